Context: an optimization exercise on an open-source flow, tuned for small area, a short achievable clock period and few clock cycles per item. The choices shown serve that exercise and are no tape-out recipe. RTL that was checked went through simulation tests only; none was proved equivalent to the original. Runs are listed by start time; runs that overlapped did not see each other's results, and the first one shown may already differ from the original design. Some runs may be left out. An edit can pass the tests and still lose a function that they never use. The RTL of runs 2 to 5, 13, 15 and 24 to 27 was laid out without a check of its function. Power is estimated from default activity; no workload was simulated.

File: design/flow/run.sh
#!/bin/bash
# synth_recipe.tcl (not shown) runs the flow's synth.tcl, then flattens the netlist and writes it again
# the make line also repeats each setting of config.mk as NAME=value (left out here)
make -C /OpenROAD-flow-scripts/flow DESIGN_CONFIG=/design/flow/config.mk WORK_HOME=/design/flow/orfs CLKGATE_MAP_FILE= SYNTH_SCRIPT=/design/flow/synth_recipe.tcl finish
File: design/flow/config.mk
export PLATFORM = sky130hd
export DESIGN_NAME = rank_order
export DESIGN_NICKNAME = rank_order
export VERILOG_FILES = /design/flow/design.v
export SDC_FILE = /design/flow/constraint.sdc
export NUM_CORES = 4
export LEC_CHECK = 0
export CAP_MARGIN = 20
export CORE_MARGIN = 2
export CORE_UTILIZATION = 40
export SLEW_MARGIN = 20
File: design/flow/constraint.sdc
create_clock -name core_clock -period 5.0 [get_ports {iClk}]
set_input_delay 1.0000 -clock core_clock [delete_from_list [all_inputs] [get_ports {iClk}]]
set_output_delay 1.0000 -clock core_clock [all_outputs]
set_load 0.01 [all_outputs]
File: design/flow/design.v
module comparison (
	input 	    iClk,
	input [7:0] iNum1,
	input [7:0] iNum2,
	output reg [7:0] oNum_Smaller,
	output reg [7:0] oNum_Greater
);
	always@ (posedge iClk) begin
		if (iNum1 <= iNum2) begin
			oNum_Smaller <=  iNum1;
			oNum_Greater <=  iNum2;
		end
		else begin
			oNum_Smaller <=  iNum2;
			oNum_Greater <=  iNum1;
		end
	end
endmodule
module rank_order(
	input iClk,
	input iRst_n,
	input iValid,
	output oReady,
	input [3:0] iOrder,
	input [7:0] iNum1, iNum2, iNum3,
	input [7:0] iNum4, iNum5, iNum6,
	input [7:0] iNum7, iNum8, iNum9,
	output reg [7:0] oValue,
	output reg oValid
);
	assign oReady = 1'b1;
	reg [9:1] vld;
	reg [3:0] ord [1:9];
	integer k;
	always @ (posedge iClk) begin
		if (!iRst_n) vld <= 9'd0;
		else vld <= {vld[8:1], iValid};
		ord[1] <= iOrder;
		for (k = 2; k <= 9; k = k + 1) ord[k] <= ord[k-1];
	end
	wire [7:0] buffer [0 : 8];
	wire [7:0] A11, A12, A13, A14, A15, A16, A17, A18, A19;
	comparison C11(.iClk(iClk), .iNum1(iNum1), .iNum2(iNum2), .oNum_Smaller(A11), .oNum_Greater(A12) );
	comparison C12(.iClk(iClk), .iNum1(iNum3), .iNum2(iNum4), .oNum_Smaller(A13), .oNum_Greater(A14) );
	comparison C13(.iClk(iClk), .iNum1(iNum5), .iNum2(iNum6), .oNum_Smaller(A15), .oNum_Greater(A16) );
	comparison C14(.iClk(iClk), .iNum1(iNum7), .iNum2(iNum8), .oNum_Smaller(A17), .oNum_Greater(A18) );
	reg [7:0] A19_q; always @ (posedge iClk) A19_q <= iNum9; assign A19 = A19_q;
	wire [7:0] A21, A22, A23, A24, A25, A26, A27, A28, A29;
	reg [7:0] A21_q; always @ (posedge iClk) A21_q <= A11; assign A21 = A21_q;
	comparison C21(.iClk(iClk), .iNum1(A12), .iNum2(A13), .oNum_Smaller(A22), .oNum_Greater(A23) );
	comparison C22(.iClk(iClk), .iNum1(A14), .iNum2(A15), .oNum_Smaller(A24), .oNum_Greater(A25) );
	comparison C23(.iClk(iClk), .iNum1(A16), .iNum2(A17), .oNum_Smaller(A26), .oNum_Greater(A27) );
	comparison C24(.iClk(iClk), .iNum1(A18), .iNum2(A19), .oNum_Smaller(A28), .oNum_Greater(A29) );
	wire [7:0] A31, A32, A33, A34, A35, A36, A37, A38, A39;
	comparison C31(.iClk(iClk), .iNum1(A21), .iNum2(A22), .oNum_Smaller(A31), .oNum_Greater(A32) );
	comparison C32(.iClk(iClk), .iNum1(A23), .iNum2(A24), .oNum_Smaller(A33), .oNum_Greater(A34) );
	comparison C33(.iClk(iClk), .iNum1(A25), .iNum2(A26), .oNum_Smaller(A35), .oNum_Greater(A36) );
	comparison C34(.iClk(iClk), .iNum1(A27), .iNum2(A28), .oNum_Smaller(A37), .oNum_Greater(A38) );
	reg [7:0] A39_q; always @ (posedge iClk) A39_q <= A29; assign A39 = A39_q;
	wire [7:0] A41, A42, A43, A44, A45, A46, A47, A48, A49;
	reg [7:0] A41_q; always @ (posedge iClk) A41_q <= A31; assign A41 = A41_q;
	comparison C41(.iClk(iClk), .iNum1(A32), .iNum2(A33), .oNum_Smaller(A42), .oNum_Greater(A43) );
	comparison C42(.iClk(iClk), .iNum1(A34), .iNum2(A35), .oNum_Smaller(A44), .oNum_Greater(A45) );
	comparison C43(.iClk(iClk), .iNum1(A36), .iNum2(A37), .oNum_Smaller(A46), .oNum_Greater(A47) );
	comparison C44(.iClk(iClk), .iNum1(A38), .iNum2(A39), .oNum_Smaller(A48), .oNum_Greater(A49) );
	wire [7:0] A51, A52, A53, A54, A55, A56, A57, A58, A59;
	comparison C51(.iClk(iClk), .iNum1(A41), .iNum2(A42), .oNum_Smaller(A51), .oNum_Greater(A52) );
	comparison C52(.iClk(iClk), .iNum1(A43), .iNum2(A44), .oNum_Smaller(A53), .oNum_Greater(A54) );
	comparison C53(.iClk(iClk), .iNum1(A45), .iNum2(A46), .oNum_Smaller(A55), .oNum_Greater(A56) );
	comparison C54(.iClk(iClk), .iNum1(A47), .iNum2(A48), .oNum_Smaller(A57), .oNum_Greater(A58) );
	reg [7:0] A59_q; always @ (posedge iClk) A59_q <= A49; assign A59 = A59_q;
	wire [7:0] A61, A62, A63, A64, A65, A66, A67, A68, A69;
	reg [7:0] A61_q; always @ (posedge iClk) A61_q <= A51; assign A61 = A61_q;
	comparison C61(.iClk(iClk), .iNum1(A52), .iNum2(A53), .oNum_Smaller(A62), .oNum_Greater(A63) );
	comparison C62(.iClk(iClk), .iNum1(A54), .iNum2(A55), .oNum_Smaller(A64), .oNum_Greater(A65) );
	comparison C63(.iClk(iClk), .iNum1(A56), .iNum2(A57), .oNum_Smaller(A66), .oNum_Greater(A67) );
	comparison C64(.iClk(iClk), .iNum1(A58), .iNum2(A59), .oNum_Smaller(A68), .oNum_Greater(A69) );
	wire [7:0] A71, A72, A73, A74, A75, A76, A77, A78, A79;
	comparison C71(.iClk(iClk), .iNum1(A61), .iNum2(A62), .oNum_Smaller(A71), .oNum_Greater(A72) );
	comparison C72(.iClk(iClk), .iNum1(A63), .iNum2(A64), .oNum_Smaller(A73), .oNum_Greater(A74) );
	comparison C73(.iClk(iClk), .iNum1(A65), .iNum2(A66), .oNum_Smaller(A75), .oNum_Greater(A76) );
	comparison C74(.iClk(iClk), .iNum1(A67), .iNum2(A68), .oNum_Smaller(A77), .oNum_Greater(A78) );
	reg [7:0] A79_q; always @ (posedge iClk) A79_q <= A69; assign A79 = A79_q;
	wire [7:0] A81, A82, A83, A84, A85, A86, A87, A88, A89;
	reg [7:0] A81_q; always @ (posedge iClk) A81_q <= A71; assign A81 = A81_q;
	comparison C81(.iClk(iClk), .iNum1(A72), .iNum2(A73), .oNum_Smaller(A82), .oNum_Greater(A83) );
	comparison C82(.iClk(iClk), .iNum1(A74), .iNum2(A75), .oNum_Smaller(A84), .oNum_Greater(A85) );
	comparison C83(.iClk(iClk), .iNum1(A76), .iNum2(A77), .oNum_Smaller(A86), .oNum_Greater(A87) );
	comparison C84(.iClk(iClk), .iNum1(A78), .iNum2(A79), .oNum_Smaller(A88), .oNum_Greater(A89) );
	comparison C91(.iClk(iClk), .iNum1(A81), .iNum2(A82), .oNum_Smaller(buffer[0]), .oNum_Greater(buffer[1]) );
	comparison C92(.iClk(iClk), .iNum1(A83), .iNum2(A84), .oNum_Smaller(buffer[2]), .oNum_Greater(buffer[3]) );
	comparison C93(.iClk(iClk), .iNum1(A85), .iNum2(A86), .oNum_Smaller(buffer[4]), .oNum_Greater(buffer[5]) );
	comparison C94(.iClk(iClk), .iNum1(A87), .iNum2(A88), .oNum_Smaller(buffer[6]), .oNum_Greater(buffer[7]) );
	reg [7:0] B8_q; always @ (posedge iClk) B8_q <= A89; assign buffer[8] = B8_q;
	always @ (posedge iClk) begin
		if (!iRst_n) oValid <= 1'b0;
		else oValid <= vld[9];
		oValue <= buffer[ord[9] - 1'b1];
	end
endmodule
==> results of run 1 <==
[power by group]
| group | switching, mW | internal, mW |
|---|---|---|
| Clock | 2.25 | 3.60 |
| Sequential | 1.94 | 8.24 |
| Combinational | 5.70 | 8.70 |
[per-stage QoR]
step           area (µm²)  instances  power, mW
6_report            35800       3584       30.4
5_1_grt             35800       3584       32.4
4_1_cts             35800       3584       30.8
3_5_place_dp        33100       3441       24.8
3_3_place_gp        33100       3441       24.3
2_1_floorplan       31600       2350       23.0
[kinds of logic after synthesis]
kind of cell | after synthesis | synth area share [%]
AOI/OAI and AO/OA | 249 | 8.97
other | 1 | 0.0118
xor gates and xnor gates | 1 | 0.0277
DFF | 702 | 44.4
and+or+nand+nor | 183 | 4.03
adders and majority gates | 288 | 11.4
buffers and inverters | 334 | 5.86
muxes | 592 | 25.3
[Yosys cell counts (2+ instances only)]
| master | number |
|---|---|
| dfxtp_1 | 702 |
| a21oi_1 | 36 |
| nand4_1 | 72 |
| nor2b_4 | 36 |
| inv_1 | 288 |
| mux2_4 | 360 |
| nor2_1 | 48 |
| o211ai_2 | 36 |
| clkbuf_1 | 3 |
| and2_1 | 10 |
| a22oi_1 | 14 |
| buf_4 | 2 |
| ha_1 | 288 |
| nand3_1 | 2 |
| a211o_1 | 8 |
| o221ai_1 | 8 |
| o21ai_0 | 36 |
| o32ai_4 | 36 |
| a32oi_1 | 2 |
| nor2b_1 | 4 |
| a21oi_2 | 37 |
| mux2_2 | 224 |
| buf_12 | 36 |
| mux2i_1 | 8 |
| buf_1 | 3 |
| nand2_1 | 7 |
| a211oi_2 | 36 |
[worst max-delay path: stages]
cell and delay (ns):
clkdlybuf4s50_1 0.51, inv_1 0.06, ha_1 0.31, a211oi_2 0.25, nor2_1 0.10, o32ai_4 0.79
mux2_2 0.42
[worst min path at each step]
stage	startpoint	to	slack (ns)	depth (start not counted)
after floorplan	C11.oNum_Smaller[0]	A21_q[0]	0.31	0
after global placement	C24.oNum_Greater[1]	A39_q[1]	0.32	0
after detailed placement	ord[8][1]	ord[9][1]	0.31	0
after CTS	C71.oNum_Smaller[1]	A81_q[1]	0.32	0
after global routing	C44.oNum_Greater[1]	A59_q[1]	0.32	0
final	C44.oNum_Greater[1]	A59_q[1]	0.32	0
[layer usage]
metal	routed length [µm]	GRT usage, %	part of all wire [%]	up-vias
li1	-	-	-	8565
met1	25200	16.8	45	7994
met3	1750	2.30	3.2	114
met4	1830	5.69	3.3	0
met2	26600	23.8	48	240
met5	0	0	0	-
[final cells by class]
| type | count | area, µm² | share of cell area (%) |
|---|---|---|---|
| Tap cell | 1050 | 1310 | 3.67 |
| Inverter | 288 | 1080 | 3.02 |
| Multi-Input combinational cell | 1314 | 15700 | 44.0 |
| Clock buffer | 103 | 2210 | 6.17 |
| Sequential cell | 702 | 14100 | 39.3 |
| Clock inverter | 40 | 513 | 1.43 |
| Timing Repair Buffer | 87 | 871 | 2.43 |
==> run notes, run 1 <==
Die X 285 µm; Hold Path Class flip-flop to flip-flop; Post-synth EDFFs 0; commonest non-fill, non-tap cell in the layout dfxtp_1; fin nets around 2,800; Cell Rows 103; Post-Syn Area between 30,000 and 40,000 µm²; Final Hold Viols 0; crit path kind primary input to flip-flop; WHS 0.323 ns; number of port buffers between 80 and 90; DP HPWL approximately 43,000 µm; Core ar. 78,600 µm²; #FFs+latches synth between 700 and 800; initial cell density of the core ~40%; Unique masters post-synth 35; CP endpoint C11.oNum_Smaller[3]; Die H 285 µm; PnR worst setup slack just over 2 ns; Largest register FFs 36; maxcap violations 0; clk root buf clkbuf_16; Antenna diodes 0; CP Max Fanout 16; DR vias/cell 4.72; clk sinks between 700 and 800; postcts setup bufs 0; clk slew on worst S/H paths roughly 0.060 ns; first drt pass iteration count 5; Max Slew Vio Count 0; Final min period a little under 3 ns; vias in the first global route roughly 18,000; RSZ-0062 raised after global routing false; Leak approximately 16 nW; Most flops, register ord; Antenna Nets Post-Route 0; Tcrit/Tclk final between 50% and 60%; Num CTS Buffers between 70 and 80; CTS tree built; crit path launch type primary input; CP required 5.49 ns; Area Growth Syn to Fin 13.1%; leading area contributor after synthesis dfxtp_1; total gr overflow 0; Clock Skews between 0.02 and 0.025 ns; peak supply drop about 350 µV; initial detailed-routing violation count 510; Util after Layout 45.5%; FF-to-FF End C52.oNum_Smaller[1]; drt total wl 55,400 µm; pin count of the biggest net entering global routing 22; Post-CTS Hold Buffers 0; Rel. slew slack between 30% and 40%; Vias between 15,000 and 20,000; Top FF cell, synth dfxtp_1; YS warnings 4; first-pass GRT wire length just over 90,000 µm; post-synthesis sequential area ratio between 40% and 50%; cells on worst reg2reg path 6; clk buf depth 3; # fillers 7,101; CP arrival approximately 3.4 ns; IO Pins 89; ratio of cells with drive above 1 in the final layout 35.5%; share of the synthesized area in the top cell type between 40 and 50%; Fmax approximately 340 MHz; Synth Area per Inst ~13 µm²; Mapped Cells 2,350; CTS resizes 0; Global Route Usage Sum a little over an eighth; Pwr per Cell Area around 850 nW/µm²; die area about 80,000 µm²; top post-synthesis cells by area dfxtp_1 44%, mux2_4 17%, ha_1 11%; status timing/DRC/antenna clean; asr flop ratio synth 0%; gpl congestion 0.835; FF-to-FF setup slack 2.53 ns; WL/cell between 15 and 20 µm; Tightest Pin Transition between 1 and 1.5 ns; Critical R2R Launch C42.oNum_Smaller[5]; biggest regs ord (36), vld (9); initial antenna violation count 0; pre-CTS setup slack roughly 1.4 ns; Max H-tree Level 3; Setup crit start iNum2[5]; crit end category flip-flop; drt drc 0; Final Setup Violations 0; syn nets roughly 2,700; commonest non-fill, non-tap cells in the layout 702 x dfxtp_1, 360 x mux2_4, 288 x inv_1, 288 x ha_1, 224 x mux2_2; Clock Latency Late Sink between 0.6 and 0.7 ns; setup TNS 0 ns
Testbench counts, summed over its fixed seeds: cycles 9,680, items 9,600.
==> inputs of run 2 (changes only) <==
==> design/flow/design.v (replaced) <==
module comparison (
	input       iClk,
	input [7:0] iNum1,
	input [7:0] iNum2,
	output reg [7:0] oNum_Smaller,
	output reg [7:0] oNum_Greater
);
	always @(posedge iClk) begin
		if (iNum1 <= iNum2) begin
			oNum_Smaller <= iNum1;
			oNum_Greater <= iNum2;
		end else begin
			oNum_Smaller <= iNum2;
			oNum_Greater <= iNum1;
		end
	end
endmodule
module rank_order(
	input iClk,
	input iRst_n,
	input iValid,
	output oReady,
	input [3:0] iOrder,
	input [7:0] iNum1, iNum2, iNum3,
	input [7:0] iNum4, iNum5, iNum6,
	input [7:0] iNum7, iNum8, iNum9,
	output reg [7:0] oValue,
	output reg oValid
);
	assign oReady = 1'b1;
	wire [7:0] x [0:8];
	assign x[0] = iNum1; assign x[1] = iNum2; assign x[2] = iNum3;
	assign x[3] = iNum4; assign x[4] = iNum5; assign x[5] = iNum6;
	assign x[6] = iNum7; assign x[7] = iNum8; assign x[8] = iNum9;
	reg [3:0] rank [0:8];
	reg [8:0] sel;
	reg [7:0] res;
	reg le;
	integer i, j;
	always @* begin
		for (i = 0; i < 9; i = i + 1) rank[i] = 4'd0;
		for (i = 0; i < 9; i = i + 1)
			for (j = 0; j < i; j = j + 1) begin
				le = (x[j] <= x[i]);
				rank[i] = rank[i] + le;
				rank[j] = rank[j] + !le;
			end
		res = 8'd0;
		for (i = 0; i < 9; i = i + 1) begin
			sel[i] = (rank[i] == iOrder - 4'd1);
			res = res | ({8{sel[i]}} & x[i]);
		end
	end
	always @(posedge iClk) begin
		if (!iRst_n) oValid <= 1'b0;
		else oValid <= iValid;
		oValue <= res;
	end
endmodule
==> run 2 against run 1 <==
Compared with the run above: now fails the layout checks on setup timing; die area is 71% lower; area after synthesis is 71% lower; via count is 43% lower; combinational power is 77% lower; non-clock buffer count is 284 higher; first-iteration DRC count is 27% higher; count of clock-buffer cells in the layout is 99 lower; fmax is 50% lower; critical path depth is 12 higher; total power is 88% lower; synthesized cell count is 55% lower; sequential share of layout area is 38 points lower; highest routed layer is now met5.
==> run notes, run 2 <==
Leak about 6.9 nW; crit path kind primary input to flip-flop; setup TNS -7.39 ns; Tightest Pin Transition 0.690 ns; post-synthesis sequential area ratio 1.98%; maxcap violations 0; xor and xnor area share after synthesis 4.51%; initial cell density of the core between 40% and 50%; peak supply drop around 240 µV; Post-synth EDFFs 0; number of port buffers 87; pin count of the biggest net entering global routing 17; Final Hold Viols 0; first drt pass iteration count 7; Mapped Cells roughly 1,100; Synth Area per Inst ~8.6 µm²; drt total wl roughly 36,000 µm; share of the synthesized area in the top cell type a little over two fifths; largest family of logic cells by synthesized area adder cells; Most flops, register oValue; commonest non-fill, non-tap cell in the layout ha_1; CP max-delay cell fa_2; Antenna Nets Post-Route 0; status failed layout checks; Largest register FFs 8; DP HPWL between 30,000 and 40,000 µm; top post-synthesis cells by area ha_1 44%, fa_1 7.5%, a21o_1 6.1%; Max Slew Vio Count 0; Top FF cell, synth dfxtp_1; non-filler cells, final 1,705; IO Pins 89; Area Growth Syn to Fin 44.5%; PnR worst setup slack -0.939 ns; max incr delay on CP about 0.58 ns; Post-CTS Hold Buffers 0; Top delay family on crit path adder cells; clk slew on worst S/H paths 0.04 ns; Die X approximately 150 µm; first-pass GRT wire length between 50,000 and 60,000 µm; Fmax 168 MHz; CP required 5.18 ns; Vias between 9,000 and 10,000; clk buf depth 2; drt drc 0; leading area contributor after synthesis ha_1; # fillers roughly 2,000; layout check failures setup timing; Final min period about 5.9 ns; Antenna diodes 0; synthesized-area fraction occupied by and/or/nand/nor cells around an eighth; initial antenna violation count 1; WP buf/inv 6; total gr overflow 0; Post-Synth Adder-Cell Area 51.3%; ratio of cells with drive above 1 in the final layout between 20% and 30%; count leader, synth ha_1; YS warnings 2; WL/cell between 20 and 25 µm; biggest regs oValue (8), oValid (1); vias in the first global route 9,389; crit-path cells clkdlybuf4s50_1 -> inv_2 -> buf_4 -> ha_4 -> nand4_1 -> o21a_1 -> fa_1 -> inv_1 -> fa_1 -> fa_1 -> inv_1 -> ha_2 -> inv_2 -> fa_2 -> xnor2_2 -> nand2_2 -> o32ai_4 -> a22oi_1 -> nand4_1; Rel. slew slack around 54%; compound-cell area share of the yosys netlist 23.9%; clk root buf clkbuf_16; mux cell area share after synthesis less than 1%; #FFs+latches synth 9; die area roughly 24,000 µm²; Core ar. 22,400 µm²; CTS tree built; fin nets roughly 1,900; initial detailed-routing violation count 650; crit end category flip-flop; Unique masters post-synth between 50 and 60; DR vias/cell approximately 5.7; gpl congestion approximately 0.95; crit path launch type primary input; placed cells approximately 1,700; asr flop ratio synth 0%; Global Route Usage Sum 29.6%; Hold Path Class primary input to flip-flop; Top cell by count, worst path fa_1; CP Max Fanout 8; syn nets about 1,500; commonest cells in the netlist 318 x ha_1, 113 x inv_1, 101 x o21ai_0, 81 x a21oi_1, 78 x nand4_1; RSZ-0062 raised after global routing true; Die H about 150 µm; Max H-tree Level 1; CP arrival between 6 and 7 ns; commonest non-fill, non-tap cells in the layout 304 x ha_1, 266 x buf_4, 93 x inv_1; Cell Rows 55; clk sinks 9; Tcrit/Tclk final 119%; Num CTS Buffers 3; Pwr per Cell Area around 270 nW/µm²; Post-Syn Area roughly 9100 µm²; Final Setup Violations 8; pre-CTS setup slack -1.63 ns
[run 2: cell types whose count changed in the layout (fill, tap and decap cells not counted), sizes merged, moves of 74 or more]
| cell | before | now |
|---|---|---|
| a21o | 0 | 74 |
| buf | 0 | 284 |
| clkbuf | 103 | 6 |
| dfxtp | 702 | 9 |
| inv | 291 | 112 |
| mux2 | 584 | 0 |
[run 2: per-stage QoR]
stage,power [mW],instance area [µm²],utilization (%),hold slack [ns]
floorplan,1.88,9150,-,1.12
global placement,2.81,12300,55.0,1.58
detailed placement,2.87,12300,55.0,1.60
CTS,3.26,12700,56.8,1.32
global route,3.90,13100,58.5,1.21
finish,3.58,13100,58.5,1.18
[run 2: tightest hold or removal path: stages]
cell	delay [ns]
clkbuf_2	0.10
buf_4	0.16
a21boi_2	0.06
nand3_1	0.07
[run 2: worst paths after layout]
kind / depth (start not counted) / from / slack [ns] / endpoint
hold / removal: 4 / iNum6[5] / 1.18 / oValue[5]
setup / recovery: 19 / iNum6[7] / -0.94 / oValue[4]
[run 2: logic make-up after synthesis]
family / Yosys count
flops: 9
other cells: 1
buf+inv: 120
mux: 3
fa+ha+maj: 352
simple gates: 191
compound gates: 335
xor+xnor: 41
[run 2: area by class of cell]
| class | count | area, µm² | area share, % |
|---|---|---|---|
| timing repair buffer | 371 | 3140 | 23.9 |
| clock buffer | 4 | 78.8 | 0.601 |
| multi-input combinational | 923 | 8940 | 68.1 |
| sequential | 9 | 180 | 1.37 |
| tap | 285 | 357 | 2.72 |
| inverter | 113 | 428 | 3.26 |
[run 2: where the power goes]
group	leakage, nW	internal (mW)	switching (mW)
Clock	0.0382	0.107	0.0400
Sequential	0.0750	0.108	0.0128
Combinational	6.77	1.63	1.68
Total	6.88	1.84	1.73
[run 2: per-layer routing]
layer  part of all wire, %  GRT usage [%]  up-vias
li1                      -              -     4742
met1                    44           39.9     4546
met2                    44           47.7      324
met3                   7.0           4.82       97
met4                   4.5           10.7        2
met5                 0.033              0        -
[run 2: repair_timing]
action / in CTS / in global routing
endpoints found under the setup margin: 8 / 8
pin swaps: 25 / 50
buffers inserted: 13 / 12
gates resized for setup: 64 / 111
==> inputs of run 3 (changes only) <==
--- a/design/flow/design.v
+++ b/design/flow/design.v
@@ -32,22 +32,60 @@
 	assign x[0] = iNum1; assign x[1] = iNum2; assign x[2] = iNum3;
 	assign x[3] = iNum4; assign x[4] = iNum5; assign x[5] = iNum6;
 	assign x[6] = iNum7; assign x[7] = iNum8; assign x[8] = iNum9;
+	function [1:0] fa(input a, input b, input c);
+		fa = {(a & b) | (a & c) | (b & c), a ^ b ^ c};
+	endfunction
+	function [3:0] pc8(input [7:0] v);
+		reg [1:0] f0, f1, f2, f3, f4;
+		reg h0c, h0s, h1c, h1s;
+		begin
+			f0 = fa(v[0], v[1], v[2]);
+			f1 = fa(v[3], v[4], v[5]);
+			h0s = v[6] ^ v[7]; h0c = v[6] & v[7];
+			f2 = fa(f0[0], f1[0], h0s);             
+			f3 = fa(f0[1], f1[1], h0c);             
+			h1s = f3[0] ^ f2[1]; h1c = f3[0] & f2[1];    
+			f4 = {f3[1] & h1c, f3[1] ^ h1c};        
+			pc8 = {f4[1], f4[0], h1s, f2[0]};
+		end
+	endfunction
+	function le8(input [7:0] a, input [7:0] b);
+		reg [7:0] g, e;  
+		reg [3:0] g2, e2; reg [1:0] g4, e4;
+		integer n;
+		begin
+			g = a & ~b; e = ~(g | (~a & b));
+			for (n = 0; n < 4; n = n + 1) begin
+				g2[n] = g[2*n+1] | (e[2*n+1] & g[2*n]);
+				e2[n] = e[2*n+1] & e[2*n];
+			end
+			for (n = 0; n < 2; n = n + 1) begin
+				g4[n] = g2[2*n+1] | (e2[2*n+1] & g2[2*n]);
+				e4[n] = e2[2*n+1] & e2[2*n];
+			end
+			le8 = ~(g4[1] | (e4[1] & g4[0]));
+		end
+	endfunction
+	reg [7:0] c [0:8];    
 	reg [3:0] rank [0:8];
+	reg [3:0] km1;
 	reg [8:0] sel;
 	reg [7:0] res;
 	reg le;
 	integer i, j;
 	always @* begin
-		for (i = 0; i < 9; i = i + 1) rank[i] = 4'd0;
+		for (i = 0; i < 9; i = i + 1) c[i] = 8'd0;
 		for (i = 0; i < 9; i = i + 1)
 			for (j = 0; j < i; j = j + 1) begin
-				le = (x[j] <= x[i]);
-				rank[i] = rank[i] + le;
-				rank[j] = rank[j] + !le;
+				le = le8(x[j], x[i]);
+				c[i][j] = le;        
+				c[j][i-1] = !le;     
 			end
+		km1 = iOrder - 4'd1;
 		res = 8'd0;
 		for (i = 0; i < 9; i = i + 1) begin
-			sel[i] = (rank[i] == iOrder - 4'd1);
+			rank[i] = pc8(c[i]);
+			sel[i] = (rank[i] == km1);
 			res = res | ({8{sel[i]}} & x[i]);
 		end
 	end
==> run 3 against run 2 <==
Compared with the run above: critical endpoint is now oValue[1]; combinational power down 25%; count of clock-buffer cells in the layout unchanged; die area down 12%; cell count down 15%; the layout still fails its checks (setup timing); core utilization up 4.3 points; critical path type unchanged; highest routed layer is now met4.
==> run notes, run 3 <==
commonest non-fill, non-tap cells in the layout 252 x ha_1, 194 x buf_4, 85 x inv_1; placed cells 1,415; CTS tree built; # fillers ~1,600; Antenna diodes 0; Leak a little over 6 nW; syn nets approximately 1,300; design area 12,200 µm²; Final min period ~5.0 ns; crit end category flip-flop; gpl congestion 0.983; clk root buf clkbuf_16; pin count of the biggest net entering global routing 12; layout check failures setup timing; Die H 145 µm; Cell Rows 51; initial cell density of the core 40.7%; peak supply drop around 120 µV; status failed layout checks; PnR worst setup slack -0.00441 ns; ratio of cells with drive above 1 in the final layout between 30 and 40%; top post-synthesis cells by area ha_1 44%, fa_1 8.6%, inv_1 5.9%; vias in the first global route about 8,300; total gr overflow 0; placed cell areas approximately 11,000 µm²; Tcrit/Tclk final 100%; Hold Crit Endpoint oValue[3]; crit path launch type primary input; crit path kind primary input to flip-flop; Post-synth EDFFs 0; WL/cell about 21 µm; Die X between 100 and 150 µm; CP required 5.19 ns; Pwr per Cell Area roughly 230 nW/µm²; Global Route Usage Sum 28.9%; Fmax 200 MHz; Max Slew Vio Count 0; commonest cells in the netlist 281 x ha_1, 124 x inv_1, 57 x o21a_1, 52 x a21oi_1, 43 x o21ai_0; YS warnings 3; Rel. slew slack 50.2%; pre-CTS setup slack -0.721 ns; commonest non-fill, non-tap cell in the layout ha_1; area of the multi-input gates 8260 µm²; die area ~21,000 µm²; first-pass GRT wire length 45,800 µm; first drt pass iteration count 5; count leader, synth ha_1; DP HPWL between 20,000 and 25,000 µm; Core ar. 19,500 µm²; Mapped Cells 875; clk slew on worst S/H paths approximately 0.04 ns; non-filler cells, final 1,445; worst hold start iNum6[3]; Unique masters post-synth between 40 and 50; clk sinks 9; Num CTS Buffers 3; IO Pins 89; CP arrival roughly 5.2 ns; CP Max Fanout 7; Vias ~8,200; Top FF cell, synth dfxtp_1; asr flop ratio synth 0%; Area Growth Syn to Fin 54.1%; Largest register FFs 8; Post-CTS Hold Buffers 0; Most flops, register oValue; Hold Path Class primary input to flip-flop; Max H-tree Level 1; clk buf depth 2; biggest regs oValue (8), oValid (1); #FFs+latches synth 9; number of port buffers between 80 and 90; Tightest Pin Transition between 0.7 and 0.8 ns; Final Setup Violations 2; Synth Area per Inst ~9.1 µm²; Final Power roughly 2.8 mW; Final Hold Viols 0; hold path cells 4; fin nets 1,575; drt drc 0; share of the synthesized area in the top cell type between 40 and 50%; maxcap violations 0; Post-Syn Area between 7000 and 8000 µm²; initial antenna violation count 0; DR vias/cell about 5.7; Reg area between 150 and 200 µm²; initial detailed-routing violation count around 490; leading area contributor after synthesis ha_1; drt total wl 30,300 µm; Antenna Nets Post-Route 0; post-synthesis sequential area ratio approximately 2.3%
## run 3: worst max-delay path by stage
stage                     slack [ns]  depth (start not counted)      from        end
after floorplan                 0.26                         18  iNum7[1]  oValue[0]
after global placement         -0.67                         19  iNum8[1]  oValue[7]
after detailed placement       -0.72                         19  iNum8[1]  oValue[7]
after CTS                    0.00002                         18  iNum6[5]  oValue[3]
after global routing           -0.06                         20  iNum3[7]  oValue[0]
final                         -0.004                         20  iNum2[1]  oValue[1]
## run 3: power by group
group | total [mW] | internal [mW] | leakage, nW | switching (mW)
clock | 0.159 | 0.108 | 0.0382 | 0.0509
sequential | 0.123 | 0.107 | 0.0750 | 0.0158
combinational | 2.47 | 1.26 | 5.95 | 1.22
total | 2.75 | 1.47 | 6.07 | 1.28
## run 3: logic make-up (layout without fill, tap and decap cells)
group / after synthesis / in the layout / synth area share, %
buffers and inverters: 135 / 440 / 6.64
adders and majority gates: 315 / 315 / 53.0
AOI/OAI and AO/OA: 278 / 278 / 24.6
xor gates and xnor gates: 41 / 41 / 6.00
and+or+nand+nor: 96 / 96 / 7.43
other: 1 / 1 / 0.0473
DFF: 9 / 9 / 2.27
## run 3: routing by layer
| metal | global-route usage [%] | up-vias | routed length [µm] |
|---|---|---|---|
| met5 | 0 | - | 0 |
| met4 | 7.41 | 0 | 1040 |
| met3 | 1.35 | 63 | 1550 |
| met2 | 48.0 | 266 | 13900 |
| met1 | 41.3 | 3947 | 13900 |
| li1 | - | 3899 | - |
## run 3: timing repair
action	in CTS	in global routing
setup buffers	8	19
resized for setup	155	186
endpoints found under the setup margin	8	8
hold endpoints to repair	0	0
gates cloned	0	1
pin swaps	69	86
## run 3: metrics by stage
step	hold WS [ns]	utilization, %	TNS, ns
after detailed placement	1.58	55.0	-5.28
after global placement	1.57	55.0	-4.86
final	1.19	62.7	-0.00492
after global routing	1.23	62.7	-0.313
after CTS	1.28	57.8	0
after floorplan	1.12	-	0
## run 3: layout make-up
| cell class | instances | area share (%) |
|---|---|---|
| clock buffer | 4 | 0.646 |
| inverter | 124 | 4.11 |
| multi-input combinational | 731 | 67.6 |
| sequential | 9 | 1.48 |
| tap | 265 | 2.72 |
| timing repair buffer | 312 | 23.4 |
## run 3: worst max-delay path: stages
cell and delay [ns]:
dlygate4sd2_1 0.24, buf_6 0.14, ha_1 0.29, a31o_2 0.21, a21oi_2 0.17, nor2b_1 0.08, o211ai_1 0.29, a21oi_2 0.16
fa_1 0.52, inv_2 0.04, fa_2 0.35, inv_2 0.09, ha_4 0.14, ha_4 0.20, xnor2_4 0.13, nor4_4 0.60
buf_4 0.25, a22oi_2 0.08, o21a_1 0.11, nand3_1 0.10
==> inputs of run 4 (changes only) <==
==> design/flow/design.v (replaced) <==
module comparison (
	input       iClk,
	input [7:0] iNum1,
	input [7:0] iNum2,
	output reg [7:0] oNum_Smaller,
	output reg [7:0] oNum_Greater
);
	always @(posedge iClk) begin
		if (iNum1 <= iNum2) begin
			oNum_Smaller <= iNum1;
			oNum_Greater <= iNum2;
		end else begin
			oNum_Smaller <= iNum2;
			oNum_Greater <= iNum1;
		end
	end
endmodule
module rank_order(
	input iClk,
	input iRst_n,
	input iValid,
	output oReady,
	input [3:0] iOrder,
	input [7:0] iNum1, iNum2, iNum3,
	input [7:0] iNum4, iNum5, iNum6,
	input [7:0] iNum7, iNum8, iNum9,
	output reg [7:0] oValue,
	output reg oValid
);
	assign oReady = 1'b1;
	wire [7:0] x [0:8];
	assign x[0] = iNum1; assign x[1] = iNum2; assign x[2] = iNum3;
	assign x[3] = iNum4; assign x[4] = iNum5; assign x[5] = iNum6;
	assign x[6] = iNum7; assign x[7] = iNum8; assign x[8] = iNum9;
	function ge8(input [7:0] a, input [7:0] b);
		reg cy; integer q;
		begin
			cy = 1'b1;
			for (q = 0; q < 8; q = q + 1) cy = (a[q] & ~b[q]) | (a[q] & cy) | (~b[q] & cy);
			ge8 = cy;
		end
	endfunction
	function [1:0] fa(input a, input b, input c);
		fa = {(a & b) | (a & c) | (b & c), a ^ b ^ c};
	endfunction
	function [3:0] pc8(input [7:0] v);
		reg [1:0] f0, f1, f2, f3, f4;
		reg h0c, h0s, h1c, h1s;
		begin
			f0 = fa(v[0], v[1], v[2]);
			f1 = fa(v[3], v[4], v[5]);
			h0s = v[6] ^ v[7]; h0c = v[6] & v[7];
			f2 = fa(f0[0], f1[0], h0s);
			f3 = fa(f0[1], f1[1], h0c);
			h1s = f3[0] ^ f2[1]; h1c = f3[0] & f2[1];
			f4 = {f3[1] & h1c, f3[1] ^ h1c};
			pc8 = {f4[1], f4[0], h1s, f2[0]};
		end
	endfunction
	reg [35:0] ge_d;
	integer i, j, n;
	always @* begin
		n = 0;
		for (i = 1; i < 9; i = i + 1)
			for (j = 0; j < i; j = j + 1) begin
				ge_d[n] = ge8(x[i], x[j]);
				n = n + 1;
			end
	end
	reg [35:0] ge_q;
	reg [71:0] x_q;
	reg [3:0] ord_q;
	reg vld_q;
	always @(posedge iClk) begin
		if (!iRst_n) vld_q <= 1'b0;
		else vld_q <= iValid;
		ge_q <= ge_d;
		x_q <= {iNum9, iNum8, iNum7, iNum6, iNum5, iNum4, iNum3, iNum2, iNum1};
		ord_q <= iOrder;
	end
	reg [7:0] c [0:8];
	reg [3:0] km1;
	reg [7:0] res;
	always @* begin
		for (i = 0; i < 9; i = i + 1) c[i] = 8'd0;
		n = 0;
		for (i = 1; i < 9; i = i + 1)
			for (j = 0; j < i; j = j + 1) begin
				c[i][j] = ge_q[n];
				c[j][i-1] = !ge_q[n];
				n = n + 1;
			end
		km1 = ord_q - 4'd1;
		res = 8'd0;
		for (i = 0; i < 9; i = i + 1)
			if (pc8(c[i]) == km1) res = res | x_q[8*i +: 8];
	end
	always @(posedge iClk) begin
		if (!iRst_n) oValid <= 1'b0;
		else oValid <= vld_q;
		oValue <= res;
	end
endmodule
==> run 4 against run 3 <==
Compared with the run above: now clean on timing, DRC and antenna; critical path type is now flip-flop to flip-flop; clock power grew to 8.2 times the previous value; sequential cell count grew 113; combinational power down 19%; count of clock-buffer cells in the layout is 14 higher; area after synthesis grew 17%; setup slack better by 1.4 ns; core utilization is 15 points lower; total power up 62%; sequential power rose to 9.3 times the previous value.
==> run notes, run 4 <==
Top FF cell, synth dfxtp_1; Post-synth EDFFs 0; Reg power frac 25.7%; WP buf/inv 2; Internal about 2.7 mW; Max Slew Vio Count 0; Area Growth Syn to Fin 16.9%; biggest regs x_q (72), ge_q (36), oValue (8); CP max-delay cell a2111oi_0; initial antenna violation count 0; Synth Area per Inst a little under 8 µm²; commonest cells in the netlist 165 x inv_1, 122 x dfxtp_1, 104 x nand2_1, 81 x nor2_1, 69 x clkbuf_1; maxcap violations 0; Vias around 9,500; Num CTS Buffers 17; Antenna Nets Post-Route 0; design area between 10,000 and 15,000 µm²; IO Pins around 90; Unique masters post-synth between 40 and 50; Largest register FFs 72; Post-Syn Area 9300 µm²; max incr delay on CP 0.69 ns; Tcrit/Tclk final about 70%; Clock Latency Late Sink 0.43 ns; crit path launch type flip-flop; CP arrival ~3.8 ns; crit path kind flip-flop to flip-flop; peak supply drop between 200 and 250 µV; fin nets between 1,000 and 1,500; clk slew on worst S/H paths roughly 0.070 ns; Final Power between 4 and 5 mW; WL/cell around 24 µm; first-pass GRT wire length about 54,000 µm; postcts setup bufs 0; Pwr per Cell Area a little over 400 nW/µm²; Clock Skews between 0.008 and 0.009 ns; Max H-tree Level 4; Cell Rows 55; Fmax about 280 MHz; setup TNS 0 ns; Tightest Pin Transition 1.10 ns; share of the synthesized area in the top cell type between 20% and 30%; non-filler cells, final 1,495; drt drc 0; post-synthesis sequential area ratio about a quarter; crit-path cells inv_1 -> fa_1 -> fa_1 -> inv_1 -> ha_1 -> ha_1 -> xor2_1 -> nor4bb_1 -> a2111oi_0 -> nand3_1; Mapped Cells about 1,200; syn nets about 1,300; # fillers roughly 2,200; total gr overflow 0; commonest non-fill, non-tap cells in the layout 165 x inv_1, 122 x dfxtp_1, 104 x nand2_1; number of port buffers 87; clk buf depth 2; Sw Ratio 40.0%; CTS tree built; placed cell areas approximately 10,000 µm²; logic gate share of total power about 45%; Util after Layout between 40% and 50%; drt total wl 36,000 µm; crit end category flip-flop; Die H approximately 160 µm; CTS resizes 0; initial detailed-routing violation count 1,570; clk sinks roughly 120; count leader, synth inv_1; Final Setup Violations 0; Most flops, register x_q; Antenna diodes 0; Rel. slew slack a little over a quarter; leading area contributor after synthesis dfxtp_1; die area around 24,000 µm²; YS warnings 2; Top delay family on crit path adder cells; top post-synthesis cells by area dfxtp_1 26%, fa_1 7.8%, inv_1 6.7%; commonest non-fill, non-tap cell in the layout inv_1; placed cells roughly 1,500; gpl congestion between 1 and 1.5; pre-CTS setup slack approximately 1.4 ns; Die X about 160 µm; switching power roughly 1.8 mW; RSZ-0062 raised after global routing false; pin count of the biggest net entering global routing 23; Post-CTS Hold Buffers 0; ratio of cells with drive above 1 in the final layout between 4 and 5%; CP required 5.26 ns; Leak approximately 4.7 nW; #FFs+latches synth 122; clock power share 29.1%; WHS 0.440 ns; initial cell density of the core around 40%; clk root buf clkbuf_16; Core ar. 22,700 µm²; status timing/DRC/antenna clean; first drt pass iteration count 11; asr flop ratio synth 0%; Final Hold Viols 0; CP Max Fanout 8; PnR worst setup slack 1.42 ns; DP HPWL 26,800 µm; vias in the first global route 8,681; DR vias/cell 6.35; Final min period about 3.6 ns; Global Route Usage Sum between 20% and 30%; Hold Path Class flip-flop to flip-flop
run 4: cell count changes in the layout (fill, tap and decap cells not counted), sizes merged, moves of 36 or more:
cell,change
a222oi,+38
buf,-214
clkdlybuf4s50,+42
dfxtp,+113
ha,-253
inv,+56
nand2,+86
nor2,+59
nor3,+61
nor4,+36
o21a,-57
o31ai,+37
run 4: per-layer routing:
metal	up-vias	track usage (%)	part of all wire, %
li1	4277	-	-
met1	4464	41.4	43
met2	645	45.9	44
met3	107	5.15	9.6
met4	0	9.17	3.4
met5	-	0	0
run 4: kinds of logic after synthesis:
logic type	after synthesis	share of synthesized area, %
other cells	1	0.0403
simple gates	376	21.0
buf+inv	256	10.6
xor+xnor	38	5.01
fa+ha+maj	71	12.3
flops	122	26.3
compound gates	304	24.9
run 4: power groups by stage:
stage               clock (mW)  combinational (mW)  sequential (mW)
global route              1.35                2.19             1.15
global placement             0                1.93             1.17
finish                    1.30                2.01             1.14
detailed placement           0                1.97             1.17
CTS                       1.31                1.98             1.15
floorplan                    0                1.34             1.15
run 4: worst paths after layout:
path | slack (ns) | cells past startpoint | from | endpoint
max | 1.42 | 10 | ge_q[5] | oValue[2]
min | 0.44 | 1 | vld_q | oValid
max reg2reg | 1.42 | 10 | ge_q[5] | oValue[2]
min reg2reg | 0.44 | 1 | vld_q | oValid
run 4: cell type report:
| type | count | area, µm² | share of cell area (%) |
|---|---|---|---|
| Timing Repair Buffer | 97 | 946 | 8.71 |
| Multi-Input combinational cell | 790 | 5870 | 54.0 |
| Clock buffer | 18 | 439 | 4.04 |
| Sequential cell | 122 | 2440 | 22.5 |
| Tap cell | 285 | 357 | 3.28 |
| Inverter | 169 | 634 | 5.84 |
| Clock inverter | 14 | 174 | 1.60 |
==> inputs of run 5 (changes only) <==
==> design/flow/flow/run.sh (new file) <==
#!/bin/bash
# Standard ORFS layout, with plain buffers on the ports and free cell swaps in repair.
set -euo pipefail
bash standard.sh "BUFFER_PORTS_ARGS=-buffer_cell sky130_fd_sc_hd__buf_2" MATCH_CELL_FOOTPRINT=0 finish > standard.log 2>&1
==> design/flow/standard.sh (new file) <==
#!/bin/bash
# synth_recipe.tcl (not shown) runs the flow's synth.tcl, then flattens the netlist and writes it again
# the make line also repeats each setting of config.mk as NAME=value (left out here)
make -C /OpenROAD-flow-scripts/flow DESIGN_CONFIG=/design/flow/config.mk WORK_HOME=/design/flow/orfs CLKGATE_MAP_FILE= SYNTH_SCRIPT=/design/flow/synth_recipe.tcl "${@:-finish}"
removed: design/flow/run.sh
==> run 5 against run 4 <==
Compared with the run above: register-to-register slack better by 0.17 ns; area after synthesis did not move; clock skew increased by 0.0031 ns; combinational power shrank 7%; cell count shrank 0.67%; fmax grew 5.0%; sequential share of layout area rose by 1.1 points; critical path depth stayed put; first-iteration DRC count fell by 23%; hold slack worse by 0.011 ns; synthesized cell count unchanged; count of clock-buffer cells in the layout is the same.
==> run notes, run 5 <==
Die X 156 µm; Hold Path Class flip-flop to flip-flop; Max Slew Vio Count 0; clk buf depth 2; CP max-delay cell a2111oi_0; peak supply drop ~250 µV; asr flop ratio synth 0%; commonest cells in the netlist 165 x inv_1, 122 x dfxtp_1, 104 x nand2_1, 81 x nor2_1, 69 x clkbuf_1; Final Hold Viols 0; Synth Area per Inst between 7 and 8 µm²; initial antenna violation count 3; Mapped Cells between 1,000 and 1,500; Cell Rows 55; Die H 156 µm; Fmax 294 MHz; vias in the first global route between 8,000 and 9,000; clock power share between 30% and 40%; logic gate share of total power 43.4%; Clock Latency Late Sink around 0.42 ns; Unique masters post-synth 49; first drt pass iteration count 10; CP arrival between 3 and 4 ns; initial detailed-routing violation count roughly 1,200; Core ar. 22,700 µm²; hold path cells 1; clk sinks ~120; worst hold start vld_q; postcts setup bufs 0; Reg power frac 26.5%; initial cell density of the core 40.9%; pin count of the biggest net entering global routing 23; fin nets roughly 1,300; WHS 0.429 ns; post-synthesis sequential area ratio 26.3%; crit path launch type flip-flop; leading area contributor after synthesis dfxtp_1; Max H-tree Level 4; Rel. slew slack 39.8%; CTS resizes 0; clk root buf clkbuf_16; Num CTS Buffers 17; syn nets roughly 1,300; design area 10,400 µm²; Critical R2R Launch ge_q[4]; CP required 5.28 ns; crit-path cells inv_1 -> fa_1 -> fa_1 -> inv_1 -> ha_1 -> ha_1 -> xor2_1 -> nor4bb_1 -> a2111oi_0 -> nand3_1; Internal 2.67 mW; RSZ-0062 raised after global routing false; # fillers 2,257; CTS tree built; drt drc 0; crit end category flip-flop; cells on worst reg2reg path 10; drt total wl 35,400 µm; Sw Ratio between 30% and 40%; DP HPWL roughly 27,000 µm; Final Setup Violations 0; crit path kind flip-flop to flip-flop; gpl congestion a little over 1; Final min period 3.41 ns; share of the synthesized area in the top cell type 26.3%; switching power 1.64 mW; Pwr per Cell Area approximately 420 nW/µm²; commonest non-fill, non-tap cell in the layout inv_1; Leak approximately 4.6 nW; Post-CTS Hold Buffers 0; commonest non-fill, non-tap cells in the layout 165 x inv_1, 122 x dfxtp_1, 104 x nand2_1; WL/cell 23.9 µm; ratio of cells with drive above 1 in the final layout about a tenth; Antenna diodes 0; Clock Skews between 0.01 and 0.015 ns; die area 24,500 µm²; clk slew on worst S/H paths roughly 0.060 ns; Post-synth EDFFs 0; biggest regs x_q (72), ge_q (36), oValue (8); status timing/DRC/antenna clean; DR vias/cell ~6.3; YS warnings 2; total gr overflow 0; Post-Syn Area 9300 µm²; Antenna Nets Post-Route 0; Tightest Pin Transition 0.880 ns; Tcrit/Tclk final around two thirds; setup TNS 0 ns; first-pass GRT wire length 52,800 µm; Vias roughly 9,300; Area Growth Syn to Fin 11.5%; top post-synthesis cells by area dfxtp_1 26%, fa_1 7.8%, inv_1 6.7%; count leader, synth inv_1; maxcap violations 0; #FFs+latches synth 122; max incr delay on CP about 0.77 ns; placed cell areas slightly below 10,000 µm²; Final Power 4.32 mW; Most flops, register x_q; Setup crit start ge_q[4]; IO Pins roughly 90; number of port buffers 87; Largest register FFs 72; CP Max Fanout 8; Top FF cell, synth dfxtp_1; Global Route Usage Sum between 20 and 30%
-- run 5: cells by family after synthesis --
logic type                 count (synthesis)  share of synthesized area [%]
and+or+nand+nor                          376                           21.0
AOI/OAI and AO/OA                        304                           24.9
xor gates and xnor gates                  38                           5.01
buffers and inverters                    256                           10.6
DFF                                      122                           26.3
other                                      1                         0.0403
adders and majority gates                 71                           12.3
-- run 5: per-stage QoR --
stage | utilization, % | instances | setup slack [ns]
2_1_floorplan | - | 1168 | 2.15
3_3_place_gp | 42.9 | 1453 | 1.75
3_5_place_dp | 42.9 | 1453 | 1.68
4_1_cts | 45.6 | 1485 | 1.67
5_1_grt | 45.6 | 1485 | 1.52
6_report | 45.6 | 1485 | 1.59
-- run 5: per-layer routing --
layer  track usage [%]  routed length, µm  vias to the layer above
met2              46.3              16000                      625
met1              40.4              15000                     4374
met5                 0                 12                        -
met4              7.69                885                        2
met3              5.79               3550                       92
li1                  -                  -                     4249
-- run 5: final cells by class --
type / instances / area, µm² / area share (%)
Timing Repair Buffer: 87 / 435 / 4.20
Multi-Input combinational cell: 790 / 5870 / 56.7
Sequential cell: 122 / 2440 / 23.6
Tap cell: 285 / 357 / 3.44
Clock buffer: 18 / 429 / 4.14
Clock inverter: 14 / 194 / 1.87
Inverter: 169 / 634 / 6.12
-- run 5: power groups by stage --
stage | Combinational, mW | Sequential (mW) | Clock [mW]
3_5_place_dp | 1.83 | 1.17 | 0
2_1_floorplan | 1.34 | 1.15 | 0
3_3_place_gp | 1.78 | 1.17 | 0
6_report | 1.87 | 1.14 | 1.30
5_1_grt | 2.05 | 1.15 | 1.35
4_1_cts | 1.85 | 1.15 | 1.31
-- run 5: final timing paths --
| path | to | slack, ns |
|---|---|---|
| max | oValue[6] | 1.59 |
| min | oValid | 0.43 |
| max reg2reg | oValue[6] | 1.59 |
| min reg2reg | oValid | 0.43 |
-- run 5: critical path: cells and delay by family, from the launching register on --
| kind | cells | cell delay [ns] |
|---|---|---|
| compound gates | 1 | 0.77 |
| xor+xnor | 1 | 0.23 |
| fa+ha+maj | 4 | 1.43 |
| buf+inv | 2 | 0.11 |
| flops | 1 | 0.35 |
| simple gates | 2 | 0.37 |
==> inputs of run 6 (changes only) <==
--- a/design/flow/design.v
+++ b/design/flow/design.v
@@ -28,10 +28,7 @@
 	output reg oValid
 );
 	assign oReady = 1'b1;
-	wire [7:0] x [0:8];
-	assign x[0] = iNum1; assign x[1] = iNum2; assign x[2] = iNum3;
-	assign x[3] = iNum4; assign x[4] = iNum5; assign x[5] = iNum6;
-	assign x[6] = iNum7; assign x[7] = iNum8; assign x[8] = iNum9;
+	wire [71:0] x = {iNum9, iNum8, iNum7, iNum6, iNum5, iNum4, iNum3, iNum2, iNum1};
 	function ge8(input [7:0] a, input [7:0] b);
 		reg cy; integer q;
 		begin
@@ -57,44 +54,45 @@
 			pc8 = {f4[1], f4[0], h1s, f2[0]};
 		end
 	endfunction
-	reg [35:0] ge_d;
-	integer i, j, n;
-	always @* begin
-		n = 0;
-		for (i = 1; i < 9; i = i + 1)
-			for (j = 0; j < i; j = j + 1) begin
-				ge_d[n] = ge8(x[i], x[j]);
-				n = n + 1;
+	wire [80:0] ge_d;
+	reg  [80:0] ge_q;
+	genvar gi, gj;
+	generate
+		for (gi = 0; gi < 9; gi = gi + 1) begin : row
+			for (gj = 0; gj < gi; gj = gj + 1) begin : col
+				assign ge_d[9*gi+gj] = ge8(x[8*gi +: 8], x[8*gj +: 8]);
+				always @(posedge iClk) ge_q[9*gi+gj] <= ge_d[9*gi+gj];
 			end
-	end
-	reg [35:0] ge_q;
+		end
+	endgenerate
 	reg [71:0] x_q;
 	reg [3:0] ord_q;
 	reg vld_q;
 	always @(posedge iClk) begin
 		if (!iRst_n) vld_q <= 1'b0;
 		else vld_q <= iValid;
-		ge_q <= ge_d;
-		x_q <= {iNum9, iNum8, iNum7, iNum6, iNum5, iNum4, iNum3, iNum2, iNum1};
+		x_q <= x;
 		ord_q <= iOrder;
 	end
-	reg [7:0] c [0:8];
-	reg [3:0] km1;
-	reg [7:0] res;
-	always @* begin
-		for (i = 0; i < 9; i = i + 1) c[i] = 8'd0;
-		n = 0;
-		for (i = 1; i < 9; i = i + 1)
-			for (j = 0; j < i; j = j + 1) begin
-				c[i][j] = ge_q[n];
-				c[j][i-1] = !ge_q[n];
-				n = n + 1;
+	wire [3:0] km1 = ord_q - 4'd1;
+	wire [8:0] sel;
+	wire [71:0] pick;
+	generate
+		for (gi = 0; gi < 9; gi = gi + 1) begin : rank
+			wire [7:0] c;
+			for (gj = 0; gj < 9; gj = gj + 1) begin : cb
+				if (gj < gi) begin : lo
+					assign c[gj] = ge_q[9*gi+gj];
+				end else if (gj > gi) begin : hi
+					assign c[gj-1] = ~ge_q[9*gj+gi];
+				end
 			end
-		km1 = ord_q - 4'd1;
-		res = 8'd0;
-		for (i = 0; i < 9; i = i + 1)
-			if (pc8(c[i]) == km1) res = res | x_q[8*i +: 8];
-	end
+			assign sel[gi] = (pc8(c) == km1);
+			assign pick[8*gi +: 8] = {8{sel[gi]}} & x_q[8*gi +: 8];
+		end
+	endgenerate
+	wire [7:0] res = pick[7:0] | pick[15:8] | pick[23:16] | pick[31:24] | pick[39:32]
+	               | pick[47:40] | pick[55:48] | pick[63:56] | pick[71:64];
 	always @(posedge iClk) begin
 		if (!iRst_n) oValid <= 1'b0;
 		else oValid <= vld_q;
==> run 6 against run 5 <==
Compared with the run above: still clean on timing, DRC and antenna; first-iteration DRC count increased by 6.2%; count of clock-buffer cells in the layout unchanged; sequential cell count unchanged; sequential share of layout area decreased by 0.11 points; register-to-register slack got worse by 0.16 ns; via count decreased by 1.7%; total power decreased by 0.88%; combinational power increased by 3%.
==> run notes, run 6 <==
Final min period ~3.6 ns; Clock Latency Late Sink approximately 0.42 ns; #FFs+latches synth approximately 120; Post-Syn Area approximately 9400 µm²; Post-CTS Hold Buffers 0; top post-synthesis cells by area dfxtp_1 26%, fa_1 7.7%, inv_1 6.7%; CP Max Fanout 8; Max H-tree Level 4; Tcrit/Tclk final 71.4%; FF-to-FF End oValue[7]; crit path launch type flip-flop; Leak 4.65 nW; Mapped Cells about 1,200; PnR worst setup slack roughly 1.4 ns; post-synthesis sequential area ratio a little over a quarter; Setup crit start ge_q[9]; hold path cells 1; total gr overflow 0; asr flop ratio synth 0%; drt drc 0; clk root buf clkbuf_16; cells on worst reg2reg path 11; Global Route Usage Sum ~28%; ratio of cells with drive above 1 in the final layout between 10 and 15%; clk slew on worst S/H paths approximately 0.060 ns; Final Hold Viols 0; IO Pins 89; Vias ~9,000; setup TNS 0 ns; status timing/DRC/antenna clean; leading area contributor after synthesis dfxtp_1; Die H 157 µm; max incr delay on CP between 0.8 and 0.9 ns; Area Growth Syn to Fin 11.2%; Most flops, register x_q; Final Setup Violations 0; initial cell density of the core 41.1%; YS warnings 1; peak supply drop ~290 µV; Cell Rows 55; WHS 0.432 ns; maxcap violations 0; commonest non-fill, non-tap cell in the layout inv_1; Final Power approximately 4.3 mW; pre-CTS setup slack roughly 1.5 ns; drt total wl 34,400 µm; fin nets between 1,000 and 1,500; Top FF cell, synth dfxtp_1; clk sinks 122; biggest regs x_q (72), ge_q (36), oValue (8); number of port buffers 87; Die X roughly 160 µm; Hold Path Class flip-flop to flip-flop; WP buf/inv 2; first drt pass iteration count 10; CP required between 5 and 6 ns; Largest register FFs about 70; CTS tree built; Unique masters post-synth 50; Pwr per Cell Area roughly 410 nW/µm²; crit-path cells inv_1 -> fa_1 -> fa_1 -> inv_1 -> ha_1 -> ha_1 -> xnor3_2 -> nand4_1 -> nor2_1 -> a2111oi_0 -> nand3_1; gpl congestion ~0.96; Top delay family on crit path adder cells; pin count of the biggest net entering global routing 23; Rel. slew slack 32.7%; syn nets 1,320; FF-to-FF setup slack ~1.4 ns; CP max-delay cell a2111oi_0; Max Slew Vio Count 0; Levels on crit path 11; commonest non-fill, non-tap cells in the layout 166 x inv_1, 122 x dfxtp_1, 103 x nand2_1; initial detailed-routing violation count ~1,300; Antenna Nets Post-Route 0; die area approximately 25,000 µm²; DP HPWL between 20,000 and 30,000 µm; vias in the first global route between 8,000 and 9,000; clk buf depth 2; crit end category flip-flop; switching power between 1.5 and 2 mW; share of the synthesized area in the top cell type 26.1%; count leader, synth inv_1; Synth Area per Inst between 7 and 8 µm²; crit path kind flip-flop to flip-flop; initial antenna violation count 2; Post-synth EDFFs 0; Clock Skews 0.0150 ns; WL/cell roughly 23 µm; CTS resizes 0; RSZ-0062 raised after global routing false; Sw Ratio between 40% and 50%; Internal 2.56 mW; first-pass GRT wire length roughly 52,000 µm; clock power share around 28%; logic gate share of total power a little under half; DR vias/cell a little over 6; Critical R2R Launch ge_q[9]; CP endpoint oValue[7]; Num CTS Buffers 17; CP arrival about 3.8 ns; Fmax between 200 and 300 MHz; commonest cells in the netlist 166 x inv_1, 122 x dfxtp_1, 103 x nand2_1, 89 x nor2_1, 73 x clkbuf_1; Tightest Pin Transition about 1 ns; Reg power frac a little over a quarter; Core ar. between 20,000 and 25,000 µm²; postcts setup bufs 0
[run 6: cell types whose count changed in the layout (fill, tap and decap cells not counted), moves of 2 or more]
| cell | before | now |
|---|---|---|
| inv_6 | 3 | 5 |
| bufinv_16 | 4 | 1 |
| a2111oi_0 | 8 | 5 |
| nand4_1 | 0 | 8 |
| nor4bb_1 | 23 | 5 |
| nor2_1 | 81 | 89 |
| xnor2_1 | 13 | 10 |
| and4bb_2 | 0 | 6 |
| a2111oi_4 | 0 | 3 |
| nor4b_1 | 1 | 5 |
[run 6: logic make-up (layout without fill, tap and decap cells)]
kind of cell               count (synthesis)  count (layout)  share of synthesized area (%)
and+or+nand+nor                          384             384                           20.8
AOI/OAI and AO/OA                        304             304                           25.2
buffers and inverters                    258             289                           10.6
DFF                                      122             122                           26.1
adders and majority gates                 71              71                           12.2
xor gates and xnor gates                  37              37                           5.06
other                                      1               2                         0.0400
[run 6: worst min path at each step]
stage | start | end | slack, ns
3_3_place_gp | vld_q | oValid | 0.42
4_1_cts | vld_q | oValid | 0.44
2_1_floorplan | vld_q | oValid | 0.41
3_5_place_dp | vld_q | oValid | 0.42
5_1_grt | vld_q | oValid | 0.44
6_report | vld_q | oValid | 0.43
[run 6: routing by layer]
layer | share of wire, % | track usage (%) | vias up | wire [µm]
met5 | 0 | 0 | - | 0
met1 | 44 | 39.9 | 4291 | 15100
met2 | 44 | 43.7 | 539 | 15100
met3 | 9.2 | 5.40 | 69 | 3180
li1 | - | - | 4281 | -
met4 | 3.1 | 8.21 | 0 | 1080
[run 6: power groups by stage]
stage / sequential (mW) / combinational, mW / clock, mW
2_1_floorplan: 1.15 / 1.36 / 0
3_3_place_gp: 1.17 / 1.86 / 0
3_5_place_dp: 1.17 / 1.90 / 0
4_1_cts: 1.15 / 1.91 / 1.21
5_1_grt: 1.15 / 2.14 / 1.26
6_report: 1.15 / 1.93 / 1.20
[run 6: cell type report]
cell class,count,area (µm²)
multi-input combinational,797,5930
tap,313,392
sequential,122,2440
timing repair buffer,87,435
inverter,170,638
clock buffer,18,439
antenna,1,2.50
clock inverter,14,136
fill,2278,12400
[run 6: metrics by stage]
stage	cells	instance area, µm²	util, %
6_report	1522	10400	45.7
5_1_grt	1521	10400	45.7
4_1_cts	1521	10400	45.7
3_5_place_dp	1489	9830	43.2
3_3_place_gp	1489	9830	43.2
2_1_floorplan	1177	9360	-
Testbench counts for the RTL of run 6, summed over its fixed seeds: cycles 9,616, items 9,600.
==> inputs of run 7 (changes only) <==
--- a/design/flow/config.mk
+++ b/design/flow/config.mk
@@ -8,4 +8,6 @@
 export CAP_MARGIN = 20
 export CORE_MARGIN = 2
 export CORE_UTILIZATION = 40
+export CTS_BUF_LIST = sky130_fd_sc_hd__clkbuf_4 sky130_fd_sc_hd__clkbuf_8
+export SETUP_SLACK_MARGIN = 2.2
 export SLEW_MARGIN = 20
==> run 7 against run 6 <==
Compared with the run above: total power rose by 7.6%; highest routed layer unchanged; largest cell class unchanged; hold slack better by 0.012 ns; area after synthesis did not move; cell count grew 0.92%; routed wire length grew 3.1%.
==> run notes, run 7 <==
placed cells approximately 1,500; ratio of cells with drive above 1 in the final layout between 20% and 30%; maxcap violations 0; Tightest Pin Transition around 0.90 ns; Synth Area per Inst 7.96 µm²; fin nets 1,354; Sw Ratio between 40% and 50%; Core ar. 22,800 µm²; logic gate share of total power a little over half; Die H 157 µm; Post-Syn Area between 9000 and 10,000 µm²; clk slew on worst S/H paths roughly 0.080 ns; CP max-delay cell fa_1; Antenna diodes 0; leading area contributor after synthesis dfxtp_1; first-pass GRT wire length 51,800 µm; initial detailed-routing violation count between 1,000 and 1,500; Fmax between 300 and 400 MHz; crit path launch type flip-flop; Final Power roughly 4.6 mW; DR vias/cell around 6.1; share of the synthesized area in the top cell type 26.1%; Hold Path Class flip-flop to flip-flop; Final Hold Viols 0; CP required between 5 and 6 ns; initial antenna violation count 1; worst hold start vld_q; number of port buffers 87; peak supply drop 269 µV; Post-synth EDFFs 0; CTS tree built; Clock Latency Late Sink between 0.4 and 0.5 ns; Global Route Usage Sum 28.5%; pin count of the biggest net entering global routing 23; count leader, synth inv_1; #FFs+latches synth roughly 120; Leak approximately 4.7 nW; first drt pass iteration count 12; Mapped Cells 1,177; Post-CTS Hold Buffers 0; drt total wl roughly 35,000 µm; Top cell by count, worst path ha_4; Reg power frac ~25%; clk root buf clkbuf_8; global-route met3 utilization 5.81%; setup TNS 0 ns; Tcrit/Tclk final between 60% and 70%; status timing/DRC/antenna clean; clk buf depth 2; total gr overflow 0; Vias between 9,000 and 10,000; Area Growth Syn to Fin 16.6%; IO Pins 89; Most Crowded Layer GR met2; Clock Skews approximately 0.014 ns; crit end category flip-flop; commonest non-fill, non-tap cell in the layout inv_1; switching power 1.91 mW; commonest cells in the netlist 166 x inv_1, 122 x dfxtp_1, 103 x nand2_1, 89 x nor2_1, 73 x clkbuf_1; met1 usage 40.1%; Rel. slew slack between 30% and 40%; syn nets ~1,300; Largest register FFs slightly above 70; Antenna Nets Post-Route 0; RSZ-0062 raised after global routing true; Pwr per Cell Area 422 nW/µm²; clk sinks between 100 and 150; Final min period between 3 and 4 ns; Final Setup Violations 0; commonest non-fill, non-tap cells in the layout 146 x inv_1, 101 x dfxtp_1, 100 x nand2_1; die area 24,700 µm²; Setup crit start ge_q[55]; Unique masters post-synth 50; max incr delay on CP 0.55 ns; crit path kind flip-flop to flip-flop; Cell Rows 55; clock power share a little over 20%; CP arrival between 3 and 4 ns; post-synthesis sequential area ratio between 20% and 30%; WL/cell roughly 23 µm; DP HPWL between 20,000 and 30,000 µm; biggest regs x_q (72), ge_q (36), oValue (8); YS warnings 1; asr flop ratio synth 0%; Critical R2R Launch ge_q[55]; non-filler cells, final about 1,500; Internal about 2.7 mW; Most flops, register x_q; top post-synthesis cells by area dfxtp_1 26%, fa_1 7.7%, inv_1 6.7%; Top FF cell, synth dfxtp_1; vias in the first global route just over 8,000; initial cell density of the core between 40% and 50%; Max H-tree Level 4; met2 usage between 40% and 50%; Num CTS Buffers 17; CP Max Fanout 6; crit-path cells fa_2 -> fa_1 -> inv_1 -> ha_4 -> ha_4 -> xnor3_2 -> nand4_1 -> nor2_2 -> a2111oi_4 -> nand3_1; Max Slew Vio Count 0; Util after Layout between 40% and 50%; gpl congestion 0.922; drt drc 0; Die X ~160 µm
-- run 7: stage by stage --
stage	hold slack [ns]	area [µm²]	worst slack (ns)
finish	0.444	10900	1.96
global route	0.468	10900	1.90
CTS	0.442	10600	1.99
detailed placement	0.423	9870	1.42
global placement	0.416	9860	1.22
floorplan	0.412	9390	2.20
-- run 7: final timing paths --
path | slack [ns] | cells after the start | endpoint
worst max-delay path | 1.96 | 10 | oValue[6]
worst max register to register | 1.96 | 10 | oValue[6]
worst min register to register | 0.44 | 1 | oValid
worst min-delay path | 0.44 | 1 | oValid
-- run 7: power by group through the flow --
stage	clock network, mW	registers, mW	logic [mW]
detailed placement	0	1.17	1.91
floorplan	0	1.15	1.37
global placement	0	1.17	1.88
global route	1.00	1.16	2.70
CTS	0.950	1.15	2.16
finish	0.950	1.15	2.50
-- run 7: repair_timing --
action,4_1_cts,5_1_grt
cloned,0,0
pin swaps,22,38
hold endpoints to repair,0,0
endpoints found under the setup margin,8,8
gates resized for setup,55,67
setup buffers,4,12
-- run 7: layer usage --
metal  part of all wire, %  vias up  wire length [µm]
met5                     0        -                 0
met1                    43     4363             15200
met4                   3.0        0              1050
met2                    44      553             15800
li1                      -     4305                 -
met3                   9.7       76              3430
-- run 7: cell type report --
cell class | count | area [µm²]
Clock inverter | 12 | 165
Timing Repair Buffer | 103 | 571
Clock buffer | 19 | 255
Sequential cell | 122 | 2480
Tap cell | 313 | 392
Fill cell | 2217 | 11900
Multi-Input combinational cell | 797 | 6420
Inverter | 170 | 638
-- run 7: cell families after synthesis --
family	count (synthesis)	share of synthesized area [%]
and+or+nand+nor	384	20.8
other	1	0.0400
xor gates and xnor gates	37	5.06
AOI/OAI and AO/OA	304	25.2
adders and majority gates	71	12.2
DFF	122	26.1
buffers and inverters	258	10.6
-- run 7: worst max-delay path, delay by kind of cell (launching register included) --
kind	cells	cell delay, ns
xor gates and xnor gates	1	0.32
buffers and inverters	1	0.06
and+or+nand+nor	3	0.33
adders and majority gates	4	1.37
AOI/OAI and AO/OA	1	0.47
DFF	1	0.34
==> inputs of run 8 (changes only) <==
--- a/design/flow/design.v
+++ b/design/flow/design.v
@@ -40,18 +40,14 @@
 	function [1:0] fa(input a, input b, input c);
 		fa = {(a & b) | (a & c) | (b & c), a ^ b ^ c};
 	endfunction
-	function [3:0] pc8(input [7:0] v);
-		reg [1:0] f0, f1, f2, f3, f4;
-		reg h0c, h0s, h1c, h1s;
+	function [2:0] pc7(input [6:0] v);
+		reg [1:0] f0, f1, f2, f3;
 		begin
 			f0 = fa(v[0], v[1], v[2]);
 			f1 = fa(v[3], v[4], v[5]);
-			h0s = v[6] ^ v[7]; h0c = v[6] & v[7];
-			f2 = fa(f0[0], f1[0], h0s);
-			f3 = fa(f0[1], f1[1], h0c);
-			h1s = f3[0] ^ f2[1]; h1c = f3[0] & f2[1];
-			f4 = {f3[1] & h1c, f3[1] ^ h1c};
-			pc8 = {f4[1], f4[0], h1s, f2[0]};
+			f2 = fa(f0[0], f1[0], v[6]);    
+			f3 = fa(f0[1], f1[1], f2[1]);   
+			pc7 = {f3[1], f3[0], f2[0]};
 		end
 	endfunction
 	wire [80:0] ge_d;
@@ -75,6 +71,7 @@
 		ord_q <= iOrder;
 	end
 	wire [3:0] km1 = ord_q - 4'd1;
+	wire [3:0] km2 = ord_q - 4'd2;
 	wire [8:0] sel;
 	wire [71:0] pick;
 	generate
@@ -87,7 +84,8 @@
 					assign c[gj-1] = ~ge_q[9*gj+gi];
 				end
 			end
-			assign sel[gi] = (pc8(c) == km1);
+			wire [3:0] p = {1'b0, pc7(c[6:0])};
+			assign sel[gi] = c[7] ? (p == km2) : (p == km1);
 			assign pick[8*gi +: 8] = {8{sel[gi]}} & x_q[8*gi +: 8];
 		end
 	endgenerate
==> run 8 against run 7 <==
Compared with the run above: fmax up 2.8%; final area down 14%; setup slack improved by 0.083 ns; still clean on timing, DRC and antenna; critical path depth is 2 higher; non-clock buffer count is 8 lower; synthesized cell count decreased by 15%; sequential power about the same; sequential cell count did not move; count of clock-buffer cells in the layout decreased by 1; die area down 12%; largest cell class unchanged.
==> run notes, run 8 <==
Reg area ~2500 µm²; asr flop ratio synth 0%; Num CTS Buffers 17; Clock Skews about 0.017 ns; Final Setup Violations 0; Final min period 2.95 ns; CP max-delay cell fa_1; Vias ~8,500; #FFs+latches synth 122; crit end category flip-flop; non-filler cells, final ~1,300; Rel. slew slack approximately half; commonest non-fill, non-tap cell in the layout o21ai_0; clk slew on worst S/H paths roughly 0.08 ns; post-synthesis sequential area ratio 29.6%; Most flops, register x_q; DR vias/cell between 6 and 7; Die X roughly 150 µm; Fmax between 300 and 400 MHz; first-pass GRT wire length roughly 47,000 µm; status timing/DRC/antenna clean; top post-synthesis cells by area dfxtp_1 30%, o21ai_0 8.9%, fa_1 8.7%; Max H-tree Level 4; Top cell by count, worst path fa_2; global-route met3 utilization under 10%; Antenna diodes 0; Largest register FFs 72; Max Slew Vio Count 0; Die H approximately 150 µm; clk root buf clkbuf_8; Cell Rows 52; WP buf/inv 3; Post-Syn Area 8240 µm²; Hold Path Class flip-flop to flip-flop; Tcrit/Tclk final between 50 and 60%; total gr overflow 0; setup TNS 0 ns; RSZ-0062 raised after global routing true; gpl congestion ~0.93; vias in the first global route a little under 8,000; YS warnings 1; area of the multi-input gates roughly 5300 µm²; first drt pass iteration count 9; clk sinks 122; initial detailed-routing violation count 1,298; max incr delay on CP 0.53 ns; Area Growth Syn to Fin 13.3%; crit-path cells fa_1 -> inv_1 -> fa_2 -> inv_2 -> fa_2 -> xor2_1 -> nor4_1 -> a41oi_2 -> buf_6 -> o22ai_1 -> a221oi_2 -> nand4_1; CTS tree built; Setup crit start ge_q[38]; commonest non-fill, non-tap cells in the layout 145 x o21ai_0, 109 x dfxtp_1, 87 x inv_1, 87 x buf_2, 73 x o22ai_1; met1 usage ~40%; hold path cells 1; clk buf depth 2; Final Power ~3.6 mW; fin nets roughly 1,200; share of the synthesized area in the top cell type between 20% and 30%; WL/cell approximately 24 µm; pin count of the biggest net entering global routing 25; biggest regs x_q (72), ge_q (36), oValue (8); initial antenna violation count 1; initial cell density of the core 40.7%; count leader, synth o21ai_0; Pwr per Cell Area 383 nW/µm²; Clock Latency Late Sink 0.45 ns; IO Pins 89; crit path kind flip-flop to flip-flop; Tightest Pin Transition 0.757 ns; Hold Crit Endpoint oValid; Core ar. between 20,000 and 25,000 µm²; met2 usage approximately 45%; Post-synth EDFFs 0; Antenna Nets Post-Route 0; placed cells around 1,300; leading area contributor after synthesis dfxtp_1; DP HPWL 23,000 µm; Most Crowded Layer GR met2; Final Hold Viols 0; commonest cells in the netlist 146 x o21ai_0, 122 x dfxtp_1, 94 x inv_1, 76 x o22ai_1, 59 x clkbuf_1; drt drc 0; Top delay family on crit path adder cells; Critical R2R Launch ge_q[38]; CP required 5.38 ns; peak supply drop between 200 and 250 µV; maxcap violations 0; die area between 20,000 and 25,000 µm²; FF-to-FF setup slack ~2 ns; FF-to-FF End oValue[4]; number of port buffers 87; worst hold start vld_q; Top FF cell, synth dfxtp_1; CP arrival around 3.3 ns; syn nets roughly 1,100; cells on worst reg2reg path 12; Global Route Usage Sum between 20% and 30%; Leak about 3.6 nW; crit path launch type flip-flop; CP Max Fanout 8; Mapped Cells ~1,000; drt total wl 31,900 µm; Unique masters post-synth 53; Synth Area per Inst ~8.2 µm²; ratio of cells with drive above 1 in the final layout 18.3%; # fillers around 2,000
## run 8: cell count changes after synthesis, moves of 25 or more
cell,before,now
a21o_1,35,4
o21ai_0,40,146
a21oi_1,27,54
o31ai_1,37,2
a221o_1,27,1
nor3_1,63,4
nor4_1,39,3
nor2_1,89,37
o22ai_1,29,76
a31oi_1,0,25
ha_1,28,3
nand2_1,103,56
maj3_1,7,39
inv_1,166,94
## run 8: kinds of logic (layout without fill, tap and decap cells)
logic type,after synthesis,after routing,share of synthesized area [%]
other cells,1,1,0.0455
fa+ha+maj,82,82,14.5
flops,122,122,29.6
buf+inv,180,225,8.55
simple gates,137,137,7.91
mux,3,3,0.365
xor+xnor,39,39,4.33
compound gates,436,436,34.7
## run 8: worst max-delay path by stage
stage                end  slack (ns)  cells past startpoint
2_1_floorplan  oValue[6]        2.19                     12
3_3_place_gp   oValue[4]        1.79                     11
3_5_place_dp   oValue[7]        1.69                     11
4_1_cts        oValue[5]        2.00                     13
5_1_grt        oValue[4]        1.94                     12
6_report       oValue[4]        2.05                     12
## run 8: timing repair
item,CTS,global route
gates resized for setup,27,21
hold buffers,0,0
endpoints found under the setup margin,8,8
pin swaps,16,19
buffers inserted,7,1
## run 8: worst reg2reg max path, stage by stage, from the launching register on
cell      delay (ns)
dfxtp_2         0.35
fa_1            0.53
inv_1           0.05
fa_2            0.35
inv_2           0.06
fa_2            0.45
xor2_1          0.18
nor4_1          0.32
a41oi_2         0.07
buf_6           0.19
o22ai_1         0.22
a221oi_2        0.05
nand4_1         0.07
## run 8: cell type report
| cell class | count | area share, % |
|---|---|---|
| clock buffer | 18 | 2.59 |
| clock inverter | 14 | 1.23 |
| inverter | 98 | 3.94 |
| multi-input combinational | 698 | 56.6 |
| sequential | 122 | 26.3 |
| tap | 270 | 3.62 |
| timing repair buffer | 95 | 5.70 |
## run 8: metal layers
layer | vias up | part of all wire [%] | routed length, µm
met2 | 585 | 45 | 14400
met4 | 0 | 4.1 | 1310
met1 | 4018 | 40 | 12900
met3 | 77 | 10 | 3290
met5 | - | 0 | 0
li1 | 3802 | - | -
## run 8: metrics by stage
stage / setup WS, ns / utilization [%] / cell area, µm² / hold slack, ns
after global placement: 1.79 / 43.0 / 8710 / 0.416
after detailed placement: 1.69 / 43.0 / 8710 / 0.430
final: 2.05 / 46.1 / 9340 / 0.446
after global routing: 1.94 / 46.1 / 9340 / 0.475
after floorplan: 2.19 / - / 8270 / 0.412
after CTS: 2.00 / 45.8 / 9270 / 0.449
## run 8: report_power, final
group          switching, mW  internal, mW  leakage [nW]
Sequential            0.0851          1.08          1.03
Clock                  0.433         0.358         0.180
Combinational          0.947         0.680          2.42
Testbench counts for the RTL of run 8, summed over its fixed seeds: cycles 9,616, items 9,600.
==> inputs of run 9 (changes only) <==
==> design/flow/flow/run.sh (replaced) <==
#!/bin/bash
# Standard ORFS layout with three changes: no full/half adder cells in synthesis
# (ABC maps that logic itself), plain buffers on the ports, and free cell swaps
# in repair.
set -euo pipefail
bash standard.sh ADDER_MAP_FILE= "BUFFER_PORTS_ARGS=-buffer_cell sky130_fd_sc_hd__buf_2" MATCH_CELL_FOOTPRINT=0 finish > standard.log 2>&1
==> run 9 against run 8 <==
Compared with the run above: non-clock buffer count is 15 higher; largest cell class unchanged; critical endpoint is now ge_q[76]; register-to-register slack better by 0.23 ns; clock skew is 0.0049 ns higher; via count shrank 7.5%; die area is 15% higher; synthesized cell count rose by 5.3%; highest routed layer is now met5; core utilization grew 0.96 points.
==> run notes, run 9 <==
commonest cells in the netlist 167 x maj3_2, 122 x dfxtp_1, 59 x inv_1, 49 x nand2_1; gpl congestion roughly 0.86; Die H 158 µm; Critical R2R Launch ge_q[47]; DP HPWL a little under 20,000 µm; clk sinks between 100 and 150; clk root buf clkbuf_8; Cell Rows 56; clk slew on worst S/H paths 0.09 ns; CP Max Fanout 8; initial detailed-routing violation count 392; commonest non-fill, non-tap cell in the layout maj3_2; leading area contributor after synthesis dfxtp_1; Synth Area per Inst 8.99 µm²; # fillers ~2,200; worst hold start vld_q; biggest regs x_q (72), ge_q (36), oValue (8); status timing/DRC/antenna clean; drt total wl ~26,000 µm; syn nets approximately 1,100; maxcap violations 0; setup TNS 0 ns; Max Slew Vio Count 0; Post-Syn Area 9470 µm²; post-synthesis sequential area ratio about a quarter; Clock Skews about 0.022 ns; Largest register FFs a little over 70; Final Hold Viols 0; #FFs+latches synth 122; Num CTS Buffers 17; commonest non-fill, non-tap cells in the layout 179 x maj3_2, 103 x dfxtp_1, 72 x buf_2; crit end category flip-flop; clk buf depth 2; Antenna Nets Post-Route 0; Clock Latency Late Sink between 0.4 and 0.5 ns; Vias about 7,800; placed cells ~1,400; crit path kind primary input to flip-flop; Unique masters post-synth between 70 and 80; die area approximately 25,000 µm²; Setup crit start iNum9[0]; RSZ-0062 raised after global routing true; Max H-tree Level 4; WL/cell about 18 µm; Final min period about 2.8 ns; Leak 4.36 nW; Fmax 357 MHz; Most flops, register x_q; YS warnings 1; Final Setup Violations 0; IO Pins 89; asr flop ratio synth 0%; Tightest Pin Transition about 0.8 ns; Die X between 150 and 200 µm; fin nets 1,187; top post-synthesis cells by area dfxtp_1 26%, maj3_2 20%, maj3_1 3.9%; Top FF cell, synth dfxtp_1; CP required 5.33 ns; vias in the first global route between 7,000 and 8,000; Post-CTS Hold Buffers 0; total gr overflow 0; Area Growth Syn to Fin 16.0%; Antenna diodes 0; non-filler cells, final roughly 1,400; Core ar. 23,300 µm²; Tcrit/Tclk final a little under three fifths; Final Power around 3.6 mW; number of port buffers a little under 90; Post-synth EDFFs 0; Pwr per Cell Area around 330 nW/µm²; Mapped Cells 1,053; crit path launch type primary input; first-pass GRT wire length about 42,000 µm; DR vias/cell 5.45; CP arrival 3.13 ns; Global Route Usage Sum between 20% and 30%; peak supply drop roughly 180 µV; count leader, synth maj3_2; initial antenna violation count 1; initial cell density of the core between 40% and 50%; share of the synthesized area in the top cell type 25.8%; first drt pass iteration count 5; CTS tree built; drt drc 0; ratio of cells with drive above 1 in the final layout 36.0%; Rel. slew slack 46.5%; Hold Path Class flip-flop to flip-flop; pin count of the biggest net entering global routing 31
## run 9: worst max-delay path: stages
cell and delay, ns:
buf_12 0.10, nor2_4 0.20, a21o_1 0.15, a31oi_1 0.10, maj3_2 0.32, maj3_2 0.31
maj3_2 0.31, maj3_2 0.31, maj3_2 0.31
## run 9: cells by family after synthesis
| kind of cell | after synthesis | synth area share (%) |
|---|---|---|
| other | 1 | 0.0396 |
| XOR/XNOR | 76 | 10.1 |
| AND/OR/NAND/NOR | 260 | 15.2 |
| adder cells (fa/ha/maj) | 204 | 23.8 |
| AO/OA/AOI/OAI | 235 | 17.3 |
| multiplexers | 11 | 1.19 |
| buffers and inverters | 144 | 6.60 |
| flip-flops | 122 | 25.8 |
## run 9: report_power, final
| group | total [mW] | internal, mW | switching, mW |
|---|---|---|---|
| sequential | 1.19 | 1.07 | 0.116 |
| combinational | 1.49 | 0.720 | 0.772 |
| clock | 0.911 | 0.421 | 0.490 |
| total | 3.59 | 2.21 | 1.38 |
## run 9: routing by layer
metal	vias up	global-route usage, %	part of all wire [%]
met5	-	0	0.064
met4	2	8.74	3.2
met3	46	3.37	3.7
met2	187	37.9	51
met1	3682	26.8	42
li1	3928	-	-
## run 9: per-stage QoR
stage	hold slack [ns]	util, %	worst slack [ns]	cell area (µm²)
2_1_floorplan	0.412	-	1.94	9620
3_3_place_gp	0.416	42.9	1.65	10000
3_5_place_dp	0.420	42.9	1.63	10000
4_1_cts	0.436	45.5	2.17	10600
5_1_grt	0.445	47.1	2.15	11000
6_report	0.434	47.1	2.20	11000
## run 9: repair_timing
action / CTS / global route
pin swaps: 21 / 64
resized for setup: 51 / 68
hold endpoints to repair: 0 / 0
buffers inserted: 3 / 17
endpoints found under the setup margin: 31 / 39
## run 9: final cells by class
type / count / area (µm²) / share of cell area [%]
Sequential cell: 122 / 2480 / 22.6
Inverter: 70 / 273 / 2.48
Clock buffer: 17 / 234 / 2.13
Timing Repair Buffer: 110 / 767 / 6.98
Clock inverter: 15 / 179 / 1.63
Tap cell: 319 / 399 / 3.63
Multi-Input combinational cell: 787 / 6660 / 60.6
## run 9: worst paths after layout
kind / end / slack, ns / depth (start not counted)
worst max-delay path: ge_q[76] / 2.20 / 9
worst min-delay path: oValid / 0.43 / 1
worst max register to register: oValue[0] / 2.28 / 8
worst min register to register: oValid / 0.43 / 1
==> inputs of run 10 (changes only) <==
--- a/design/flow/design.v
+++ b/design/flow/design.v
@@ -40,25 +40,29 @@
 	function [1:0] fa(input a, input b, input c);
 		fa = {(a & b) | (a & c) | (b & c), a ^ b ^ c};
 	endfunction
-	function [2:0] pc7(input [6:0] v);
-		reg [1:0] f0, f1, f2, f3;
-		begin
-			f0 = fa(v[0], v[1], v[2]);
-			f1 = fa(v[3], v[4], v[5]);
-			f2 = fa(f0[0], f1[0], v[6]);    
-			f3 = fa(f0[1], f1[1], f2[1]);   
-			pc7 = {f3[1], f3[0], f2[0]};
-		end
-	endfunction
-	wire [80:0] ge_d;
-	reg  [80:0] ge_q;
+	wire [80:0] ge;
 	genvar gi, gj;
 	generate
+		for (gi = 0; gi < 9; gi = gi + 1) begin : cmp
+			for (gj = 0; gj < gi; gj = gj + 1) begin : col
+				assign ge[9*gi+gj] = ge8(x[8*gi +: 8], x[8*gj +: 8]);
+			end
+		end
+	endgenerate
+	reg [5:0] cs_q [0:8];
+	generate
 		for (gi = 0; gi < 9; gi = gi + 1) begin : row
-			for (gj = 0; gj < gi; gj = gj + 1) begin : col
-				assign ge_d[9*gi+gj] = ge8(x[8*gi +: 8], x[8*gj +: 8]);
-				always @(posedge iClk) ge_q[9*gi+gj] <= ge_d[9*gi+gj];
+			wire [7:0] c;
+			for (gj = 0; gj < 9; gj = gj + 1) begin : cb
+				if (gj < gi) begin : lo
+					assign c[gj] = ge[9*gi+gj];
+				end else if (gj > gi) begin : hi
+					assign c[gj-1] = ~ge[9*gj+gi];
+				end
 			end
+			wire [1:0] f0 = fa(c[0], c[1], c[2]);
+			wire [1:0] f1 = fa(c[3], c[4], c[5]);
+			always @(posedge iClk) cs_q[gi] <= {c[7], c[6], f1, f0};
 		end
 	endgenerate
 	reg [71:0] x_q;
@@ -76,16 +80,11 @@
 	wire [71:0] pick;
 	generate
 		for (gi = 0; gi < 9; gi = gi + 1) begin : rank
-			wire [7:0] c;
-			for (gj = 0; gj < 9; gj = gj + 1) begin : cb
-				if (gj < gi) begin : lo
-					assign c[gj] = ge_q[9*gi+gj];
-				end else if (gj > gi) begin : hi
-					assign c[gj-1] = ~ge_q[9*gj+gi];
-				end
-			end
-			wire [3:0] p = {1'b0, pc7(c[6:0])};
-			assign sel[gi] = c[7] ? (p == km2) : (p == km1);
+			wire [5:0] v = cs_q[gi];
+			wire [1:0] f2 = fa(v[0], v[2], v[4]);
+			wire [1:0] f3 = fa(v[1], v[3], f2[1]);
+			wire [3:0] p = {1'b0, f3[1], f3[0], f2[0]};
+			assign sel[gi] = v[5] ? (p == km2) : (p == km1);
 			assign pick[8*gi +: 8] = {8{sel[gi]}} & x_q[8*gi +: 8];
 		end
 	endgenerate
==> design/flow/flow/run.sh (replaced) <==
#!/bin/bash
# Standard ORFS layout (standard.sh) with three changes:
#  - synthesis is the standard flow's own script, except that the final ABC mapping uses
#    flow/abc_delay.script (delay-targeted mapping) instead of ORFS's speed script;
#  - the port buffers are plain buf_2 cells;
#  - repair may swap cells across footprints.
set -euo pipefail
work=$(pwd)
export MY_ABC_SCRIPT=$work/flow/abc_delay.script
export FLOW_SYNTH_TCL=$work/synth_recipe.tcl
bash standard.sh "SYNTH_SCRIPT=$work/flow/synth.tcl" \
  "BUFFER_PORTS_ARGS=-buffer_cell sky130_fd_sc_hd__buf_2" MATCH_CELL_FOOTPRINT=0 \
  finish > standard.log 2>&1
==> design/flow/flow/abc_delay.script (new file) <==
strash
dch
map -D 1500
topo
buffer -c
upsize -c -D 1500
dnsize -c -D 1500
==> design/flow/flow/synth.tcl (new file) <==
# The standard flow's synthesis script, with the final ABC call pointed at our own ABC script.
proc abc {args} {
  set i [lsearch -exact $args -script]
  if {$i >= 0} { lset args [expr {$i + 1}] $::env(MY_ABC_SCRIPT) }
  yosys abc {*}$args
}
source $::env(FLOW_SYNTH_TCL)
==> run 10 against run 9 <==
Compared with the run above: global-route usage is 4.3 points higher; combinational power is about 10% lower; count of clock-buffer cells in the layout stayed put; register-to-register slack better by 0.07 ns; sequential share of layout area is 8.9 points higher; first-iteration DRC count is 150% higher; area after synthesis is 16% lower; fmax is 0.17% lower; via count is 0.24% higher; total power is 0.49% higher; largest cell class unchanged; largest power group is now registers.
==> run notes, run 10 <==
status timing/DRC/antenna clean; hold path cells 2; Final Setup Violations 0; pin count of the biggest net entering global routing 18; WL/cell between 20 and 25 µm; Max Slew Vio Count 0; Top FF cell, synth dfxtp_1; Core ar. around 19,000 µm²; count leader, synth inv_1; CP Max Fanout 10; total gr overflow 0; Post-Synth Adder-Cell Area about 8.9%; syn nets 1,064; Num CTS Buffers 17; crit path launch type primary input; commonest non-fill, non-tap cells in the layout 159 x inv_1, 145 x o22ai_1, 139 x dfxtp_1; design area 8910 µm²; clk buf depth 2; placed cell areas 8460 µm²; top post-synthesis cells by area dfxtp_1 35%, o22ai_1 11%, o221ai_1 8.9%; Hold Crit Endpoint oValid; maxcap violations 0; IO Pins roughly 90; Area Growth Syn to Fin 12.0%; Post-CTS Hold Buffers 0; FF-to-FF End oValue[3]; Tcrit/Tclk final a little under three fifths; CP required between 5 and 6 ns; asr flop ratio synth 0%; drt total wl 28,000 µm; Most flops, register x_q; die area roughly 21,000 µm²; synthesized-area fraction occupied by and/or/nand/nor cells between 4 and 5%; FF-to-FF setup slack 2.35 ns; setup TNS 0 ns; CTS tree built; commonest cells in the netlist 161 x inv_1, 145 x o22ai_1, 140 x dfxtp_1, 81 x o221ai_1, 66 x a22oi_1; initial detailed-routing violation count 976; Post-Syn Area between 7000 and 8000 µm²; Final min period around 2.8 ns; cells on worst reg2reg path 14; RSZ-0062 raised after global routing true; Leak 3.83 nW; first drt pass iteration count 8; initial cell density of the core 40.9%; Global Route Usage Sum 26.1%; biggest regs x_q (72), cs_q (54), oValue (8); share of the synthesized area in the top cell type 35.2%; Mapped Cells roughly 950; gpl congestion 0.950; Rel. slew slack 62.6%; crit path kind primary input to flip-flop; CP arrival 3.13 ns; Synth Area per Inst between 8 and 9 µm²; Final Hold Viols 0; Clock Latency Late Sink ~0.46 ns; Vias 7,864; peak supply drop 153 µV; DR vias/cell just over 6; xor and xnor area share after synthesis approximately 3.6%; clk sinks 140; Tightest Pin Transition about 0.56 ns; Die X 145 µm; Post-synth EDFFs 0; largest family of logic cells by synthesized area compound AO/OA/AOI/OAI gates; #FFs+latches synth 140; Max H-tree Level 4; DP HPWL ~21,000 µm; Largest register FFs 72; Clock Skews roughly 0.0077 ns; Cell Rows slightly above 50; drt drc 0; compound-cell area share of the yosys netlist a little over a third; Die H about 150 µm; mux cell area share after synthesis 0.126%; fin nets 1,106; Fmax approximately 360 MHz; leading area contributor after synthesis dfxtp_1; first-pass GRT wire length about 43,000 µm; post-synthesis sequential area ratio between 30% and 40%; Unique masters post-synth 38; Critical R2R Launch ord_q[1]; vias in the first global route around 7,300; initial antenna violation count 1; Pwr per Cell Area around 400 nW/µm²; clk slew on worst S/H paths around 0.080 ns; Hold Path Class flip-flop to flip-flop; crit end category flip-flop; clk root buf clkbuf_8; Antenna Nets Post-Route 0; worst hold start vld_q; number of port buffers slightly below 90; ratio of cells with drive above 1 in the final layout around 14%; commonest non-fill, non-tap cell in the layout inv_1; YS warnings 2
## run 10: cell type report
type / instances / area, µm²
fill: 1936 / 10500
multi-input combinational: 567 / 4270
sequential: 140 / 2810
inverter: 173 / 657
timing repair buffer: 89 / 463
tap: 265 / 332
clock buffer: 17 / 234
clock inverter: 14 / 146
antenna: 1 / 2.50
## run 10: per-stage QoR
stage               hold slack (ns)  worst slack (ns)  power [mW]  util [%]  instances
global placement              0.397              1.81        2.67      43.5       1232
finish                        0.412              2.19        3.61      45.8       1266
CTS                           0.421              2.23        3.58      45.5       1263
global route                  0.431              2.17        3.81      45.8       1266
floorplan                     0.388              2.33        2.26         -        946
detailed placement            0.409              1.83        2.68      43.5       1232
## run 10: logic make-up after synthesis
family,count (synthesis)
AO/OA/AOI/OAI,417
XOR/XNOR,31
adder cells (fa/ha/maj),39
buffers and inverters,239
flip-flops,140
multiplexers,1
other,1
AND/OR/NAND/NOR,78
## run 10: power breakdown
group	internal (mW)	total [mW]	switching, mW
registers	1.28	1.37	0.0847
logic	0.532	1.34	0.811
clock network	0.441	0.898	0.457
## run 10: repair_timing
| action | 4_1_cts | 5_1_grt |
|---|---|---|
| endpoints found under the setup margin | 8 | 9 |
| gates resized for setup | 4 | 9 |
| cloned | 0 | 0 |
| pin swaps | 0 | 1 |
| hold endpoints to repair | 0 | 0 |
| buffers inserted | 0 | 2 |
## run 10: worst max-delay path, stage by stage
cell      delay, ns
buf_2          0.23
inv_1          0.21
o221ai_1       0.25
o221ai_1       0.25
o221ai_1       0.16
a21oi_1        0.13
o22ai_1        0.36
fa_1           0.52
## run 10: layer usage
layer	track usage, %	up-vias	share of wire, %
li1	-	3592	-
met1	37.6	3789	45
met2	39.6	440	44
met3	4.94	43	8.7
met4	8.09	0	2.2
met5	0	-	0
## run 10: how the worst max path moves through the flow
| stage | from | depth (start not counted) | slack, ns | endpoint |
|---|---|---|---|---|
| floorplan | iNum2[4] | 8 | 2.33 | cs_q[1][2] |
| global placement | iNum9[2] | 8 | 1.81 | cs_q[8][0] |
| detailed placement | iNum9[2] | 8 | 1.83 | cs_q[8][0] |
| CTS | ord_q[1] | 12 | 2.23 | oValue[3] |
| global route | ord_q[1] | 14 | 2.17 | oValue[7] |
| finish | iNum9[2] | 8 | 2.19 | cs_q[8][0] |
Testbench counts for the RTL of run 10, summed over its fixed seeds: cycles 9,616, items 9,600.
==> inputs of run 11 (changes only) <==
--- a/design/flow/design.v
+++ b/design/flow/design.v
@@ -40,29 +40,25 @@
 	function [1:0] fa(input a, input b, input c);
 		fa = {(a & b) | (a & c) | (b & c), a ^ b ^ c};
 	endfunction
-	wire [80:0] ge;
+	function [2:0] pc7(input [6:0] v);
+		reg [1:0] f0, f1, f2, f3;
+		begin
+			f0 = fa(v[0], v[1], v[2]);
+			f1 = fa(v[3], v[4], v[5]);
+			f2 = fa(f0[0], f1[0], v[6]);    
+			f3 = fa(f0[1], f1[1], f2[1]);   
+			pc7 = {f3[1], f3[0], f2[0]};
+		end
+	endfunction
+	wire [80:0] ge_d;
+	reg  [80:0] ge_q;
 	genvar gi, gj;
 	generate
-		for (gi = 0; gi < 9; gi = gi + 1) begin : cmp
+		for (gi = 0; gi < 9; gi = gi + 1) begin : row
 			for (gj = 0; gj < gi; gj = gj + 1) begin : col
-				assign ge[9*gi+gj] = ge8(x[8*gi +: 8], x[8*gj +: 8]);
+				assign ge_d[9*gi+gj] = ge8(x[8*gi +: 8], x[8*gj +: 8]);
+				always @(posedge iClk) ge_q[9*gi+gj] <= ge_d[9*gi+gj];
 			end
-		end
-	endgenerate
-	reg [5:0] cs_q [0:8];
-	generate
-		for (gi = 0; gi < 9; gi = gi + 1) begin : row
-			wire [7:0] c;
-			for (gj = 0; gj < 9; gj = gj + 1) begin : cb
-				if (gj < gi) begin : lo
-					assign c[gj] = ge[9*gi+gj];
-				end else if (gj > gi) begin : hi
-					assign c[gj-1] = ~ge[9*gj+gi];
-				end
-			end
-			wire [1:0] f0 = fa(c[0], c[1], c[2]);
-			wire [1:0] f1 = fa(c[3], c[4], c[5]);
-			always @(posedge iClk) cs_q[gi] <= {c[7], c[6], f1, f0};
 		end
 	endgenerate
 	reg [71:0] x_q;
@@ -80,11 +76,16 @@
 	wire [71:0] pick;
 	generate
 		for (gi = 0; gi < 9; gi = gi + 1) begin : rank
-			wire [5:0] v = cs_q[gi];
-			wire [1:0] f2 = fa(v[0], v[2], v[4]);
-			wire [1:0] f3 = fa(v[1], v[3], f2[1]);
-			wire [3:0] p = {1'b0, f3[1], f3[0], f2[0]};
-			assign sel[gi] = v[5] ? (p == km2) : (p == km1);
+			wire [7:0] c;
+			for (gj = 0; gj < 9; gj = gj + 1) begin : cb
+				if (gj < gi) begin : lo
+					assign c[gj] = ge_q[9*gi+gj];
+				end else if (gj > gi) begin : hi
+					assign c[gj-1] = ~ge_q[9*gj+gi];
+				end
+			end
+			wire [3:0] p = {1'b0, pc7(c[6:0])};
+			assign sel[gi] = c[7] ? (p == km2) : (p == km1);
 			assign pick[8*gi +: 8] = {8{sel[gi]}} & x_q[8*gi +: 8];
 		end
 	endgenerate
==> run 11 against run 10 <==
Compared with the run above: register-to-register slack lost 0.31 ns; cell count shrank 6.7%; critical path type is now flip-flop to flip-flop; still clean on timing, DRC and antenna; largest power group is now combinational cells; clock power is essentially flat; sequential share of layout area shrank 2.5 points; via count shrank 7.0%.
==> run notes, run 11 <==
status timing/DRC/antenna clean; Hold Path Class flip-flop to flip-flop; WL/cell approximately 22 µm; Die H around 140 µm; drt total wl 25,800 µm; Post-CTS Hold Buffers 0; Rel. slew slack just over 60%; non-filler cells, final about 1,200; clk root buf clkbuf_8; Pwr per Cell Area about 410 nW/µm²; clk sinks about 120; fin nets 1,057; commonest non-fill, non-tap cell in the layout o22ai_1; drt drc 0; IO Pins 89; design area 8550 µm²; crit path kind flip-flop to flip-flop; Core ar. 18,100 µm²; crit end category flip-flop; WL met1 around 11,000 µm; WL met3 about 2200 µm; switching power approximately 1.3 mW; Mapped Cells about 900; Fmax 338 MHz; leading area contributor after synthesis dfxtp_1; Global Route Usage Sum between 20% and 30%; Final Hold Viols 0; Tightest Pin Transition approximately 0.58 ns; first-pass GRT wire length about 38,000 µm; cells on worst reg2reg path 13; maxcap violations 0; Internal around 2.2 mW; FF-to-FF End oValue[7]; Cell Rows 49; Post-Syn Area around 7400 µm²; Unique masters post-synth 34; Antenna Nets Post-Route 0; share of the synthesized area in the top cell type between 30 and 40%; CP required between 5 and 6 ns; Leak about 3.5 nW; Tcrit/Tclk final between 50% and 60%; asr flop ratio synth 0%; gpl congestion around 0.87; number of port buffers just under 90; met2 WL roughly 12,000 µm; Max H-tree Level 4; post-synthesis sequential area ratio approximately 33%; Critical R2R Launch ge_q[19]; top post-synthesis cells by area dfxtp_1 33%, a22oi_1 12%, o22ai_1 12%; clock power share between 20% and 30%; Vias around 7,300; crit path launch type flip-flop; Clock Latency Late Sink approximately 0.45 ns; Synth Area per Inst between 8 and 9 µm²; die area 19,700 µm²; Reg power frac between 30% and 40%; vias in the first global route slightly below 7,000; initial detailed-routing violation count between 800 and 900; setup TNS 0 ns; Final Setup Violations 0; Top FF cell, synth dfxtp_1; pin count of the biggest net entering global routing 18; CP arrival around 3.3 ns; logic gate share of total power about two fifths; Final min period between 2 and 3 ns; syn nets a little over 1,000; Sw Ratio 38.2%; initial cell density of the core 41.1%; FF-to-FF setup slack approximately 2.0 ns; initial antenna violation count 0; peak supply drop ~150 µV; Die X around 140 µm; #FFs+latches synth roughly 120; Largest register FFs 72; DP HPWL between 15,000 and 20,000 µm; RSZ-0062 raised after global routing true; placed cells ~1,100; count leader, synth o22ai_1; commonest cells in the netlist 144 x o22ai_1, 122 x dfxtp_1, 121 x a22oi_1, 113 x inv_1, 65 x nand2_1; placed cell areas just under 8000 µm²; Most flops, register x_q; top layer in use met4; Post-synth EDFFs 0; total gr overflow 0; commonest non-fill, non-tap cells in the layout 143 x o22ai_1, 114 x a22oi_1, 102 x dfxtp_1; Hold Crit Endpoint oValid; Clock Skews between 0.01 and 0.015 ns; Antenna diodes 0; # fillers 1,748; clk slew on worst S/H paths ~0.080 ns; Area Growth Syn to Fin 15.1%; Num CTS Buffers 17; first drt pass iteration count 6; DR vias/cell between 6 and 7; CTS tree built; YS warnings 1; Max Slew Vio Count 0; hold path cells 2; biggest regs x_q (72), ge_q (36), oValue (8); ratio of cells with drive above 1 in the final layout 21.5%; clk buf depth 2; worst hold start vld_q; CP Max Fanout 2
==> run 11: cell count changes after synthesis, moves of 6 or more <==
cell	change
a221oi_1	-17
a22oi_1	+55
buf_1	+8
buf_2	-7
clkinv_1	-6
dfxtp_1	-18
fa_1	+7
ha_1	-7
inv_1	-48
nand2_1	+26
nand4_1	+6
nor2_1	-16
o21ai_0	+17
o221ai_1	-42
==> run 11: area by class of cell <==
| class | count | area [µm²] | share of cell area, % |
|---|---|---|---|
| timing repair buffer | 98 | 533 | 6.23 |
| clock buffer | 18 | 248 | 2.90 |
| inverter | 120 | 455 | 5.32 |
| tap | 229 | 287 | 3.35 |
| multi-input combinational | 580 | 4390 | 51.4 |
| clock inverter | 14 | 163 | 1.90 |
| sequential | 122 | 2470 | 28.9 |
==> run 11: timing repair <==
item                       CTS  global route
setup endpoints to repair    8             8
resized for setup           42            32
buffers inserted             8             3
pin swaps                   18            21
==> run 11: critical path: stages, from the launching register on <==
cell     delay (ns)
dfxtp_2        0.33
inv_2          0.05
fa_1           0.56
inv_2          0.05
fa_2           0.33
inv_2          0.06
fa_2           0.46
xnor2_2        0.25
nor4_4         0.06
buf_4          0.14
a22oi_2        0.18
nand4_1        0.14
a21oi_1        0.13
nand4_1        0.08
==> run 11: cell families after synthesis <==
family / after synthesis / share of synthesized area, %
AO/OA/AOI/OAI: 417 / 37.5
XOR/XNOR: 30 / 3.99
adder cells (fa/ha/maj): 39 / 10.2
buffers and inverters: 187 / 9.57
flip-flops: 122 / 32.9
other: 1 / 0.0505
AND/OR/NAND/NOR: 93 / 5.79
==> run 11: stage by stage <==
step           power (mW)  setup WS, ns  util [%]  hold WS [ns]
3_3_place_gp         2.41          1.94      43.6         0.403
6_report             3.48          2.04      47.3         0.415
5_1_grt              3.69          1.93      47.3         0.452
2_1_floorplan        2.05          2.24         -         0.388
3_5_place_dp         2.43          1.86      43.6         0.406
4_1_cts              3.41          2.15      46.8         0.418
==> run 11: worst max path at each step <==
| stage | endpoint | start | slack (ns) | cells past startpoint |
|---|---|---|---|---|
| floorplan | oValue[4] | ge_q[54] | 2.24 | 11 |
| global placement | oValue[1] | ge_q[28] | 1.94 | 11 |
| detailed placement | oValue[7] | ge_q[18] | 1.86 | 12 |
| CTS | oValue[3] | ge_q[19] | 2.15 | 13 |
| global route | oValue[7] | ge_q[19] | 1.93 | 13 |
| finish | oValue[7] | ge_q[19] | 2.04 | 13 |
==> run 11: power groups by stage <==
stage	clock network [mW]	logic [mW]	registers, mW
after detailed placement	0	1.26	1.17
after global placement	0	1.25	1.17
after CTS	0.909	1.36	1.15
after global routing	0.953	1.58	1.16
final	0.899	1.43	1.15
after floorplan	0	0.883	1.16
==> run 11: per-layer routing <==
layer / GRT usage, % / up-vias
met5: 0 / -
met3: 4.72 / 42
met4: 6.86 / 0
met1: 35.8 / 3490
li1: - / 3419
met2: 40.7 / 361
Testbench counts for the RTL of run 11, summed over its fixed seeds: cycles 9,616, items 9,600.
==> inputs of run 12 (changes only) <==
--- a/design/flow/design.v
+++ b/design/flow/design.v
@@ -40,25 +40,29 @@
 	function [1:0] fa(input a, input b, input c);
 		fa = {(a & b) | (a & c) | (b & c), a ^ b ^ c};
 	endfunction
-	function [2:0] pc7(input [6:0] v);
-		reg [1:0] f0, f1, f2, f3;
-		begin
-			f0 = fa(v[0], v[1], v[2]);
-			f1 = fa(v[3], v[4], v[5]);
-			f2 = fa(f0[0], f1[0], v[6]);    
-			f3 = fa(f0[1], f1[1], f2[1]);   
-			pc7 = {f3[1], f3[0], f2[0]};
-		end
-	endfunction
-	wire [80:0] ge_d;
-	reg  [80:0] ge_q;
+	wire [80:0] ge;
 	genvar gi, gj;
 	generate
+		for (gi = 0; gi < 9; gi = gi + 1) begin : cmp
+			for (gj = 0; gj < gi; gj = gj + 1) begin : col
+				assign ge[9*gi+gj] = ge8(x[8*gi +: 8], x[8*gj +: 8]);
+			end
+		end
+	endgenerate
+	reg [5:0] cs_q [0:8];
+	generate
 		for (gi = 0; gi < 9; gi = gi + 1) begin : row
-			for (gj = 0; gj < gi; gj = gj + 1) begin : col
-				assign ge_d[9*gi+gj] = ge8(x[8*gi +: 8], x[8*gj +: 8]);
-				always @(posedge iClk) ge_q[9*gi+gj] <= ge_d[9*gi+gj];
+			wire [7:0] c;
+			for (gj = 0; gj < 9; gj = gj + 1) begin : cb
+				if (gj < gi) begin : lo
+					assign c[gj] = ge[9*gi+gj];
+				end else if (gj > gi) begin : hi
+					assign c[gj-1] = ~ge[9*gj+gi];
+				end
 			end
+			wire [1:0] f0 = fa(c[0], c[1], c[2]);
+			wire [1:0] f1 = fa(c[3], c[4], c[5]);
+			always @(posedge iClk) cs_q[gi] <= {c[7], c[6], f1, f0};
 		end
 	endgenerate
 	reg [71:0] x_q;
@@ -76,16 +80,11 @@
 	wire [71:0] pick;
 	generate
 		for (gi = 0; gi < 9; gi = gi + 1) begin : rank
-			wire [7:0] c;
-			for (gj = 0; gj < 9; gj = gj + 1) begin : cb
-				if (gj < gi) begin : lo
-					assign c[gj] = ge_q[9*gi+gj];
-				end else if (gj > gi) begin : hi
-					assign c[gj-1] = ~ge_q[9*gj+gi];
-				end
-			end
-			wire [3:0] p = {1'b0, pc7(c[6:0])};
-			assign sel[gi] = c[7] ? (p == km2) : (p == km1);
+			wire [5:0] v = cs_q[gi];
+			wire [1:0] f2 = fa(v[0], v[2], v[4]);
+			wire [1:0] f3 = fa(v[1], v[3], f2[1]);
+			wire [3:0] p = {1'b0, f3[1], f3[0], f2[0]};
+			assign sel[gi] = v[5] ? (p == km2) : (p == km1);
 			assign pick[8*gi +: 8] = {8{sel[gi]}} & x_q[8*gi +: 8];
 		end
 	endgenerate
--- a/design/flow/config.mk
+++ b/design/flow/config.mk
@@ -7,7 +7,7 @@
 export LEC_CHECK = 0
 export CAP_MARGIN = 20
 export CORE_MARGIN = 2
-export CORE_UTILIZATION = 40
+export CORE_UTILIZATION = 55
 export CTS_BUF_LIST = sky130_fd_sc_hd__clkbuf_4 sky130_fd_sc_hd__clkbuf_8
-export SETUP_SLACK_MARGIN = 2.2
+export SETUP_SLACK_MARGIN = 2.6
 export SLEW_MARGIN = 20
==> run 12 against run 11 <==
Compared with the run above: still clean on timing, DRC and antenna; core utilization increased by 27 points; global-route usage increased by 13 points; first-iteration DRC count increased by 84%; routed wire length increased by 24%; via count increased by 20%; synthesized cell count increased by 6.4%; setup slack improved by 0.45 ns; hold slack improved by 0.0044 ns; area after synthesis increased by 7.1%; cell count increased by 4.3%; final area increased by 21%; sequential cell count increased by 18; critical path type unchanged; critical endpoint is now oValue[3]; largest cell class unchanged; largest power group unchanged.
==> run notes, run 12 <==
Tightest Pin Transition between 0.5 and 0.6 ns; max incr delay on CP approximately 0.47 ns; initial detailed-routing violation count between 1,500 and 2,000; #FFs+latches synth 140; Antenna diodes 0; DR vias/cell just over 7; die area about 15,000 µm²; Synth Area per Inst between 8 and 9 µm²; Post-Syn Area about 8000 µm²; clk root buf clkbuf_8; CP required ~5.4 ns; RSZ-0062 raised after global routing true; FF-to-FF setup slack roughly 2.5 ns; Tcrit/Tclk final 50.2%; clock power share a little under a quarter; CTS tree built; Final Hold Viols 0; initial cell density of the core 56.9%; Reg power frac 33.0%; Clock Skews 0.0141 ns; Die X 124 µm; Most flops, register x_q; drt total wl ~32,000 µm; Global Route Usage Sum between 30% and 40%; clk sinks 140; placed cells between 1,000 and 1,500; Top cell by count, worst path fa_1; first drt pass iteration count 7; Top delay family on crit path adder cells; Antenna Nets Post-Route 0; number of port buffers between 80 and 90; Top FF cell, synth dfxtp_1; Final min period approximately 2.5 ns; crit path kind flip-flop to flip-flop; Largest register FFs 72; post-synthesis sequential area ratio a little over a third; WP buf/inv 3; Hold Path Class flip-flop to flip-flop; crit end category flip-flop; worst hold start vld_q; commonest non-fill, non-tap cells in the layout 131 x dfxtp_1, 125 x inv_1, 104 x o22ai_1; first-pass GRT wire length approximately 47,000 µm; syn nets around 1,100; Post-CTS Hold Buffers 0; Fmax between 300 and 400 MHz; logic gate share of total power around 43%; gpl congestion between 0.9 and 1; peak supply drop 258 µV; setup TNS 0 ns; crit path launch type flip-flop; initial antenna violation count 0; clk slew on worst S/H paths about 0.1 ns; Area Growth Syn to Fin 30.1%; Util after Layout between 70% and 80%; Core ar. ~14,000 µm²; placed cell areas 8480 µm²; DP HPWL 21,700 µm; Cell Rows 43; commonest cells in the netlist 161 x inv_1, 145 x o22ai_1, 140 x dfxtp_1, 81 x o221ai_1, 66 x a22oi_1; design area approximately 10,000 µm²; Post-synth EDFFs 0; Levels on crit path 10; switching power around 1.7 mW; Setup crit start cs_q[5][0]; Final Setup Violations 0; clk buf depth 2; total gr overflow 0; status timing/DRC/antenna clean; Die H approximately 120 µm; drt drc 0; Pwr per Cell Area 401 nW/µm²; Leak around 4.2 nW; biggest regs x_q (72), cs_q (54), oValue (8); Sw Ratio ~41%; pin count of the biggest net entering global routing 18; count leader, synth inv_1; IO Pins 89; crit-path cells fa_1 -> inv_1 -> fa_1 -> nor2_2 -> a2111oi_4 -> nand2_1 -> buf_4 -> clkinvlp_4 -> a221oi_2 -> o2111ai_1; share of the synthesized area in the top cell type a little over a third; Hold Crit Endpoint oValid; Rel. slew slack ~65%; commonest non-fill, non-tap cell in the layout dfxtp_1; Mapped Cells 946; Critical R2R Launch cs_q[5][0]; Max Slew Vio Count 0; leading area contributor after synthesis dfxtp_1; Clock Latency Late Sink approximately 0.48 ns; YS warnings 2; non-filler cells, final 1,232; asr flop ratio synth 0%; CP max-delay cell fa_1; WL/cell 25.9 µm; Num CTS Buffers 17; maxcap violations 0; Unique masters post-synth 38; Max H-tree Level 4; fin nets ~1,200; cells on worst reg2reg path 10; hold path cells 2; top post-synthesis cells by area dfxtp_1 35%, o22ai_1 11%, o221ai_1 8.9%; FF-to-FF End oValue[3]; Internal 2.45 mW; Vias between 8,000 and 9,000; vias in the first global route approximately 8,000; CP arrival 2.86 ns; ratio of cells with drive above 1 in the final layout 36.2%; CP Max Fanout 4
==> run 12: changes by cell type after synthesis, moves of 6 or more <==
cell      delta
ha_1         +7
o221ai_1    +42
o21ai_0     -17
nand2_1     -26
fa_1         -7
buf_2        +7
nor2_1      +16
buf_1        -8
a22oi_1     -55
a221oi_1    +17
inv_1       +48
clkinv_1     +6
dfxtp_1     +18
nand4_1      -6
==> run 12: layout make-up <==
type	instances	area, µm²
repair inverters	3	22.5
multi-input cells	569	5160
repair buffers	135	950
clock buffers	17	234
inverters	173	741
fillers	1033	3640
clock inverters	15	200
flip-flops and latches	140	2820
well taps	180	225
==> run 12: tightest hold or removal path, stage by stage, from the launching register on <==
cell	delay, ns
dfxtp_1	0.31
inv_1	0.05
nor2_1	0.03
==> run 12: metal layers <==
layer	vias to the layer above	track usage (%)	part of all wire [%]
li1	3716	-	-
met1	4149	54.2	40
met2	756	59.1	44
met3	136	8.59	13
met4	0	12.4	3.5
met5	-	0	0
==> run 12: stage by stage <==
step                      hold slack (ns)  worst slack (ns)  total power [mW]
after floorplan                     0.388              2.51              2.29
after global placement              0.396              1.82              2.68
after detailed placement            0.408              1.85              2.74
after CTS                           0.423              2.52              3.87
after global routing                0.432              2.42              4.31
final                               0.419              2.49              4.15
==> run 12: worst max path at each step <==
stage	to	slack, ns
3_5_place_dp	cs_q[3][2]	1.85
5_1_grt	oValue[3]	2.42
2_1_floorplan	cs_q[3][2]	2.51
3_3_place_gp	cs_q[3][2]	1.82
6_report	oValue[3]	2.49
4_1_cts	oValue[3]	2.52
==> run 12: power groups by stage <==
stage          clock network, mW  logic (mW)  registers, mW
2_1_floorplan                  0       0.910           1.38
3_3_place_gp                   0        1.30           1.38
3_5_place_dp                   0        1.35           1.39
4_1_cts                    0.981        1.52           1.37
5_1_grt                     1.03        1.89           1.39
6_report                   0.989        1.79           1.37
==> run 12: logic make-up (layout without fill, tap and decap cells) <==
group | after synthesis | after routing | share of synthesized area, %
AO/OA/AOI/OAI | 417 | 417 | 36.3
buffers and inverters | 239 | 343 | 11.5
flip-flops | 140 | 140 | 35.2
AND/OR/NAND/NOR | 78 | 78 | 4.34
adder cells (fa/ha/maj) | 39 | 39 | 8.87
XOR/XNOR | 31 | 33 | 3.60
other | 1 | 1 | 0.0471
multiplexers | 1 | 1 | 0.126
==> run 12: repair_timing <==
action,4_1_cts,5_1_grt
pin swaps,32,52
buffers inserted,18,30
endpoints found under the hold margin,0,0
cloned,2,3
resized for setup,86,163
setup endpoints to repair,38,43
Testbench counts for the RTL of run 12, summed over its fixed seeds: cycles 9,616, items 9,600.
==> inputs of run 13 (changes only) <==
--- a/design/flow/design.v
+++ b/design/flow/design.v
@@ -40,51 +40,59 @@
 	function [1:0] fa(input a, input b, input c);
 		fa = {(a & b) | (a & c) | (b & c), a ^ b ^ c};
 	endfunction
-	wire [80:0] ge;
+	function [4:0] oh4(input [3:0] v);
+		reg n0, x0, a0, n1, x1, a1;
+		begin
+			n0 = ~(v[0] | v[1]); a0 = v[0] & v[1]; x0 = v[0] ^ v[1];
+			n1 = ~(v[2] | v[3]); a1 = v[2] & v[3]; x1 = v[2] ^ v[3];
+			oh4[0] = n0 & n1;
+			oh4[1] = (x0 & n1) | (n0 & x1);
+			oh4[2] = (a0 & n1) | (x0 & x1) | (n0 & a1);
+			oh4[3] = (a0 & x1) | (x0 & a1);
+			oh4[4] = a0 & a1;
+		end
+	endfunction
+	wire [80:0] ge_d;
+	reg  [80:0] ge_q;
 	genvar gi, gj;
 	generate
-		for (gi = 0; gi < 9; gi = gi + 1) begin : cmp
+		for (gi = 0; gi < 9; gi = gi + 1) begin : row
 			for (gj = 0; gj < gi; gj = gj + 1) begin : col
-				assign ge[9*gi+gj] = ge8(x[8*gi +: 8], x[8*gj +: 8]);
+				assign ge_d[9*gi+gj] = ge8(x[8*gi +: 8], x[8*gj +: 8]);
+				always @(posedge iClk) ge_q[9*gi+gj] <= ge_d[9*gi+gj];
 			end
 		end
 	endgenerate
-	reg [5:0] cs_q [0:8];
-	generate
-		for (gi = 0; gi < 9; gi = gi + 1) begin : row
-			wire [7:0] c;
-			for (gj = 0; gj < 9; gj = gj + 1) begin : cb
-				if (gj < gi) begin : lo
-					assign c[gj] = ge[9*gi+gj];
-				end else if (gj > gi) begin : hi
-					assign c[gj-1] = ~ge[9*gj+gi];
-				end
-			end
-			wire [1:0] f0 = fa(c[0], c[1], c[2]);
-			wire [1:0] f1 = fa(c[3], c[4], c[5]);
-			always @(posedge iClk) cs_q[gi] <= {c[7], c[6], f1, f0};
-		end
-	endgenerate
 	reg [71:0] x_q;
-	reg [3:0] ord_q;
+	reg [8:0] kh_q;    
 	reg vld_q;
 	always @(posedge iClk) begin
 		if (!iRst_n) vld_q <= 1'b0;
 		else vld_q <= iValid;
 		x_q <= x;
-		ord_q <= iOrder;
+		kh_q <= 9'd1 << (iOrder - 4'd1);
 	end
-	wire [3:0] km1 = ord_q - 4'd1;
-	wire [3:0] km2 = ord_q - 4'd2;
 	wire [8:0] sel;
 	wire [71:0] pick;
 	generate
 		for (gi = 0; gi < 9; gi = gi + 1) begin : rank
-			wire [5:0] v = cs_q[gi];
-			wire [1:0] f2 = fa(v[0], v[2], v[4]);
-			wire [1:0] f3 = fa(v[1], v[3], f2[1]);
-			wire [3:0] p = {1'b0, f3[1], f3[0], f2[0]};
-			assign sel[gi] = v[5] ? (p == km2) : (p == km1);
+			wire [7:0] c;
+			for (gj = 0; gj < 9; gj = gj + 1) begin : cb
+				if (gj < gi) begin : lo
+					assign c[gj] = ge_q[9*gi+gj];
+				end else if (gj > gi) begin : hi
+					assign c[gj-1] = ~ge_q[9*gj+gi];
+				end
+			end
+			wire [1:0] f0 = fa(c[0], c[1], c[2]);
+			wire [1:0] f1 = fa(c[3], c[4], c[5]);
+			wire [4:0] ohu = oh4({c[7], c[6], f1[0], f0[0]});
+			wire [2:0] ohv = {f0[1] & f1[1], f0[1] ^ f1[1], ~(f0[1] | f1[1])};
+			wire [2:0] m;
+			for (gj = 0; gj < 3; gj = gj + 1) begin : mw
+				assign m[gj] = |(ohu & kh_q[2*gj +: 5]);
+			end
+			assign sel[gi] = |(ohv & m);
 			assign pick[8*gi +: 8] = {8{sel[gi]}} & x_q[8*gi +: 8];
 		end
 	endgenerate
--- a/design/flow/config.mk
+++ b/design/flow/config.mk
@@ -7,7 +7,7 @@
 export LEC_CHECK = 0
 export CAP_MARGIN = 20
 export CORE_MARGIN = 2
-export CORE_UTILIZATION = 55
+export CORE_UTILIZATION = 40
 export CTS_BUF_LIST = sky130_fd_sc_hd__clkbuf_4 sky130_fd_sc_hd__clkbuf_8
-export SETUP_SLACK_MARGIN = 2.6
+export SETUP_SLACK_MARGIN = 2.2
 export SLEW_MARGIN = 20
==> run 13 against run 12 <==
Compared with the run above: register-to-register slack got worse by 0.20 ns; critical path type unchanged; largest cell class unchanged; first-iteration DRC count shrank 36%; die area up 43%; still clean on timing, DRC and antenna; highest routed layer is now met5; count of clock-buffer cells in the layout up 3; hold slack got worse by 0.013 ns.
==> run notes, run 13 <==
status timing/DRC/antenna clean; Fmax around 370 MHz; YS warnings 1; FF-to-FF setup slack ~2.3 ns; top post-synthesis cells by area dfxtp_1 30%, a22oi_1 15%, o22ai_1 11%; maxcap violations 0; Antenna Nets Post-Route 0; Final min period 2.71 ns; Core ar. approximately 20,000 µm²; first-pass GRT wire length approximately 47,000 µm; IO Pins 89; clk root buf clkbuf_8; Synth Area per Inst ~8 µm²; drt drc 0; peak supply drop 152 µV; Unique masters post-synth 21; commonest cells in the netlist 168 x a22oi_1, 143 x o22ai_1, 127 x dfxtp_1, 127 x inv_1, 116 x nand2_1; DP HPWL ~23,000 µm; placed cells 1,351; cells on worst reg2reg path 14; fin nets 1,251; Clock Skews roughly 0.017 ns; commonest non-fill, non-tap cells in the layout 143 x o22ai_1, 131 x a22oi_1, 127 x inv_1; ratio of cells with drive above 1 in the final layout between 10% and 20%; Cell Rows 52; non-filler cells, final around 1,400; Leak just over 4 nW; Final Hold Viols 0; first drt pass iteration count 6; Setup crit start ge_q[19]; pin count of the biggest net entering global routing 28; Die H 149 µm; # fillers between 2,000 and 2,500; post-synthesis sequential area ratio roughly 30%; Post-Syn Area approximately 8400 µm²; syn nets 1,225; #FFs+latches synth 127; setup TNS 0 ns; Area Growth Syn to Fin 15.3%; vias in the first global route 8,188; clk sinks roughly 130; initial detailed-routing violation count slightly below 1,000; number of port buffers between 80 and 90; commonest non-fill, non-tap cell in the layout o22ai_1; die area ~22,000 µm²; Tcrit/Tclk final between 50% and 60%; Hold Crit Endpoint oValid; CP required between 5 and 6 ns; crit end category flip-flop; Util after Layout 47.4%; Post-synth EDFFs 0; postcts setup bufs 0; Post-CTS Hold Buffers 0; Vias roughly 8,900; area of the multi-input gates about 5400 µm²; Largest register FFs 72; DR vias/cell about 6.5; crit-path cells inv_1 -> fa_2 -> inv_1 -> ha_2 -> a22oi_1 -> nand2_1 -> a22oi_2 -> nand3_1 -> a22oi_2 -> nand2_4 -> nand2_1 -> nand2_1 -> a21oi_2 -> nand4_1; total gr overflow 0; Global Route Usage Sum 27.7%; leading area contributor after synthesis dfxtp_1; Final Setup Violations 0; CTS tree built; clk buf depth 2; biggest regs x_q (72), ge_q (36), kh_q (9); Final Power approximately 3.4 mW; CP Max Fanout 8; count leader, synth a22oi_1; worst hold start vld_q; Rel. slew slack 24.3%; WL/cell 22.6 µm; Most flops, register x_q; Hold Path Class flip-flop to flip-flop; share of the synthesized area in the top cell type between 30% and 40%; Max Slew Vio Count 0; CP max-delay cell fa_2; crit path kind flip-flop to flip-flop; FF-to-FF End oValue[2]; asr flop ratio synth 0%; Critical R2R Launch ge_q[19]; Num CTS Buffers 17; max incr delay on CP just under 0.6 ns; hold path cells 2; Tightest Pin Transition about 1.1 ns; initial antenna violation count 4; Top FF cell, synth dfxtp_1; CP arrival 3.03 ns; Reg area between 2000 and 3000 µm²; Top cell by count, worst path nand2_1; Clock Latency Late Sink ~0.44 ns; Mapped Cells around 1,100; initial cell density of the core between 40% and 50%; crit path launch type flip-flop; clk slew on worst S/H paths approximately 0.08 ns; Die X about 150 µm; Pwr per Cell Area around 360 nW/µm²; drt total wl roughly 31,000 µm; RSZ-0062 raised after global routing false; gpl congestion 0.954; Max H-tree Level 4
run 13: kinds of logic after synthesis:
| group | share of synthesized area [%] |
|---|---|
| DFF | 30.3 |
| other | 0.0447 |
| adders and majority gates | 12.3 |
| and+or+nand+nor | 10.1 |
| buffers and inverters | 9.53 |
| AOI/OAI and AO/OA | 37.6 |
run 13: worst max path at each step:
stage               depth (start not counted)  slack (ns)   endpoint
floorplan                                  14        2.55  oValue[0]
global placement                           11        2.08  oValue[3]
detailed placement                         11        2.07  oValue[7]
CTS                                        12        2.16  oValue[7]
global route                               14        2.14  oValue[2]
finish                                     14        2.29  oValue[2]
run 13: critical path: cells and delay by family, from the launching register on:
family / cells / cell delay, ns
buffers and inverters: 2 / 0.13
AND/OR/NAND/NOR: 6 / 0.67
adder cells (fa/ha/maj): 2 / 0.79
AO/OA/AOI/OAI: 4 / 0.67
flip-flops: 1 / 0.31
run 13: metrics by stage:
| stage | hold WS (ns) | area (µm²) | setup WS (ns) |
|---|---|---|---|
| 6_report | 0.406 | 9680 | 2.29 |
| 5_1_grt | 0.430 | 9680 | 2.14 |
| 4_1_cts | 0.410 | 9310 | 2.16 |
| 3_5_place_dp | 0.401 | 8860 | 2.07 |
| 3_3_place_gp | 0.389 | 8860 | 2.08 |
| 2_1_floorplan | 0.388 | 8390 | 2.55 |
run 13: area by class of cell:
cell class,instances,share of cell area [%]
Multi-Input combinational cell,735,56.0
Sequential cell,127,26.4
Inverter,132,5.12
Timing Repair Buffer,87,4.50
Tap cell,270,3.49
Clock buffer,20,2.84
Clock inverter,11,1.60
Antenna cell,2,0.0517
run 13: routing by layer:
layer | share of wire, % | wire [µm] | global-route usage (%)
met5 | 0.086 | 27 | 0
met4 | 2.1 | 643 | 8.57
met3 | 9.2 | 2880 | 5.57
met2 | 45 | 14300 | 43.8
met1 | 43 | 13500 | 38.3
run 13: what timing repair did:
action | in CTS | in global routing
pin swaps | 2 | 41
setup endpoints to repair | 8 | 8
resized for setup | 10 | 79
run 13: report_power, final:
group | switching, mW | internal [mW] | total [mW]
clock network | 0.410 | 0.534 | 0.944
logic | 0.814 | 0.501 | 1.31
registers | 0.0733 | 1.11 | 1.18
total | 1.30 | 2.14 | 3.44
==> inputs of run 14 (changes only) <==
==> design/flow/design.v: back to that of run 10 <==
--- a/design/flow/flow/run.sh
+++ b/design/flow/flow/run.sh
@@ -9,5 +9,5 @@
 export MY_ABC_SCRIPT=$work/flow/abc_delay.script
 export FLOW_SYNTH_TCL=$work/synth_recipe.tcl
 bash standard.sh "SYNTH_SCRIPT=$work/flow/synth.tcl" \
-  "BUFFER_PORTS_ARGS=-buffer_cell sky130_fd_sc_hd__buf_2" MATCH_CELL_FOOTPRINT=0 \
+  "BUFFER_PORTS_ARGS=-buffer_cell sky130_fd_sc_hd__buf_1" MATCH_CELL_FOOTPRINT=0 \
   finish > standard.log 2>&1
--- a/design/flow/config.mk
+++ b/design/flow/config.mk
@@ -7,7 +7,7 @@
 export LEC_CHECK = 0
 export CAP_MARGIN = 20
 export CORE_MARGIN = 2
-export CORE_UTILIZATION = 40
+export CORE_UTILIZATION = 55
 export CTS_BUF_LIST = sky130_fd_sc_hd__clkbuf_4 sky130_fd_sc_hd__clkbuf_8
 export SETUP_SLACK_MARGIN = 2.2
 export SLEW_MARGIN = 20
==> run 14 against run 13 <==
Compared with the run above: cell count decreased by 13%; count of clock-buffer cells in the layout down 3; sequential share of layout area is 5.0 points higher; largest power group unchanged; sequential power grew 15%.
==> run notes, run 14 <==
fin nets around 1,100; Clock Skews 0.0117 ns; initial antenna violation count 0; count leader, synth inv_1; Fmax around 360 MHz; Die X 124 µm; Tcrit/Tclk final a little under three fifths; pin count of the biggest net entering global routing 18; # fillers roughly 1,200; Synth Area per Inst between 8 and 9 µm²; Critical R2R Launch ord_q[1]; Hold Path Class flip-flop to flip-flop; Clock Latency Late Sink 0.46 ns; Die H between 100 and 150 µm; Global Route Usage Sum between 30 and 40%; vias in the first global route roughly 7,700; #FFs+latches synth 140; Post-CTS Hold Buffers 0; peak supply drop between 200 and 250 µV; ratio of cells with drive above 1 in the final layout approximately an eighth; setup TNS 0 ns; CTS tree built; initial cell density of the core 56.9%; Leak roughly 3.7 nW; leading area contributor after synthesis dfxtp_1; Final min period 2.80 ns; crit path launch type primary input; commonest non-fill, non-tap cell in the layout inv_1; Antenna Nets Post-Route 0; commonest non-fill, non-tap cells in the layout 154 x inv_1, 141 x o22ai_1, 139 x dfxtp_1; Reg area around 2800 µm²; Area Growth Syn to Fin 12.3%; CP max-delay cell o22ai_1; Post-synth EDFFs 0; area of the multi-input gates 4320 µm²; clk root buf clkbuf_8; total gr overflow 0; WHS 0.410 ns; commonest cells in the netlist 161 x inv_1, 145 x o22ai_1, 140 x dfxtp_1, 81 x o221ai_1, 66 x a22oi_1; Mapped Cells about 950; syn nets 1,064; asr flop ratio synth 0%; share of the synthesized area in the top cell type between 30% and 40%; clk sinks 140; max incr delay on CP about 0.32 ns; CP arrival 3.12 ns; Top FF cell, synth dfxtp_1; Pwr per Cell Area 403 nW/µm²; Final Hold Viols 0; hold path cells 2; Post-Syn Area ~8000 µm²; drt total wl between 20,000 and 30,000 µm; Num CTS Buffers 17; YS warnings 2; Hold Crit Endpoint oValid; Rel. slew slack 33.9%; first-pass GRT wire length 43,000 µm; Most flops, register x_q; top post-synthesis cells by area dfxtp_1 35%, o22ai_1 11%, o221ai_1 8.9%; DR vias/cell around 7; Antenna diodes 0; Core ar. 14,000 µm²; die area between 15,000 and 20,000 µm²; first drt pass iteration count 9; Final Power approximately 3.6 mW; RSZ-0062 raised after global routing true; CP Max Fanout 11; Largest register FFs 72; Vias between 8,000 and 9,000; post-synthesis sequential area ratio roughly a third; number of port buffers between 80 and 90; IO Pins 89; Max H-tree Level 4; WL/cell between 20 and 25 µm; clk buf depth 2; clk slew on worst S/H paths about 0.09 ns; Tightest Pin Transition approximately 0.99 ns; crit end category flip-flop; cells on worst reg2reg path 11; Final Setup Violations 0; maxcap violations 0; Max Slew Vio Count 0; crit path kind primary input to flip-flop; CP required between 5 and 6 ns; status timing/DRC/antenna clean; crit-path cells clkbuf_2 -> inv_1 -> o221ai_1 -> o221ai_1 -> a21oi_1 -> a221oi_1 -> o22ai_1 -> inv_1 -> ha_1 -> a21oi_1 -> o21ai_0; initial detailed-routing violation count between 1,500 and 2,000; FF-to-FF setup slack 2.34 ns; Unique masters post-synth 38; Cell Rows 43; worst hold start vld_q; DP HPWL around 21,000 µm; pre-CTS setup slack 1.39 ns; PnR worst setup slack around 2.2 ns; gpl congestion between 0.9 and 1; drt drc 0; FF-to-FF End oValue[3]; Util after Layout a little under two thirds; biggest regs x_q (72), cs_q (54), oValue (8)
[run 14: cell types whose count changed in the layout (fill, tap and decap cells not counted), moves of 17 or more]
cell and change:
clkbuf_2 +30, nand3_1 -50, o221ai_1 +43, buf_1 +55, dfxtp_1 +21, a22oi_1 -65, inv_1 +27, nand2_1 -64
buf_4 +17, a22oi_2 -37, ha_1 -37, a32oi_1 -27, buf_2 -87
[run 14: worst max-delay path by stage]
stage,cells past startpoint,slack [ns],startpoint,to
after floorplan,8,2.33,iNum2[4],cs_q[1][2]
after global placement,9,1.31,iNum7[2],cs_q[3][2]
after detailed placement,9,1.39,iNum7[2],cs_q[3][2]
after CTS,9,2.18,iNum5[2],cs_q[3][2]
after global routing,8,2.15,iNum6[3],cs_q[5][0]
final,11,2.20,iNum6[2],cs_q[4][3]
[run 14: timing repair]
action	4_1_cts	5_1_grt
setup buffers	3	10
gates resized for setup	17	52
cloned	0	1
pin swaps	1	1
setup endpoints to repair	29	38
[run 14: worst max-delay path, delay by kind of cell]
family	cells	cell delay [ns]
AO/OA/AOI/OAI	7	1.38
buffers and inverters	3	0.55
adder cells (fa/ha/maj)	1	0.19
[run 14: layout make-up]
cell class	instances	area share, %
timing repair buffer	106	6.03
clock buffer	17	2.62
clock inverter	15	1.43
sequential	140	31.4
tap	180	2.52
multi-input combinational	567	48.3
timing repair inverter	1	0.0560
inverter	173	7.60
[run 14: cells by family (layout without fill, tap and decap cells)]
family	count (synthesis)	count (layout)	synth area share (%)
simple gates	78	78	4.34
other cells	1	1	0.0471
compound gates	417	417	36.3
fa+ha+maj	39	39	8.87
xor+xnor	31	31	3.60
buf+inv	239	312	11.5
flops	140	140	35.2
mux	1	1	0.126
[run 14: layer usage]
| layer | GRT usage [%] | part of all wire, % | wire (µm) |
|---|---|---|---|
| met4 | 11.1 | 2.8 | 789 |
| met3 | 9.15 | 13 | 3760 |
| met1 | 50.8 | 42 | 11800 |
| met2 | 52.5 | 42 | 12000 |
| met5 | 0 | 0 | 0 |
[run 14: per-stage QoR]
step / instances / instance area (µm²)
finish: 1199 / 8940
global route: 1199 / 8940
CTS: 1188 / 8710
detailed placement: 1153 / 8290
global placement: 1153 / 8290
floorplan: 946 / 7960
[run 14: report_power, final]
group / leakage (nW) / switching [mW] / internal (mW) / total [mW]
combinational: 2.39 / 0.851 / 0.538 / 1.39
sequential: 1.18 / 0.0832 / 1.28 / 1.36
clock: 0.174 / 0.492 / 0.358 / 0.850
Testbench counts for the RTL of run 14, summed over its fixed seeds: cycles 9,616, items 9,600.
==> inputs of run 15 (changes only) <==
--- a/design/flow/design.v
+++ b/design/flow/design.v
@@ -66,16 +66,18 @@
 		end
 	endgenerate
 	reg [71:0] x_q;
-	reg [3:0] ord_q;
+	reg [2:0] k1_q, k2_q;
+	reg k1_ok, k2_ok;
 	reg vld_q;
 	always @(posedge iClk) begin
 		if (!iRst_n) vld_q <= 1'b0;
 		else vld_q <= iValid;
 		x_q <= x;
-		ord_q <= iOrder;
+		k1_q <= iOrder - 4'd1;
+		k2_q <= iOrder - 4'd2;
+		k1_ok <= (iOrder >= 4'd1) && (iOrder <= 4'd8);
+		k2_ok <= (iOrder >= 4'd2) && (iOrder <= 4'd9);
 	end
-	wire [3:0] km1 = ord_q - 4'd1;
-	wire [3:0] km2 = ord_q - 4'd2;
 	wire [8:0] sel;
 	wire [71:0] pick;
 	generate
@@ -83,8 +85,8 @@
 			wire [5:0] v = cs_q[gi];
 			wire [1:0] f2 = fa(v[0], v[2], v[4]);
 			wire [1:0] f3 = fa(v[1], v[3], f2[1]);
-			wire [3:0] p = {1'b0, f3[1], f3[0], f2[0]};
-			assign sel[gi] = v[5] ? (p == km2) : (p == km1);
+			wire [2:0] p = {f3[1], f3[0], f2[0]};
+			assign sel[gi] = v[5] ? (k2_ok && p == k2_q) : (k1_ok && p == k1_q);
 			assign pick[8*gi +: 8] = {8{sel[gi]}} & x_q[8*gi +: 8];
 		end
 	endgenerate
--- a/design/flow/flow/run.sh
+++ b/design/flow/flow/run.sh
@@ -9,5 +9,5 @@
 export MY_ABC_SCRIPT=$work/flow/abc_delay.script
 export FLOW_SYNTH_TCL=$work/synth_recipe.tcl
 bash standard.sh "SYNTH_SCRIPT=$work/flow/synth.tcl" \
-  "BUFFER_PORTS_ARGS=-buffer_cell sky130_fd_sc_hd__buf_1" MATCH_CELL_FOOTPRINT=0 \
+  "BUFFER_PORTS_ARGS=-buffer_cell sky130_fd_sc_hd__buf_2" MATCH_CELL_FOOTPRINT=0 \
   finish > standard.log 2>&1
--- a/design/flow/config.mk
+++ b/design/flow/config.mk
@@ -7,7 +7,7 @@
 export LEC_CHECK = 0
 export CAP_MARGIN = 20
 export CORE_MARGIN = 2
-export CORE_UTILIZATION = 55
+export CORE_UTILIZATION = 40
 export CTS_BUF_LIST = sky130_fd_sc_hd__clkbuf_4 sky130_fd_sc_hd__clkbuf_8
-export SETUP_SLACK_MARGIN = 2.2
+export SETUP_SLACK_MARGIN = 2.0
 export SLEW_MARGIN = 20
==> run 15 against run 14 <==
Compared with the run above: still clean on timing, DRC and antenna; non-clock buffer count fell by 17; count of clock-buffer cells in the layout rose by 2; clock skew decreased by 0.0022 ns; sequential share of layout area increased by 0.58 points; area after synthesis rose by 1.1%; clock power increased by 18%; core utilization down 18 points; fmax fell by 0.86%; sequential cell count grew 4; total power is 3.6% higher; global-route usage is 8.7 points lower; setup slack worse by 0.024 ns; highest routed layer unchanged.
==> run notes, run 15 <==
status timing/DRC/antenna clean; drt total wl 28,700 µm; Area Growth Syn to Fin 12.0%; Max Slew Vio Count 0; Rel. slew slack about 36%; Final Setup Violations 0; WHS between 0.4 and 0.5 ns; Core ar. a little under 20,000 µm²; Synth Area per Inst 8.46 µm²; Max H-tree Level 4; YS warnings 2; top post-synthesis cells by area dfxtp_1 36%, o22ai_1 12%, o221ai_1 8.8%; Setup crit start iNum7[2]; Pwr per Cell Area a little over 400 nW/µm²; Unique masters post-synth 35; pin count of the biggest net entering global routing 18; syn nets about 1,100; ratio of cells with drive above 1 in the final layout between 10% and 20%; clock power share 26.8%; WP buf/inv 3; commonest non-fill, non-tap cell in the layout inv_1; leading area contributor after synthesis dfxtp_1; Antenna Nets Post-Route 0; crit end category flip-flop; maxcap violations 0; die area between 20,000 and 25,000 µm²; vias in the first global route about 7,300; Vias roughly 8,000; Fmax roughly 350 MHz; drt drc 0; CP max-delay cell fa_1; Final Hold Viols 0; logic gate share of total power a little over a third; first-pass GRT wire length about 44,000 µm; crit path launch type primary input; Post-synth EDFFs 0; Tcrit/Tclk final 56.4%; Hold Path Class flip-flop to flip-flop; Global Route Usage Sum between 20% and 30%; biggest regs x_q (72), cs_q (54), oValue (8); Reg power frac a little under two fifths; share of the synthesized area in the top cell type a little over a third; worst hold start vld_q; gpl congestion ~0.95; #FFs+latches synth roughly 140; Largest register FFs 72; Mapped Cells 951; clk sinks approximately 140; WL met3 3030 µm; crit-path cells buf_2 -> clkinv_1 -> o221ai_1 -> o221ai_1 -> a21oi_1 -> a221oi_1 -> o22ai_1 -> inv_1 -> fa_1; count leader, synth inv_1; Num CTS Buffers 17; Sw Ratio roughly 37%; initial cell density of the core between 40% and 50%; Top FF cell, synth dfxtp_1; initial detailed-routing violation count 1,267; DR vias/cell ~6.3; Top delay family on crit path compound AO/OA/AOI/OAI gates; WL/cell ~23 µm; WL met1 approximately 12,000 µm; Die X around 150 µm; clk root buf clkbuf_8; first drt pass iteration count 9; Top cell by count, worst path o221ai_1; number of port buffers between 80 and 90; Final min period 2.82 ns; RSZ-0062 raised after global routing false; setup TNS 0 ns; post-synthesis sequential area ratio 35.8%; initial antenna violation count 1; top layer in use met4; Critical R2R Launch cs_q[0][0]; IO Pins 89; DP HPWL around 21,000 µm; asr flop ratio synth 0%; Most flops, register x_q; CTS tree built; peak supply drop 161 µV; Tightest Pin Transition 0.967 ns; CP required 5.32 ns; Clock Skews between 0.009 and 0.01 ns; switching power ~1.4 mW; CP Max Fanout 10; Post-Syn Area just over 8000 µm²; max incr delay on CP roughly 0.43 ns; Post-CTS Hold Buffers 0; Die H between 100 and 150 µm; Cell Rows 51; crit path kind primary input to flip-flop; clk slew on worst S/H paths 0.08 ns; Clock Latency Late Sink roughly 0.45 ns; fin nets between 1,000 and 1,500; clk buf depth 2; commonest cells in the netlist 166 x inv_1, 148 x o22ai_1, 144 x dfxtp_1, 81 x o221ai_1, 66 x a22oi_1; Internal around 2.4 mW; CP arrival 3.14 ns; total gr overflow 0; met2 WL 12,500 µm; commonest non-fill, non-tap cells in the layout 166 x inv_1, 148 x o22ai_1, 144 x dfxtp_1; Leak 3.84 nW
run 15: changes by cell type after synthesis, sizes merged, moves of 5 or more:
cell	delta
buf	+5
nand2	-25
xor2	-7
nor2	+8
a21oi	+8
a2111oi	+5
run 15: what timing repair did:
action                     in CTS  in global routing
resized for setup               0                  6
setup endpoints to repair       0                  8
setup buffers                   0                  0
run 15: worst paths after layout:
check	endpoint	slack, ns	cells past startpoint
max	cs_q[3][2]	2.18	9
min	oValid	0.41	2
max reg2reg	oValue[0]	2.20	7
min reg2reg	oValid	0.41	2
run 15: cell families after synthesis:
family                   synth area share, %
AO/OA/AOI/OAI                           37.2
buffers and inverters                   11.7
flip-flops                              35.8
AND/OR/NAND/NOR                         3.02
adder cells (fa/ha/maj)                 8.77
XOR/XNOR                                3.05
multiplexers                           0.373
other                                 0.0466
run 15: power by group through the flow:
stage | Clock [mW] | Sequential, mW | Combinational (mW)
after detailed placement | 0 | 1.43 | 1.29
after global placement | 0 | 1.43 | 1.27
after global routing | 1.06 | 1.43 | 1.47
after floorplan | 0 | 1.42 | 0.896
after CTS | 1.01 | 1.41 | 1.29
final | 0.999 | 1.41 | 1.32
run 15: worst reg2reg max path, cell delays in order, from the launching register on:
cell and delay, ns:
dfxtp_1 0.33, fa_1 0.41, inv_1 0.07, fa_1 0.48
xnor2_1 0.18, o32ai_2 0.84, a221oi_1 0.27, nand4_1 0.15
run 15: final cells by class:
type / count / area, µm²
fillers: 1932 / 10600
clock buffers: 19 / 262
diodes: 1 / 2.50
multi-input cells: 563 / 4260
inverters: 175 / 657
well taps: 265 / 332
repair buffers: 89 / 450
clock inverters: 13 / 173
flip-flops and latches: 144 / 2880
run 15: through the flow:
step	setup slack, ns	utilization [%]	total power, mW	cell area (µm²)	instances
after floorplan	2.34	-	2.31	8050	951
after global placement	1.82	43.7	2.71	8560	1236
after detailed placement	1.82	43.7	2.72	8560	1236
after CTS	2.01	45.9	3.71	8990	1268
after global routing	2.05	46.0	3.96	9010	1269
final	2.18	46.0	3.73	9010	1269
run 15: routing by layer:
metal / vias to the layer above / global-route usage (%)
li1: 3636 / -
met1: 3754 / 38.9
met2: 552 / 40.0
met3: 72 / 5.64
met4: 0 / 7.45
met5: - / 0
==> inputs of run 16 (changes only) <==
--- a/design/flow/design.v
+++ b/design/flow/design.v
@@ -66,18 +66,16 @@
 		end
 	endgenerate
 	reg [71:0] x_q;
-	reg [2:0] k1_q, k2_q;
-	reg k1_ok, k2_ok;
+	reg [3:0] ord_q;
 	reg vld_q;
 	always @(posedge iClk) begin
 		if (!iRst_n) vld_q <= 1'b0;
 		else vld_q <= iValid;
 		x_q <= x;
-		k1_q <= iOrder - 4'd1;
-		k2_q <= iOrder - 4'd2;
-		k1_ok <= (iOrder >= 4'd1) && (iOrder <= 4'd8);
-		k2_ok <= (iOrder >= 4'd2) && (iOrder <= 4'd9);
+		ord_q <= iOrder;
 	end
+	wire [3:0] km1 = ord_q - 4'd1;
+	wire [3:0] km2 = ord_q - 4'd2;
 	wire [8:0] sel;
 	wire [71:0] pick;
 	generate
@@ -85,8 +83,8 @@
 			wire [5:0] v = cs_q[gi];
 			wire [1:0] f2 = fa(v[0], v[2], v[4]);
 			wire [1:0] f3 = fa(v[1], v[3], f2[1]);
-			wire [2:0] p = {f3[1], f3[0], f2[0]};
-			assign sel[gi] = v[5] ? (k2_ok && p == k2_q) : (k1_ok && p == k1_q);
+			wire [3:0] p = {1'b0, f3[1], f3[0], f2[0]};
+			assign sel[gi] = v[5] ? (p == km2) : (p == km1);
 			assign pick[8*gi +: 8] = {8{sel[gi]}} & x_q[8*gi +: 8];
 		end
 	endgenerate
==> run 16 against run 15 <==
Compared with the run above: fmax up 1.6%; routed wire length fell by 2.8%; critical path type is now flip-flop to flip-flop; count of clock-buffer cells in the layout shrank 2; register-to-register slack improved by 0.02 ns; first-iteration DRC count decreased by 22%; synthesized cell count is 0.53% lower; critical path depth is the same; die area is 1.1% lower; setup slack gained 0.045 ns; combinational power barely moved.
==> run notes, run 16 <==
vias in the first global route between 7,000 and 8,000; Largest register FFs 72; gpl congestion approximately 0.95; clk root buf clkbuf_8; Tightest Pin Transition 0.921 ns; Cell Rows a little over 50; IO Pins 89; RSZ-0062 raised after global routing false; met2 WL about 12,000 µm; Post-synth EDFFs 0; drt drc 0; Vias 7,880; Final Hold Viols 0; Unique masters post-synth 38; Core ar. 19,500 µm²; Clock Skews 0.00709 ns; Antenna Nets Post-Route 0; top layer in use met4; count leader, synth inv_1; number of port buffers 87; ratio of cells with drive above 1 in the final layout between 10% and 20%; first drt pass iteration count 6; #FFs+latches synth 140; clk buf depth 2; CTS tree built; placed cells between 1,000 and 1,500; syn nets 1,064; Num CTS Buffers 17; Fmax approximately 360 MHz; # fillers approximately 1,900; PnR worst setup slack between 2 and 2.5 ns; CP Max Fanout 10; YS warnings 2; Most flops, register x_q; Pwr per Cell Area between 400 and 500 nW/µm²; WL/cell around 22 µm; commonest non-fill, non-tap cell in the layout inv_1; peak supply drop about 150 µV; asr flop ratio synth 0%; Clock Latency Late Sink ~0.46 ns; area of the multi-input gates ~4300 µm²; total gr overflow 0; Max Slew Vio Count 0; crit end category flip-flop; Global Route Usage Sum roughly a quarter; Die H about 150 µm; fin nets 1,105; share of the synthesized area in the top cell type roughly a third; clk sinks 140; Synth Area per Inst 8.41 µm²; status timing/DRC/antenna clean; die area around 21,000 µm²; Rel. slew slack between 30% and 40%; clk slew on worst S/H paths around 0.08 ns; Hold Path Class flip-flop to flip-flop; pre-CTS setup slack approximately 1.8 ns; commonest cells in the netlist 161 x inv_1, 145 x o22ai_1, 140 x dfxtp_1, 81 x o221ai_1, 66 x a22oi_1; initial antenna violation count 1; crit path launch type flip-flop; pin count of the biggest net entering global routing 18; drt total wl about 28,000 µm; maxcap violations 0; DR vias/cell about 6.2; CP required 5.40 ns; CP max-delay cell a2111oi_1; leading area contributor after synthesis dfxtp_1; WL met1 12,500 µm; initial cell density of the core between 40% and 50%; WL met3 roughly 2500 µm; Final Setup Violations 0; initial detailed-routing violation count between 900 and 1,000; commonest non-fill, non-tap cells in the layout 160 x inv_1, 145 x o22ai_1, 139 x dfxtp_1; top post-synthesis cells by area dfxtp_1 35%, o22ai_1 11%, o221ai_1 8.9%; Top FF cell, synth dfxtp_1; Util after Layout between 40% and 50%; crit-path cells clkinv_1 -> ha_1 -> o21ai_0 -> nor2_1 -> a2111oi_1 -> nand2_1 -> inv_1 -> a21oi_1 -> nand4_1; Die X around 150 µm; Post-Syn Area between 7000 and 8000 µm²; Mapped Cells 946; Final min period between 2 and 3 ns; Leak 3.82 nW; first-pass GRT wire length 42,600 µm; crit path kind flip-flop to flip-flop; CP arrival approximately 3.2 ns; Reg area roughly 2800 µm²; Tcrit/Tclk final between 50 and 60%; Max H-tree Level 4; max incr delay on CP 0.51 ns; biggest regs x_q (72), cs_q (54), oValue (8); DP HPWL roughly 21,000 µm; non-filler cells, final 1,265; post-synthesis sequential area ratio between 30% and 40%; WHS 0.412 ns; Area Growth Syn to Fin 11.3%; setup TNS 0 ns
==> run 16: cell types whose count changed in the layout (fill, tap and decap cells not counted), moves of 4 or more <==
cell and change:
a2111oi_0 -5, a21oi_1 -8, dfxtp_1 -5, inv_1 -6, nand2_1 +25, nand3_1 +4, nor2_1 -8, xnor2_1 -4
xor2_1 +5
==> run 16: final cells by class <==
class / instances / share of cell area, %
diodes: 1 / 0.0282
multi-input cells: 567 / 48.0
repair buffers: 88 / 5.00
clock inverters: 14 / 1.65
clock buffers: 17 / 2.64
flip-flops and latches: 140 / 31.6
well taps: 265 / 3.74
inverters: 173 / 7.33
==> run 16: power breakdown <==
part | internal, mW | switching, mW
Combinational | 0.516 | 0.800
Clock | 0.441 | 0.455
Sequential | 1.28 | 0.0836
==> run 16: critical path: cells and delay by family (launching register included) <==
kind                     cells  cell delay (ns)
AO/OA/AOI/OAI                3             0.91
adder cells (fa/ha/maj)      1             0.48
buffers and inverters        2             0.51
AND/OR/NAND/NOR              3             0.45
flip-flops                   1             0.36
==> run 16: final timing paths <==
| check | start | slack [ns] | end | cells past startpoint |
|---|---|---|---|---|
| worst max-delay path | ord_q[1] | 2.22 | oValue[0] | 9 |
| worst min-delay path | vld_q | 0.41 | oValid | 2 |
| worst max register to register | ord_q[1] | 2.22 | oValue[0] | 9 |
| worst min register to register | vld_q | 0.41 | oValid | 2 |
==> run 16: through the flow <==
step	area, µm²	total power, mW
2_1_floorplan	7960	2.26
3_3_place_gp	8460	2.67
3_5_place_dp	8460	2.68
4_1_cts	8840	3.57
5_1_grt	8860	3.78
6_report	8860	3.58
==> run 16: routing by layer <==
layer / up-vias / track usage (%)
met4: 0 / 8.09
met3: 47 / 4.94
met2: 446 / 39.5
li1: 3593 / -
met1: 3794 / 37.6
met5: - / 0
==> run 16: cell families (layout without fill, tap and decap cells) <==
logic type,Yosys count,in the layout,share of synthesized area (%)
other,1,2,0.0471
DFF,140,140,35.2
muxes,1,1,0.126
AOI/OAI and AO/OA,417,417,36.3
xor gates and xnor gates,31,31,3.60
buffers and inverters,239,292,11.5
and+or+nand+nor,78,78,4.34
adders and majority gates,39,39,8.87
==> run 16: what timing repair did <==
item	4_1_cts	5_1_grt
setup buffers	0	1
gates resized for setup	2	2
hold buffers	0	0
gates cloned	0	0
pin swaps	0	1
endpoints found under the setup margin	6	5
Testbench counts for the RTL of run 16, summed over its fixed seeds: cycles 9,616, items 9,600.
==> inputs of run 17 (changes only) <==
--- a/design/flow/config.mk
+++ b/design/flow/config.mk
@@ -9,5 +9,7 @@
 export CORE_MARGIN = 2
 export CORE_UTILIZATION = 40
 export CTS_BUF_LIST = sky130_fd_sc_hd__clkbuf_4 sky130_fd_sc_hd__clkbuf_8
+export CTS_CLUSTER_DIAMETER = 60
+export CTS_CLUSTER_SIZE = 30
 export SETUP_SLACK_MARGIN = 2.0
 export SLEW_MARGIN = 20
==> run 17 against run 16 <==
Compared with the run above: cell count unchanged; register-to-register slack about the same; first-iteration DRC count stayed put; critical path type unchanged; largest cell class unchanged.
==> run notes, run 17 <==
commonest non-fill, non-tap cells in the layout 160 x inv_1, 145 x o22ai_1, 139 x dfxtp_1; clk root buf clkbuf_8; YS warnings 2; maxcap violations 0; cells on worst reg2reg path 9; Pwr per Cell Area 404 nW/µm²; worst hold start vld_q; largest family of logic cells by synthesized area compound AO/OA/AOI/OAI gates; Reg area 2800 µm²; top post-synthesis cells by area dfxtp_1 35%, o22ai_1 11%, o221ai_1 8.9%; commonest non-fill, non-tap cell in the layout inv_1; CTS tree built; RSZ-0062 raised after global routing false; biggest regs x_q (72), cs_q (54), oValue (8); placed cells ~1,200; Area Growth Syn to Fin 11.3%; Tcrit/Tclk final between 50% and 60%; Die H 145 µm; Clock Latency Late Sink between 0.4 and 0.5 ns; WP buf/inv 2; Critical R2R Launch ord_q[1]; vias in the first global route 7,344; syn nets 1,064; Most flops, register x_q; drt total wl about 28,000 µm; number of port buffers between 80 and 90; Largest register FFs 72; Post-Syn Area between 7000 and 8000 µm²; Die X 145 µm; total gr overflow 0; count leader, synth inv_1; share of the synthesized area in the top cell type 35.2%; DP HPWL roughly 21,000 µm; #FFs+latches synth 140; Clock Skews approximately 0.0071 ns; peak supply drop 153 µV; synthesized-area fraction occupied by and/or/nand/nor cells approximately 4.3%; compound-cell area share of the yosys netlist 36.3%; post-synthesis sequential area ratio between 30% and 40%; Post-synth EDFFs 0; Hold Path Class flip-flop to flip-flop; clk buf depth 2; clk slew on worst S/H paths 0.08 ns; CP max-delay cell a2111oi_1; Cell Rows just over 50; Rel. slew slack 38.3%; Post-Synth Adder-Cell Area slightly below 9%; status timing/DRC/antenna clean; clk sinks 140; Tightest Pin Transition 0.921 ns; Final min period 2.78 ns; IO Pins 89; gpl congestion 0.950; mux cell area share after synthesis less than 1%; max incr delay on CP around 0.51 ns; Vias 7,880; Synth Area per Inst about 8.4 µm²; Leak between 3 and 4 nW; ratio of cells with drive above 1 in the final layout a little over an eighth; Mapped Cells ~950; leading area contributor after synthesis dfxtp_1; Core ar. 19,500 µm²; Fmax roughly 360 MHz; setup TNS 0 ns; non-filler cells, final 1,265; Num CTS Buffers 17; FF-to-FF End oValue[0]; Top delay family on crit path compound AO/OA/AOI/OAI gates; Max H-tree Level 4; asr flop ratio synth 0%; WL/cell 22.1 µm; Antenna Nets Post-Route 0; commonest cells in the netlist 161 x inv_1, 145 x o22ai_1, 140 x dfxtp_1, 81 x o221ai_1, 66 x a22oi_1; Global Route Usage Sum about a quarter; crit end category flip-flop; crit-path cells clkinv_1 -> ha_1 -> o21ai_0 -> nor2_1 -> a2111oi_1 -> nand2_1 -> inv_1 -> a21oi_1 -> nand4_1; Final Power roughly 3.6 mW; die area around 21,000 µm²; Util after Layout a little under half; area of the multi-input gates 4250 µm²; Top FF cell, synth dfxtp_1; initial cell density of the core 40.9%; first drt pass iteration count 6; Final Setup Violations 0; DR vias/cell between 6 and 7; fin nets about 1,100; placed cell areas around 8500 µm²; design area 8860 µm²; first-pass GRT wire length approximately 43,000 µm; xor and xnor area share after synthesis 3.60%; CP required between 5 and 6 ns; pin count of the biggest net entering global routing 18; drt drc 0; Final Hold Viols 0; hold path cells 2; CP Max Fanout 10; crit path launch type flip-flop; Hold Crit Endpoint oValid; initial detailed-routing violation count between 900 and 1,000; Max Slew Vio Count 0; # fillers 1,949; FF-to-FF setup slack around 2.2 ns; crit path kind flip-flop to flip-flop; CP arrival about 3.2 ns; initial antenna violation count 1; Unique masters post-synth 38
==> run 17: cell counts in the layout (fill, tap and decap cells not counted) <==
Identical to the previous run, type by type.
==> run 17: layout make-up <==
class / instances / share of cell area, %
multi-input combinational: 567 / 48.0
sequential: 140 / 31.6
inverter: 173 / 7.33
timing repair buffer: 88 / 5.00
tap: 265 / 3.74
clock buffer: 17 / 2.64
clock inverter: 14 / 1.65
antenna: 1 / 0.0282
==> run 17: kinds of logic after synthesis <==
group,after synthesis
and+or+nand+nor,78
adders and majority gates,39
AOI/OAI and AO/OA,417
buffers and inverters,239
muxes,1
DFF,140
other,1
xor gates and xnor gates,31
==> run 17: routing by layer <==
| metal | vias to the layer above | share of wire [%] | wire length (µm) | global-route usage [%] |
|---|---|---|---|---|
| li1 | 3593 | - | - | - |
| met1 | 3794 | 45 | 12500 | 37.6 |
| met2 | 446 | 44 | 12200 | 39.5 |
| met3 | 47 | 9.1 | 2530 | 4.94 |
| met4 | 0 | 2.3 | 634 | 8.09 |
| met5 | - | 0 | 0 | 0 |
==> run 17: per-stage QoR <==
| stage | setup WS (ns) | hold WS [ns] |
|---|---|---|
| 2_1_floorplan | 2.33 | 0.388 |
| 3_3_place_gp | 1.81 | 0.397 |
| 3_5_place_dp | 1.83 | 0.409 |
| 4_1_cts | 2.16 | 0.421 |
| 5_1_grt | 2.02 | 0.431 |
| 6_report | 2.22 | 0.412 |
==> run 17: worst max path at each step <==
stage               startpoint          to  slack, ns  cells past startpoint
floorplan             iNum2[4]  cs_q[1][2]       2.33                      8
global placement      iNum9[2]  cs_q[8][0]       1.81                      8
detailed placement    iNum9[2]  cs_q[8][0]       1.83                      8
CTS                   ord_q[1]   oValue[2]       2.16                     10
global route          ord_q[1]   oValue[5]       2.02                     10
finish                ord_q[1]   oValue[0]       2.22                      9
==> run 17: worst register-to-register path, stage by stage, from the launching register on <==
cell and delay, ns:
dfxtp_1 0.36, clkinv_1 0.27, ha_1 0.48, o21ai_0 0.28, nor2_1 0.07, a2111oi_1 0.51, nand2_1 0.27, inv_1 0.24
a21oi_1 0.13, nand4_1 0.11
==> run 17: power breakdown <==
group	leakage (nW)	switching, mW	internal [mW]
combinational	2.45	0.800	0.516
clock	0.188	0.455	0.441
sequential	1.18	0.0836	1.28
total	3.82	1.34	2.24
==> run 17: what timing repair did <==
action / CTS / global route
hold endpoints to repair: 0 / 0
gates resized for setup: 2 / 2
hold buffers: 0 / 0
setup endpoints to repair: 6 / 5
pin swaps: 0 / 1
buffers inserted: 0 / 1
==> inputs of run 18 (changes only) <==
==> design/flow/flow/abc_delay.script (replaced) <==
strash
dch
map -D 1500
topo
--- a/design/flow/config.mk
+++ b/design/flow/config.mk
@@ -9,7 +9,5 @@
 export CORE_MARGIN = 2
 export CORE_UTILIZATION = 40
 export CTS_BUF_LIST = sky130_fd_sc_hd__clkbuf_4 sky130_fd_sc_hd__clkbuf_8
-export CTS_CLUSTER_DIAMETER = 60
-export CTS_CLUSTER_SIZE = 30
 export SETUP_SLACK_MARGIN = 2.0
 export SLEW_MARGIN = 20
==> run 18 against run 17 <==
Compared with the run above: still clean on timing, DRC and antenna; cell count is 1.9% lower; setup slack lost 0.076 ns; critical path depth is 3 higher; critical path type is now primary input to flip-flop; critical endpoint is now cs_q[6][3]; largest cell class unchanged; largest power group unchanged.
==> run notes, run 18 <==
syn nets between 900 and 1,000; peak supply drop between 150 and 200 µV; die area between 20,000 and 25,000 µm²; setup TNS 0 ns; Cell Rows 50; leading area contributor after synthesis dfxtp_1; Die X 142 µm; drt total wl about 27,000 µm; crit end category flip-flop; Area Growth Syn to Fin 16.5%; asr flop ratio synth 0%; initial detailed-routing violation count around 1,100; CP required ~5.3 ns; Max Slew Vio Count 0; Post-CTS Hold Buffers 0; number of port buffers between 80 and 90; Die H ~140 µm; Vias around 8,000; # fillers between 1,500 and 2,000; #FFs+latches synth 140; IO Pins a little under 90; Final Hold Viols 0; Antenna Nets Post-Route 0; Most flops, register x_q; Fmax 351 MHz; Clock Latency Late Sink between 0.4 and 0.5 ns; clk root buf clkbuf_8; WL/cell approximately 22 µm; DR vias/cell ~6.4; area of the multi-input gates between 4000 and 5000 µm²; Leak ~3.2 nW; Final min period approximately 2.9 ns; first-pass GRT wire length 41,200 µm; gpl congestion between 0.9 and 1; Rel. slew slack 43.8%; fin nets 1,111; top post-synthesis cells by area dfxtp_1 37%, o22ai_1 12%, o221ai_1 9.3%; Unique masters post-synth 27; biggest regs x_q (72), cs_q (54), oValue (8); commonest cells in the netlist 173 x clkinv_1, 145 x o22ai_1, 140 x dfxtp_1, 81 x o221ai_1, 66 x a22oi_1; Synth Area per Inst 8.66 µm²; RSZ-0062 raised after global routing false; clk sinks 140; Post-synth EDFFs 0; Final Setup Violations 0; initial antenna violation count 0; DP HPWL between 20,000 and 25,000 µm; Hold Path Class flip-flop to flip-flop; Final Power approximately 3.6 mW; Global Route Usage Sum around 27%; count leader, synth clkinv_1; CTS tree built; Pwr per Cell Area about 400 nW/µm²; total gr overflow 0; Tcrit/Tclk final 57.0%; Core ar. 18,700 µm²; Reg area around 2800 µm²; YS warnings 2; worst hold start vld_q; initial cell density of the core roughly two fifths; first drt pass iteration count 8; post-synthesis sequential area ratio between 30% and 40%; Num CTS Buffers 17; vias in the first global route just over 7,000; CP arrival approximately 3.2 ns; commonest non-fill, non-tap cell in the layout clkinv_1; Mapped Cells just under 900; commonest non-fill, non-tap cells in the layout 167 x clkinv_1, 145 x o22ai_1, 139 x dfxtp_1; Max H-tree Level 4; clk slew on worst S/H paths roughly 0.080 ns; crit path launch type primary input; pin count of the biggest net entering global routing 18; drt drc 0; Critical R2R Launch ord_q[1]; Post-Syn Area around 7600 µm²; Tightest Pin Transition 0.839 ns; Clock Skews about 0.011 ns; Top FF cell, synth dfxtp_1; ratio of cells with drive above 1 in the final layout ~14%; Largest register FFs about 70; maxcap violations 0; clk buf depth 2; crit path kind primary input to flip-flop; CP Max Fanout 11; status timing/DRC/antenna clean; share of the synthesized area in the top cell type between 30% and 40%; Setup crit start iNum6[1]
run 18: cell types whose count changed in the layout (fill, tap and decap cells not counted), moves of 2 or more:
cell | before | now
clkinv_2 | 4 | 0
inv_6 | 3 | 6
o21ai_1 | 2 | 0
inv_1 | 160 | 0
a221oi_2 | 2 | 0
o21ai_0 | 37 | 39
a221oi_1 | 17 | 19
inv_8 | 0 | 2
clkinv_1 | 11 | 167
inv_2 | 2 | 0
buf_4 | 1 | 7
clkinvlp_4 | 3 | 8
run 18: final cells by class:
cell class	instances	share of cell area [%]
diodes	1	0.0281
clock buffers	17	2.63
clock inverters	15	1.98
inverters	173	7.56
multi-input cells	567	47.4
flip-flops and latches	140	31.6
well taps	234	3.29
repair buffers	94	5.49
run 18: final timing paths:
kind                                   end  slack, ns  depth (start not counted)
worst max-delay path            cs_q[6][3]       2.15                         12
worst min register to register      oValid       0.41                          2
worst max register to register   oValue[3]       2.27                         11
worst min-delay path                oValid       0.41                          2
run 18: power by group:
| part | switching (mW) | internal, mW |
|---|---|---|
| clock | 0.481 | 0.460 |
| sequential | 0.0840 | 1.28 |
| combinational | 0.814 | 0.528 |
| total | 1.38 | 2.27 |
run 18: critical path, stage by stage:
cell,delay [ns]
buf_2,0.17
clkinv_1,0.33
o22ai_1,0.27
o221ai_1,0.20
o221ai_1,0.12
a21oi_1,0.10
a221oi_1,0.25
a221oi_1,0.11
a21oi_2,0.27
clkinv_1,0.13
a21oi_1,0.14
o21ai_0,0.09
run 18: logic make-up (layout without fill, tap and decap cells):
kind of cell / count (synthesis) / in the layout / share of synthesized area (%)
simple gates: 78 / 78 / 4.33
flops: 140 / 140 / 36.7
fa+ha+maj: 39 / 39 / 9.25
compound gates: 417 / 417 / 37.4
other cells: 1 / 2 / 0.0491
xor+xnor: 31 / 31 / 3.56
mux: 1 / 1 / 0.131
buf+inv: 174 / 299 / 8.61
run 18: per-layer routing:
layer  GRT usage (%)  share of wire [%]  vias up  wire [µm]
li1                -                  -     3628          -
met1            39.6                 46     3738      12300
met2            38.6                 42      477      11400
met3            6.59                 10       57       2700
met4            7.58                2.0        0        538
met5               0                  0        -          0
run 18: repair_timing:
action | 4_1_cts | 5_1_grt
gates resized for setup | 7 | 8
pin swaps | 1 | 0
endpoints found under the setup margin | 8 | 15
setup buffers | 1 | 5
endpoints found under the hold margin | 0 | 0
run 18: stage by stage:
stage / area, µm² / cells / hold slack [ns] / utilization (%) / setup slack (ns)
final: 8890 / 1241 / 0.407 / 47.5 / 2.15
after CTS: 8810 / 1235 / 0.408 / 47.1 / 2.00
after global placement: 8360 / 1202 / 0.390 / 44.7 / 1.52
after floorplan: 7630 / 881 / 0.383 / - / 2.33
after detailed placement: 8360 / 1202 / 0.392 / 44.7 / 1.51
after global routing: 8890 / 1240 / 0.441 / 47.5 / 2.01
==> inputs of run 19 (changes only) <==
--- a/design/flow/design.v
+++ b/design/flow/design.v
@@ -49,20 +49,24 @@
 			end
 		end
 	endgenerate
-	reg [5:0] cs_q [0:8];
+	function cbit(input [80:0] g, input integer i, input integer j);
+		cbit = (j < i) ? g[9*i+j] : ~g[9*j+i];
+	endfunction
+	reg [3:0] cs_q [0:8];
+	reg [8:0] ring_q;    
 	generate
 		for (gi = 0; gi < 9; gi = gi + 1) begin : row
-			wire [7:0] c;
-			for (gj = 0; gj < 9; gj = gj + 1) begin : cb
-				if (gj < gi) begin : lo
-					assign c[gj] = ge[9*gi+gj];
-				end else if (gj > gi) begin : hi
-					assign c[gj-1] = ~ge[9*gj+gi];
-				end
+			localparam integer A = (gi + 2) % 9, B = (gi + 3) % 9, C = (gi + 4) % 9;
+			localparam integer D = (gi + 5) % 9, E = (gi + 6) % 9, F = (gi + 7) % 9;
+			wire [1:0] f0 = fa(cbit(ge, gi, A), cbit(ge, gi, B), cbit(ge, gi, C));
+			wire [1:0] f1 = fa(cbit(ge, gi, D), cbit(ge, gi, E), cbit(ge, gi, F));
+			always @(posedge iClk) cs_q[gi] <= {f1, f0};
+			localparam integer N = (gi + 1) % 9;
+			if (N < gi) begin : rl
+				always @(posedge iClk) ring_q[gi] <= ge[9*gi+N];
+			end else begin : rh
+				always @(posedge iClk) ring_q[gi] <= ge[9*N+gi];
 			end
-			wire [1:0] f0 = fa(c[0], c[1], c[2]);
-			wire [1:0] f1 = fa(c[3], c[4], c[5]);
-			always @(posedge iClk) cs_q[gi] <= {c[7], c[6], f1, f0};
 		end
 	endgenerate
 	reg [71:0] x_q;
@@ -80,11 +84,14 @@
 	wire [71:0] pick;
 	generate
 		for (gi = 0; gi < 9; gi = gi + 1) begin : rank
-			wire [5:0] v = cs_q[gi];
-			wire [1:0] f2 = fa(v[0], v[2], v[4]);
+			wire [3:0] v = cs_q[gi];
+			localparam integer P = (gi + 8) % 9, N = (gi + 1) % 9;
+			wire rp = (P < gi) ? ring_q[P] : ~ring_q[P];    
+			wire rn = (N < gi) ? ring_q[gi] : ~ring_q[gi];  
+			wire [1:0] f2 = fa(v[0], v[2], rp);
 			wire [1:0] f3 = fa(v[1], v[3], f2[1]);
 			wire [3:0] p = {1'b0, f3[1], f3[0], f2[0]};
-			assign sel[gi] = v[5] ? (p == km2) : (p == km1);
+			assign sel[gi] = rn ? (p == km2) : (p == km1);
 			assign pick[8*gi +: 8] = {8{sel[gi]}} & x_q[8*gi +: 8];
 		end
 	endgenerate
==> design/flow/flow/abc_delay.script (replaced) <==
strash
dch
map -D 1500
topo
buffer -c
upsize -c -D 1500
dnsize -c -D 1500
==> run 19 against run 18 <==
Compared with the run above: still clean on timing, DRC and antenna; sequential cell count is 9 lower; synthesized cell count is 7.6% higher; cell count is 2.3% higher; hold slack better by 0.00089 ns; count of clock-buffer cells in the layout is 1 higher; via count is 0.75% lower; largest cell class unchanged.
==> run notes, run 19 <==
crit end category flip-flop; clk sinks about 130; commonest non-fill, non-tap cells in the layout 143 x o22ai_1, 134 x inv_1, 129 x dfxtp_1; placed cell areas between 8000 and 9000 µm²; FF-to-FF setup slack ~2.3 ns; asr flop ratio synth 0%; ratio of cells with drive above 1 in the final layout a little over an eighth; compound-cell area share of the yosys netlist 37.6%; YS warnings 2; Vias between 7,000 and 8,000; initial detailed-routing violation count around 1,100; Unique masters post-synth 43; Tcrit/Tclk final approximately 56%; Max H-tree Level 4; FF-to-FF End oValue[2]; total gr overflow 0; Final Setup Violations 0; worst hold start vld_q; Die H 143 µm; xor and xnor area share after synthesis 4.14%; Reg power frac a little over a third; drt drc 0; Post-Synth Adder-Cell Area under 10%; CP Max Fanout 14; Pwr per Cell Area a little over 400 nW/µm²; vias in the first global route between 7,000 and 8,000; Post-Syn Area a little under 8000 µm²; Core ar. roughly 19,000 µm²; Top FF cell, synth dfxtp_1; biggest regs x_q (72), cs_q (36), ring_q (9); Num CTS Buffers 17; Leak roughly 3.7 nW; #FFs+latches synth around 130; Area Growth Syn to Fin 12.9%; initial cell density of the core between 40% and 50%; setup TNS 0 ns; pin count of the biggest net entering global routing 17; largest family of logic cells by synthesized area compound AO/OA/AOI/OAI gates; DP HPWL around 21,000 µm; Fmax roughly 360 MHz; CP required between 5 and 6 ns; status timing/DRC/antenna clean; Sw Ratio 35.9%; maxcap violations 0; count leader, synth o22ai_1; Final Hold Viols 0; number of port buffers between 80 and 90; DR vias/cell between 6 and 7; Final Power between 3 and 4 mW; top post-synthesis cells by area dfxtp_1 34%, o22ai_1 12%, a22oi_1 10%; fin nets 1,112; first drt pass iteration count 6; Global Route Usage Sum approximately 28%; Die X approximately 140 µm; WHS between 0.4 and 0.5 ns; CP max-delay cell fa_1; RSZ-0062 raised after global routing false; leading area contributor after synthesis dfxtp_1; WL/cell 22.4 µm; Post-synth EDFFs 0; crit path launch type primary input; Clock Latency Late Sink 0.45 ns; commonest cells in the netlist 143 x o22ai_1, 135 x inv_1, 131 x dfxtp_1, 104 x a22oi_1, 63 x o21ai_0; drt total wl ~28,000 µm; initial antenna violation count 0; Mapped Cells 948; clk buf depth 2; clk root buf clkbuf_8; CTS tree built; Internal between 2 and 2.5 mW; Hold Path Class flip-flop to flip-flop; Largest register FFs 72; commonest non-fill, non-tap cell in the layout o22ai_1; Final min period between 2 and 3 ns; switching power 1.29 mW; clk slew on worst S/H paths ~0.080 ns; Max Slew Vio Count 0; Rel. slew slack between 30% and 40%; crit-path cells buf_2 -> inv_1 -> o22ai_1 -> o221ai_1 -> o221ai_1 -> a21oi_1 -> a221oi_1 -> o22ai_1 -> fa_1 -> inv_1; die area ~21,000 µm²; design area 8760 µm²; post-synthesis sequential area ratio 33.8%; CP arrival about 3.2 ns; logic gate share of total power around 35%; CP endpoint cs_q[1][0]; Cell Rows 50; synthesized-area fraction occupied by and/or/nand/nor cells under 10%; IO Pins a little under 90; max incr delay on CP 0.54 ns; gpl congestion 0.943; cells on worst reg2reg path 14; Util after Layout 46.4%; Antenna Nets Post-Route 0; Critical R2R Launch ord_q[0]; first-pass GRT wire length between 40,000 and 50,000 µm; crit path kind primary input to flip-flop; Most flops, register x_q; clock power share between 20% and 30%; Setup crit start iNum2[1]; Synth Area per Inst ~8 µm²; peak supply drop around 160 µV; # fillers 1,944; syn nets 1,064; share of the synthesized area in the top cell type about a third; Clock Skews about 0.011 ns; mux cell area share after synthesis 0%; Tightest Pin Transition just over 1 ns
-- run 19: layer usage --
metal / track usage, % / vias to the layer above / routed length [µm]
li1: - / 3593 / -
met1: 40.8 / 3759 / 12800
met2: 43.0 / 453 / 12500
met3: 5.33 / 36 / 2660
met4: 6.81 / 0 / 412
met5: 0 / - / 0
-- run 19: cell type report --
cell class	count	area, µm²	share of cell area (%)
repair buffers	87	435	4.97
clock inverters	14	226	2.59
multi-input cells	602	4310	49.2
diodes	1	2.50	0.0286
flip-flops and latches	131	2630	30.0
well taps	260	325	3.71
inverters	157	594	6.78
clock buffers	18	241	2.76
-- run 19: timing repair --
action                                 CTS  global route
pin swaps                                1             0
endpoints found under the hold margin    0             0
gates resized for setup                  1             3
setup buffers                            0             0
setup endpoints to repair                8             2
hold buffers                             0             0
-- run 19: cell families (layout without fill, tap and decap cells) --
kind of cell	count (synthesis)	in the layout
AOI/OAI and AO/OA	439	439
buffers and inverters	215	276
DFF	131	131
and+or+nand+nor	90	90
adders and majority gates	37	37
xor gates and xnor gates	35	35
other	1	2
-- run 19: power by group through the flow --
stage / registers, mW / clock network (mW) / logic [mW]
global placement: 1.30 / 0 / 1.24
detailed placement: 1.30 / 0 / 1.26
floorplan: 1.29 / 0 / 0.876
finish: 1.28 / 1.04 / 1.27
global route: 1.29 / 1.11 / 1.42
CTS: 1.28 / 1.07 / 1.26
-- run 19: worst min path at each step --
stage                         to  cells after the start
final                     oValid                      2
after global routing      oValid                      2
after CTS                 oValid                      2
after detailed placement  oValid                      2
after global placement    oValid                      2
after floorplan           oValid                      2
-- run 19: stage by stage --
step | cells | worst slack, ns
after floorplan | 948 | 2.27
after global placement | 1237 | 1.79
after detailed placement | 1237 | 1.79
after CTS | 1269 | 2.18
after global routing | 1269 | 2.00
final | 1270 | 2.20
-- run 19: critical path, delay by kind of cell --
| family | cells | cell delay (ns) |
|---|---|---|
| adders and majority gates | 1 | 0.54 |
| buffers and inverters | 3 | 0.46 |
| AOI/OAI and AO/OA | 6 | 1.15 |
Testbench counts for the RTL of run 19, summed over its fixed seeds: cycles 9,616, items 9,600.
==> inputs of run 20 (changes only) <==
--- a/design/flow/config.mk
+++ b/design/flow/config.mk
@@ -9,5 +9,5 @@
 export CORE_MARGIN = 2
 export CORE_UTILIZATION = 40
 export CTS_BUF_LIST = sky130_fd_sc_hd__clkbuf_4 sky130_fd_sc_hd__clkbuf_8
-export SETUP_SLACK_MARGIN = 2.0
+export SETUP_SLACK_MARGIN = 2.4
 export SLEW_MARGIN = 20
==> run 20 against run 19 <==
Compared with the run above: clock skew rose by 0.0015 ns; cell count rose by 2.5%; sequential share of layout area fell by 1.3 points; non-clock buffer count rose by 33; critical path depth rose by 1; synthesized cell count did not move; still clean; total power fell by 1.9%; first-iteration DRC count rose by 2.6%; die area did not move.
==> run notes, run 20 <==
die area a little over 20,000 µm²; clk slew on worst S/H paths around 0.090 ns; Most Crowded Layer GR met2; non-filler cells, final 1,302; drt drc 0; initial antenna violation count 0; met2 usage about two fifths; fin nets 1,145; clk buf depth 2; clk sinks approximately 130; Final Setup Violations 0; asr flop ratio synth 0%; first-pass GRT wire length roughly 42,000 µm; pre-CTS setup slack about 1.9 ns; Clock Latency Late Sink roughly 0.45 ns; initial cell density of the core a little over 40%; top post-synthesis cells by area dfxtp_1 34%, o22ai_1 12%, a22oi_1 10%; peak supply drop 126 µV; PnR worst setup slack around 2.4 ns; post-synthesis sequential area ratio 33.8%; DP HPWL between 20,000 and 25,000 µm; Leak between 3 and 4 nW; met1 usage between 30% and 40%; IO Pins 89; first drt pass iteration count 6; Final min period 2.59 ns; Core ar. 18,900 µm²; Post-synth EDFFs 0; Top FF cell, synth dfxtp_1; setup TNS 0 ns; status timing/DRC/antenna clean; Fmax 385 MHz; Num CTS Buffers 17; maxcap violations 0; YS warnings 2; placed cell areas between 8000 and 9000 µm²; Largest register FFs between 70 and 80; vias in the first global route around 7,000; Vias ~8,000; gpl congestion approximately 0.96; pin count of the biggest net entering global routing 17; number of port buffers 87; Area Growth Syn to Fin 18.7%; Antenna diodes 0; design area about 9200 µm²; Max H-tree Level 4; crit path kind primary input to flip-flop; Post-CTS Hold Buffers 0; crit end category flip-flop; Hold Path Class flip-flop to flip-flop; # fillers 1,861; global-route met3 utilization 5.73%; Global Route Usage Sum between 20% and 30%; clk root buf clkbuf_8; commonest cells in the netlist 143 x o22ai_1, 135 x inv_1, 131 x dfxtp_1, 104 x a22oi_1, 63 x o21ai_0; Die X approximately 140 µm; placed cells 1,237; share of the synthesized area in the top cell type about a third; commonest non-fill, non-tap cells in the layout 127 x o22ai_1, 125 x dfxtp_1, 124 x inv_1; CP Max Fanout 7; leading area contributor after synthesis dfxtp_1; Max Slew Vio Count 0; Tcrit/Tclk final about 52%; DR vias/cell 6.13; CTS tree built; total gr overflow 0; Final Hold Viols 0; Antenna Nets Post-Route 0; Die H 143 µm; CP required around 5.3 ns; Util after Layout 48.7%; count leader, synth o22ai_1; CP arrival between 2 and 3 ns; syn nets 1,064; Mapped Cells approximately 950; crit path launch type primary input; Post-Syn Area 7760 µm²; commonest non-fill, non-tap cell in the layout o22ai_1; Most flops, register x_q; Cell Rows 50; biggest regs x_q (72), cs_q (36), ring_q (9); ratio of cells with drive above 1 in the final layout approximately a fifth; RSZ-0062 raised after global routing true; #FFs+latches synth 131; drt total wl about 28,000 µm; Unique masters post-synth 43; Pwr per Cell Area about 380 nW/µm²; Synth Area per Inst just over 8 µm²; initial detailed-routing violation count ~1,100; Clock Skews 0.0127 ns; WL/cell around 22 µm
[run 20: cell counts after synthesis]
Identical to the previous run, type by type.
[run 20: final cells by class]
type | instances | area, µm² | share of cell area, %
multi-input cells | 602 | 4500 | 48.8
flip-flops and latches | 131 | 2640 | 28.7
repair buffers | 120 | 719 | 7.81
inverters | 157 | 642 | 6.97
well taps | 260 | 325 | 3.53
clock buffers | 17 | 234 | 2.54
clock inverters | 15 | 150 | 1.63
[run 20: routing by layer]
| metal | vias to the layer above | wire, µm | share of wire (%) |
|---|---|---|---|
| met5 | - | 0 | 0 |
| met4 | 0 | 752 | 2.7 |
| met3 | 71 | 2910 | 10 |
| met2 | 451 | 12300 | 43 |
| met1 | 3794 | 12400 | 44 |
| li1 | 3659 | - | - |
[run 20: logic make-up (layout without fill, tap and decap cells)]
group | after synthesis | count (layout) | synth area share (%)
flip-flops | 131 | 131 | 33.8
AND/OR/NAND/NOR | 90 | 90 | 5.06
XOR/XNOR | 35 | 35 | 4.14
buffers and inverters | 215 | 309 | 10.7
adder cells (fa/ha/maj) | 37 | 37 | 8.68
AO/OA/AOI/OAI | 439 | 439 | 37.6
other | 1 | 1 | 0.0483
[run 20: final timing paths]
check / startpoint / to / slack [ns] / depth (start not counted)
max: iNum6[1] / cs_q[5][0] / 2.41 / 11
min: vld_q / oValid / 0.42 / 2
max reg2reg: ring_q[1] / oValue[5] / 2.50 / 10
min reg2reg: vld_q / oValid / 0.42 / 2
[run 20: through the flow]
| step | hold slack, ns | total power, mW |
|---|---|---|
| after global placement | 0.392 | 2.55 |
| after floorplan | 0.388 | 2.17 |
| after CTS | 0.420 | 3.47 |
| after global routing | 0.446 | 3.73 |
| final | 0.421 | 3.53 |
| after detailed placement | 0.408 | 2.57 |
[run 20: report_power, final]
part / switching, mW / internal (mW) / total, mW
Clock: 0.455 / 0.404 / 0.860
Sequential: 0.0738 / 1.20 / 1.27
Combinational: 0.813 / 0.584 / 1.40
[run 20: repair_timing]
| action | in CTS | in global routing |
|---|---|---|
| buffers inserted | 5 | 28 |
| cloned | 0 | 0 |
| resized for setup | 14 | 57 |
| setup endpoints to repair | 13 | 33 |
| pin swaps | 2 | 15 |
[run 20: worst max-delay path, cell delays in order]
cell        delay, ns
buf_2            0.18
clkinvlp_4       0.19
o22ai_1          0.18
o221ai_1         0.14
o221ai_2         0.13
o221ai_1         0.19
a21oi_1          0.22
o22ai_1          0.14
inv_1            0.13
ha_1             0.25
xor2_1           0.16
==> inputs of run 21 (changes only) <==
--- a/design/flow/config.mk
+++ b/design/flow/config.mk
@@ -9,5 +9,5 @@
 export CORE_MARGIN = 2
 export CORE_UTILIZATION = 40
 export CTS_BUF_LIST = sky130_fd_sc_hd__clkbuf_4 sky130_fd_sc_hd__clkbuf_8
-export SETUP_SLACK_MARGIN = 2.4
+export SETUP_SLACK_MARGIN = 2.8
 export SLEW_MARGIN = 20
==> run 21 against run 20 <==
Compared with the run above: still clean; global-route usage grew 2.3 points; fmax grew 6.2%; final area grew 22%; core utilization grew 10 points; critical path type is now flip-flop to flip-flop; critical endpoint is now oValue[5].
==> run notes, run 21 <==
status timing/DRC/antenna clean; count leader, synth o22ai_1; Cell Rows 50; hold path cells 2; Clock Skews approximately 0.012 ns; PnR worst setup slack 2.56 ns; gpl congestion around 0.9; max incr delay on CP 0.46 ns; clk root buf clkbuf_8; crit end category flip-flop; crit path kind flip-flop to flip-flop; placed cells around 1,200; non-filler cells, final ~1,400; #FFs+latches synth between 100 and 150; CP Max Fanout 8; Levels on crit path 9; cells on worst reg2reg path 9; total gr overflow 0; Die H approximately 140 µm; Max H-tree Level 4; asr flop ratio synth 0%; Final Power between 4 and 5 mW; CTS tree built; clk slew on worst S/H paths roughly 0.080 ns; setup TNS 0 ns; IO Pins between 80 and 90; Mapped Cells 948; crit-path cells fa_2 -> inv_2 -> fa_1 -> o21ai_2 -> a211oi_2 -> nand2_1 -> clkinvlp_4 -> a221oi_2 -> o2111ai_1; Leak between 4 and 5 nW; top post-synthesis cells by area dfxtp_1 34%, o22ai_1 12%, a22oi_1 10%; maxcap violations 0; leading area contributor after synthesis dfxtp_1; Die X 143 µm; Post-synth EDFFs 0; CP max-delay cell fa_1; WHS roughly 0.40 ns; commonest non-fill, non-tap cells in the layout 115 x dfxtp_1, 108 x o22ai_1, 93 x buf_4; Clock Latency Late Sink between 0.4 and 0.5 ns; area of the multi-input gates around 5300 µm²; RSZ-0062 raised after global routing true; Final Hold Viols 0; Area Growth Syn to Fin 44.2%; drt drc 0; crit path launch type flip-flop; Largest register FFs a little over 70; clk sinks around 130; Tcrit/Tclk final between 40 and 50%; Most flops, register x_q; Antenna Nets Post-Route 0; Pwr per Cell Area roughly 360 nW/µm²; Global Route Usage Sum between 20 and 30%; first-pass GRT wire length between 40,000 and 50,000 µm; peak supply drop around 150 µV; Top delay family on crit path adder cells; Max Slew Vio Count 0; Num CTS Buffers 17; commonest cells in the netlist 143 x o22ai_1, 135 x inv_1, 131 x dfxtp_1, 104 x a22oi_1, 63 x o21ai_0; Antenna diodes 0; Post-CTS Hold Buffers 0; # fillers about 1,600; commonest non-fill, non-tap cell in the layout dfxtp_1; first drt pass iteration count 8; YS warnings 2; CP required about 5.3 ns; vias in the first global route approximately 7,900; number of port buffers between 80 and 90; ratio of cells with drive above 1 in the final layout between 40% and 50%; Top FF cell, synth dfxtp_1; syn nets roughly 1,100; die area 20,500 µm²; initial cell density of the core roughly two fifths; WL/cell ~23 µm; initial antenna violation count 0; WP buf/inv 2; fin nets about 1,200; Post-Syn Area about 7800 µm²; share of the synthesized area in the top cell type between 30% and 40%; Synth Area per Inst roughly 8.2 µm²; Reg area roughly 2700 µm²; pin count of the biggest net entering global routing 17; post-synthesis sequential area ratio approximately 34%; Core ar. around 19,000 µm²; clk buf depth 2; Hold Path Class flip-flop to flip-flop; Final min period approximately 2.4 ns; initial detailed-routing violation count about 1,300; DP HPWL 21,500 µm; drt total wl roughly 32,000 µm; Vias just under 9,000; Unique masters post-synth 43; Final Setup Violations 0; pre-CTS setup slack roughly 1.9 ns; CP arrival ~2.8 ns; biggest regs x_q (72), cs_q (36), ring_q (9); DR vias/cell 6.34; Fmax between 400 and 500 MHz
## run 21: cell counts after synthesis
No cell type changed its count.
## run 21: layer usage
layer / routed length, µm / up-vias / global-route usage (%)
met1: 12900 / 4156 / 41.2
met3: 3730 / 116 / 6.71
met4: 1050 / 0 / 10.3
met2: 14000 / 632 / 45.2
li1: - / 3838 / -
met5: 0 / - / 0
## run 21: area by class of cell
class,instances,area share (%)
multi-input combinational,602,47.0
sequential,131,23.8
timing repair buffer,188,14.6
inverter,157,7.21
tap,260,2.91
clock buffer,19,2.28
clock inverter,13,1.62
timing repair inverter,8,0.470
## run 21: stage by stage
step	cell area (µm²)	utilization, %
6_report	11200	59.2
5_1_grt	11200	59.2
4_1_cts	10500	55.5
3_5_place_dp	8600	45.5
3_3_place_gp	8600	45.5
2_1_floorplan	8320	-
## run 21: path summary, 6_finish.rpt
check              end        from  slack (ns)
max          oValue[5]  cs_q[4][2]        2.56
min             oValid       vld_q        0.40
max reg2reg  oValue[5]  cs_q[4][2]        2.56
min reg2reg     oValid       vld_q        0.40
## run 21: power by group
group | internal (mW) | total, mW | switching [mW]
Clock | 0.562 | 0.987 | 0.425
Combinational | 0.791 | 1.77 | 0.984
Sequential | 1.20 | 1.28 | 0.0772
Total | 2.56 | 4.04 | 1.49
## run 21: logic make-up (layout without fill, tap and decap cells)
family,count (synthesis),count (layout),share of synthesized area [%]
AOI/OAI and AO/OA,439,439,37.6
xor gates and xnor gates,35,35,4.14
and+or+nand+nor,90,90,5.06
other,1,1,0.0483
adders and majority gates,37,37,8.68
buffers and inverters,215,385,10.7
DFF,131,131,33.8
## run 21: worst reg2reg max path, cell delays in order (launching register included)
cell and delay [ns]:
dfxtp_2 0.34, fa_2 0.38, inv_2 0.06, fa_1 0.46, o21ai_2 0.16, a211oi_2 0.06, nand2_1 0.11, clkinvlp_4 0.27
a221oi_2 0.32, o2111ai_1 0.15
## run 21: what timing repair did
item,CTS,global route
gates cloned,7,2
setup buffers,61,39
pin swaps,87,61
setup endpoints to repair,44,34
resized for setup,290,97
==> inputs of run 22 (changes only) <==
--- a/design/flow/config.mk
+++ b/design/flow/config.mk
@@ -9,5 +9,5 @@
 export CORE_MARGIN = 2
 export CORE_UTILIZATION = 40
 export CTS_BUF_LIST = sky130_fd_sc_hd__clkbuf_4 sky130_fd_sc_hd__clkbuf_8
-export SETUP_SLACK_MARGIN = 2.8
+export SETUP_SLACK_MARGIN = 2.6
 export SLEW_MARGIN = 20
==> run 22 against run 21 <==
Compared with the run above: still clean; sequential cell count is the same; final area shrank 11%; total power shrank 6.1%; global-route usage shrank 0.78 points; critical path type is now primary input to flip-flop; largest cell class unchanged.
==> run notes, run 22 <==
status timing/DRC/antenna clean; CP required between 5 and 6 ns; IO Pins 89; clk root buf clkbuf_8; gpl congestion 0.926; Largest register FFs roughly 70; Final Power between 3 and 4 mW; Tcrit/Tclk final about half; commonest non-fill, non-tap cells in the layout 120 x dfxtp_1, 118 x o22ai_1, 103 x inv_1; Num CTS Buffers 17; CP arrival ~2.7 ns; placed cell areas around 8400 µm²; initial detailed-routing violation count slightly above 1,000; Vias roughly 8,300; YS warnings 2; #FFs+latches synth roughly 130; logic gate share of total power a little over 40%; pin count of the biggest net entering global routing 17; drt total wl 29,800 µm; Final min period 2.41 ns; biggest regs x_q (72), cs_q (36), ring_q (9); CP Max Fanout 11; met1 usage between 40% and 50%; Die H between 100 and 150 µm; pre-CTS setup slack approximately 1.8 ns; syn nets 1,064; WL/cell 22.5 µm; Core ar. 18,900 µm²; Pwr per Cell Area about 380 nW/µm²; DP HPWL 21,800 µm; Max Slew Vio Count 0; commonest cells in the netlist 143 x o22ai_1, 135 x inv_1, 131 x dfxtp_1, 104 x a22oi_1, 63 x o21ai_0; fin nets approximately 1,200; peak supply drop around 140 µV; maxcap violations 0; Post-CTS Hold Buffers 0; Synth Area per Inst between 8 and 9 µm²; asr flop ratio synth 0%; Sw Ratio roughly 37%; Max H-tree Level 4; first drt pass iteration count 5; Top FF cell, synth dfxtp_1; Global Route Usage Sum approximately 29%; share of the synthesized area in the top cell type around 34%; PnR worst setup slack approximately 2.6 ns; clock power share about a quarter; DR vias/cell between 6 and 7; Hold Path Class flip-flop to flip-flop; Cell Rows 50; Post-Syn Area 7760 µm²; Area Growth Syn to Fin 28.0%; Clock Skews between 0.01 and 0.015 ns; crit path kind primary input to flip-flop; Mapped Cells 948; count leader, synth o22ai_1; FF-to-FF setup slack around 2.6 ns; total gr overflow 0; number of port buffers 87; Reg power frac 33.7%; Util after Layout a little over half; Internal 2.38 mW; placed cells approximately 1,200; initial antenna violation count 1; drt drc 0; setup TNS 0 ns; Final Hold Viols 0; CTS tree built; Clock Latency Late Sink 0.45 ns; Post-synth EDFFs 0; design area 9930 µm²; global-route met3 utilization between 5 and 6%; ratio of cells with drive above 1 in the final layout around 32%; clk slew on worst S/H paths 0.08 ns; Leak 4.08 nW; Fmax about 420 MHz; top post-synthesis cells by area dfxtp_1 34%, o22ai_1 12%, a22oi_1 10%; met2 usage 43.5%; clk buf depth 2; Die X about 140 µm; commonest non-fill, non-tap cell in the layout dfxtp_1; Most flops, register x_q; crit end category flip-flop; first-pass GRT wire length between 40,000 and 50,000 µm; Antenna Nets Post-Route 0; die area slightly above 20,000 µm²; Final Setup Violations 0; crit path launch type primary input; switching power 1.42 mW; vias in the first global route between 7,000 and 8,000; Most Crowded Layer GR met2; clk sinks 131; post-synthesis sequential area ratio 33.8%; Unique masters post-synth 43; non-filler cells, final between 1,000 and 1,500; leading area contributor after synthesis dfxtp_1; RSZ-0062 raised after global routing true; initial cell density of the core between 40% and 50%; WHS ~0.41 ns
run 22: changes by cell type in the layout (fill, tap and decap cells not counted), sizes merged:
cell | previous run | this run
clkinv | 15 | 7
clkinvlp | 20 | 18
clkbuf | 36 | 38
inv | 139 | 145
buf | 171 | 119
bufinv | 4 | 3
diode | 0 | 1
run 22: cell type report:
class | instances | area [µm²]
well taps | 260 | 325
clock inverters | 14 | 178
inverters | 157 | 684
clock buffers | 18 | 241
multi-input cells | 602 | 4870
flip-flops and latches | 131 | 2650
diodes | 1 | 2.50
fillers | 1871 | 8960
repair inverters | 2 | 12.5
repair buffers | 139 | 956
run 22: metal layers:
| layer | vias to the layer above | part of all wire (%) |
|---|---|---|
| li1 | 3722 | - |
| met1 | 3964 | 44 |
| met2 | 513 | 44 |
| met3 | 67 | 10 |
| met4 | 0 | 2.3 |
| met5 | - | 0 |
run 22: cell families (layout without fill, tap and decap cells):
kind of cell | count (synthesis) | count (layout) | synth area share [%]
other | 1 | 2 | 0.0483
xor gates and xnor gates | 35 | 35 | 4.14
buffers and inverters | 215 | 330 | 10.7
DFF | 131 | 131 | 33.8
and+or+nand+nor | 90 | 90 | 5.06
AOI/OAI and AO/OA | 439 | 439 | 37.6
adders and majority gates | 37 | 37 | 8.68
run 22: worst max-delay path, stage by stage:
cell      delay, ns
clkbuf_4       0.17
inv_6          0.12
o22ai_1        0.08
o21ai_0        0.23
o221ai_1       0.21
a21oi_2        0.23
o22ai_2        0.13
fa_1           0.54
run 22: power by group through the flow:
stage,Clock (mW),Sequential [mW],Combinational [mW]
floorplan,0,1.29,0.904
detailed placement,0,1.30,1.28
CTS,0.958,1.28,1.43
global placement,0,1.30,1.27
global route,1.01,1.29,1.72
finish,0.946,1.28,1.57
run 22: path summary, 6_finish.rpt:
kind                endpoint  depth (start not counted)       from
setup / recovery  cs_q[7][2]                          8   iNum8[2]
hold / removal        oValid                          2      vld_q
setup reg to reg   oValue[7]                         10  ring_q[3]
hold reg to reg       oValid                          2      vld_q
run 22: timing repair:
item	CTS	global route
gates cloned	1	1
resized for setup	103	112
hold endpoints to repair	0	0
setup buffers	32	20
endpoints found under the setup margin	34	35
pin swaps	32	42
==> inputs of run 23 (changes only) <==
--- a/design/flow/config.mk
+++ b/design/flow/config.mk
@@ -7,7 +7,7 @@
 export LEC_CHECK = 0
 export CAP_MARGIN = 20
 export CORE_MARGIN = 2
-export CORE_UTILIZATION = 40
+export CORE_UTILIZATION = 50
 export CTS_BUF_LIST = sky130_fd_sc_hd__clkbuf_4 sky130_fd_sc_hd__clkbuf_8
 export SETUP_SLACK_MARGIN = 2.6
 export SLEW_MARGIN = 20
==> run 23 against run 22 <==
Compared with the run above: still clean; clock power is 6.1% lower; total power shrank 1.7%; via count up 0.42%; sequential share of layout area is 0.73 points higher; synthesized cell count unchanged; hold slack improved by 0.0039 ns; first-iteration DRC count up 8.6%.
==> run notes, run 23 <==
status timing/DRC/antenna clean; CP required 5.31 ns; Global Route Usage Sum a little over a third; placed cell areas 8320 µm²; setup TNS 0 ns; Top FF cell, synth dfxtp_1; Final Power between 3 and 4 mW; Most Crowded Layer GR met2; number of port buffers 87; Post-synth EDFFs 0; post-synthesis sequential area ratio 33.8%; clk sinks roughly 130; vias in the first global route roughly 7,800; Most flops, register x_q; worst hold start vld_q; count leader, synth o22ai_1; Post-CTS Hold Buffers 0; max incr delay on CP about 0.45 ns; initial cell density of the core about half; met2 usage a little over half; commonest cells in the netlist 143 x o22ai_1, 135 x inv_1, 131 x dfxtp_1, 104 x a22oi_1, 63 x o21ai_0; pin count of the biggest net entering global routing 17; WP buf/inv 2; design area between 9000 and 10,000 µm²; Fmax between 400 and 500 MHz; Hold Path Class flip-flop to flip-flop; biggest regs x_q (72), cs_q (36), ring_q (9); asr flop ratio synth 0%; initial antenna violation count 0; Leak between 4 and 5 nW; CP arrival between 2 and 3 ns; drt drc 0; Synth Area per Inst between 8 and 9 µm²; ratio of cells with drive above 1 in the final layout ~31%; crit end category flip-flop; Core ar. 15,200 µm²; Die H between 100 and 150 µm; Post-Syn Area between 7000 and 8000 µm²; Top delay family on crit path adder cells; hold path cells 2; global-route met3 utilization ~8.5%; syn nets around 1,100; Die X 129 µm; clk root buf clkbuf_8; Util after Layout between 60% and 70%; Clock Latency Late Sink 0.44 ns; CP Max Fanout 7; Unique masters post-synth 43; Max H-tree Level 4; Largest register FFs a little over 70; crit path launch type flip-flop; met1 usage between 50% and 60%; crit-path cells fa_2 -> inv_2 -> fa_1 -> o21ai_1 -> a211oi_1 -> nand2_1 -> clkinvlp_4 -> a221oi_2 -> o2111ai_1; Tcrit/Tclk final 49.7%; DP HPWL 21,800 µm; RSZ-0062 raised after global routing true; crit path kind flip-flop to flip-flop; FF-to-FF setup slack roughly 2.5 ns; Num CTS Buffers 17; total gr overflow 0; CTS tree built; CP max-delay cell fa_1; share of the synthesized area in the top cell type between 30% and 40%; cells on worst reg2reg path 9; clk slew on worst S/H paths around 0.080 ns; commonest non-fill, non-tap cell in the layout o22ai_1; die area around 17,000 µm²; Final Setup Violations 0; WHS approximately 0.41 ns; gpl congestion around 1; Cell Rows 45; Final min period around 2.5 ns; Pwr per Cell Area 385 nW/µm²; initial detailed-routing violation count around 1,100; Mapped Cells about 950; Vias between 8,000 and 9,000; clk buf depth 2; first-pass GRT wire length between 40,000 and 50,000 µm; fin nets between 1,000 and 1,500; Critical R2R Launch cs_q[4][2]; leading area contributor after synthesis dfxtp_1; WL/cell around 24 µm; DR vias/cell 6.68; top post-synthesis cells by area dfxtp_1 34%, o22ai_1 12%, a22oi_1 10%; Max Slew Vio Count 0; commonest non-fill, non-tap cells in the layout 116 x o22ai_1, 115 x dfxtp_1, 103 x inv_1; #FFs+latches synth 131; Antenna diodes 0; Clock Skews between 0.01 and 0.015 ns; Area Growth Syn to Fin 25.0%; Hold Crit Endpoint oValid; IO Pins 89; FF-to-FF End oValue[5]; peak supply drop between 200 and 250 µV; YS warnings 2; maxcap violations 0; Final Hold Viols 0; Levels on crit path 9; first drt pass iteration count 5; Antenna Nets Post-Route 0; drt total wl about 30,000 µm
run 23: cell types whose count changed in the layout (fill, tap and decap cells not counted), moves of 3 or more:
cell and delta:
a22oi_1 +5, clkbuf_4 -4, inv_6 +4, buf_4 -5, o22ai_2 +3, a21oi_1 +4, o221ai_2 -6, buf_6 -5
dfxtp_1 -5, a21oi_2 -4, dfxtp_2 +4, a22oi_2 -5, o221ai_1 +6
run 23: how the worst max path moves through the flow:
| stage | startpoint | end |
|---|---|---|
| after CTS | cs_q[2][2] | oValue[5] |
| after global placement | iNum9[2] | cs_q[2][2] |
| final | cs_q[4][2] | oValue[5] |
| after floorplan | iNum4[1] | cs_q[1][0] |
| after detailed placement | iNum9[2] | cs_q[2][2] |
| after global routing | cs_q[1][2] | oValue[5] |
run 23: where the power goes:
group,total [mW],leakage (nW),internal [mW],switching (mW)
registers,1.28,1.11,1.20,0.0785
logic,1.56,2.76,0.669,0.894
clock network,0.888,0.196,0.423,0.465
run 23: tightest hold or removal path: stages, from the launching register on:
cell     delay [ns]
dfxtp_1        0.31
inv_1          0.04
nor2_1         0.03
run 23: routing by layer:
layer | vias to the layer above | wire length [µm]
met1 | 4007 | 12700
met2 | 541 | 12900
met3 | 47 | 3520
met4 | 0 | 511
li1 | 3706 | -
met5 | - | 0
run 23: repair_timing:
action | in CTS | in global routing
endpoints found under the setup margin | 39 | 36
pin swaps | 30 | 44
buffers inserted | 23 | 21
gates resized for setup | 87 | 115
cloned | 1 | 1
run 23: metrics by stage:
step                      setup slack [ns]  std cells
after floorplan                       2.46        948
after detailed placement              1.73       1165
after global placement                1.73       1165
after CTS                             2.54       1221
after global routing                  2.39       1243
final                                 2.51       1243
run 23: area by class of cell:
type                    count  area (µm²)
repair inverters            2        12.5
clock buffers              18         248
flip-flops and latches    131        2660
multi-input cells         602        4780
repair buffers            131         925
fillers                  1347        5510
clock inverters            14         143
well taps                 188         235
inverters                 157         686
run 23: cell families after synthesis:
logic type / Yosys count / share of synthesized area [%]
adders and majority gates: 37 / 8.68
and+or+nand+nor: 90 / 5.06
xor gates and xnor gates: 35 / 4.14
DFF: 131 / 33.8
other: 1 / 0.0483
buffers and inverters: 215 / 10.7
AOI/OAI and AO/OA: 439 / 37.6
==> inputs of run 24 (changes only) <==
--- a/design/flow/design.v
+++ b/design/flow/design.v
@@ -70,16 +70,18 @@
 		end
 	endgenerate
 	reg [71:0] x_q;
-	reg [3:0] ord_q;
+	reg [2:0] k1_q, k2_q;
+	reg k1_ok, k2_ok;
 	reg vld_q;
 	always @(posedge iClk) begin
 		if (!iRst_n) vld_q <= 1'b0;
 		else vld_q <= iValid;
 		x_q <= x;
-		ord_q <= iOrder;
+		k1_q <= iOrder - 4'd1;
+		k2_q <= iOrder - 4'd2;
+		k1_ok <= (iOrder >= 4'd1) && (iOrder <= 4'd8);
+		k2_ok <= (iOrder >= 4'd2) && (iOrder <= 4'd9);
 	end
-	wire [3:0] km1 = ord_q - 4'd1;
-	wire [3:0] km2 = ord_q - 4'd2;
 	wire [8:0] sel;
 	wire [71:0] pick;
 	generate
@@ -90,8 +92,8 @@
 			wire rn = (N < gi) ? ring_q[gi] : ~ring_q[gi];  
 			wire [1:0] f2 = fa(v[0], v[2], rp);
 			wire [1:0] f3 = fa(v[1], v[3], f2[1]);
-			wire [3:0] p = {1'b0, f3[1], f3[0], f2[0]};
-			assign sel[gi] = rn ? (p == km2) : (p == km1);
+			wire [2:0] p = {f3[1], f3[0], f2[0]};
+			assign sel[gi] = rn ? (k2_ok && p == k2_q) : (k1_ok && p == k1_q);
 			assign pick[8*gi +: 8] = {8{sel[gi]}} & x_q[8*gi +: 8];
 		end
 	endgenerate
--- a/design/flow/config.mk
+++ b/design/flow/config.mk
@@ -7,7 +7,7 @@
 export LEC_CHECK = 0
 export CAP_MARGIN = 20
 export CORE_MARGIN = 2
-export CORE_UTILIZATION = 50
+export CORE_UTILIZATION = 40
 export CTS_BUF_LIST = sky130_fd_sc_hd__clkbuf_4 sky130_fd_sc_hd__clkbuf_8
-export SETUP_SLACK_MARGIN = 2.6
+export SETUP_SLACK_MARGIN = 2.4
 export SLEW_MARGIN = 20
==> run 24 against run 23 <==
Compared with the run above: combinational power fell by 5%; area after synthesis up 0.87%; setup slack got worse by 0.12 ns; hold slack got worse by 0.0026 ns; core utilization fell by 16 points; synthesized cell count increased by 0.53%; sequential share of layout area rose by 1.7 points; non-clock buffer count decreased by 35; critical path type is now primary input to flip-flop; critical endpoint is now cs_q[4][0].
==> run notes, run 24 <==
Synth Area per Inst about 8.2 µm²; biggest regs x_q (72), cs_q (36), ring_q (9); Clock Latency Late Sink between 0.4 and 0.5 ns; peak supply drop between 150 and 200 µV; first-pass GRT wire length 43,400 µm; leading area contributor after synthesis dfxtp_1; Tcrit/Tclk final between 50% and 60%; Final Setup Violations 0; top post-synthesis cells by area dfxtp_1 35%, o22ai_1 13%, a22oi_1 9.5%; syn nets 1,069; Unique masters post-synth 34; crit path launch type primary input; Final min period 2.60 ns; status timing/DRC/antenna clean; crit path kind primary input to flip-flop; Core ar. approximately 19,000 µm²; CTS tree built; commonest non-fill, non-tap cells in the layout 136 x o22ai_1, 135 x inv_1, 132 x dfxtp_1; clk buf depth 2; Post-synth EDFFs 0; setup TNS 0 ns; initial cell density of the core about two fifths; Final Hold Viols 0; Mapped Cells approximately 950; crit-path cells buf_2 -> inv_1 -> a22oi_1 -> o21ai_0 -> a21oi_1 -> a221oi_2 -> o22ai_1 -> fa_1 -> inv_1; clk root buf clkbuf_8; placed cells approximately 1,200; ratio of cells with drive above 1 in the final layout between 20% and 30%; Top FF cell, synth dfxtp_1; commonest non-fill, non-tap cell in the layout o22ai_1; WL/cell 22.7 µm; pre-CTS setup slack 1.82 ns; non-filler cells, final around 1,300; Num CTS Buffers 17; share of the synthesized area in the top cell type 34.5%; Max H-tree Level 4; Die H 144 µm; hold path cells 2; CP arrival ~3.0 ns; die area 20,700 µm²; #FFs+latches synth between 100 and 150; Critical R2R Launch ring_q[5]; fin nets ~1,100; YS warnings 2; vias in the first global route between 7,000 and 8,000; number of port buffers between 80 and 90; Rel. slew slack between 50% and 60%; Hold Crit Endpoint oValid; Antenna diodes 0; pin count of the biggest net entering global routing 17; FF-to-FF setup slack between 2 and 2.5 ns; Vias 8,196; CP required around 5.4 ns; Leak 3.87 nW; Hold Path Class flip-flop to flip-flop; clk sinks around 140; DR vias/cell 6.37; drt drc 0; RSZ-0062 raised after global routing true; Max Slew Vio Count 0; drt total wl around 29,000 µm; IO Pins a little under 90; Pwr per Cell Area slightly above 400 nW/µm²; Global Route Usage Sum approximately 28%; gpl congestion 0.958; PnR worst setup slack 2.40 ns; asr flop ratio synth 0%; Die X 144 µm; cells on worst reg2reg path 9; initial detailed-routing violation count 1,043; post-synthesis sequential area ratio around a third; Area Growth Syn to Fin 18.6%; Top cell by count, worst path inv_1; FF-to-FF End oValue[7]; worst hold start vld_q; Most flops, register x_q; total gr overflow 0; CP max-delay cell fa_1; Antenna Nets Post-Route 0; Post-CTS Hold Buffers 0; first drt pass iteration count 5; Tightest Pin Transition around 0.7 ns; max incr delay on CP about 0.50 ns; crit end category flip-flop; initial antenna violation count 2; count leader, synth o22ai_1; Post-Syn Area about 8000 µm²; commonest cells in the netlist 158 x o22ai_1, 152 x inv_1, 135 x dfxtp_1, 99 x a22oi_1, 59 x o21ai_0; maxcap violations 0; Fmax 384 MHz; Clock Skews roughly 0.014 ns; # fillers about 1,900; CP Max Fanout 10; Largest register FFs just over 70; Cell Rows 51; clk slew on worst S/H paths around 0.08 ns; DP HPWL ~21,000 µm
-- run 24: cell count changes after synthesis, moves of 6 or more --
| cell | previous run | this run |
|---|---|---|
| a2111oi_0 | 0 | 12 |
| a21oi_1 | 61 | 55 |
| a221oi_1 | 10 | 16 |
| inv_1 | 135 | 152 |
| nand2_1 | 52 | 28 |
| o22ai_1 | 143 | 158 |
-- run 24: layout make-up --
class / instances / area (µm²) / area share (%)
flip-flops and latches: 135 / 2710 / 29.2
well taps: 265 / 332 / 3.57
clock buffers: 21 / 283 / 3.05
inverters: 170 / 683 / 7.36
multi-input cells: 586 / 4570 / 49.2
clock inverters: 11 / 145 / 1.56
repair inverters: 2 / 10.0 / 0.108
repair buffers: 96 / 553 / 5.96
-- run 24: worst max-delay path by stage --
stage,from,end,cells past startpoint
6_report,iNum9[3],cs_q[4][0],9
5_1_grt,ring_q[5],oValue[7],9
4_1_cts,ring_q[2],oValue[0],11
3_5_place_dp,iNum9[2],cs_q[5][0],10
3_3_place_gp,iNum9[2],cs_q[5][0],10
2_1_floorplan,iNum8[1],cs_q[1][2],9
-- run 24: power by group --
group          internal, mW  leakage [nW]  switching (mW)  total (mW)
logic                 0.591          2.52           0.889        1.48
registers              1.24          1.14          0.0909        1.33
clock network         0.539         0.212           0.437       0.976
total                  2.37          3.87            1.42        3.78
-- run 24: stage by stage --
| step | area (µm²) | util [%] | power (mW) | hold WS (ns) |
|---|---|---|---|---|
| 6_report | 9280 | 48.0 | 3.78 | 0.410 |
| 4_1_cts | 8830 | 45.7 | 3.61 | 0.415 |
| 5_1_grt | 9280 | 48.0 | 3.98 | 0.428 |
| 3_5_place_dp | 8370 | 43.3 | 2.62 | 0.407 |
| 3_3_place_gp | 8370 | 43.3 | 2.61 | 0.400 |
| 2_1_floorplan | 7840 | - | 2.21 | 0.388 |
-- run 24: critical path, delay by kind of cell --
family	cells	cell delay, ns
buffers and inverters	3	0.57
adder cells (fa/ha/maj)	1	0.50
AO/OA/AOI/OAI	5	0.93
-- run 24: metal layers --
layer	vias up	track usage, %	wire length (µm)
met2	535	42.6	12600
met1	3898	39.9	12600
met4	4	8.31	862
met3	92	6.23	3120
li1	3667	-	-
met5	-	0	36
-- run 24: timing repair --
| action | 4_1_cts | 5_1_grt |
|---|---|---|
| pin swaps | 1 | 23 |
| setup buffers | 0 | 6 |
| gates cloned | 0 | 2 |
| endpoints found under the setup margin | 13 | 32 |
| gates resized for setup | 16 | 101 |
-- run 24: kinds of logic after synthesis --
| group | after synthesis | synth area share, % |
|---|---|---|
| multiplexers | 5 | 0.640 |
| buffers and inverters | 232 | 11.4 |
| other | 1 | 0.0479 |
| flip-flops | 135 | 34.5 |
| AND/OR/NAND/NOR | 64 | 3.44 |
| adder cells (fa/ha/maj) | 37 | 8.60 |
| XOR/XNOR | 29 | 3.25 |
| AO/OA/AOI/OAI | 450 | 38.1 |
==> inputs of run 25 (changes only) <==
--- a/design/flow/config.mk
+++ b/design/flow/config.mk
@@ -9,5 +9,5 @@
 export CORE_MARGIN = 2
 export CORE_UTILIZATION = 40
 export CTS_BUF_LIST = sky130_fd_sc_hd__clkbuf_4 sky130_fd_sc_hd__clkbuf_8
-export SETUP_SLACK_MARGIN = 2.4
+export SETUP_SLACK_MARGIN = 2.6
 export SLEW_MARGIN = 20
==> run 25 against run 24 <==
Compared with the run above: synthesized cell count unchanged; sequential cell count unchanged; global-route usage hardly changed; via count grew 1.3%; clock power grew 8%; die area unchanged; final area grew 9.2%; sequential share of layout area down 2.4 points; largest cell class unchanged.
==> run notes, run 25 <==
Leak approximately 4.2 nW; total gr overflow 0; clk root buf clkbuf_8; vias in the first global route 7,562; Antenna diodes 0; synthesized-area fraction occupied by and/or/nand/nor cells roughly 3.4%; first-pass GRT wire length 43,600 µm; worst hold start vld_q; Pwr per Cell Area approximately 400 nW/µm²; IO Pins slightly below 90; clk buf depth 2; commonest non-fill, non-tap cell in the layout dfxtp_1; placed cells between 1,000 and 1,500; #FFs+latches synth between 100 and 150; Clock Latency Late Sink 0.45 ns; Hold Path Class flip-flop to flip-flop; CP required about 5.3 ns; Num CTS Buffers 17; xor and xnor area share after synthesis ~3.2%; initial antenna violation count 0; Max H-tree Level 4; hold path cells 2; largest family of logic cells by synthesized area compound AO/OA/AOI/OAI gates; placed cell areas ~8500 µm²; clk sinks roughly 140; asr flop ratio synth 0%; Top delay family on crit path adder cells; DR vias/cell roughly 6.3; CP arrival 2.82 ns; crit path kind flip-flop to flip-flop; Unique masters post-synth 34; max incr delay on CP 0.45 ns; RSZ-0062 raised after global routing true; commonest cells in the netlist 158 x o22ai_1, 152 x inv_1, 135 x dfxtp_1, 99 x a22oi_1, 59 x o21ai_0; area of the multi-input gates roughly 5000 µm²; setup TNS 0 ns; Antenna Nets Post-Route 0; global-route met3 utilization under 10%; commonest non-fill, non-tap cells in the layout 128 x dfxtp_1, 122 x o22ai_1, 120 x inv_1; clk slew on worst S/H paths ~0.080 ns; status timing/DRC/antenna clean; FF-to-FF End oValue[4]; pin count of the biggest net entering global routing 17; Critical R2R Launch ring_q[2]; Post-synth EDFFs 0; leading area contributor after synthesis dfxtp_1; DP HPWL approximately 21,000 µm; post-synthesis sequential area ratio about a third; met2 usage a little over two fifths; mux cell area share after synthesis 0.639%; CP max-delay cell fa_2; share of the synthesized area in the top cell type about a third; CP Max Fanout 8; top post-synthesis cells by area dfxtp_1 35%, o22ai_1 13%, a22oi_1 9.5%; gpl congestion between 0.9 and 1; die area between 20,000 and 25,000 µm²; design area around 10,000 µm²; Synth Area per Inst slightly above 8 µm²; non-filler cells, final 1,322; drt total wl just under 30,000 µm; CTS tree built; Core ar. just under 20,000 µm²; Die H 144 µm; crit end category flip-flop; Fmax roughly 400 MHz; Post-Syn Area between 7000 and 8000 µm²; Hold Crit Endpoint oValid; Post-Synth Adder-Cell Area about 8.6%; compound-cell area share of the yosys netlist a little under two fifths; first drt pass iteration count 6; count leader, synth o22ai_1; Largest register FFs 72; initial cell density of the core approximately 40%; drt drc 0; syn nets 1,069; Area Growth Syn to Fin 29.6%; Final Hold Viols 0; fin nets roughly 1,200; Top FF cell, synth dfxtp_1; Most flops, register x_q; cells on worst reg2reg path 10; crit-path cells fa_2 -> inv_2 -> fa_2 -> o21ai_1 -> a2111oi_2 -> mux2i_2 -> buf_6 -> o22ai_2 -> a221oi_2 -> nand4_1; initial detailed-routing violation count around 1,100; Tcrit/Tclk final between 40% and 50%; Rel. slew slack 54.5%; ratio of cells with drive above 1 in the final layout ~33%; WP buf/inv 2; Reg area 2720 µm²; Most Crowded Layer GR met2; PnR worst setup slack between 2 and 3 ns; Die X 144 µm; Tightest Pin Transition 0.682 ns; # fillers 1,812; Clock Skews roughly 0.011 ns; met1 usage between 40% and 50%; Final min period ~2.5 ns; crit path launch type flip-flop; Mapped Cells around 950; FF-to-FF setup slack around 2.5 ns; Vias between 8,000 and 9,000; Max Slew Vio Count 0; number of port buffers slightly below 90; peak supply drop about 170 µV; Global Route Usage Sum ~28%; YS warnings 2; WL/cell about 23 µm; pre-CTS setup slack 1.82 ns; maxcap violations 0; Final Setup Violations 0; Top cell by count, worst path fa_2; Cell Rows 51; biggest regs x_q (72), cs_q (36), ring_q (9)
-- run 25: repair_timing --
action / CTS / global route
cloned: 0 / 2
buffers inserted: 17 / 27
setup endpoints to repair: 36 / 35
hold buffers: 0 / 0
gates resized for setup: 131 / 103
pin swaps: 38 / 47
-- run 25: worst max path at each step --
stage                             to  slack (ns)  depth (start not counted)       from
after floorplan           cs_q[1][0]        2.46                          9   iNum4[1]
after global placement    cs_q[1][0]        1.78                         10   iNum2[1]
after detailed placement  cs_q[1][0]        1.82                         10   iNum2[1]
after CTS                  oValue[4]        2.57                         10  ring_q[2]
after global routing       oValue[3]        2.42                         10  ring_q[2]
final                      oValue[4]        2.50                         10  ring_q[2]
-- run 25: worst register-to-register path, cell delays in order, from the launching register on --
cell	delay (ns)
dfxtp_2	0.34
fa_2	0.38
inv_2	0.06
fa_2	0.45
o21ai_1	0.22
a2111oi_2	0.09
mux2i_2	0.20
buf_6	0.22
o22ai_2	0.11
a221oi_2	0.20
nand4_1	0.10
-- run 25: cell type report --
class                           count  area share (%)
Clock buffer                       23            3.06
Tap cell                          265            3.27
Inverter                          170            6.87
Timing Repair Buffer              132            9.14
Timing Repair inverter              2           0.123
Multi-Input combinational cell    586            49.1
Clock inverter                      9            1.59
Sequential cell                   135            26.8
-- run 25: through the flow --
stage | hold slack, ns | utilization (%) | total power, mW
2_1_floorplan | 0.388 | - | 2.23
3_3_place_gp | 0.403 | 43.8 | 2.59
3_5_place_dp | 0.401 | 43.8 | 2.61
4_1_cts | 0.413 | 49.2 | 3.86
5_1_grt | 0.451 | 52.4 | 4.26
6_report | 0.413 | 52.4 | 4.04
-- run 25: logic make-up (layout without fill, tap and decap cells) --
family / count (synthesis) / count (layout)
simple gates: 64 / 64
mux: 5 / 5
fa+ha+maj: 37 / 37
buf+inv: 232 / 336
flops: 135 / 135
compound gates: 450 / 450
other cells: 1 / 1
xor+xnor: 29 / 29
-- run 25: per-layer routing --
layer / routed length [µm] / part of all wire [%] / vias up
li1: - / - / 3749
met1: 12900 / 43 / 4029
met2: 13200 / 44 / 467
met3: 3060 / 10 / 59
met4: 601 / 2.0 / 0
met5: 0 / 0 / -
-- run 25: power by group --
part           total [mW]  switching [mW]  leakage (nW)  internal [mW]
registers            1.33          0.0915          1.14           1.24
logic                1.66           0.953          2.80          0.709
clock network        1.05           0.428         0.233          0.620
total                4.04            1.47          4.17           2.57
==> inputs of run 26 (changes only) <==
--- a/design/flow/design.v
+++ b/design/flow/design.v
@@ -37,6 +37,14 @@
 			ge8 = cy;
 		end
 	endfunction
+	function gt8(input [7:0] a, input [7:0] b);
+		reg cy; integer q;
+		begin
+			cy = 1'b0;
+			for (q = 0; q < 8; q = q + 1) cy = (a[q] & ~b[q]) | (a[q] & cy) | (~b[q] & cy);
+			gt8 = cy;
+		end
+	endfunction
 	function [1:0] fa(input a, input b, input c);
 		fa = {(a & b) | (a & c) | (b & c), a ^ b ^ c};
 	endfunction
@@ -45,7 +53,11 @@
 	generate
 		for (gi = 0; gi < 9; gi = gi + 1) begin : cmp
 			for (gj = 0; gj < gi; gj = gj + 1) begin : col
-				assign ge[9*gi+gj] = ge8(x[8*gi +: 8], x[8*gj +: 8]);
+				if ((gi + gj) % 2 == 1) begin : fwd
+					assign ge[9*gi+gj] = ge8(x[8*gi +: 8], x[8*gj +: 8]);
+				end else begin : rev
+					assign ge[9*gi+gj] = ~gt8(x[8*gj +: 8], x[8*gi +: 8]);
+				end
 			end
 		end
 	endgenerate
@@ -70,18 +82,16 @@
 		end
 	endgenerate
 	reg [71:0] x_q;
-	reg [2:0] k1_q, k2_q;
-	reg k1_ok, k2_ok;
+	reg [3:0] ord_q;
 	reg vld_q;
 	always @(posedge iClk) begin
 		if (!iRst_n) vld_q <= 1'b0;
 		else vld_q <= iValid;
 		x_q <= x;
-		k1_q <= iOrder - 4'd1;
-		k2_q <= iOrder - 4'd2;
-		k1_ok <= (iOrder >= 4'd1) && (iOrder <= 4'd8);
-		k2_ok <= (iOrder >= 4'd2) && (iOrder <= 4'd9);
+		ord_q <= iOrder;
 	end
+	wire [3:0] km1 = ord_q - 4'd1;
+	wire [3:0] km2 = ord_q - 4'd2;
 	wire [8:0] sel;
 	wire [71:0] pick;
 	generate
@@ -92,8 +102,8 @@
 			wire rn = (N < gi) ? ring_q[gi] : ~ring_q[gi];  
 			wire [1:0] f2 = fa(v[0], v[2], rp);
 			wire [1:0] f3 = fa(v[1], v[3], f2[1]);
-			wire [2:0] p = {f3[1], f3[0], f2[0]};
-			assign sel[gi] = rn ? (k2_ok && p == k2_q) : (k1_ok && p == k1_q);
+			wire [3:0] p = {1'b0, f3[1], f3[0], f2[0]};
+			assign sel[gi] = rn ? (p == km2) : (p == km1);
 			assign pick[8*gi +: 8] = {8{sel[gi]}} & x_q[8*gi +: 8];
 		end
 	endgenerate
==> run 26 against run 25 <==
Compared with the run above: still clean; routed wire length down 2.3%; sequential share of layout area decreased by 0.30 points; register-to-register slack better by 0.07 ns; first-iteration DRC count shrank 18%; clock skew is 0.0015 ns lower; final area fell by 1.0%; hold slack lost 0.0031 ns; largest cell class unchanged; largest power group unchanged; highest routed layer unchanged.
==> run notes, run 26 <==
Post-synth EDFFs 0; Most flops, register x_q; Die X around 140 µm; PnR worst setup slack around 2.6 ns; CP arrival 2.81 ns; clk slew on worst S/H paths ~0.080 ns; Post-Syn Area between 7000 and 8000 µm²; # fillers about 1,800; Antenna Nets Post-Route 0; pin count of the biggest net entering global routing 17; total gr overflow 0; Die H approximately 140 µm; Clock Latency Late Sink roughly 0.45 ns; #FFs+latches synth 131; status timing/DRC/antenna clean; Max H-tree Level 4; Top FF cell, synth dfxtp_1; initial detailed-routing violation count roughly 900; ratio of cells with drive above 1 in the final layout 33.5%; Num CTS Buffers 17; crit path launch type flip-flop; Vias 8,092; Pwr per Cell Area around 390 nW/µm²; post-synthesis sequential area ratio between 30% and 40%; commonest non-fill, non-tap cell in the layout dfxtp_1; share of the synthesized area in the top cell type between 30 and 40%; CP required between 5 and 6 ns; first-pass GRT wire length 43,300 µm; Mapped Cells 929; Fmax about 410 MHz; clk root buf clkbuf_8; first drt pass iteration count 6; Tcrit/Tclk final 48.5%; Clock Skews just over 0.009 ns; syn nets roughly 1,000; Cell Rows 50; number of port buffers between 80 and 90; YS warnings 2; Synth Area per Inst roughly 8.4 µm²; non-filler cells, final roughly 1,300; Hold Path Class flip-flop to flip-flop; placed cell areas approximately 8500 µm²; drt total wl a little under 30,000 µm; Final Hold Viols 0; asr flop ratio synth 0%; design area between 10,000 and 15,000 µm²; commonest cells in the netlist 138 x o22ai_1, 134 x inv_1, 131 x dfxtp_1, 101 x a22oi_1, 59 x a21oi_1; Final Power slightly below 4 mW; Max Slew Vio Count 0; vias in the first global route 7,620; clk buf depth 2; Final min period about 2.4 ns; commonest non-fill, non-tap cells in the layout 118 x dfxtp_1, 113 x o22ai_1, 100 x inv_1; Rel. slew slack 63.5%; DR vias/cell between 6 and 7; count leader, synth o22ai_1; Final Setup Violations 0; Area Growth Syn to Fin 29.3%; DP HPWL approximately 21,000 µm; Tightest Pin Transition roughly 0.55 ns; WHS slightly above 0.4 ns; clk sinks 131; die area 20,500 µm²; CTS tree built; placed cells between 1,000 and 1,500; Leak 4.07 nW; Largest register FFs just over 70; pre-CTS setup slack between 1.5 and 2 ns; Global Route Usage Sum 28.2%; RSZ-0062 raised after global routing true; CP Max Fanout 8; initial cell density of the core slightly above 40%; gpl congestion roughly 0.94; IO Pins 89; WL/cell 22.4 µm; crit end category flip-flop; Core ar. about 19,000 µm²; biggest regs x_q (72), cs_q (36), ring_q (9); initial antenna violation count 1; peak supply drop about 160 µV; leading area contributor after synthesis dfxtp_1; Util after Layout 53.1%; maxcap violations 0; crit path kind flip-flop to flip-flop; fin nets roughly 1,100; setup TNS 0 ns; Unique masters post-synth 44; drt drc 0; top post-synthesis cells by area dfxtp_1 34%, o22ai_1 11%, a22oi_1 9.8%
==> run 26: cell count changes in the layout (fill, tap and decap cells not counted), moves of 9 or more <==
cell and change:
dfxtp_1 -10, inv_1 -20, xnor2_1 -9, nand2_1 +9, buf_4 +12, o22ai_1 -9
==> run 26: per-layer routing <==
metal  vias up  part of all wire, %  global-route usage, %
met2       475                   44                   42.5
met5         -                    0                  0.251
met3        72                   11                   7.73
li1       3667                    -                      -
met1      3878                   43                   39.1
met4         0                  2.4                   9.55
==> run 26: layout make-up <==
type                    instances  area [µm²]  share of cell area [%]
clock buffers                  19         262                    2.61
well taps                     260         325                    3.24
repair buffers                141        1020                    10.2
diodes                          1        2.50                  0.0249
multi-input cells             585        4950                    49.3
clock inverters                12         133                    1.32
inverters                     151         676                    6.73
flip-flops and latches        131        2660                    26.5
repair inverters                1        5.00                  0.0499
==> run 26: final timing paths <==
path              cells past startpoint  slack (ns)  startpoint   endpoint
setup / recovery                     12        2.57   ring_q[4]  oValue[0]
hold / removal                        2        0.41       vld_q     oValid
setup reg to reg                     12        2.57   ring_q[4]  oValue[0]
hold reg to reg                       2        0.41       vld_q     oValid
==> run 26: cell families after synthesis <==
| logic type | after synthesis | synth area share [%] |
|---|---|---|
| compound gates | 439 | 38.6 |
| fa+ha+maj | 38 | 9.02 |
| other cells | 1 | 0.0483 |
| flops | 131 | 33.8 |
| buf+inv | 213 | 10.7 |
| simple gates | 78 | 4.48 |
| xor+xnor | 29 | 3.37 |
==> run 26: power breakdown <==
part | internal [mW] | switching [mW] | leakage [nW] | total [mW]
sequential | 1.20 | 0.0752 | 1.11 | 1.28
clock | 0.466 | 0.421 | 0.182 | 0.886
combinational | 0.747 | 0.959 | 2.78 | 1.71
==> run 26: timing repair <==
| action | in CTS | in global routing |
|---|---|---|
| endpoints found under the setup margin | 30 | 33 |
| hold buffers | 0 | 0 |
| gates resized for setup | 98 | 95 |
| buffers inserted | 33 | 21 |
| pin swaps | 33 | 39 |
| cloned | 1 | 0 |
==> run 26: critical path: stages, from the launching register on <==
cell and delay, ns:
dfxtp_4 0.37, fa_2 0.39, inv_2 0.06, fa_1 0.44
nand2_1 0.08, o21ai_0 0.07, a21oi_1 0.16, o221ai_2 0.14
a21oi_4 0.16, buf_12 0.14, a32oi_1 0.11, o21a_1 0.15
nand4_1 0.09
==> inputs of run 27 (changes only) <==
--- a/design/flow/config.mk
+++ b/design/flow/config.mk
@@ -9,5 +9,5 @@
 export CORE_MARGIN = 2
 export CORE_UTILIZATION = 40
 export CTS_BUF_LIST = sky130_fd_sc_hd__clkbuf_4 sky130_fd_sc_hd__clkbuf_8
-export SETUP_SLACK_MARGIN = 2.6
+export SETUP_SLACK_MARGIN = 2.4
 export SLEW_MARGIN = 20
==> run 27 against run 26 <==
Compared with the run above: still clean; core utilization fell by 3.2 points; area after synthesis did not move; routed wire length rose by 1.2%; total power fell by 2.5%; first-iteration DRC count rose by 25%; final area fell by 6.0%; critical path depth fell by 2; sequential share of layout area rose by 1.5 points; fmax fell by 6.4%; count of clock-buffer cells in the layout rose by 1; hold slack barely moved; global-route usage barely moved.
==> run notes, run 27 <==
status timing/DRC/antenna clean; RSZ-0062 raised after global routing true; # fillers roughly 1,800; met2 WL 12,900 µm; FF-to-FF End oValue[5]; WL met1 roughly 13,000 µm; Final min period roughly 2.6 ns; share of the synthesized area in the top cell type between 30% and 40%; top post-synthesis cells by area dfxtp_1 34%, o22ai_1 11%, a22oi_1 9.8%; vias in the first global route around 7,300; Largest register FFs 72; crit path launch type primary input; DR vias/cell roughly 6.2; CTS tree built; setup TNS 0 ns; DP HPWL roughly 22,000 µm; Unique masters post-synth between 40 and 50; Vias between 7,000 and 8,000; IO Pins 89; initial cell density of the core roughly 40%; total gr overflow 0; mux cell area share after synthesis 0%; Final Setup Violations 0; logic gate share of total power about two fifths; maxcap violations 0; Final Hold Viols 0; cells on worst reg2reg path 9; crit end category flip-flop; Die H between 100 and 150 µm; crit path kind primary input to flip-flop; drt drc 0; switching power about 1.4 mW; CP Max Fanout 12; syn nets between 1,000 and 1,500; initial antenna violation count 2; compound-cell area share of the yosys netlist around 39%; worst hold start vld_q; xor and xnor area share after synthesis ~3.4%; Post-CTS Hold Buffers 0; drt total wl between 20,000 and 30,000 µm; Max Slew Vio Count 0; post-synthesis sequential area ratio between 30% and 40%; Core ar. 18,900 µm²; Post-Syn Area just under 8000 µm²; biggest regs x_q (72), cs_q (36), ring_q (9); CP required between 5 and 6 ns; Rel. slew slack 61.7%; Max H-tree Level 4; largest family of logic cells by synthesized area compound AO/OA/AOI/OAI gates; leading area contributor after synthesis dfxtp_1; Critical R2R Launch ring_q[8]; synthesized-area fraction occupied by and/or/nand/nor cells 4.48%; Die X ~140 µm; die area 20,500 µm²; Hold Path Class flip-flop to flip-flop; pin count of the biggest net entering global routing 17; gpl congestion ~0.95; initial detailed-routing violation count approximately 1,100; WL met3 3020 µm; commonest non-fill, non-tap cell in the layout o22ai_1; Global Route Usage Sum ~28%; design area between 9000 and 10,000 µm²; fin nets between 1,000 and 1,500; clock power share about a quarter; clk slew on worst S/H paths roughly 0.07 ns; commonest cells in the netlist 138 x o22ai_1, 134 x inv_1, 131 x dfxtp_1, 101 x a22oi_1, 59 x a21oi_1; clk buf depth 2; Cell Rows 50; clk sinks around 130; Post-Synth Adder-Cell Area 9.02%; YS warnings 2; first drt pass iteration count 6; Mapped Cells between 900 and 1,000; Fmax 386 MHz; Tightest Pin Transition about 0.57 ns; Num CTS Buffers 17; Most flops, register x_q; Top FF cell, synth dfxtp_1; Pwr per Cell Area roughly 400 nW/µm²; Synth Area per Inst between 8 and 9 µm²; CP arrival 2.93 ns; WL/cell ~23 µm; Hold Crit Endpoint oValid; #FFs+latches synth roughly 130; FF-to-FF setup slack between 2 and 2.5 ns; Leak 3.90 nW; Sw Ratio a little under two fifths; Area Growth Syn to Fin 21.5%; Antenna Nets Post-Route 0; Tcrit/Tclk final between 50% and 60%; Clock Skews just under 0.008 ns; count leader, synth o22ai_1; ratio of cells with drive above 1 in the final layout a little under a quarter; commonest non-fill, non-tap cells in the layout 124 x o22ai_1, 122 x inv_1, 122 x dfxtp_1; peak supply drop between 100 and 150 µV; Reg power frac 34.0%; Clock Latency Late Sink between 0.4 and 0.5 ns; placed cell areas 8270 µm²; clk root buf clkbuf_8; first-pass GRT wire length around 43,000 µm; asr flop ratio synth 0%; top layer in use met4; hold path cells 2; Post-synth EDFFs 0; number of port buffers 87; Internal ~2.4 mW
run 27: cell type report:
cell class | count | area (µm²) | share of cell area (%)
repair inverters | 3 | 15.0 | 0.159
repair buffers | 121 | 797 | 8.45
diodes | 1 | 2.50 | 0.0265
multi-input cells | 585 | 4600 | 48.7
inverters | 151 | 623 | 6.60
well taps | 260 | 325 | 3.45
clock inverters | 12 | 155 | 1.64
clock buffers | 20 | 275 | 2.92
flip-flops and latches | 131 | 2640 | 28.0
run 27: per-layer routing:
| metal | global-route usage [%] | up-vias |
|---|---|---|
| li1 | - | 3628 |
| met1 | 40.8 | 3814 |
| met2 | 41.8 | 476 |
| met3 | 6.03 | 65 |
| met4 | 9.34 | 0 |
| met5 | 0 | - |
run 27: power by group through the flow:
| stage | Sequential, mW | Clock, mW | Combinational, mW |
|---|---|---|---|
| after global routing | 1.30 | 1.01 | 1.67 |
| after detailed placement | 1.31 | 0 | 1.30 |
| after floorplan | 1.29 | 0 | 0.910 |
| after CTS | 1.28 | 0.969 | 1.43 |
| final | 1.28 | 0.953 | 1.54 |
| after global placement | 1.30 | 0 | 1.29 |
run 27: repair_timing:
item	4_1_cts	5_1_grt
cloned	0	3
endpoints found under the setup margin	19	31
pin swaps	6	10
buffers inserted	11	23
gates resized for setup	27	69
run 27: critical path, cell delays in order:
cell	delay, ns
buf_2	0.21
clkinvlp_4	0.25
o221ai_1	0.25
o221ai_1	0.18
o221ai_1	0.12
a21oi_1	0.11
o22ai_1	0.15
inv_1	0.11
fa_1	0.51
inv_1	0.04
run 27: kinds of logic (layout without fill, tap and decap cells):
family | Yosys count | after routing
buffers and inverters | 213 | 307
adder cells (fa/ha/maj) | 38 | 38
flip-flops | 131 | 131
XOR/XNOR | 29 | 29
other | 1 | 2
AO/OA/AOI/OAI | 439 | 439
AND/OR/NAND/NOR | 78 | 78
run 27: worst max path at each step:
stage                     startpoint          to  slack, ns  cells after the start
final                       iNum9[2]  cs_q[8][0]       2.41                     10
after global routing       ring_q[8]   oValue[5]       2.33                      9
after CTS                   iNum7[2]  cs_q[1][2]       2.40                      9
after detailed placement    iNum7[2]  cs_q[2][0]       1.80                      9
after global placement      iNum7[2]  cs_q[2][0]       1.77                      9
after floorplan             iNum2[6]  cs_q[1][2]       2.40                      6
run 27: stage by stage:
stage	util, %	power, mW	setup WS [ns]	std cells	hold slack [ns]
6_report	49.9	3.77	2.41	1284	0.410
5_1_grt	49.9	3.98	2.33	1284	0.435
4_1_cts	47.5	3.68	2.40	1257	0.415
3_5_place_dp	43.8	2.60	1.80	1214	0.402
3_3_place_gp	43.8	2.59	1.77	1214	0.400
2_1_floorplan	-	2.20	2.40	929	0.388
==> inputs of run 28 (changes only) <==
--- a/design/flow/design.v
+++ b/design/flow/design.v
@@ -37,14 +37,6 @@
 			ge8 = cy;
 		end
 	endfunction
-	function gt8(input [7:0] a, input [7:0] b);
-		reg cy; integer q;
-		begin
-			cy = 1'b0;
-			for (q = 0; q < 8; q = q + 1) cy = (a[q] & ~b[q]) | (a[q] & cy) | (~b[q] & cy);
-			gt8 = cy;
-		end
-	endfunction
 	function [1:0] fa(input a, input b, input c);
 		fa = {(a & b) | (a & c) | (b & c), a ^ b ^ c};
 	endfunction
@@ -53,11 +45,7 @@
 	generate
 		for (gi = 0; gi < 9; gi = gi + 1) begin : cmp
 			for (gj = 0; gj < gi; gj = gj + 1) begin : col
-				if ((gi + gj) % 2 == 1) begin : fwd
-					assign ge[9*gi+gj] = ge8(x[8*gi +: 8], x[8*gj +: 8]);
-				end else begin : rev
-					assign ge[9*gi+gj] = ~gt8(x[8*gj +: 8], x[8*gi +: 8]);
-				end
+				assign ge[9*gi+gj] = ge8(x[8*gi +: 8], x[8*gj +: 8]);
 			end
 		end
 	endgenerate
--- a/design/flow/config.mk
+++ b/design/flow/config.mk
@@ -9,5 +9,6 @@
 export CORE_MARGIN = 2
 export CORE_UTILIZATION = 40
 export CTS_BUF_LIST = sky130_fd_sc_hd__clkbuf_4 sky130_fd_sc_hd__clkbuf_8
-export SETUP_SLACK_MARGIN = 2.4
+export GPL_TIMING_DRIVEN = 0
+export SETUP_SLACK_MARGIN = 2.6
 export SLEW_MARGIN = 20
==> run 28 against run 27 <==
Compared with the run above: still clean on timing, DRC and antenna; first-iteration DRC count is 15% lower; sequential cell count did not move; via count is 5.2% higher; sequential share of layout area fell by 2.4 points; non-clock buffer count up 78; global-route usage up 1.0 points; synthesized cell count up 2.0%; count of clock-buffer cells in the layout unchanged; critical endpoint is now cs_q[4][0].
==> run notes, run 28 <==
clk root buf clkbuf_8; share of the synthesized area in the top cell type between 30% and 40%; Fmax 405 MHz; placed cell areas 8780 µm²; Final Hold Viols 0; CP required about 5.4 ns; maxcap violations 0; WP buf/inv 4; crit path kind primary input to flip-flop; FF-to-FF End oValue[7]; Post-synth EDFFs 0; max incr delay on CP between 0.5 and 0.6 ns; Hold Path Class flip-flop to flip-flop; top post-synthesis cells by area dfxtp_1 34%, o22ai_1 12%, a22oi_1 10%; asr flop ratio synth 0%; Top delay family on crit path compound AO/OA/AOI/OAI gates; DR vias/cell just over 6; Clock Skews around 0.014 ns; count leader, synth o22ai_1; leading area contributor after synthesis dfxtp_1; ratio of cells with drive above 1 in the final layout between 30% and 40%; clk sinks between 100 and 150; syn nets ~1,100; CP arrival between 2 and 3 ns; die area roughly 20,000 µm²; Die X 143 µm; FF-to-FF setup slack roughly 2.6 ns; Final min period approximately 2.5 ns; commonest cells in the netlist 143 x o22ai_1, 135 x inv_1, 131 x dfxtp_1, 104 x a22oi_1, 63 x o21ai_0; initial antenna violation count 1; first-pass GRT wire length ~44,000 µm; Post-Syn Area 7760 µm²; drt total wl slightly above 30,000 µm; gpl congestion 0.979; CP max-delay cell fa_1; design area a little over 10,000 µm²; fin nets 1,225; commonest non-fill, non-tap cells in the layout 119 x o22ai_1, 117 x dfxtp_1, 101 x inv_1; commonest non-fill, non-tap cell in the layout o22ai_1; Max Slew Vio Count 0; initial cell density of the core 41.1%; Vias roughly 8,400; crit end category flip-flop; clk slew on worst S/H paths around 0.080 ns; Rel. slew slack ~54%; Tcrit/Tclk final between 40% and 50%; post-synthesis sequential area ratio between 30% and 40%; # fillers about 1,800; pin count of the biggest net entering global routing 17; biggest regs x_q (72), cs_q (36), ring_q (9); IO Pins ~90; Unique masters post-synth between 40 and 50; Cell Rows 50; cells on worst reg2reg path 11; vias in the first global route slightly below 8,000; RSZ-0062 raised after global routing true; Most flops, register x_q; DP HPWL 21,800 µm; Max H-tree Level 4; Core ar. approximately 19,000 µm²; CP Max Fanout 10; worst hold start vld_q; drt drc 0; Leak approximately 4.4 nW; first drt pass iteration count 7; peak supply drop around 140 µV; Mapped Cells about 950; Hold Crit Endpoint oValid; Antenna Nets Post-Route 0; Synth Area per Inst about 8.2 µm²; initial detailed-routing violation count ~960; crit-path cells buf_2 -> inv_4 -> buf_8 -> a22oi_1 -> o21ai_1 -> o221ai_1 -> a21oi_1 -> o22ai_2 -> fa_1 -> inv_1; Area Growth Syn to Fin 33.9%; #FFs+latches synth roughly 130; CTS tree built; Top FF cell, synth dfxtp_1; total gr overflow 0; crit path launch type primary input; WL/cell 21.9 µm; Num CTS Buffers 17; setup TNS 0 ns; Pwr per Cell Area 376 nW/µm²; number of port buffers 87; Critical R2R Launch cs_q[1][2]; Tightest Pin Transition approximately 0.69 ns; clk buf depth 2; hold path cells 2; Final Setup Violations 0; status timing/DRC/antenna clean; Clock Latency Late Sink 0.46 ns; Largest register FFs 72; YS warnings 2; Global Route Usage Sum around 29%; Die H roughly 140 µm
-- run 28: changes by cell type in the layout (fill, tap and decap cells not counted), moves of 12 or more --
cell      change
inv_1        -21
xnor2_1      +12
buf_6        +19
clkbuf_2     +21
inv_4        +13
o21ai_0      -12
buf_4        +29
inv_2        +22
o221ai_1     -12
-- run 28: cells by family after synthesis --
family          Yosys count  share of synthesized area (%)
compound gates          439                           37.6
buf+inv                 215                           10.7
flops                   131                           33.8
simple gates             90                           5.06
fa+ha+maj                37                           8.68
xor+xnor                 35                           4.14
other cells               1                         0.0483
-- run 28: per-layer routing --
metal | GRT usage, % | share of wire (%) | up-vias
li1 | - | - | 3831
met1 | 41.7 | 44 | 4043
met2 | 44.3 | 44 | 463
met3 | 6.57 | 10 | 58
met4 | 8.31 | 2.3 | 0
met5 | 0 | 0 | -
-- run 28: what timing repair did --
item                                    in CTS  in global routing
endpoints found under the setup margin      38                 33
pin swaps                                   39                 48
endpoints found under the hold margin        0                  0
hold buffers                                 0                  0
gates resized for setup                    123                143
setup buffers                               30                 22
cloned                                       0                  3
-- run 28: tightest hold or removal path, delay by kind of cell, from the launching register on --
family	cells	cell delay, ns
buffers and inverters	1	0.04
flip-flops	1	0.30
AND/OR/NAND/NOR	1	0.03
-- run 28: area by class of cell --
class                      instances  area, µm²  area share [%]
antenna                            1       2.50          0.0241
buffer                            58        463            4.46
clock buffer                      20        269            2.59
clock inverter                    12        156            1.51
inverter                         157        681            6.55
multi-input combinational        602       4880            47.0
sequential                       131       2660            25.6
tap                              260        325            3.13
timing repair buffer             141        941            9.05
timing repair inverter             1       7.51          0.0722
-- run 28: through the flow --
stage	util, %	power (mW)	cells	hold WS [ns]	worst slack [ns]
after CTS	52.1	3.77	1357	0.410	2.56
after floorplan	-	2.20	948	0.388	2.46
final	55.0	3.91	1383	0.409	2.53
after global routing	55.0	4.12	1383	0.435	2.43
after global placement	46.5	2.59	1295	0.397	1.76
after detailed placement	46.5	2.62	1295	0.397	1.72
-- run 28: how the worst max path moves through the flow --
| stage | start | to | slack (ns) | depth (start not counted) |
|---|---|---|---|---|
| after CTS | cs_q[1][2] | oValue[2] | 2.56 | 11 |
| after global placement | iNum9[2] | cs_q[2][2] | 1.76 | 10 |
| after floorplan | iNum4[1] | cs_q[1][0] | 2.46 | 9 |
| after detailed placement | iNum9[2] | cs_q[2][2] | 1.72 | 10 |
| after global routing | cs_q[3][2] | oValue[2] | 2.43 | 11 |
| final | iNum7[1] | cs_q[4][0] | 2.53 | 10 |
-- run 28: power by group --
part	switching [mW]	internal (mW)
clock	0.434	0.526
combinational	0.947	0.729
sequential	0.0684	1.20
Testbench counts for the RTL of run 28, summed over its fixed seeds: cycles 9,616, items 9,600.
==> inputs of run 29 (changes only) <==
--- a/design/flow/config.mk
+++ b/design/flow/config.mk
@@ -9,6 +9,5 @@
 export CORE_MARGIN = 2
 export CORE_UTILIZATION = 40
 export CTS_BUF_LIST = sky130_fd_sc_hd__clkbuf_4 sky130_fd_sc_hd__clkbuf_8
-export GPL_TIMING_DRIVEN = 0
-export SETUP_SLACK_MARGIN = 2.6
+export SETUP_SLACK_MARGIN = 2.5
 export SLEW_MARGIN = 20
==> run 29 against run 28 <==
Compared with the run above: via count down 2.4%; sequential share of layout area up 1.8 points; sequential power about the same; cell count down 4.9%; core utilization down 3.9 points; clock skew about the same; non-clock buffer count down 71; clock power up 9%; final area down 7.0%; combinational power down 9%; largest cell class unchanged.
==> run notes, run 29 <==
initial detailed-routing violation count around 1,100; hold path cells 2; max incr delay on CP between 0.3 and 0.4 ns; worst hold start vld_q; post-synthesis sequential area ratio between 30% and 40%; Unique masters post-synth 43; Area Growth Syn to Fin 24.5%; share of the synthesized area in the top cell type roughly 34%; Max H-tree Level 4; Largest register FFs around 70; Max Slew Vio Count 0; Post-Syn Area just under 8000 µm²; Tcrit/Tclk final 51.0%; fin nets between 1,000 and 1,500; CP required roughly 5.4 ns; crit end category flip-flop; Post-synth EDFFs 0; first drt pass iteration count 8; DR vias/cell roughly 6.2; RSZ-0062 raised after global routing true; Num CTS Buffers 17; die area about 21,000 µm²; Antenna diodes 0; CTS tree built; total gr overflow 0; Vias roughly 8,200; Critical R2R Launch ring_q[3]; setup TNS 0 ns; syn nets between 1,000 and 1,500; IO Pins between 80 and 90; biggest regs x_q (72), cs_q (36), ring_q (9); Cell Rows 50; first-pass GRT wire length between 40,000 and 50,000 µm; ratio of cells with drive above 1 in the final layout about 28%; CP Max Fanout 8; Leak roughly 4.0 nW; status timing/DRC/antenna clean; Final Hold Viols 0; pin count of the biggest net entering global routing 17; Final min period 2.55 ns; Pwr per Cell Area between 400 and 500 nW/µm²; maxcap violations 0; clk sinks ~130; Most flops, register x_q; Hold Path Class flip-flop to flip-flop; asr flop ratio synth 0%; commonest non-fill, non-tap cell in the layout o22ai_1; Setup crit start iNum6[3]; YS warnings 2; Die X 143 µm; crit path launch type primary input; initial cell density of the core 41.1%; initial antenna violation count 0; CP arrival roughly 2.9 ns; clk root buf clkbuf_8; number of port buffers 87; clk slew on worst S/H paths roughly 0.080 ns; Die H 143 µm; WL/cell 22.6 µm; Post-CTS Hold Buffers 0; non-filler cells, final about 1,300; clk buf depth 2; DP HPWL between 20,000 and 25,000 µm; drt total wl 29,700 µm; placed cells 1,237; gpl congestion approximately 0.96; top post-synthesis cells by area dfxtp_1 34%, o22ai_1 12%, a22oi_1 10%; Global Route Usage Sum between 20 and 30%; vias in the first global route approximately 7,600; crit-path cells buf_2 -> clkinvlp_4 -> buf_4 -> a22oi_1 -> a21oi_1 -> a221oi_2 -> o22ai_2 -> ha_1 -> xnor2_1; Antenna Nets Post-Route 0; drt drc 0; Clock Skews roughly 0.014 ns; Final Setup Violations 0; leading area contributor after synthesis dfxtp_1; Clock Latency Late Sink about 0.45 ns; Mapped Cells roughly 950; commonest non-fill, non-tap cells in the layout 121 x o22ai_1, 120 x dfxtp_1, 109 x inv_1; peak supply drop about 180 µV; Synth Area per Inst 8.18 µm²; commonest cells in the netlist 143 x o22ai_1, 135 x inv_1, 131 x dfxtp_1, 104 x a22oi_1, 63 x o21ai_0; Top FF cell, synth dfxtp_1; CP max-delay cell ha_1; count leader, synth o22ai_1; Core ar. approximately 19,000 µm²; cells on worst reg2reg path 9; #FFs+latches synth around 130; Fmax slightly below 400 MHz; crit path kind primary input to flip-flop
## run 29: worst max-delay path: cells and delay by family
family | cells | cell delay, ns
fa+ha+maj | 1 | 0.31
xor+xnor | 1 | 0.23
compound gates | 4 | 0.64
buf+inv | 3 | 0.71
## run 29: logic make-up (layout without fill, tap and decap cells)
kind of cell | Yosys count | after routing | share of synthesized area, %
AOI/OAI and AO/OA | 439 | 439 | 37.6
buffers and inverters | 215 | 322 | 10.7
DFF | 131 | 131 | 33.8
and+or+nand+nor | 90 | 90 | 5.06
adders and majority gates | 37 | 37 | 8.68
xor gates and xnor gates | 35 | 35 | 4.14
other | 1 | 1 | 0.0483
## run 29: area by class of cell
cell class                 instances  area (µm²)
multi-input combinational        602        4730
sequential                       131        2650
tap                              260         325
timing repair inverter             5        27.5
clock buffer                      19         262
fill                            1843        9230
inverter                         157         654
timing repair buffer             128         808
clock inverter                    13         205
## run 29: path summary, 6_finish.rpt
path	endpoint	slack [ns]
worst max-delay path	cs_q[8][2]	2.45
worst min-delay path	oValid	0.41
worst max register to register	oValue[5]	2.47
worst min register to register	oValid	0.41
## run 29: where the power goes
group / total [mW] / internal (mW) / switching (mW)
Sequential: 1.28 / 1.20 / 0.0824
Clock: 1.05 / 0.619 / 0.427
Combinational: 1.53 / 0.641 / 0.893
## run 29: layer usage
| layer | vias up | global-route usage, % | wire [µm] | share of wire, % |
|---|---|---|---|---|
| li1 | 3698 | - | - | - |
| met1 | 3865 | 39.7 | 12600 | 42 |
| met2 | 536 | 42.9 | 12900 | 43 |
| met3 | 91 | 7.71 | 3330 | 11 |
| met4 | 0 | 8.82 | 865 | 2.9 |
| met5 | - | 0 | 0 | 0 |
## run 29: repair_timing
item                                    4_1_cts  5_1_grt
pin swaps                                     7       28
buffers inserted                             19       22
gates resized for setup                      50       96
endpoints found under the setup margin       31       33
gates cloned                                  1        4
## run 29: per-stage QoR
stage / utilization [%] / cell area, µm² / total power, mW / hold WS, ns / setup WS, ns
2_1_floorplan: - / 7860 / 2.18 / 0.388 / 2.46
3_3_place_gp: 44.1 / 8320 / 2.56 / 0.397 / 1.84
3_5_place_dp: 44.1 / 8320 / 2.57 / 0.395 / 1.80
4_1_cts: 48.3 / 9130 / 3.71 / 0.409 / 2.43
5_1_grt: 51.1 / 9660 / 4.07 / 0.430 / 2.39
6_report: 51.1 / 9660 / 3.87 / 0.406 / 2.45

==> separate check: timing with driven ports <==
In the flow no input, the clock included, has a driving cell. The finished layouts below were timed again as built, in two steps.
Step 1 assumes that a clkbuf_16 drives the clock port and a buf_2 every other input.
Step 2 also shifts input and output timing later by t, the mid clock arrival at the registers, as if the neighbouring blocks saw the same clock.
Slacks: ideal / step 1 / step 2; pairs: ideal / step 1.
| run | shift t [ns] | setup WS [ns] | worst setup path at the end |
|---|---|---|---|
| run 1 | 0.655 | 2.045 / 2.073 / 1.418 | input to register |
| run 2 | 0.272 | -0.939 / -0.933 / -1.204 | input to register |
| run 3 | 0.288 | -0.004 / 0.012 / -0.277 | input to register |
| run 4 | 0.475 | 1.422 / 1.422 / 1.417 | input to register |
| run 5 | 0.470 | 1.594 / 1.594 / 1.594 | register to register |
| run 6 | 0.459 | 1.429 / 1.429 / 1.429 | register to register |
| run 7 | 0.490 | 1.962 / 1.962 / 1.867 | input to register |
| run 8 | 0.483 | 2.045 / 2.045 / 1.839 | input to register |
| run 9 | 0.492 | 2.199 / 2.197 / 1.705 | input to register |
| run 10 | 0.499 | 2.195 / 2.216 / 1.716 | input to register |
| run 11 | 0.489 | 2.043 / 2.043 / 2.043 | register to register |
| run 12 | 0.512 | 2.491 / 2.491 / 2.081 | input to register |
| run 13 | 0.480 | 2.294 / 2.294 / 2.294 | register to register |
| run 14 | 0.498 | 2.204 / 2.224 / 1.726 | input to register |
| run 15 | 0.483 | 2.180 / 2.199 / 1.718 | input to register |
| run 16 | 0.499 | 2.225 / 2.225 / 1.753 | input to register |
| run 17 | 0.499 | 2.225 / 2.225 / 1.753 | input to register |
| run 18 | 0.502 | 2.149 / 2.175 / 1.672 | input to register |
| run 19 | 0.481 | 2.202 / 2.220 / 1.739 | input to register |
| run 20 | 0.490 | 2.405 / 2.422 / 1.932 | input to register |
| run 21 | 0.481 | 2.556 / 2.556 / 2.138 | input to register |
| run 22 | 0.479 | 2.592 / 2.595 / 2.115 | input to register |
| run 23 | 0.477 | 2.513 / 2.513 / 2.139 | input to register |
| run 24 | 0.496 | 2.397 / 2.416 / 1.920 | input to register |
| run 25 | 0.480 | 2.501 / 2.501 / 2.119 | input to register |
| run 26 | 0.484 | 2.574 / 2.574 / 2.135 | input to register |
| run 27 | 0.475 | 2.407 / 2.422 / 1.947 | input to register |
| run 28 | 0.492 | 2.528 / 2.547 / 2.057 | input to register |
| run 29 | 0.481 | 2.452 / 2.461 / 1.979 | input to register |
For run 1, which loses most, drivers alone change the setup slack by +0.028 ns; drivers and shift together by -0.627 ns.
